This is an optimization exercise on Yosys and OpenROAD, whose aim is small area, not a production implementation. RTL that was checked went through simulation tests only; none was proved equivalent to the original. Runs are listed by start time; runs that overlapped did not see each other's results, and the first one shown may already differ from the original design. The series may have gaps, and a smaller design here may also do less where the tests do not look. Only the layout flow was run in runs 3 and 4; the RTL was not checked for function there. Power figures rest on the tool's default switching activity, not on a simulated workload. No driver is modelled on the clock port, so clocking that relies on it looks cheaper here than on a real chip.

--- design/flow/config.mk ---
export PLATFORM = sky130hd
export DESIGN_NAME = hdmi
export DESIGN_NICKNAME = hdmi
export VERILOG_FILES = /design/flow/design.v
export SDC_FILE = /design/flow/constraint.sdc
export NUM_CORES = 4
export LEC_CHECK = 0
export CAP_MARGIN = 20
export CORE_MARGIN = 2
export CORE_UTILIZATION = 30
export SLEW_MARGIN = 20
--- design/flow/constraint.sdc ---
create_clock -name core_clock -period 10.0 [get_ports {I_CLK_PIXEL}]
set_input_delay 2.0000 -clock core_clock [delete_from_list [all_inputs] [get_ports {I_CLK_PIXEL}]]
set_output_delay 2.0000 -clock core_clock [all_outputs]
set_load 0.01 [all_outputs]
--- design/flow/design.v ---
module  hdmi_delay_line
  #(parameter G_WIDTH = 40, G_DEPTH = 11)
   (
    input                i_clk,
    input [G_WIDTH-1:0]  i_d,
    output [G_WIDTH-1:0] o_q
    );
   reg [0:G_DEPTH-1][G_WIDTH-1:0] q_pipe;
   always @(posedge i_clk) begin
      q_pipe   <= { i_d, q_pipe[0 : G_DEPTH-2] };
   end
   assign o_q = q_pipe[G_DEPTH-1];
endmodule
module encoder
(
 input CLK,
 input [7:0] DATA,
 input [1:0] C,
 input VDE,    
 input ADE,    
 input [3:0] AUX,
 output reg [9:0] ENCODED
 );
   wire [8:0]     xored;
   wire [8:0]     xnored;
   wire [3:0]     ones;
   reg [8:0]      data_word;
   reg [8:0]      data_word_inv;
   wire [3:0]     data_word_disparity;
   reg [3:0]      dc_bias;
   assign xored[0] = DATA[0];
   assign xored[1] = DATA[1] ^ xored[0];
   assign xored[2] = DATA[2] ^ xored[1];
   assign xored[3] = DATA[3] ^ xored[2];
   assign xored[4] = DATA[4] ^ xored[3];
   assign xored[5] = DATA[5] ^ xored[4];
   assign xored[6] = DATA[6] ^ xored[5];
   assign xored[7] = DATA[7] ^ xored[6];
   assign xored[8] = 1'b1;
   assign xnored[0] = DATA[0];
   assign xnored[1] = DATA[1] ~^ xnored[0];
   assign xnored[2] = DATA[2] ~^ xnored[1];
   assign xnored[3] = DATA[3] ~^ xnored[2];
   assign xnored[4] = DATA[4] ~^ xnored[3];
   assign xnored[5] = DATA[5] ~^ xnored[4];
   assign xnored[6] = DATA[6] ~^ xnored[5];
   assign xnored[7] = DATA[7] ~^ xnored[6];
   assign xnored[8] = 1'b0;
   assign ones = 4'b0 + DATA[0] + DATA[1] + DATA[2] + DATA[3] + DATA[4] + DATA[5] + DATA[6] + DATA[7];
   always @(ones, DATA[0], xnored, xored) begin
      if (ones > 4 || (ones == 4 && !DATA[0])) begin
         data_word     = xnored;
         data_word_inv = ~xnored;
      end else begin
         data_word     = xored;
         data_word_inv = ~xored;
      end
   end
   assign data_word_disparity = 4'b1100 + data_word[0] + data_word[1] + data_word[2] + data_word[3] + data_word[4] + data_word[5] + data_word[6] + data_word[7];
   always @(posedge CLK) begin
      if (VDE) begin
         if (dc_bias == 0 || data_word_disparity == 0) begin
            if (data_word[8]) begin
               ENCODED <= {2'b01, data_word[7:0]};
               dc_bias <= dc_bias + data_word_disparity;
            end else begin
               ENCODED <= {2'b10, data_word_inv[7:0]};
               dc_bias <= dc_bias - data_word_disparity;
            end
         end else if ((!dc_bias[3] && !data_word_disparity[3]) || (dc_bias[3] && data_word_disparity[3])) begin
            ENCODED <= {1'b1, data_word[8], data_word_inv[7:0]};
            dc_bias <= dc_bias + data_word[8] - data_word_disparity;
         end else begin
            ENCODED <= {1'b0, data_word};
            dc_bias <= dc_bias - data_word_inv[8] + data_word_disparity;
         end
      end else if (ADE) begin
         case (AUX)
           4'b0000 : ENCODED <= 10'b1010011100;
           4'b0001 : ENCODED <= 10'b1001100011;
           4'b0010 : ENCODED <= 10'b1011100100;
           4'b0011 : ENCODED <= 10'b1011100010;
           4'b0100 : ENCODED <= 10'b0101110001;
           4'b0101 : ENCODED <= 10'b0100011110;
           4'b0110 : ENCODED <= 10'b0110001110;
           4'b0111 : ENCODED <= 10'b0100111100;
           4'b1000 : ENCODED <= 10'b1011001100;
           4'b1001 : ENCODED <= 10'b0100111001;
           4'b1010 : ENCODED <= 10'b0110011100;
           4'b1011 : ENCODED <= 10'b1011000110;
           4'b1100 : ENCODED <= 10'b1010001110;
           4'b1101 : ENCODED <= 10'b1001110001;
           4'b1110 : ENCODED <= 10'b0101100011;
           default : ENCODED <= 10'b1011000011;
         endcase
      end else begin
         case (C)
           2'b00   : ENCODED <= 10'b1101010100;
           2'b01   : ENCODED <= 10'b0010101011;
           2'b10   : ENCODED <= 10'b0101010100;
           default : ENCODED <= 10'b1010101011;
         endcase
         dc_bias <= 0;
      end
   end
endmodule
module hdmidataencoder
#(parameter FREQ=27000000, FS=48000, CTS=27000, N=6144)
(
   input          i_pixclk,
   input          i_reset,
   input          i_hSync,
   input          i_vSync,
   input          i_blank,
   input          i_audio_enable,
   input          i_aspect_169,
   input [15:0]   i_audioL,
   input [15:0]   i_audioR,
   output [3:0]   o_d0,
   output [3:0]   o_d1,
   output [3:0]   o_d2,
   output         o_data
);
localparam [16:0] CTS_ = CTS;                      
localparam [16:0] AUDIO_TIMER_ADDITION = FS/1000;  
localparam [16:0] AUDIO_TIMER_LIMIT = FREQ/1000;   
localparam [191:0] channelStatus = (FS == 48000)?192'hc202004004:(FS == 44100)?192'hc200004004:192'hc203004004;
localparam [55:0] audioRegenPacket = {N[7:0], N[15:8], 8'h00, CTS[7:0], CTS[15:8], 16'h0000};
reg [23:0] audioPacketHeader;
reg [55:0] audioSubPacket0, audioSubPacket1, audioSubPacket2, audioSubPacket3;
reg [55:0] audioSample;
reg [7:0] channelStatusIdx;
reg [16:0] audioTimer;
reg [16:0] ctsTimer;
reg [1:0] samplesHead;
reg [3:0] dataChannel0;
reg [3:0] dataChannel1;
reg [3:0] dataChannel2;
reg [23:0] packetHeader;
reg [55:0] subpacket0, subpacket1, subpacket2, subpacket3;
reg [7:0] bchHdr;
reg [7:0] bchCode0, bchCode1, bchCode2, bchCode3;
reg [4:0] dataOffset;
reg tercData;
reg [15:0] audioRAvg;
reg [15:0] audioLAvg;
reg [15:0] counterX;
reg firstHSyncChange;
reg oddLine;
reg prevHSync;
reg prevBlank;
reg allowGeneration;
reg [3:0] dataChannel0_q;
reg [3:0] dataChannel1_q;
reg [3:0] dataChannel2_q;
reg tercData_q;
reg [23:0] pkH;
reg [55:0] pkD0, pkD1, pkD2, pkD3;
reg [8:0] ecc1;
reg [9:0] ecc2;
function [7:0] ECCcode;  
   input [7:0] code;
   input bita;
   input passthroughData;
   begin
      ECCcode = {code[6:0], 1'b0} ^ (((code[7] ^ bita) && passthroughData) ? 8'hC1 : 8'h00);
   end
endfunction
function [8:0] ECCu;
   input [7:0] code;
   input bita;
   input passthroughData;
   begin
      ECCu = {passthroughData?bita:code[7], ECCcode(code, bita, passthroughData)};
   end
endfunction
function [9:0] ECC2u;
   input [7:0] code;
   input bita;
   input bitb;
   input passthroughData;
   begin
      ECC2u = {passthroughData?bita:code[7],
               passthroughData?bitb:(code[6]^(((code[7]^bita) && passthroughData)?1'b1:1'b0)),
               ECCcode(ECCcode(code, bita, passthroughData), bitb, passthroughData)};
   end
endfunction
task SendPacket;
   input firstPacket;
begin
   dataChannel0[0]=i_hSync;
   dataChannel0[1]=i_vSync;
   dataChannel0[3]=(!firstPacket || dataOffset)?1'b1:1'b0;
   ecc1=ECCu(bchHdr, pkH[0], dataOffset<24?1'b1:1'b0);
   dataChannel0[2]=ecc1[8]; bchHdr=ecc1[7:0];
   ecc2=ECC2u(bchCode0, pkD0[0], pkD0[1], dataOffset<28?1'b1:1'b0);
   dataChannel1[0]=ecc2[9]; dataChannel2[0]=ecc2[8]; bchCode0=ecc2[7:0];
   ecc2=ECC2u(bchCode1, pkD1[0], pkD1[1], dataOffset<28?1'b1:1'b0);
   dataChannel1[1]=ecc2[9]; dataChannel2[1]=ecc2[8]; bchCode1=ecc2[7:0];
   ecc2=ECC2u(bchCode2, pkD2[0], pkD2[1], dataOffset<28?1'b1:1'b0);
   dataChannel1[2]=ecc2[9]; dataChannel2[2]=ecc2[8]; bchCode2=ecc2[7:0];
   ecc2=ECC2u(bchCode3, pkD3[0], pkD3[1], dataOffset<28?1'b1:1'b0);
   dataChannel1[3]=ecc2[9]; dataChannel2[3]=ecc2[8]; bchCode3=ecc2[7:0];
   pkH=pkH[23:1];
   pkD0=pkD0[55:2];
   pkD1=pkD1[55:2];
   pkD2=pkD2[55:2];
   pkD3=pkD3[55:2];
   dataOffset=dataOffset+5'b1;
end
endtask
task InfoGen;
begin
   if (ctsTimer >= CTS_) begin
      packetHeader=24'h000001;   
      subpacket0=audioRegenPacket;
      subpacket1=audioRegenPacket;
      subpacket2=audioRegenPacket;
      subpacket3=audioRegenPacket;
      ctsTimer = ctsTimer - CTS_ + 1'b1;
   end else begin
      if (!oddLine) begin
         packetHeader=24'h0D0282;   
         if (i_aspect_169) begin
            subpacket0=56'h000000002A1035;
         end else begin
            subpacket0=56'h00000000191046;
         end
         subpacket1=56'h00000000000000;
      end else begin
         packetHeader=24'h0A0184;   
         subpacket0=56'h00000000001160;
         subpacket1=56'h00000000000000;
      end
      subpacket2=56'h00000000000000;
      subpacket3=56'h00000000000000;
   end
end
endtask
task AproximateAudio;
begin
   audioLAvg = i_audioL;
   audioRAvg = i_audioR;
end
endtask
task AudioGen;
begin
   if (!( allowGeneration && counterX >= 32 && counterX < 64)) begin
      if (audioTimer>=AUDIO_TIMER_LIMIT) begin
         audioTimer=audioTimer-AUDIO_TIMER_LIMIT+AUDIO_TIMER_ADDITION;
         audioPacketHeader=audioPacketHeader|24'h000002|((channelStatusIdx==0?24'h100100:24'h000100)<<samplesHead);
         audioSample=((audioLAvg<<8)|(audioRAvg<<32)
                        |((^audioLAvg)?56'h08000000000000:56'h0)   
                        |((^audioRAvg)?56'h80000000000000:56'h0))  
                        ^(channelStatus[channelStatusIdx]?56'hCC000000000000:56'h0);
         case (samplesHead)
            2'd0: audioSubPacket0=audioSample;
            2'd1: audioSubPacket1=audioSample;
            2'd2: audioSubPacket2=audioSample;
            default: audioSubPacket3=audioSample;
         endcase  
         if (channelStatusIdx<191)
            channelStatusIdx=channelStatusIdx+8'd1;
         else
            channelStatusIdx=0;
         samplesHead=samplesHead+2'd1;
      end else begin
         audioTimer=audioTimer+AUDIO_TIMER_ADDITION;
         AproximateAudio();
      end
   end else begin
      audioTimer=audioTimer+AUDIO_TIMER_ADDITION;
      AproximateAudio();
      samplesHead=0;
   end
end
endtask
task SendPackets;
begin
   if (counterX<32) begin
      tercData=1;
      pkH=packetHeader; pkD0=subpacket0; pkD1=subpacket1; pkD2=subpacket2; pkD3=subpacket3;
      SendPacket(1);
      packetHeader=pkH; subpacket0=pkD0; subpacket1=pkD1; subpacket2=pkD2; subpacket3=pkD3;
   end else if (counterX<64)  begin
      pkH=audioPacketHeader; pkD0=audioSubPacket0; pkD1=audioSubPacket1; pkD2=audioSubPacket2; pkD3=audioSubPacket3;
      SendPacket(0);
      audioPacketHeader=pkH; audioSubPacket0=pkD0; audioSubPacket1=pkD1; audioSubPacket2=pkD2; audioSubPacket3=pkD3;
   end else begin
      tercData=0;
   end
end
endtask
always @(posedge i_pixclk)
if (i_reset) begin
   audioPacketHeader=0;
   audioSubPacket0=0;
   audioSubPacket1=0;
   audioSubPacket2=0;
   audioSubPacket3=0;
   channelStatusIdx=0;
   audioTimer=0;
   samplesHead=0;
   ctsTimer=0;
   dataChannel0_q<=0;
   dataChannel1_q<=0;
   dataChannel2_q<=0;
   tercData_q<=0;
   packetHeader=0;
   subpacket0=0;
   subpacket1=0;
   subpacket2=0;
   subpacket3=0;
   bchHdr=0;
   bchCode0=0;
   bchCode1=0;
   bchCode2=0;
   bchCode3=0;
   dataOffset=0;
   oddLine<=0;
   counterX<=0;
   prevHSync<=0;
   prevBlank<=0;
   firstHSyncChange<=0;
   allowGeneration<=0;
   audioRAvg=0;
   audioLAvg=0;
end else begin
   dataChannel0 = dataChannel0_q;
   dataChannel1 = dataChannel1_q;
   dataChannel2 = dataChannel2_q;
   tercData = tercData_q;
   AudioGen();
   if(allowGeneration) begin
      SendPackets();
   end else begin
      tercData=0;
   end
   ctsTimer = ctsTimer + 1'b1;
   if((prevBlank == 0) && (i_blank == 1))
      firstHSyncChange <= 1;
   if((prevBlank == 1) && (i_blank == 0))
      allowGeneration <= 0;
   if(prevHSync != i_hSync) begin
      if(firstHSyncChange) begin
         InfoGen();
         oddLine <= ! oddLine;
         counterX  <= 0;
         allowGeneration <= i_audio_enable;
      end else begin
         counterX  <= counterX + 1'b1;
      end
      firstHSyncChange <= !firstHSyncChange;
   end else
      counterX  <= counterX + 1'b1;
   prevBlank <= i_blank;
   prevHSync <= i_hSync;
   dataChannel0_q <= dataChannel0;
   dataChannel1_q <= dataChannel1;
   dataChannel2_q <= dataChannel2;
   tercData_q <= tercData;
end
assign o_d0 = dataChannel0_q;
assign o_d1 = dataChannel1_q;
assign o_d2 = dataChannel2_q;
assign o_data = tercData_q;
endmodule
module hdmi
#(parameter FREQ=25200000, FS=48000, CTS=25200, N=6144)
 (
   input        I_CLK_PIXEL,
   input        I_RESET,      
   input [7:0]  I_R,
   input [7:0]  I_G,
   input [7:0]  I_B,
   input        I_BLANK,
   input        I_HSYNC,
   input        I_VSYNC,
   input        I_ASPECT_169,
   input        I_AUDIO_ENABLE,
   input [15:0] I_AUDIO_PCM_L,
   input [15:0] I_AUDIO_PCM_R,
   output [9:0] O_RED,    
   output [9:0] O_GREEN,  
   output [9:0] O_BLUE    
);
   wire [9:0]   red;
   wire [9:0]   green;
   wire [9:0]   blue;
   wire [9:0]   enc0out;
   wire [9:0]   enc1out;
   wire [9:0]   enc2out;
   wire [29:0]  tx_in;
   wire [3:0]   tmds_d;
   wire         data;
   wire [3:0]   dataPacket0;
   wire [3:0]   dataPacket1;
   wire [3:0]   dataPacket2;
   wire [39:0]  delayLineIn;
   wire [39:0]  delayLineOut;
   wire [7:0]   ROut;
   wire [7:0]   GOut;
   wire [7:0]   BOut;
   wire         hSyncOut;
   wire         vSyncOut;
   wire         vdeOut;
   wire         dataOut;
   wire [1:0]   vhSyncOut;
   reg          prevBlank;
   reg          prevData;
   wire [3:0]   dataPacket0Out;
   wire [3:0]   dataPacket1Out;
   wire [3:0]   dataPacket2Out;
   reg          ctl0;
   reg          ctl1;
   reg          ctl2;
   reg          ctl3;
   wire [1:0]   ctl_10;
   wire [1:0]   ctl_32;
   reg [2:0]    state;
   reg [10:0]   clockCounter;
   assign delayLineIn[39:32] = I_R;
   assign delayLineIn[31:24] = I_G;
   assign delayLineIn[23:16] = I_B;
   assign delayLineIn[15] = I_HSYNC;
   assign delayLineIn[14] = I_VSYNC;
   assign delayLineIn[13] = !I_BLANK;
   assign delayLineIn[12] = data;
   assign delayLineIn[11:8] = dataPacket0;
   assign delayLineIn[7:4] = dataPacket1;
   assign delayLineIn[3:0] = dataPacket2;
   assign ROut = delayLineOut[39:32];
   assign GOut = delayLineOut[31:24];
   assign BOut = delayLineOut[23:16];
   assign hSyncOut = delayLineOut[15];
   assign vSyncOut = delayLineOut[14];
   assign vdeOut = delayLineOut[13];
   assign dataOut = delayLineOut[12];
   assign dataPacket0Out = delayLineOut[11:8];
   assign dataPacket1Out = delayLineOut[7:4];
   assign dataPacket2Out = delayLineOut[3:0];
   assign vhSyncOut = {vSyncOut , hSyncOut};
   assign ctl_10 = {ctl1, ctl0};
   assign ctl_32 = {ctl3, ctl2};
   always @(posedge I_CLK_PIXEL) begin
      if (I_RESET) begin
         state <= 3'b000;
         clockCounter <= 0;
         ctl0 <= 1'b0;
         ctl1 <= 1'b0;
         ctl2 <= 1'b0;
         ctl3 <= 1'b0;
      end else if (!prevBlank  && I_BLANK) begin
         state <= 3'b000;
         clockCounter <= 0;
      end else begin
         case (state)
            3'b000:
               if (!prevData && data) begin       
                  state <= 3'b100;
                  ctl0 <= 1'b1;
                  ctl1 <= 1'b0;
                  ctl2 <= 1'b1;
                  ctl3 <= 1'b0;
                  clockCounter <= 0;
               end else if (prevBlank && !I_BLANK) begin  
                  state <= 3'b010;
                  ctl0 <= 1'b1;
                  ctl1 <= 1'b0;
                  ctl2 <= 1'b0;
                  ctl3 <= 1'b0;
                  clockCounter <= 0;
               end
            3'b100:                     
               if (clockCounter == 8) begin
                  state <= 3'b101;
                  ctl0 <= 1'b0;
                  ctl1 <= 1'b0;
                  ctl2 <= 1'b0;
                  ctl3 <= 1'b0;
                  clockCounter <= 0;
               end else begin
                  clockCounter <= clockCounter + 1'b1;
               end
            3'b101:                     
               if (clockCounter == 1) begin
                  state <= 3'b111;
                  clockCounter <= 0;
               end else begin
                  clockCounter <= clockCounter + 1'b1;
               end
            3'b111:
               if (clockCounter == 11) begin                   
                  state <= 3'b110;
                  clockCounter <= 0;
               end else if (prevBlank && !I_BLANK) begin  
                  state <= 3'b010;
                  ctl0 <= 1'b1;
                  ctl1 <= 1'b0;
                  ctl2 <= 1'b0;
                  ctl3 <= 1'b0;
                  clockCounter <= 0;
               end else if (!data) begin                          
                  clockCounter <= clockCounter + 1'b1;
               end
            3'b110:                    
               if (clockCounter == 1) begin
                  state <= 3'b000;
                  clockCounter <= 0;
               end else begin
                  clockCounter <= clockCounter + 1'b1;
               end
            3'b010:                      
               if (clockCounter == 8)  begin
                  state <= 3'b011;
                  ctl0 <= 1'b0;
                  ctl1 <= 1'b0;
                  ctl2 <= 1'b0;
                  ctl3 <= 1'b0;
                  clockCounter <= 0;
               end else begin
                  clockCounter <= clockCounter + 1'b1;
               end
            3'b011:                     
               if (clockCounter == 1)  begin
                  state <= 3'b001;
                  clockCounter <= 0;
               end else begin
                  clockCounter <= clockCounter + 1'b1;
               end
            3'b001:
               if (clockCounter == 11)  begin                  
                  state <= 3'b000;
                  clockCounter <= 0;
               end else if (I_BLANK) begin                          
                  clockCounter <= clockCounter + 1'b1;
               end
         endcase
      end
      prevBlank <= I_RESET ? 1'b0 : I_BLANK;
      prevData <= I_RESET ? 1'b0 : data;
   end
   assign blue =  ((state == 3'b101 || state == 3'b110) && vhSyncOut == 2'b00) ? 10'b1010001110 :
                  ((state == 3'b101 || state == 3'b110) && vhSyncOut == 2'b01) ? 10'b1001110001 :
                  ((state == 3'b101 || state == 3'b110) && vhSyncOut == 2'b10) ? 10'b0101100011 :
                  ((state == 3'b101 || state == 3'b110) && vhSyncOut == 2'b11) ? 10'b1011000011 :
                  (state == 3'b011)                                                          ? 10'b1011001100 : enc0out;
   assign green = (state == 3'b011                                 ) ? 10'b0100110011 :
                  (state == 3'b101 || state == 3'b110) ? 10'b0100110011 : enc1out;
   assign red =   (state == 3'b011                                 ) ? 10'b1011001100 :
                  (state == 3'b101 || state == 3'b110) ? 10'b0100110011 : enc2out;
   hdmi_delay_line delay_line
     (
      .i_clk(I_CLK_PIXEL),
      .i_d(delayLineIn),
      .o_q(delayLineOut)
      );
   hdmidataencoder
     #(
       .FREQ(FREQ),
       .FS(FS),
       .CTS(CTS),
       .N(N)
       )
   dataencoder
     (
      .i_pixclk    (I_CLK_PIXEL),
      .i_reset     (I_RESET),
      .i_aspect_169 (I_ASPECT_169),
      .i_blank     (I_BLANK),
      .i_hSync     (I_HSYNC),
      .i_vSync     (I_VSYNC),
      .i_audio_enable  (I_AUDIO_ENABLE),
      .i_audioL    (I_AUDIO_PCM_L),
      .i_audioR    (I_AUDIO_PCM_R),
      .o_d0        (dataPacket0),
      .o_d1        (dataPacket1),
      .o_d2        (dataPacket2),
      .o_data      (data)
      );
   encoder enc0
     (
      .CLK      (I_CLK_PIXEL),
      .DATA     (BOut),
      .C        (vhSyncOut),
      .VDE      (vdeOut),
      .ADE      (dataOut),
      .AUX      (dataPacket0Out),
      .ENCODED  (enc0out)
     );
   encoder enc1
     (
     .CLK      (I_CLK_PIXEL),
     .DATA     (GOut),
     .C        (ctl_10),
     .VDE      (vdeOut),
     .ADE      (dataOut),
     .AUX      (dataPacket1Out),
     .ENCODED  (enc1out)
      );
   encoder enc2
     (
      .CLK     (I_CLK_PIXEL),
      .DATA    (ROut),
      .C       (ctl_32),
      .VDE     (vdeOut),
      .ADE     (dataOut),
      .AUX     (dataPacket2Out),
      .ENCODED (enc2out)
      );
assign O_RED   = red;
assign O_GREEN = green;
assign O_BLUE  = blue;
endmodule
--- design/flow/run.sh ---
#!/bin/bash
# synth_recipe.tcl (not shown) runs the flow's synth.tcl, then flattens the netlist and writes it again
# the make line also repeats each setting of config.mk as NAME=value (left out here)
make -C /OpenROAD-flow-scripts/flow DESIGN_CONFIG=/design/flow/config.mk WORK_HOME=/design/flow/orfs CLKGATE_MAP_FILE= SYNTH_SCRIPT=/design/flow/synth_recipe.tcl finish
==> summary.txt, run 1 <==
sw power slightly below 5 mW; sw frac 0.330; status complete, no violations; CTS Hold Bufs 0; Clk Latency, worst-skew pair 0.73 ns; Max-Cap Viols 0; worst vdd ir 0.535 mV; Post-synth EDFFs 12; Setup crit end enc2.dc_bias[3]; Final Cycle Share 0.847; Worst Setup SP delay_line.q_pipe[32]; first-pass GRT wire length approximately 140000 um; most frequent CP cell fa_1; Non-Filler Instances 6238; Clk pwr share 0.303; FF-to-FF path depth 28; CP required roughly 10 ns; worst hold start delay_line.q_pipe[57]; area share of the largest cell type after synthesis 0.547; Critical Path End Type flip-flop; area leader, netlist dfxtp_1; final RePlAce weighted congestion around 0.8; hold crit path type flip-flop to flip-flop; setup repair bufs after CTS 0; IO Count 93; Max H-tree Level 3; die width 379 um; Leakage 19.1 nW; Vias 28.9k; Reg clk slew, reported paths around 0.06 ns; total power per unit cell area roughly 300 nW/um^2; CTS root buf clkbuf_16; RSZ-0062 raised after global routing false; ratio of cells with drive above 1 in the final layout 0.0663; largest net degree at the start of global routing between 150 and 200; CP arrival between 8 and 9 ns; # DRC 0; final worst slack 1.53 ns; Combinational Power Share 0.358; Post-Synthesis Cell Area about 42000 um^2; dpl cells roughly 6k; Std-Cell Core Area roughly 140000 um^2; worst reg-to-reg setup slack between 1.5 and 2 ns; Worst R2R Start delay_line.q_pipe[32]; Post-DRT Antenna Nets 0; # resized after CTS 0; Slew HR 0.267; setup TNS 0 ns; Pins Over Slew Limit 0; clock buffer depth 3; Chip Height around 380 um; largest cells by area after synthesis dfxtp_1, nand2_1, mux2i_1; Final HPWL DP approximately 52000 um; CP Class flip-flop to flip-flop; area delta synth->final 15.5%; Mapped Cells between 4k and 5k; Final min period between 8 and 9 ns; Hold Path Depth 0; r2r endpoint enc2.dc_bias[3]; grt total ovfl 0; clk sinks about 1.2k; worst path bufs/invs 6; Slew @ Worst Pin 1.10 ns; library cells used by synthesis between 90 and 100; Crit path max-delay family adder cells; Stages on worst setup path 28; peak fanout along the critical path 10; Vias/cell 4.63; pre-CTS setup slack 1.34 ns; initial antenna violation count 1; All-Layer GR Usage 0.115; internal power ~9.9 mW; site row count ~140; setup violators final 0; Crit-path slowest cell xnor2_1; Inserted Clock Buffers 116; Avg Synthesized Cell Area just under 10 um^2; TritonRoute pass-1 iters 6; WL final 83800 um; fin nets 4472; die footprint ~140000 um^2; CTS tree yes; synth warn 4; Setup Skew roughly 0.044 ns; DR WL/cell between 10 and 15 um; Starting Density 0.302; final hold viol count 0; Seq pwr share 0.339; #FFs+latches synth between 1k and 1.5k; CP startpoint kind flip-flop; detailed router's first-iteration violation count roughly 1.8k; ys flop type dfxtp_1; Port-buffer cells 92; number of global-route vias before repair around 27k; Worst path max stage delay roughly 0.73 ns; register area share after synthesis 0.556; Max Freq roughly 120 MHz; FFs w/ async S/R, synth 0; Post-Syn Nets 4495
==> worst min-delay path by stage <==
stage,endpoint,slack [ns]
after floorplan,delay_line.q_pipe[100],0.31
after global placement,delay_line.q_pipe[75],0.31
after detailed placement,delay_line.q_pipe[178],0.31
after CTS,delay_line.q_pipe[17],0.29
after global routing,delay_line.q_pipe[17],0.29
final,delay_line.q_pipe[17],0.29
==> cell families after synthesis <==
| family | after synthesis | share of synthesized area |
|---|---|---|
| compound gates | 957 | 0.139 |
| buf+inv | 390 | 0.0372 |
| flops | 1166 | 0.556 |
| xor+xnor | 212 | 0.0442 |
| mux | 212 | 0.0505 |
| fa+ha+maj | 145 | 0.0493 |
| simple gates | 1207 | 0.124 |
==> power groups by stage <==
stage               Combinational, mW  Sequential [mW]  Clock (mW)
floorplan                        4.23             5.06           0
global placement                 5.10             5.12           0
detailed placement               5.28             5.12           0
CTS                              5.32             5.02        4.62
global route                     6.07             5.03        4.80
finish                           5.29             5.01        4.48
==> cell usage after synthesis, types with 23 or more instances <==
master,number
dfxtp_1,1154
ha_1,107
xor2_1,76
nor3_1,30
a31oi_1,23
clkbuf_1,184
xnor2_1,135
fa_1,36
nand3_1,28
nor2_1,291
nand2_1,664
buf_2,68
o22ai_1,139
and3_1,34
o21ai_1,24
mux2i_1,206
o21ai_0,115
a21oi_1,385
a22oi_1,79
inv_1,125
a211oi_1,44
==> worst reg2reg max path: cells and delay by family, from the launching register on <==
kind                       cells  cell delay [ns]
xor gates and xnor gates       5             1.42
and+or+nand+nor                1             0.27
adders and majority gates     11             4.53
DFF                            1             0.37
AOI/OAI and AO/OA              4             0.78
muxes                          1             0.36
buffers and inverters          6             0.46
==> per-layer routing <==
metal | vias up | track usage | part of all wire
met3 | 155 | 0.0219 | 0.040
met1 | 13600 | 0.154 | 0.48
li1 | 14600 | - | -
met5 | - | 0 | 0
met4 | 0 | 0.0368 | 0.026
met2 | 455 | 0.184 | 0.45
==> layout by cell type, fill, tap and decap left out, drive strengths merged, types with 23 or more instances in the layout <==
cell type	netlist	layout
nand3	29	29
o22ai	139	139
buf	78	29
inv	127	138
clkinv	1	34
o21ai	143	143
a22oi	79	79
xnor2	136	136
ha	107	107
clkbuf	184	154
nor2	292	292
a21oi	386	386
clkdlybuf4s50	0	91
and3	35	35
a31oi	24	24
nor3	34	34
nand2	667	667
fa	36	36
xor2	76	76
mux2i	206	206
a211oi	45	45
dfxtp	1154	1154
or3	23	23
==> area by class of cell <==
class / count / area [um^2]
antenna: 1 / 2.50
sequential: 1166 / 23500
clock inverter: 60 / 769
timing repair buffer: 121 / 1170
inverter: 128 / 480
tap: 1876 / 2350
multi-input combinational: 2733 / 17300
clock buffer: 153 / 3250
fill: 14000 / 90800
==> flip-flops by register name, indices dropped and copies added (netlist names), 11 cells and up, named ones only <==
signal,cells
dataencoder.ctsTimer,17
dataencoder.audioPacketHeader,24
dataencoder.audioTimer,13
dataencoder.audioRAvg,16
dataencoder.subpacket2,56
dataencoder.subpacket3,56
dataencoder.subpacket1,56
dataencoder.audioSubPacket1,56
dataencoder.audioSubPacket0,56
dataencoder.audioLAvg,16
dataencoder.audioSubPacket3,56
delay_line.q_pipe,428
clockCounter,11
dataencoder.audioSubPacket2,56
dataencoder.subpacket0,56
dataencoder.counterX,16
dataencoder.packetHeader,24
==> stage by stage <==
stage | area [um^2] | hold WS (ns) | util | total power, mW
after floorplan | 42200 | 0.310 | - | 9.29
after global placement | 44700 | 0.310 | 0.320 | 10.2
after detailed placement | 44700 | 0.312 | 0.320 | 10.4
after CTS | 48700 | 0.291 | 0.349 | 15.0
after global routing | 48700 | 0.289 | 0.349 | 15.9
final | 48700 | 0.287 | 0.349 | 14.8
==> run 2, diff against run 1 <==
==> design/flow/design.v (replaced) <==
module  hdmi_delay_line
  #(parameter G_WIDTH = 40, G_DEPTH = 11)
   (
    input                i_clk,
    input [G_WIDTH-1:0]  i_d,
    output [G_WIDTH-1:0] o_q
    );
   reg [G_WIDTH*G_DEPTH-1:0] q_pipe;
   always @(posedge i_clk) begin
      q_pipe <= {q_pipe, i_d};   
   end
   assign o_q = q_pipe[G_WIDTH*G_DEPTH-1 -: G_WIDTH];
endmodule
module encoder
(
 input CLK,
 input [7:0] DATA,
 input [1:0] C,
 input VDE,    
 input ADE,    
 input [3:0] AUX,
 output reg [9:0] ENCODED
 );
   wire [8:0]     xored;
   wire [8:0]     xnored;
   wire [3:0]     ones;
   reg [8:0]      data_word;
   reg [8:0]      data_word_inv;
   wire [3:0]     data_word_disparity;
   reg [3:0]      dc_bias;
   assign xored[0] = DATA[0];
   assign xored[1] = DATA[1] ^ xored[0];
   assign xored[2] = DATA[2] ^ xored[1];
   assign xored[3] = DATA[3] ^ xored[2];
   assign xored[4] = DATA[4] ^ xored[3];
   assign xored[5] = DATA[5] ^ xored[4];
   assign xored[6] = DATA[6] ^ xored[5];
   assign xored[7] = DATA[7] ^ xored[6];
   assign xored[8] = 1'b1;
   assign xnored[0] = DATA[0];
   assign xnored[1] = DATA[1] ~^ xnored[0];
   assign xnored[2] = DATA[2] ~^ xnored[1];
   assign xnored[3] = DATA[3] ~^ xnored[2];
   assign xnored[4] = DATA[4] ~^ xnored[3];
   assign xnored[5] = DATA[5] ~^ xnored[4];
   assign xnored[6] = DATA[6] ~^ xnored[5];
   assign xnored[7] = DATA[7] ~^ xnored[6];
   assign xnored[8] = 1'b0;
   assign ones = 4'b0 + DATA[0] + DATA[1] + DATA[2] + DATA[3] + DATA[4] + DATA[5] + DATA[6] + DATA[7];
   always @(ones, DATA[0], xnored, xored) begin
      if (ones > 4 || (ones == 4 && !DATA[0])) begin
         data_word     = xnored;
         data_word_inv = ~xnored;
      end else begin
         data_word     = xored;
         data_word_inv = ~xored;
      end
   end
   assign data_word_disparity = 4'b1100 + data_word[0] + data_word[1] + data_word[2] + data_word[3] + data_word[4] + data_word[5] + data_word[6] + data_word[7];
   always @(posedge CLK) begin
      if (VDE) begin
         if (dc_bias == 0 || data_word_disparity == 0) begin
            if (data_word[8]) begin
               ENCODED <= {2'b01, data_word[7:0]};
               dc_bias <= dc_bias + data_word_disparity;
            end else begin
               ENCODED <= {2'b10, data_word_inv[7:0]};
               dc_bias <= dc_bias - data_word_disparity;
            end
         end else if ((!dc_bias[3] && !data_word_disparity[3]) || (dc_bias[3] && data_word_disparity[3])) begin
            ENCODED <= {1'b1, data_word[8], data_word_inv[7:0]};
            dc_bias <= dc_bias + data_word[8] - data_word_disparity;
         end else begin
            ENCODED <= {1'b0, data_word};
            dc_bias <= dc_bias - data_word_inv[8] + data_word_disparity;
         end
      end else if (ADE) begin
         case (AUX)
           4'b0000 : ENCODED <= 10'b1010011100;
           4'b0001 : ENCODED <= 10'b1001100011;
           4'b0010 : ENCODED <= 10'b1011100100;
           4'b0011 : ENCODED <= 10'b1011100010;
           4'b0100 : ENCODED <= 10'b0101110001;
           4'b0101 : ENCODED <= 10'b0100011110;
           4'b0110 : ENCODED <= 10'b0110001110;
           4'b0111 : ENCODED <= 10'b0100111100;
           4'b1000 : ENCODED <= 10'b1011001100;
           4'b1001 : ENCODED <= 10'b0100111001;
           4'b1010 : ENCODED <= 10'b0110011100;
           4'b1011 : ENCODED <= 10'b1011000110;
           4'b1100 : ENCODED <= 10'b1010001110;
           4'b1101 : ENCODED <= 10'b1001110001;
           4'b1110 : ENCODED <= 10'b0101100011;
           default : ENCODED <= 10'b1011000011;
         endcase
      end else begin
         case (C)
           2'b00   : ENCODED <= 10'b1101010100;
           2'b01   : ENCODED <= 10'b0010101011;
           2'b10   : ENCODED <= 10'b0101010100;
           default : ENCODED <= 10'b1010101011;
         endcase
         dc_bias <= 0;
      end
   end
endmodule
module hdmidataencoder
#(parameter FREQ=27000000, FS=48000, CTS=27000, N=6144)
(
   input          i_pixclk,
   input          i_reset,
   input          i_hSync,
   input          i_vSync,
   input          i_blank,
   input          i_audio_enable,
   input          i_aspect_169,
   input [15:0]   i_audioL,
   input [15:0]   i_audioR,
   output [1:0]   o_d0,         
   output [3:0]   o_d1,
   output [3:0]   o_d2,
   output         o_data,
   output reg     o_prevBlank   
);
localparam [16:0] CTS_ = CTS;
localparam integer ATIMER_LIMIT = FREQ/FS;          
localparam [191:0] channelStatus = (FS == 48000)?192'hc202004004:(FS == 44100)?192'hc200004004:192'hc203004004;
localparam [55:0] audioRegenPacket = {N[7:0], N[15:8], 8'h00, CTS[7:0], CTS[15:8], 16'h0000};
reg [15:0] counterX;
reg        firstHSyncChange;
reg        oddLine;
reg        prevHSync;
reg        allowGeneration;
reg        wrapped;
reg [1:0]  pktType;             
reg [16:0] ctsTimer;
reg [9:0]  audioTimer;
reg [7:0]  channelStatusIdx;
reg [1:0]  samplesHead;
reg [23:0] audioPacketHeader;
reg [15:0] audioLAvg, audioRAvg;
reg [15:0] sL0, sL1, sL2, sL3;
reg [15:0] sR0, sR1, sR2, sR3;
reg [2:0]  sS0, sS1, sS2, sS3;   
reg [4:0]  sC0, sC1, sC2, sC3;   
reg [4:0]  dataOffset;
reg [7:0]  bchHdr, bchCode0, bchCode1, bchCode2, bchCode3;
function [7:0] ECCcode;
   input [7:0] code;
   input bita;
   input passthroughData;
   begin
      ECCcode = {code[6:0], 1'b0} ^ (((code[7] ^ bita) && passthroughData) ? 8'hC1 : 8'h00);
   end
endfunction
function [1:0] SubBits;
   input [15:0] l;
   input [15:0] r;
   input [2:0]  s;
   input [4:0]  cnt;
   reg [63:0] w;
   begin
      w = {8'h00, s[2], s[0], 2'b00, s[1], s[0], 2'b00, r, 8'h00, l, 8'h00};
      SubBits = w[{cnt, 1'b0} +: 2];
   end
endfunction
wire hEdge      = prevHSync != i_hSync;
wire load       = hEdge && firstHSyncChange;
wire lowX       = counterX[15:6] == 10'd0;
wire send1      = allowGeneration && lowX && !counterX[5];
wire send2      = allowGeneration && lowX &&  counterX[5];
wire send       = allowGeneration && lowX;
wire sample     = !send2 && (audioTimer >= ATIMER_LIMIT);
wire [16:0] cts1 = ctsTimer + 1'b1;
wire regen      = cts1 >= CTS_;
reg [23:0] fHdr;
reg [55:0] fSub0;
always @* begin
   case (pktType)
      2'd0: begin fHdr = 24'h000001; fSub0 = audioRegenPacket; end
      2'd1: begin fHdr = 24'h0D0282; fSub0 = 56'h00000000191046; end
      2'd2: begin fHdr = 24'h0D0282; fSub0 = 56'h000000002A1035; end
      default: begin fHdr = 24'h0A0184; fSub0 = 56'h00000000001160; end
   endcase
end
wire [55:0] fSubN = (pktType == 2'd0) ? audioRegenPacket : 56'h0;
wire [31:0] fHdrX  = {8'h00, fHdr};
wire [63:0] fSub0X = {8'h00, fSub0};
wire [63:0] fSubNX = {8'h00, fSubN};
wire        fHdrBit = !wrapped && fHdrX[counterX[4:0]];
wire [1:0]  fSub0Bits = wrapped ? 2'b00 : fSub0X[{counterX[4:0], 1'b0} +: 2];
wire [1:0]  fSubNBits = wrapped ? 2'b00 : fSubNX[{counterX[4:0], 1'b0} +: 2];
wire [1:0] a0 = SubBits(sL0, sR0, sS0, sC0);
wire [1:0] a1 = SubBits(sL1, sR1, sS1, sC1);
wire [1:0] a2 = SubBits(sL2, sR2, sS2, sC2);
wire [1:0] a3 = SubBits(sL3, sR3, sS3, sC3);
wire       hBit = send1 ? fHdrBit : audioPacketHeader[0];
wire [1:0] p0 = send1 ? fSub0Bits : a0;
wire [1:0] p1 = send1 ? fSubNBits : a1;
wire [1:0] p2 = send1 ? fSubNBits : a2;
wire [1:0] p3 = send1 ? fSubNBits : a3;
wire passH = dataOffset < 5'd24;
wire passD = dataOffset < 5'd28;
assign o_d0[0] = passH ? hBit : bchHdr[7];
assign o_d0[1] = !send1 || (dataOffset != 5'd0);
assign o_d1 = passD ? {p3[0], p2[0], p1[0], p0[0]} : {bchCode3[7], bchCode2[7], bchCode1[7], bchCode0[7]};
assign o_d2 = passD ? {p3[1], p2[1], p1[1], p0[1]} : {bchCode3[6], bchCode2[6], bchCode1[6], bchCode0[6]};
assign o_data = send;
wire       csBit = channelStatus[channelStatusIdx];
wire [2:0] sNew  = {(^audioRAvg) ^ csBit, (^audioLAvg) ^ csBit, csBit};
wire [23:0] hdrOr = 24'h000002 | ((channelStatusIdx == 8'd0 ? 24'h100100 : 24'h000100) << samplesHead);
always @(posedge i_pixclk) begin
   audioLAvg <= i_audioL;
   audioRAvg <= i_audioR;
   if (sample) begin
      case (samplesHead)
         2'd0: begin sL0 <= audioLAvg; sR0 <= audioRAvg; sS0 <= sNew; end
         2'd1: begin sL1 <= audioLAvg; sR1 <= audioRAvg; sS1 <= sNew; end
         2'd2: begin sL2 <= audioLAvg; sR2 <= audioRAvg; sS2 <= sNew; end
         default: begin sL3 <= audioLAvg; sR3 <= audioRAvg; sS3 <= sNew; end
      endcase
   end
   if (load)
      pktType <= regen ? 2'd0 : !oddLine ? (i_aspect_169 ? 2'd2 : 2'd1) : 2'd3;
end
always @(posedge i_pixclk)
if (i_reset) begin
   counterX <= 0;
   firstHSyncChange <= 0;
   oddLine <= 0;
   prevHSync <= 0;
   o_prevBlank <= 0;
   allowGeneration <= 0;
   wrapped <= 0;
   ctsTimer <= 0;
   audioTimer <= 0;
   channelStatusIdx <= 0;
   samplesHead <= 0;
   audioPacketHeader <= 0;
   sC0 <= 5'd28; sC1 <= 5'd28; sC2 <= 5'd28; sC3 <= 5'd28;
   dataOffset <= 0;
   bchHdr <= 0;
   bchCode0 <= 0; bchCode1 <= 0; bchCode2 <= 0; bchCode3 <= 0;
end else begin
   if (sample) begin
      audioTimer <= audioTimer - (ATIMER_LIMIT - 1);
      audioPacketHeader <= audioPacketHeader | hdrOr;
      channelStatusIdx <= (channelStatusIdx < 8'd191) ? channelStatusIdx + 8'd1 : 8'd0;
      samplesHead <= samplesHead + 2'd1;
      case (samplesHead)
         2'd0: sC0 <= 0;
         2'd1: sC1 <= 0;
         2'd2: sC2 <= 0;
         default: sC3 <= 0;
      endcase
   end else begin
      audioTimer <= audioTimer + 1'b1;
   end
   if (send2) begin
      samplesHead <= 0;
      audioPacketHeader <= audioPacketHeader >> 1;
      if (sC0 < 5'd28) sC0 <= sC0 + 1'b1;
      if (sC1 < 5'd28) sC1 <= sC1 + 1'b1;
      if (sC2 < 5'd28) sC2 <= sC2 + 1'b1;
      if (sC3 < 5'd28) sC3 <= sC3 + 1'b1;
   end
   if (send) begin
      bchHdr   <= ECCcode(bchHdr, hBit, passH);
      bchCode0 <= ECCcode(ECCcode(bchCode0, p0[0], passD), p0[1], passD);
      bchCode1 <= ECCcode(ECCcode(bchCode1, p1[0], passD), p1[1], passD);
      bchCode2 <= ECCcode(ECCcode(bchCode2, p2[0], passD), p2[1], passD);
      bchCode3 <= ECCcode(ECCcode(bchCode3, p3[0], passD), p3[1], passD);
      dataOffset <= dataOffset + 5'd1;
   end
   ctsTimer <= (load && regen) ? cts1 - CTS_ + 1'b1 : cts1;
   if (!o_prevBlank && i_blank)
      firstHSyncChange <= 1;
   if (o_prevBlank && !i_blank)
      allowGeneration <= 0;
   if (load) begin
      oddLine <= !oddLine;
      counterX <= 0;
      wrapped <= 0;
      allowGeneration <= i_audio_enable;
   end else begin
      counterX <= counterX + 1'b1;
      if (&counterX)
         wrapped <= 1;
   end
   if (hEdge)
      firstHSyncChange <= !firstHSyncChange;
   o_prevBlank <= i_blank;
   prevHSync <= i_hSync;
end
endmodule
module hdmi
#(parameter FREQ=25200000, FS=48000, CTS=25200, N=6144)
 (
   input        I_CLK_PIXEL,
   input        I_RESET,      
   input [7:0]  I_R,
   input [7:0]  I_G,
   input [7:0]  I_B,
   input        I_BLANK,
   input        I_HSYNC,
   input        I_VSYNC,
   input        I_ASPECT_169,
   input        I_AUDIO_ENABLE,
   input [15:0] I_AUDIO_PCM_L,
   input [15:0] I_AUDIO_PCM_R,
   output [9:0] O_RED,    
   output [9:0] O_GREEN,  
   output [9:0] O_BLUE    
);
   wire [9:0]   red;
   wire [9:0]   green;
   wire [9:0]   blue;
   wire [9:0]   enc0out;
   wire [9:0]   enc1out;
   wire [9:0]   enc2out;
   wire         dataNext;
   wire [1:0]   dataPacket0Next;
   wire [3:0]   dataPacket1Next;
   wire [3:0]   dataPacket2Next;
   wire [24:0]  videoOut;       
   wire [1:0]   syncOut11;      
   wire [1:0]   syncOut12;      
   wire [10:0]  dataLineOut;    
   wire [10:0]  dataLine1;      
   wire         data;
   wire [7:0]   ROut;
   wire [7:0]   GOut;
   wire [7:0]   BOut;
   wire         vdeOut;
   wire         dataOut;
   wire [1:0]   vhSyncOut;
   wire         prevBlank;
   reg          prevData;
   wire [3:0]   dataPacket0Out;
   wire [3:0]   dataPacket1Out;
   wire [3:0]   dataPacket2Out;
   reg          ctl0;
   reg          ctl2;
   reg [2:0]    state;
   reg [3:0]    clockCounter;
   hdmi_delay_line #(.G_WIDTH(25), .G_DEPTH(11)) video_line
     (.i_clk(I_CLK_PIXEL), .i_d({I_R, I_G, I_B, !I_BLANK}), .o_q(videoOut));
   hdmi_delay_line #(.G_WIDTH(2), .G_DEPTH(11)) sync_line
     (.i_clk(I_CLK_PIXEL), .i_d({I_VSYNC, I_HSYNC}), .o_q(syncOut11));
   hdmi_delay_line #(.G_WIDTH(2), .G_DEPTH(1)) sync_line2
     (.i_clk(I_CLK_PIXEL), .i_d(syncOut11), .o_q(syncOut12));
   hdmi_delay_line #(.G_WIDTH(11), .G_DEPTH(1)) data_line1
     (.i_clk(I_CLK_PIXEL), .i_d({dataNext, dataPacket0Next, dataPacket1Next, dataPacket2Next}), .o_q(dataLine1));
   hdmi_delay_line #(.G_WIDTH(11), .G_DEPTH(11)) data_line
     (.i_clk(I_CLK_PIXEL), .i_d(dataLine1), .o_q(dataLineOut));
   assign ROut = videoOut[24:17];
   assign GOut = videoOut[16:9];
   assign BOut = videoOut[8:1];
   assign vdeOut = videoOut[0];
   assign vhSyncOut = syncOut11;
   assign data = dataLine1[10];
   assign dataOut = dataLineOut[10];
   assign dataPacket0Out = {dataLineOut[9:8], syncOut12};
   assign dataPacket1Out = dataLineOut[7:4];
   assign dataPacket2Out = dataLineOut[3:0];
   always @(posedge I_CLK_PIXEL) begin
      if (I_RESET) begin
         state <= 3'b000;
         clockCounter <= 0;
         ctl0 <= 1'b0;
         ctl2 <= 1'b0;
      end else if (!prevBlank  && I_BLANK) begin
         state <= 3'b000;
         clockCounter <= 0;
      end else begin
         case (state)
            3'b000:
               if (!prevData && data) begin       
                  state <= 3'b100;
                  ctl0 <= 1'b1;
                  ctl2 <= 1'b1;
                  clockCounter <= 0;
               end else if (prevBlank && !I_BLANK) begin  
                  state <= 3'b010;
                  ctl0 <= 1'b1;
                  ctl2 <= 1'b0;
                  clockCounter <= 0;
               end
            3'b100:                     
               if (clockCounter == 8) begin
                  state <= 3'b101;
                  ctl0 <= 1'b0;
                  ctl2 <= 1'b0;
                  clockCounter <= 0;
               end else begin
                  clockCounter <= clockCounter + 1'b1;
               end
            3'b101:                     
               if (clockCounter == 1) begin
                  state <= 3'b111;
                  clockCounter <= 0;
               end else begin
                  clockCounter <= clockCounter + 1'b1;
               end
            3'b111:
               if (clockCounter == 11) begin                   
                  state <= 3'b110;
                  clockCounter <= 0;
               end else if (prevBlank && !I_BLANK) begin  
                  state <= 3'b010;
                  ctl0 <= 1'b1;
                  ctl2 <= 1'b0;
                  clockCounter <= 0;
               end else if (!data) begin                          
                  clockCounter <= clockCounter + 1'b1;
               end
            3'b110:                    
               if (clockCounter == 1) begin
                  state <= 3'b000;
                  clockCounter <= 0;
               end else begin
                  clockCounter <= clockCounter + 1'b1;
               end
            3'b010:                      
               if (clockCounter == 8)  begin
                  state <= 3'b011;
                  ctl0 <= 1'b0;
                  ctl2 <= 1'b0;
                  clockCounter <= 0;
               end else begin
                  clockCounter <= clockCounter + 1'b1;
               end
            3'b011:                     
               if (clockCounter == 1)  begin
                  state <= 3'b001;
                  clockCounter <= 0;
               end else begin
                  clockCounter <= clockCounter + 1'b1;
               end
            3'b001:
               if (clockCounter == 11)  begin                  
                  state <= 3'b000;
                  clockCounter <= 0;
               end else if (I_BLANK) begin                          
                  clockCounter <= clockCounter + 1'b1;
               end
         endcase
      end
      prevData <= I_RESET ? 1'b0 : data;
   end
   assign blue =  ((state == 3'b101 || state == 3'b110) && vhSyncOut == 2'b00) ? 10'b1010001110 :
                  ((state == 3'b101 || state == 3'b110) && vhSyncOut == 2'b01) ? 10'b1001110001 :
                  ((state == 3'b101 || state == 3'b110) && vhSyncOut == 2'b10) ? 10'b0101100011 :
                  ((state == 3'b101 || state == 3'b110) && vhSyncOut == 2'b11) ? 10'b1011000011 :
                  (state == 3'b011)                                                          ? 10'b1011001100 : enc0out;
   assign green = (state == 3'b011                                 ) ? 10'b0100110011 :
                  (state == 3'b101 || state == 3'b110) ? 10'b0100110011 : enc1out;
   assign red =   (state == 3'b011                                 ) ? 10'b1011001100 :
                  (state == 3'b101 || state == 3'b110) ? 10'b0100110011 : enc2out;
   hdmidataencoder
     #(
       .FREQ(FREQ),
       .FS(FS),
       .CTS(CTS),
       .N(N)
       )
   dataencoder
     (
      .i_pixclk    (I_CLK_PIXEL),
      .i_reset     (I_RESET),
      .i_aspect_169 (I_ASPECT_169),
      .i_blank     (I_BLANK),
      .i_hSync     (I_HSYNC),
      .i_vSync     (I_VSYNC),
      .i_audio_enable  (I_AUDIO_ENABLE),
      .i_audioL    (I_AUDIO_PCM_L),
      .i_audioR    (I_AUDIO_PCM_R),
      .o_d0        (dataPacket0Next),
      .o_d1        (dataPacket1Next),
      .o_d2        (dataPacket2Next),
      .o_data      (dataNext),
      .o_prevBlank (prevBlank)
      );
   encoder enc0
     (
      .CLK      (I_CLK_PIXEL),
      .DATA     (BOut),
      .C        (vhSyncOut),
      .VDE      (vdeOut),
      .ADE      (dataOut),
      .AUX      (dataPacket0Out),
      .ENCODED  (enc0out)
     );
   encoder enc1
     (
     .CLK      (I_CLK_PIXEL),
     .DATA     (GOut),
     .C        ({1'b0, ctl0}),
     .VDE      (vdeOut),
     .ADE      (dataOut),
     .AUX      (dataPacket1Out),
     .ENCODED  (enc1out)
      );
   encoder enc2
     (
      .CLK     (I_CLK_PIXEL),
      .DATA    (ROut),
      .C       ({1'b0, ctl2}),
      .VDE     (vdeOut),
      .ADE     (dataOut),
      .AUX     (dataPacket2Out),
      .ENCODED (enc2out)
      );
assign O_RED   = red;
assign O_GREEN = green;
assign O_BLUE  = blue;
endmodule
==> summary.txt, run 2 <==
Max Freq 119 MHz (+1.1%); DR WL/cell 13.7 um (+2.1%); RSZ-0062 raised after global routing false; setup TNS 0 ns (unchanged); WHS Endpoint data_line.q_pipe[40]; peak fanout along the critical path 13 (+3); Port-buffer cells 92 (unchanged); # DRC 0 (unchanged); total power per unit cell area 356 nW/um^2 (+17%); Inserted Clock Buffers 84 (-28%); fin nets 2968 (-34%); Vias 18.5k (-36%); Chip Height 322 um (-15%); Final min period 8.38 ns (-0.0934 ns); area share of the largest cell type after synthesis 0.441 (-0.106); die footprint 104000 um^2 (-28%); Leakage 13.5 nW (-29%); Setup Skew 0.0554 ns (+0.0118 ns); clk sinks 823 (-29%); CTS root buf clkbuf_16; Pins Over Slew Limit 0 (unchanged); antenna cell count 0 (-1); die width 322 um (-15%); Critical Path End Type flip-flop; count leader, synth dfxtp_1; most frequent cells in the layout dfxtp_1, nand2_1, nor2_1; FF-to-FF path depth 33 (+18%); setup repair bufs after CTS 0 (unchanged); Slew @ Worst Pin 0.890 ns (-0.210 ns); number of global-route vias before repair 17.7k (-35%); r2r endpoint enc2.dc_bias[3]; Crit path max-delay family adder cells; hold crit path type flip-flop to flip-flop; area delta synth->final 17.0%; site row count 116 (-15%); status complete, no violations; synth warn 8 (+4); hold slack 0.270 ns (-0.0174 ns); Post-DRT Antenna Nets 0 (unchanged); initial antenna violation count 1 (unchanged); Final Cycle Share 0.838 (-0.00934); Worst Setup SP video_line.q_pipe[267]; CP required 10.42 ns (about the same); largest net degree at the start of global routing 73 (-62%); Final HPWL DP 37600 um (-27%); area leader, netlist dfxtp_1; worst vdd ir 0.349 mV (-35%); register area share after synthesis 0.594 (+0.0379); Clk Latency, worst-skew pair 0.66 ns (-0.07 ns); Std-Cell Core Area 100000 um^2 (-28%); CTS tree yes; Starting Density 0.303 (+0.000513); Reg clk slew, reported paths 0.06 ns (about the same); worst reg-to-reg setup slack 1.62 ns (+0.09 ns); clock buffer depth 3 (unchanged); CP startpoint kind flip-flop; dpl cells 3971 (-34%); CP arrival 8.80 ns (-0.09 ns); worst path bufs/invs 8 (+2); Avg Synthesized Cell Area 11.3 um^2 (+15%); Pwr Total 12.6 mW (-14%); CTS Hold Bufs 0 (unchanged); first-pass GRT wire length 92000 um (-33%); Top Registers video_line.q_pipe x275, data_line.q_pipe x111, dataencoder.audioPacketHeader x24; IO Count 93 (unchanged); largest cells by area after synthesis dfxtp_1, edfxtp_1, ha_1; worst hold start data_line.q_pipe[29]; library cells used by synthesis 92 (-2.1%); All-Layer GR Usage 0.109 (-0.00553); Post-synth EDFFs 154 (+142); Max H-tree Level 3 (unchanged); Max-Cap Viols 0 (unchanged); Mapped Cells 2676 (-38%); max FFs per register 275 (-36%); ratio of cells with drive above 1 in the final layout 0.0777 (+0.0114); FFs w/ async S/R, synth 0 (unchanged); Post-Synthesis Cell Area 30300 um^2 (-28%); Post-Syn Nets 2884 (-36%); most common cell after layout, fill and taps aside dfxtp_1; Worst path max stage delay 0.54 ns (-0.19 ns); detailed router's first-iteration violation count 1163 (-34%); Commonest cells post-synth dfxtp_1, nand2_1, nor2_1; Crit-path slowest cell fa_1; # resized after CTS 0 (unchanged); Slew HR 0.407 (+0.140); number of fill cells 9858 (-30%); Vias/cell 4.48 (-3.1%); most frequent CP cell fa_1; TritonRoute pass-1 iters 5 (-1); #FFs+latches synth 823 (-29%); WL final 56700 um (-32%); final hold viol count 0 (unchanged); grt total ovfl 0 (unchanged); Worst R2R Start video_line.q_pipe[267]; Non-Filler Instances 4130 (-34%); final RePlAce weighted congestion 0.812 (+4.3%); ys flop type dfxtp_1; Hold Path Depth 0 (unchanged); Biggest register video_line.q_pipe; CP Class flip-flop to flip-flop; setup violators final 0 (unchanged)
## run 2: logic make-up after synthesis
logic type,after synthesis,synth area share
flip-flops,823,0.594
AND/OR/NAND/NOR,718,0.113
AO/OA/AOI/OAI,467,0.0977
buffers and inverters,224,0.0310
XOR/XNOR,215,0.0623
adder cells (fa/ha/maj),146,0.0690
multiplexers,83,0.0334
## run 2: how the worst max path moves through the flow
stage | end | slack (ns) | cells after the start
floorplan | enc0.dc_bias[3] | 1.98 | 32
global placement | enc2.dc_bias[3] | 1.72 | 33
detailed placement | enc2.dc_bias[3] | 1.65 | 33
CTS | enc2.dc_bias[3] | 1.60 | 33
global route | enc2.dc_bias[3] | 1.10 | 33
finish | enc2.dc_bias[3] | 1.62 | 33
## run 2: layout make-up
class	instances	area, um^2	share of cell area
clock inverters	44	574	0.0162
inverters	112	420	0.0118
repair buffers	110	1050	0.0296
flip-flops and latches	823	18000	0.508
clock buffers	114	2420	0.0681
well taps	1298	1620	0.0458
multi-input cells	1629	11400	0.321
## run 2: metal layers
metal / vias up / routed length, um / GRT usage
met5: - / 13 / 0
met4: 2 / 1240 / 0.0353
met3: 88 / 2690 / 0.0225
met2: 325 / 25600 / 0.174
met1: 8681 / 27100 / 0.147
li1: 9423 / - / -
## run 2: per-stage QoR
step | area (um^2) | utilization | setup slack (ns)
finish | 35500 | 0.354 | 1.62
floorplan | 30300 | - | 1.98
global placement | 32500 | 0.324 | 1.72
CTS | 35500 | 0.354 | 1.60
detailed placement | 32500 | 0.325 | 1.65
global route | 35500 | 0.354 | 1.10
## run 2: worst reg2reg max path, delay by kind of cell, from the launching register on
kind,cells,cell delay [ns]
compound gates,8,1.12
xor+xnor,1,0.17
fa+ha+maj,12,5.17
buf+inv,8,0.75
flops,1,0.38
simple gates,4,0.58
## run 2: power breakdown
| part | leakage [nW] | switching (mW) | internal, mW |
|---|---|---|---|
| logic | 5.11 | 3.07 | 2.60 |
| clock network | 1.46 | 1.34 | 1.89 |
| registers | 6.94 | 0.106 | 3.63 |
| total | 13.5 | 4.52 | 8.12 |
==> run 3, diff against run 2 <==
--- a/design/flow/design.v
+++ b/design/flow/design.v
@@ -21,59 +21,27 @@
  input [3:0] AUX,
  output reg [9:0] ENCODED
  );
-   wire [8:0]     xored;
-   wire [8:0]     xnored;
-   wire [3:0]     ones;
-   reg [8:0]      data_word;
-   reg [8:0]      data_word_inv;
-   wire [3:0]     data_word_disparity;
-   reg [3:0]      dc_bias;
-   assign xored[0] = DATA[0];
-   assign xored[1] = DATA[1] ^ xored[0];
-   assign xored[2] = DATA[2] ^ xored[1];
-   assign xored[3] = DATA[3] ^ xored[2];
-   assign xored[4] = DATA[4] ^ xored[3];
-   assign xored[5] = DATA[5] ^ xored[4];
-   assign xored[6] = DATA[6] ^ xored[5];
-   assign xored[7] = DATA[7] ^ xored[6];
-   assign xored[8] = 1'b1;
-   assign xnored[0] = DATA[0];
-   assign xnored[1] = DATA[1] ~^ xnored[0];
-   assign xnored[2] = DATA[2] ~^ xnored[1];
-   assign xnored[3] = DATA[3] ~^ xnored[2];
-   assign xnored[4] = DATA[4] ~^ xnored[3];
-   assign xnored[5] = DATA[5] ~^ xnored[4];
-   assign xnored[6] = DATA[6] ~^ xnored[5];
-   assign xnored[7] = DATA[7] ~^ xnored[6];
-   assign xnored[8] = 1'b0;
-   assign ones = 4'b0 + DATA[0] + DATA[1] + DATA[2] + DATA[3] + DATA[4] + DATA[5] + DATA[6] + DATA[7];
-   always @(ones, DATA[0], xnored, xored) begin
-      if (ones > 4 || (ones == 4 && !DATA[0])) begin
-         data_word     = xnored;
-         data_word_inv = ~xnored;
-      end else begin
-         data_word     = xored;
-         data_word_inv = ~xored;
-      end
-   end
-   assign data_word_disparity = 4'b1100 + data_word[0] + data_word[1] + data_word[2] + data_word[3] + data_word[4] + data_word[5] + data_word[6] + data_word[7];
+   wire [3:0] ones = DATA[0] + DATA[1] + DATA[2] + DATA[3] + DATA[4] + DATA[5] + DATA[6] + DATA[7];
+   wire       sel  = (ones > 4) || (ones == 4 && !DATA[0]);
+   wire [7:0] px;
+   assign px[0] = DATA[0];
+   genvar k;
+   generate for (k = 1; k < 8; k = k + 1) begin : g_px
+      assign px[k] = px[k-1] ^ DATA[k];
+   end endgenerate
+   wire [7:0] word = px ^ {sel, 1'b0, sel, 1'b0, sel, 1'b0, sel, 1'b0};
+   wire [3:0] n1   = word[0] + word[1] + word[2] + word[3] + word[4] + word[5] + word[6] + word[7];
+   wire [3:0] disp = n1 - 4'd4;
+   reg  [3:0] dc_bias;
+   wire cond0 = (dc_bias == 4'd0) || (n1 == 4'd4);
+   wire inv   = cond0 ? sel : (dc_bias[3] == disp[3]);
+   wire [3:0] dc_next = dc_bias + (inv ? -disp : disp)
+                        + ((!cond0 && inv && !sel) ? 4'd1 : 4'd0)
+                        - ((!cond0 && !inv && sel) ? 4'd1 : 4'd0);
    always @(posedge CLK) begin
       if (VDE) begin
-         if (dc_bias == 0 || data_word_disparity == 0) begin
-            if (data_word[8]) begin
-               ENCODED <= {2'b01, data_word[7:0]};
-               dc_bias <= dc_bias + data_word_disparity;
-            end else begin
-               ENCODED <= {2'b10, data_word_inv[7:0]};
-               dc_bias <= dc_bias - data_word_disparity;
-            end
-         end else if ((!dc_bias[3] && !data_word_disparity[3]) || (dc_bias[3] && data_word_disparity[3])) begin
-            ENCODED <= {1'b1, data_word[8], data_word_inv[7:0]};
-            dc_bias <= dc_bias + data_word[8] - data_word_disparity;
-         end else begin
-            ENCODED <= {1'b0, data_word};
-            dc_bias <= dc_bias - data_word_inv[8] + data_word_disparity;
-         end
+         ENCODED <= {inv, !sel, word ^ {8{inv}}};
+         dc_bias <= dc_next;
       end else if (ADE) begin
          case (AUX)
            4'b0000 : ENCODED <= 10'b1010011100;
@@ -138,7 +106,7 @@
 reg [7:0]  channelStatusIdx;
 reg [1:0]  samplesHead;
 reg [23:0] audioPacketHeader;
-reg [15:0] audioLAvg, audioRAvg;
+reg        sampleQ;             
 reg [15:0] sL0, sL1, sL2, sL3;
 reg [15:0] sR0, sR1, sR2, sR3;
 reg [2:0]  sS0, sS1, sS2, sS3;   
@@ -170,7 +138,11 @@
 wire send1      = allowGeneration && lowX && !counterX[5];
 wire send2      = allowGeneration && lowX &&  counterX[5];
 wire send       = allowGeneration && lowX;
-wire sample     = !send2 && (audioTimer >= ATIMER_LIMIT);
+wire sample     = sampleQ;
+wire send2Next  = !load && allowGeneration && !(o_prevBlank && !i_blank)
+                  && (counterX >= 16'd31) && (counterX <= 16'd62);
+wire sampleNext = !sampleQ && !send2Next && (audioTimer >= ATIMER_LIMIT - 1);
+wire [1:0] headNext = send2 ? 2'd0 : samplesHead;
 wire [16:0] cts1 = ctsTimer + 1'b1;
 wire regen      = cts1 >= CTS_;
 reg [23:0] fHdr;
@@ -207,17 +179,15 @@
 assign o_d2 = passD ? {p3[1], p2[1], p1[1], p0[1]} : {bchCode3[6], bchCode2[6], bchCode1[6], bchCode0[6]};
 assign o_data = send;
 wire       csBit = channelStatus[channelStatusIdx];
-wire [2:0] sNew  = {(^audioRAvg) ^ csBit, (^audioLAvg) ^ csBit, csBit};
+wire [2:0] sNew  = {(^i_audioR) ^ csBit, (^i_audioL) ^ csBit, csBit};
 wire [23:0] hdrOr = 24'h000002 | ((channelStatusIdx == 8'd0 ? 24'h100100 : 24'h000100) << samplesHead);
 always @(posedge i_pixclk) begin
-   audioLAvg <= i_audioL;
-   audioRAvg <= i_audioR;
-   if (sample) begin
-      case (samplesHead)
-         2'd0: begin sL0 <= audioLAvg; sR0 <= audioRAvg; sS0 <= sNew; end
-         2'd1: begin sL1 <= audioLAvg; sR1 <= audioRAvg; sS1 <= sNew; end
-         2'd2: begin sL2 <= audioLAvg; sR2 <= audioRAvg; sS2 <= sNew; end
-         default: begin sL3 <= audioLAvg; sR3 <= audioRAvg; sS3 <= sNew; end
+   if (sampleNext) begin
+      case (headNext)
+         2'd0: begin sL0 <= i_audioL; sR0 <= i_audioR; sS0 <= sNew; end
+         2'd1: begin sL1 <= i_audioL; sR1 <= i_audioR; sS1 <= sNew; end
+         2'd2: begin sL2 <= i_audioL; sR2 <= i_audioR; sS2 <= sNew; end
+         default: begin sL3 <= i_audioL; sR3 <= i_audioR; sS3 <= sNew; end
       endcase
    end
    if (load)
@@ -234,6 +204,7 @@
    wrapped <= 0;
    ctsTimer <= 0;
    audioTimer <= 0;
+   sampleQ <= 0;
    channelStatusIdx <= 0;
    samplesHead <= 0;
    audioPacketHeader <= 0;
@@ -242,6 +213,7 @@
    bchHdr <= 0;
    bchCode0 <= 0; bchCode1 <= 0; bchCode2 <= 0; bchCode3 <= 0;
 end else begin
+   sampleQ <= sampleNext;
    if (sample) begin
       audioTimer <= audioTimer - (ATIMER_LIMIT - 1);
       audioPacketHeader <= audioPacketHeader | hdrOr;
--- a/design/flow/config.mk
+++ b/design/flow/config.mk
@@ -7,5 +7,8 @@
 export LEC_CHECK = 0
 export CAP_MARGIN = 20
 export CORE_MARGIN = 2
-export CORE_UTILIZATION = 30
+export CORE_UTILIZATION = 50
+export CTS_BUF_LIST = sky130_fd_sc_hd__clkbuf_16
+export CTS_CLUSTER_DIAMETER = 100
+export CTS_CLUSTER_SIZE = 30
 export SLEW_MARGIN = 20
==> summary.txt, run 3 <==
Vias 17.4k (-5.8%); Final Cycle Share 0.900 (+0.0618); Clk Latency, worst-skew pair 0.60 ns (-0.06 ns); internal power 6.58 mW (-19%); Critical Path End Type flip-flop; fin nets 2738 (-7.7%); CP required 10.34 ns (-0.08 ns); TritonRoute pass-1 iters 5 (unchanged); site row count 87 (-25%); max FFs per register 275 (unchanged); Mapped Cells 2512 (-6.1%); register area share after synthesis 0.608 (+0.0144); Clk pwr share 0.168 (-0.088); clk sinks 792 (-3.8%); largest net degree at the start of global routing 75 (+2.7%); DR WL/cell 16.0 um (+16%); synth warn 8 (unchanged); count leader, synth dfxtp_1; Vias/cell 5.24 (+17%); library cells used by synthesis 83 (-9.8%); Biggest register video_line.q_pipe; sw power 3.46 mW (-24%); Avg Synthesized Cell Area 11.4 um^2 (+0.43%); Combinational Power Share 0.470 (+0.021); Leakage 11.8 nW (-13%); die footprint 59100 um^2 (-43%); detailed router's first-iteration violation count 1105 (-5.0%); # resized after CTS 0 (unchanged); Crit path max-delay family adder cells; IO Count 93 (unchanged); All-Layer GR Usage 0.180 (+0.0714); CTS Hold Bufs 0 (unchanged); area delta synth->final 9.41%; ratio of cells with drive above 1 in the final layout 0.0529 (-0.0248); Non-Filler Instances 3328 (-19%); CP arrival 9.34 ns (+0.54 ns); Post-synth EDFFs 154 (unchanged); Slew @ Worst Pin 1.00 ns (+0.112 ns); status complete, no violations; Pins Over Slew Limit 0 (unchanged); setup TNS 0 ns (unchanged); final hold viol count 0 (unchanged); antenna cell count 0 (unchanged); final RePlAce weighted congestion 0.839 (+3.4%); sw frac 0.344 (-0.0133); peak fanout along the critical path 10 (-3); Chip Height 243 um (-24%); Final Util 0.554 (+0.199); setup repair bufs after CTS 0 (unchanged); Commonest cells post-synth dfxtp_1, nand2_1, nor2_1; clock buffer depth 3 (unchanged); area share of the largest cell type after synthesis 0.447 (+0.00513); CP Class flip-flop to flip-flop; total power per unit cell area 321 nW/um^2 (-10%); hold crit path type flip-flop to flip-flop; CP startpoint kind flip-flop; die width 243 um (-24%); first-pass GRT wire length 87200 um (-5.1%); dpl cells 3273 (-18%); setup violators final 0 (unchanged); #FFs+latches synth 792 (-3.8%); WL final 53200 um (-6.2%); number of global-route vias before repair 17.0k (-4.2%); worst path bufs/invs 8 (unchanged); worst vdd ir 0.914 mV (+160%); # DRC 0 (unchanged); Max Freq 111 MHz (-6.9%); Crit-path slowest cell a21oi_1; most common cell after layout, fill and taps aside dfxtp_1; Seq pwr share 0.362 (+0.067); Post-Syn Nets 2697 (-6.5%); Reg clk slew, reported paths 0.11 ns (+0.05 ns); most frequent CP cell fa_1; Worst path max stage delay 0.72 ns (+0.18 ns); Inserted Clock Buffers 34 (-60%); area leader, netlist dfxtp_1; Final HPWL DP 36800 um (-2.2%); CTS tree yes; Top Registers video_line.q_pipe x275, data_line.q_pipe x111, dataencoder.audioPacketHeader x24; initial antenna violation count 0 (-1); grt total ovfl 0 (unchanged); RSZ-0062 raised after global routing false; Setup Skew 0.0335 ns (-0.0219 ns); CTS root buf clkbuf_16; Final min period 9.00 ns (+0.618 ns); most frequent cells in the layout dfxtp_1, nand2_1, nor2_1; Std-Cell Core Area 56500 um^2 (-44%); largest cells by area after synthesis dfxtp_1, edfxtp_1, ha_1; Max-Cap Viols 0 (unchanged); ys flop type dfxtp_1; Slew HR 0.330 (-0.0766); FFs w/ async S/R, synth 0 (unchanged); Post-Synthesis Cell Area 28600 um^2 (-5.7%); Port-buffer cells 92 (unchanged); Starting Density 0.506 (+0.203); Max H-tree Level 2 (-1); Post-DRT Antenna Nets 0 (unchanged)
[run 3: power by group through the flow]
stage	registers (mW)	logic (mW)	clock network, mW
2_1_floorplan	3.67	3.74	0
4_1_cts	3.64	4.77	1.76
3_3_place_gp	3.71	4.52	0
3_5_place_dp	3.71	4.74	0
5_1_grt	3.66	5.37	1.86
6_report	3.64	4.72	1.68
[run 3: stage by stage]
stage | setup slack (ns) | hold WS (ns) | power (mW) | instance area [um^2]
floorplan | 1.35 | 0.310 | 7.41 | 28600
global placement | 1.28 | 0.310 | 8.23 | 30200
detailed placement | 0.993 | 0.312 | 8.45 | 30200
CTS | 0.972 | 0.329 | 10.2 | 31300
global route | 0.354 | 0.332 | 10.9 | 31300
finish | 1.00 | 0.318 | 10.0 | 31300
[run 3: final cells by class]
type / count / area (um^2)
Tap cell: 756 / 946
Inverter: 119 / 447
Fill cell: 4758 / 25200
Timing Repair Buffer: 114 / 1080
Clock inverter: 21 / 219
Sequential cell: 792 / 17400
Clock buffer: 34 / 851
Multi-Input combinational cell: 1492 / 10300
[run 3: logic make-up (layout without fill, tap and decap cells)]
logic type                 Yosys count  in the layout  synth area share
buffers and inverters              228            288            0.0308
DFF                                792            792             0.608
xor gates and xnor gates           181            181            0.0557
muxes                               75             75            0.0336
and+or+nand+nor                    669            669             0.112
AOI/OAI and AO/OA                  445            445            0.0989
adders and majority gates          122            122            0.0612
[run 3: path summary, 6_finish.rpt]
check	end	startpoint	depth (start not counted)	slack [ns]
hold / removal	data_line.q_pipe[44]	data_line.q_pipe[33]	0	0.32
setup / recovery	enc2.dc_bias[3]	video_line.q_pipe[267]	36	1.00
hold reg to reg	data_line.q_pipe[44]	data_line.q_pipe[33]	0	0.32
setup reg to reg	enc2.dc_bias[3]	video_line.q_pipe[267]	36	1.00
[run 3: per-layer routing]
layer	wire, um	track usage	vias to the layer above
met5	0	0	-
met4	1580	0.0646	0
met3	1750	0.0217	93
met2	25900	0.314	315
met1	23900	0.232	8353
li1	-	-	8685
==> run 4, diff against run 3 <==
--- a/design/flow/config.mk
+++ b/design/flow/config.mk
@@ -8,7 +8,7 @@
 export CAP_MARGIN = 20
 export CORE_MARGIN = 2
 export CORE_UTILIZATION = 50
-export CTS_BUF_LIST = sky130_fd_sc_hd__clkbuf_16
-export CTS_CLUSTER_DIAMETER = 100
-export CTS_CLUSTER_SIZE = 30
+export CTS_BUF_LIST = sky130_fd_sc_hd__clkbuf_8
+export CTS_CLUSTER_DIAMETER = 60
+export CTS_CLUSTER_SIZE = 20
 export SLEW_MARGIN = 20
==> summary.txt, run 4 <==
TritonRoute pass-1 iters 7 (+2); number of global-route vias before repair 17.2k (+1.4%); most frequent CP cell fa_1; worst vdd ir 0.916 mV (+0.20%); synth warn 8 (unchanged); Final HPWL DP 36800 um (unchanged); Crit-path slowest cell a21oi_1; ratio of cells with drive above 1 in the final layout 0.0674 (+0.0146); clock buffer depth 3 (unchanged); largest cells by area after synthesis dfxtp_1, edfxtp_1, ha_1; die width 243 um (unchanged); Worst Setup SP video_line.q_pipe[267]; CTS tree yes; most common cell after layout, fill and taps aside dfxtp_1; setup repair bufs after CTS 0 (unchanged); ys flop type dfxtp_1; Mapped Cells 2512 (unchanged); grt total ovfl 0 (unchanged); final RePlAce weighted congestion 0.839 (unchanged); register area share after synthesis 0.608 (unchanged); Top Registers video_line.q_pipe x275, data_line.q_pipe x111, dataencoder.audioPacketHeader x24; # resized after CTS 0 (unchanged); Vias 17.6k (+0.82%); largest net degree at the start of global routing 75 (unchanged); Avg Synthesized Cell Area 11.4 um^2 (unchanged); Post-DRT Antenna Nets 0 (unchanged); CP arrival 9.42 ns (+0.08 ns); Port-buffer cells 92 (unchanged); Starting Density 0.506 (unchanged); Max Freq 111 MHz (about the same); WL final 53700 um (+1.0%); peak fanout along the critical path 10 (unchanged); Reg clk slew, reported paths 0.11 ns (about the same); first-pass GRT wire length 88000 um (+0.89%); CP startpoint kind flip-flop; Pins Over Slew Limit 0 (unchanged); Max-Cap Viols 0 (unchanged); Setup Skew 0.0302 ns (-0.00328 ns); CP Class flip-flop to flip-flop; FFs w/ async S/R, synth 0 (unchanged); area leader, netlist dfxtp_1; #FFs+latches synth 792 (unchanged); # DRC 0 (unchanged); total power per unit cell area 321 nW/um^2 (about the same); Critical Path End Type flip-flop; Worst R2R Start video_line.q_pipe[267]; CTS Hold Bufs 0 (unchanged); Post-Syn Nets 2697 (unchanged); area delta synth->final 9.84%; die footprint 59100 um^2 (unchanged); site row count 87 (unchanged); Pwr Total 10.1 mW (+0.33%); CP required 10.41 ns (+0.07 ns); Leakage 11.9 nW (+0.63%); worst hold start data_line.q_pipe[94]; fin nets 2759 (+0.77%); Worst path max stage delay 0.72 ns (about the same); worst path bufs/invs 8 (unchanged); status complete, no violations; Final min period 9.00 ns (+0.00412 ns); area share of the largest cell type after synthesis 0.447 (unchanged); library cells used by synthesis 83 (unchanged); DR WL/cell 16.0 um (-0.13%); Commonest cells post-synth dfxtp_1, nand2_1, nor2_1; Std-Cell Core Area 56500 um^2 (unchanged); Post-Synthesis Cell Area 28600 um^2 (unchanged); final hold viol count 0 (unchanged); max FFs per register 275 (unchanged); All-Layer GR Usage 0.182 (+0.00164); Slew HR 0.330 (-0.000711); detailed router's first-iteration violation count 1149 (+4.0%); antenna cell count 0 (unchanged); initial antenna violation count 1 (+1); Vias/cell 5.23 (-0.32%); CTS root buf clkbuf_8; IO Count 93 (unchanged); Chip Height 243 um (unchanged); most frequent cells in the layout dfxtp_1, nand2_1, nor2_1; RSZ-0062 raised after global routing false; setup violators final 0 (unchanged); Post-synth EDFFs 154 (unchanged); Slew @ Worst Pin 1.00 ns (+0.00212 ns); count leader, synth dfxtp_1; Final Cycle Share 0.900 (about the same); Inserted Clock Buffers 55 (+62%); hold crit path type flip-flop to flip-flop; Crit path max-delay family adder cells; Max H-tree Level 2 (unchanged); Biggest register video_line.q_pipe; setup TNS 0 ns (unchanged); Clk Latency, worst-skew pair 0.68 ns (+0.08 ns); clk sinks 792 (unchanged)
-- run 4: cell counts after synthesis --
No cell type changed its count.
-- run 4: layout make-up --
cell class / instances / area (um^2)
tap: 756 / 946
fill: 4787 / 25100
inverter: 119 / 447
timing repair buffer: 114 / 1080
clock buffer: 59 / 812
sequential: 792 / 17400
clock inverter: 34 / 379
multi-input combinational: 1492 / 10300
-- run 4: final timing paths --
kind                            to  slack [ns]  cells past startpoint
max                enc2.dc_bias[3]         1.0                     36
min          data_line.q_pipe[105]        0.32                      0
max reg2reg        enc2.dc_bias[3]         1.0                     36
min reg2reg  data_line.q_pipe[105]        0.32                      0
-- run 4: logic make-up (layout without fill, tap and decap cells) --
group                      after synthesis  count (layout)  synth area share
AOI/OAI and AO/OA                      445             445            0.0989
DFF                                    792             792             0.608
and+or+nand+nor                        669             669             0.112
xor gates and xnor gates               181             181            0.0557
adders and majority gates              122             122            0.0612
muxes                                   75              75            0.0336
buffers and inverters                  228             326            0.0308
-- run 4: worst register-to-register path, delay by kind of cell, from the launching register on --
kind	cells	cell delay, ns
XOR/XNOR	5	1.03
AO/OA/AOI/OAI	6	1.42
adder cells (fa/ha/maj)	13	4.89
buffers and inverters	8	0.65
flip-flops	1	0.36
AND/OR/NAND/NOR	4	0.41
-- run 4: power by group --
group	leakage [nW]	internal, mW	switching [mW]
Clock	0.626	0.678	1.04
Combinational	4.54	2.31	2.40
Sequential	6.70	3.56	0.0780
Total	11.9	6.55	3.52
-- run 4: per-layer routing --
| layer | wire length [um] | global-route usage | up-vias |
|---|---|---|---|
| li1 | - | - | 8740 |
| met3 | 1950 | 0.0265 | 104 |
| met1 | 24100 | 0.232 | 8432 |
| met5 | 12 | 0 | - |
| met4 | 1610 | 0.0664 | 2 |
| met2 | 26000 | 0.314 | 311 |
-- run 4: per-stage QoR --
step / cells / setup WS [ns] / hold WS [ns] / cell area [um^2] / utilization
after global routing: 3366 / 0.342 / 0.299 / 31400 / 0.556
after CTS: 3366 / 0.970 / 0.314 / 31400 / 0.556
final: 3366 / 0.999 / 0.318 / 31400 / 0.556
after detailed placement: 3273 / 0.993 / 0.312 / 30200 / 0.535
after global placement: 3273 / 1.28 / 0.310 / 30200 / 0.535
after floorplan: 2512 / 1.35 / 0.310 / 28600 / -
==> run 5, diff against run 4 <==
--- a/design/flow/design.v
+++ b/design/flow/design.v
@@ -21,8 +21,21 @@
  input [3:0] AUX,
  output reg [9:0] ENCODED
  );
-   wire [3:0] ones = DATA[0] + DATA[1] + DATA[2] + DATA[3] + DATA[4] + DATA[5] + DATA[6] + DATA[7];
-   wire       sel  = (ones > 4) || (ones == 4 && !DATA[0]);
+   function [3:0] popcount8;
+      input [7:0] v;
+      reg s1, c1, s2, c2, s3, c3, o0, c4, t, c5, o1, c6;
+      begin
+         s1 = v[0] ^ v[1] ^ v[2];  c1 = (v[0] & v[1]) | (v[0] & v[2]) | (v[1] & v[2]);
+         s2 = v[3] ^ v[4] ^ v[5];  c2 = (v[3] & v[4]) | (v[3] & v[5]) | (v[4] & v[5]);
+         s3 = v[6] ^ v[7];         c3 = v[6] & v[7];
+         o0 = s1 ^ s2 ^ s3;        c4 = (s1 & s2) | (s1 & s3) | (s2 & s3);
+         t  = c1 ^ c2 ^ c3;        c5 = (c1 & c2) | (c1 & c3) | (c2 & c3);
+         o1 = t ^ c4;              c6 = t & c4;
+         popcount8 = {c5 & c6, c5 ^ c6, o1, o0};
+      end
+   endfunction
+   wire [3:0] ones = popcount8(DATA);
+   wire       sel  = ones[3] | (ones[2] & (ones[1] | ones[0] | !DATA[0]));
    wire [7:0] px;
    assign px[0] = DATA[0];
    genvar k;
@@ -30,14 +43,19 @@
       assign px[k] = px[k-1] ^ DATA[k];
    end endgenerate
    wire [7:0] word = px ^ {sel, 1'b0, sel, 1'b0, sel, 1'b0, sel, 1'b0};
-   wire [3:0] n1   = word[0] + word[1] + word[2] + word[3] + word[4] + word[5] + word[6] + word[7];
-   wire [3:0] disp = n1 - 4'd4;
+   wire [3:0] n1   = popcount8(word);
+   wire [3:0] disp = {!n1[3] & !n1[2], !n1[2], n1[1:0]};
    reg  [3:0] dc_bias;
-   wire cond0 = (dc_bias == 4'd0) || (n1 == 4'd4);
+   wire cond0 = (dc_bias == 4'd0) || (disp == 4'd0);
    wire inv   = cond0 ? sel : (dc_bias[3] == disp[3]);
-   wire [3:0] dc_next = dc_bias + (inv ? -disp : disp)
-                        + ((!cond0 && inv && !sel) ? 4'd1 : 4'd0)
-                        - ((!cond0 && !inv && sel) ? 4'd1 : 4'd0);
+   wire       m = !inv & sel;
+   wire [3:0] xa = disp ^ {4{inv}};
+   wire [3:0] xb = {m, m, inv ^ sel, sel};
+   wire [3:0] cs_s = dc_bias ^ xa ^ xb;
+   wire [3:0] cs_c = (dc_bias & xa) | (dc_bias & xb) | (xa & xb);
+   wire       r1 = cs_s[1] & cs_c[0];
+   wire       r2 = (cs_s[2] & cs_c[1]) | (cs_s[2] & r1) | (cs_c[1] & r1);
+   wire [3:0] dc_next = {cs_s[3] ^ cs_c[2] ^ r2, cs_s[2] ^ cs_c[1] ^ r1, cs_s[1] ^ cs_c[0], cs_s[0]};
    always @(posedge CLK) begin
       if (VDE) begin
          ENCODED <= {inv, !sel, word ^ {8{inv}}};
@@ -92,6 +110,8 @@
 );
 localparam [16:0] CTS_ = CTS;
 localparam integer ATIMER_LIMIT = FREQ/FS;          
+localparam [9:0]  AT_STEP = 10'd0 - (ATIMER_LIMIT - 1);   
+localparam [16:0] CTS_STEP = 17'd2 - CTS_;                  
 localparam [191:0] channelStatus = (FS == 48000)?192'hc202004004:(FS == 44100)?192'hc200004004:192'hc203004004;
 localparam [55:0] audioRegenPacket = {N[7:0], N[15:8], 8'h00, CTS[7:0], CTS[15:8], 16'h0000};
 reg [15:0] counterX;
@@ -143,8 +163,7 @@
                   && (counterX >= 16'd31) && (counterX <= 16'd62);
 wire sampleNext = !sampleQ && !send2Next && (audioTimer >= ATIMER_LIMIT - 1);
 wire [1:0] headNext = send2 ? 2'd0 : samplesHead;
-wire [16:0] cts1 = ctsTimer + 1'b1;
-wire regen      = cts1 >= CTS_;
+wire regen      = (ctsTimer >= CTS_ - 1'b1) && !(&ctsTimer);
 reg [23:0] fHdr;
 reg [55:0] fSub0;
 always @* begin
@@ -193,6 +212,18 @@
    if (load)
       pktType <= regen ? 2'd0 : !oddLine ? (i_aspect_169 ? 2'd2 : 2'd1) : 2'd3;
 end
+wire bchStep = send || i_reset;
+wire passHs  = passH && !i_reset;
+wire passDs  = passD && !i_reset;
+always @(posedge i_pixclk) begin
+   if (bchStep) begin
+      bchHdr   <= ECCcode(bchHdr, hBit, passHs);
+      bchCode0 <= ECCcode(ECCcode(bchCode0, p0[0], passDs), p0[1], passDs);
+      bchCode1 <= ECCcode(ECCcode(bchCode1, p1[0], passDs), p1[1], passDs);
+      bchCode2 <= ECCcode(ECCcode(bchCode2, p2[0], passDs), p2[1], passDs);
+      bchCode3 <= ECCcode(ECCcode(bchCode3, p3[0], passDs), p3[1], passDs);
+   end
+end
 always @(posedge i_pixclk)
 if (i_reset) begin
    counterX <= 0;
@@ -210,12 +241,9 @@
    audioPacketHeader <= 0;
    sC0 <= 5'd28; sC1 <= 5'd28; sC2 <= 5'd28; sC3 <= 5'd28;
    dataOffset <= 0;
-   bchHdr <= 0;
-   bchCode0 <= 0; bchCode1 <= 0; bchCode2 <= 0; bchCode3 <= 0;
 end else begin
    sampleQ <= sampleNext;
    if (sample) begin
-      audioTimer <= audioTimer - (ATIMER_LIMIT - 1);
       audioPacketHeader <= audioPacketHeader | hdrOr;
       channelStatusIdx <= (channelStatusIdx < 8'd191) ? channelStatusIdx + 8'd1 : 8'd0;
       samplesHead <= samplesHead + 2'd1;
@@ -225,9 +253,8 @@
          2'd2: sC2 <= 0;
          default: sC3 <= 0;
       endcase
-   end else begin
-      audioTimer <= audioTimer + 1'b1;
    end
+   audioTimer <= audioTimer + (sample ? AT_STEP : 10'd1);
    if (send2) begin
       samplesHead <= 0;
       audioPacketHeader <= audioPacketHeader >> 1;
@@ -236,15 +263,9 @@
       if (sC2 < 5'd28) sC2 <= sC2 + 1'b1;
       if (sC3 < 5'd28) sC3 <= sC3 + 1'b1;
    end
-   if (send) begin
-      bchHdr   <= ECCcode(bchHdr, hBit, passH);
-      bchCode0 <= ECCcode(ECCcode(bchCode0, p0[0], passD), p0[1], passD);
-      bchCode1 <= ECCcode(ECCcode(bchCode1, p1[0], passD), p1[1], passD);
-      bchCode2 <= ECCcode(ECCcode(bchCode2, p2[0], passD), p2[1], passD);
-      bchCode3 <= ECCcode(ECCcode(bchCode3, p3[0], passD), p3[1], passD);
+   if (send)
       dataOffset <= dataOffset + 5'd1;
-   end
-   ctsTimer <= (load && regen) ? cts1 - CTS_ + 1'b1 : cts1;
+   ctsTimer <= ctsTimer + ((load && regen) ? CTS_STEP : 17'd1);
    if (!o_prevBlank && i_blank)
       firstHSyncChange <= 1;
    if (o_prevBlank && !i_blank)
--- a/design/flow/config.mk
+++ b/design/flow/config.mk
@@ -8,7 +8,7 @@
 export CAP_MARGIN = 20
 export CORE_MARGIN = 2
 export CORE_UTILIZATION = 50
-export CTS_BUF_LIST = sky130_fd_sc_hd__clkbuf_8
-export CTS_CLUSTER_DIAMETER = 60
-export CTS_CLUSTER_SIZE = 20
+export CTS_BUF_LIST = sky130_fd_sc_hd__clkbuf_16
+export CTS_CLUSTER_DIAMETER = 100
+export CTS_CLUSTER_SIZE = 30
 export SLEW_MARGIN = 20
==> summary.txt, run 5 <==
Synth Area in XOR/XNOR 0.0596 (+0.00388); Reg clk slew, reported paths 0.11 ns (about the same); Pins Over Slew Limit 0 (unchanged); final worst slack 2.47 ns (+1.47 ns); DR WL/cell 15.9 um (-0.17%); r2r endpoint enc2.dc_bias[3]; # resized after CTS 0 (unchanged); Slew @ Worst Pin 1.09 ns (+0.0881 ns); register area share after synthesis 0.644 (+0.0361); area leader, netlist dfxtp_1; Post-Synthesis Cell Area 27600 um^2 (-3.4%); antenna cell count 0 (unchanged); library cells used by synthesis 77 (-7.2%); clk sinks 792 (unchanged); Setup Skew 0.0176 ns (-0.0126 ns); worst hold start data_line.q_pipe[13]; FF/Latch Area 17800 um^2 (+2.3%); WL final 47800 um (-11%); die footprint 57100 um^2 (-3.4%); Biggest register video_line.q_pipe; worst vdd ir 0.179 mV (-80%); largest cells by area after synthesis dfxtp_1, edfxtp_1, ha_1; setup violators final 0 (unchanged); worst reg-to-reg setup slack 2.47 ns (+1.47 ns); Post-synth EDFFs 194 (+26%); grt peak-use layer met2; Port-buffer cells 92 (unchanged); Vias/cell 5.19 (-0.59%); Top Registers video_line.q_pipe x275, data_line.q_pipe x111, dataencoder.audioPacketHeader x24; initial antenna violation count 0 (-1); Final HPWL DP 32200 um (-13%); Max H-tree Level 1 (-1); # DRC 0 (unchanged); ys flop type dfxtp_1; TritonRoute pass-1 iters 5 (-2); Post-DRT Antenna Nets 0 (unchanged); Leakage 11.5 nW (-3.3%); die width 239 um (-1.7%); area share of the largest cell type after synthesis 0.433 (-0.0131); FF-to-FF path depth 25 (-31%); area delta synth->final 8.98%; Max-Cap Viols 0 (unchanged); clock buffer depth 3 (unchanged); Clk pwr share 0.206 (+0.035); Final min period 7.53 ns (-1.47 ns); #FFs+latches synth 792 (unchanged); hold crit path type flip-flop to flip-flop; Worst path max stage delay 0.58 ns (-0.14 ns); pre-CTS setup slack 2.44 ns (+1.45 ns); met1 Use GR 0.239 (+0.00680); sw power 2.21 mW (-37%); Mapped Cells 2224 (-11%); Inserted Clock Buffers 31 (-44%); Crit-path slowest cell fa_1; Critical Path End Type flip-flop; Commonest cells post-synth dfxtp_1, edfxtp_1, nor2_1; largest family of logic cells by synthesized area simple AND/OR/NAND/NOR gates; Worst R2R Start video_line.q_pipe[267]; CTS Hold Bufs 0 (unchanged); max FFs per register 275 (unchanged); Final Cycle Share 0.753 (-0.147); fin nets 2460 (-11%); multi-input logic area 9080 um^2 (-12%); most frequent CP cell ha_1; met3 Resource Use GR 0.0222 (-0.00437); site row count 86 (-1.1%); Simple-Gate Fraction of Synth Area 0.0888 (-0.0227); multiplexer area fraction after synthesis 0.0376 (+0.00400); complex-gate fraction of the synthesized area 0.0803 (-0.0186); Hold Path Depth 0 (unchanged); GR Layer Usage met2 0.276 (-0.0383); Seq pwr share 0.487 (+0.126); WHS Endpoint data_line.q_pipe[24]; RSZ-0062 raised after global routing false; most frequent cells in the layout dfxtp_1, edfxtp_1, nor2_1; CP Class flip-flop to flip-flop; Avg Synthesized Cell Area 12.4 um^2 (+9.1%); number of fill cells 4623 (-3.4%); CP required 10.41 ns (about the same); final RePlAce weighted congestion 0.823 (-2.0%); Vias 15.6k (-11%); status complete, no violations; largest net degree at the start of global routing 74 (-1.3%); Slew HR 0.271 (-0.0588); IO Count 93 (unchanged); Chip Height 239 um (-1.7%); Synth Area in Adders 0.0617 (+0.000454); ratio of cells with drive above 1 in the final layout 0.0513 (-0.0161); Post-Syn Nets 2404 (-11%); Starting Density 0.503 (-0.00295); sw frac 0.296 (-0.0529); setup repair bufs after CTS 0 (unchanged); Std-Cell Core Area 54900 um^2 (-2.9%); All-Layer GR Usage 0.169 (-0.0131); grt total ovfl 0 (unchanged); synth warn 8 (unchanged); Clk Latency, worst-skew pair 0.64 ns (-0.04 ns); setup TNS 0 ns (unchanged); number of global-route vias before repair 15.2k (-12%); CP arrival 7.94 ns (-1.48 ns); most common cell after layout, fill and taps aside dfxtp_1; first-pass GRT wire length 78300 um (-11%); Combinational Power Share 0.307 (-0.161); FFs w/ async S/R, synth 0 (unchanged); count leader, synth dfxtp_1; peak fanout along the critical path 10 (unchanged); CTS tree yes; CP startpoint kind flip-flop; internal power 5.24 mW (-20%); CTS root buf clkbuf_16; final hold viol count 0 (unchanged); Max Freq 133 MHz (+20%); detailed router's first-iteration violation count 1115 (-3.0%); total power per unit cell area 247 nW/um^2 (-23%)
## run 5: through the flow
step	std cells	area, um^2	hold WS [ns]	total power [mW]	utilization
floorplan	2224	27600	0.310	5.42	-
global placement	2950	29200	0.310	5.94	0.532
detailed placement	2951	29200	0.312	6.01	0.532
CTS	3003	30100	0.322	7.55	0.548
global route	3003	30100	0.325	7.97	0.549
finish	3003	30100	0.322	7.45	0.549
## run 5: final cells by class
class                           instances  area share
Clock buffer                           32      0.0266
Clock inverter                         20     0.00412
Inverter                              102      0.0127
Multi-Input combinational cell       1246       0.302
Sequential cell                       792       0.591
Tap cell                              704      0.0293
Timing Repair Buffer                  107      0.0342
## run 5: logic make-up after synthesis
kind of cell,Yosys count
adder cells (fa/ha/maj),120
buffers and inverters,186
XOR/XNOR,187
AO/OA/AOI/OAI,349
multiplexers,74
flip-flops,792
AND/OR/NAND/NOR,516
## run 5: how the worst max path moves through the flow
stage / from / to / slack, ns / depth (start not counted)
after floorplan: video_line.q_pipe[267] / enc2.dc_bias[3] / 3.01 / 26
after global placement: video_line.q_pipe[267] / enc2.dc_bias[3] / 2.72 / 25
after detailed placement: video_line.q_pipe[267] / enc2.dc_bias[3] / 2.44 / 25
after CTS: video_line.q_pipe[267] / enc2.dc_bias[3] / 2.44 / 25
after global routing: video_line.q_pipe[267] / enc2.dc_bias[3] / 2.04 / 25
final: video_line.q_pipe[267] / enc2.dc_bias[3] / 2.47 / 25
## run 5: critical path: cells and delay by family, from the launching register on
| kind | cells | cell delay [ns] |
|---|---|---|
| DFF | 1 | 0.49 |
| and+or+nand+nor | 3 | 0.68 |
| buffers and inverters | 4 | 0.29 |
| xor gates and xnor gates | 4 | 0.70 |
| AOI/OAI and AO/OA | 2 | 0.79 |
| adders and majority gates | 11 | 3.82 |
| muxes | 1 | 0.54 |
## run 5: metal layers
layer | vias to the layer above | share of wire | wire, um
li1 | 7775 | - | -
met1 | 7515 | 0.48 | 23100
met2 | 251 | 0.45 | 21800
met3 | 59 | 0.041 | 1980
met4 | 0 | 0.020 | 953
met5 | - | 0 | 0
## run 5: power by group through the flow
stage	registers, mW	logic [mW]	clock network (mW)
floorplan	3.66	1.76	0
global placement	3.70	2.24	0
detailed placement	3.70	2.31	0
CTS	3.63	2.32	1.60
global route	3.65	2.61	1.71
finish	3.63	2.29	1.54
==> run 6, diff against run 5 <==
--- a/design/flow/config.mk
+++ b/design/flow/config.mk
@@ -7,8 +7,9 @@
 export LEC_CHECK = 0
 export CAP_MARGIN = 20
 export CORE_MARGIN = 2
-export CORE_UTILIZATION = 50
+export CORE_UTILIZATION = 65
 export CTS_BUF_LIST = sky130_fd_sc_hd__clkbuf_16
 export CTS_CLUSTER_DIAMETER = 100
-export CTS_CLUSTER_SIZE = 30
+export CTS_CLUSTER_SIZE = 34
+export PLACE_DENSITY = 0.75
 export SLEW_MARGIN = 20
==> summary.txt, run 6 <==
antenna cell count 0 (unchanged); WL final 46900 um (-2.0%); Final HPWL DP 32100 um (-0.24%); Post-Synthesis Cell Area 27600 um^2 (unchanged); fin nets 2455 (-0.20%); die footprint 44200 um^2 (-23%); IO Count 93 (unchanged); Reg clk slew, reported paths 0.12 ns (about the same); most frequent cells in the layout dfxtp_1, edfxtp_1, nor2_1; sw power 2.14 mW (-3.1%); CTS Hold Bufs 0 (unchanged); die width 210 um (-12%); area leader, netlist dfxtp_1; CP required 10.38 ns (-0.03 ns); Vias 15.8k (+1.3%); detailed router's first-iteration violation count 1058 (-5.1%); CP Class flip-flop to flip-flop; Post-Syn Nets 2404 (unchanged); CP arrival 7.93 ns (about the same); Slew HR 0.306 (+0.0348); Clk Latency, worst-skew pair 0.61 ns (-0.03 ns); Starting Density 0.658 (+0.155); FFs w/ async S/R, synth 0 (unchanged); internal power 5.15 mW (-1.8%); Top Registers video_line.q_pipe x275, data_line.q_pipe x111, dataencoder.audioPacketHeader x24; CTS root buf clkbuf_16; Max H-tree Level 1 (unchanged); Crit-path slowest cell fa_1; Post-synth EDFFs 194 (unchanged); largest net degree at the start of global routing 74 (unchanged); final RePlAce weighted congestion 0.879 (+6.8%); Inserted Clock Buffers 27 (-13%); grt total ovfl 0 (unchanged); setup repair bufs after CTS 0 (unchanged); max FFs per register 275 (unchanged); area delta synth->final 7.62%; site row count 75 (-13%); Setup Skew 0.0349 ns (+0.0173 ns); Clk pwr share 0.190 (-0.016); Seq pwr share 0.498 (+0.011); Critical Path End Type flip-flop; library cells used by synthesis 77 (unchanged); Crit path max-delay family adder cells; dpl cells 2785 (-5.6%); Vias/cell 5.59 (+7.6%); Leakage 11.4 nW (-0.82%); RSZ-0062 raised after global routing false; clock buffer depth 3 (unchanged); register area share after synthesis 0.644 (unchanged); CP startpoint kind flip-flop; status complete, no violations; DR WL/cell 16.6 um (+4.1%); hold crit path type flip-flop to flip-flop; ratio of cells with drive above 1 in the final layout 0.0468 (-0.00456); All-Layer GR Usage 0.214 (+0.0447); Max-Cap Viols 0 (unchanged); worst vdd ir 0.216 mV (+20%); first-pass GRT wire length 76700 um (-2.0%); setup TNS 0 ns (unchanged); area share of the largest cell type after synthesis 0.433 (unchanged); # resized after CTS 0 (unchanged); Std-Cell Core Area 41900 um^2 (-24%); Final Cycle Share 0.755 (+0.00258); final hold viol count 0 (unchanged); Pins Over Slew Limit 0 (unchanged); Max Freq 132 MHz (-0.34%); peak fanout along the critical path 10 (unchanged); Post-DRT Antenna Nets 0 (unchanged); CTS tree yes; Avg Synthesized Cell Area 12.4 um^2 (unchanged); ys flop type dfxtp_1; Chip Height 210 um (-12%); Port-buffer cells 92 (unchanged); #FFs+latches synth 792 (unchanged); clk sinks 792 (unchanged); largest cells by area after synthesis dfxtp_1, edfxtp_1, ha_1; most common cell after layout, fill and taps aside dfxtp_1; Combinational Power Share 0.312 (+0.005); worst path bufs/invs 4 (unchanged); Non-Filler Instances 2827 (-5.9%); TritonRoute pass-1 iters 5 (unchanged); Slew @ Worst Pin 1.01 ns (-0.0797 ns); initial antenna violation count 0 (unchanged); Mapped Cells 2224 (unchanged); Commonest cells post-synth dfxtp_1, edfxtp_1, nor2_1; total power per unit cell area 245 nW/um^2 (-0.96%); # DRC 0 (unchanged); setup violators final 0 (unchanged); number of global-route vias before repair 15.2k (+0.0066%); count leader, synth dfxtp_1; Worst path max stage delay 0.58 ns (about the same); sw frac 0.294 (-0.00277); Biggest register video_line.q_pipe; Pwr Total 7.29 mW (-2.2%); synth warn 8 (unchanged); Final min period 7.55 ns (+0.0258 ns); most frequent CP cell ha_1
==> run 6: cell counts after synthesis <==
Identical to the previous run, type by type.
==> run 6: path summary, 6_finish.rpt <==
path | start | end | slack (ns) | cells past startpoint
worst max-delay path | video_line.q_pipe[267] | enc2.dc_bias[3] | 2.45 | 25
worst min-delay path | video_line.q_pipe[219] | video_line.q_pipe[244] | 0.33 | 0
worst max register to register | video_line.q_pipe[267] | enc2.dc_bias[3] | 2.45 | 25
worst min register to register | video_line.q_pipe[219] | video_line.q_pipe[244] | 0.33 | 0
==> run 6: stage by stage <==
| stage | setup slack, ns | instance area [um^2] | hold slack (ns) | utilization |
|---|---|---|---|---|
| floorplan | 3.01 | 27600 | 0.310 | - |
| global placement | 2.76 | 29000 | 0.309 | 0.690 |
| detailed placement | 2.45 | 29000 | 0.312 | 0.690 |
| CTS | 2.42 | 29700 | 0.328 | 0.709 |
| global route | 2.00 | 29700 | 0.336 | 0.709 |
| finish | 2.45 | 29700 | 0.325 | 0.709 |
==> run 6: kinds of logic after synthesis <==
family | count (synthesis) | synth area share
DFF | 792 | 0.644
and+or+nand+nor | 516 | 0.0888
AOI/OAI and AO/OA | 349 | 0.0803
xor gates and xnor gates | 187 | 0.0596
buffers and inverters | 186 | 0.0277
adders and majority gates | 120 | 0.0617
muxes | 74 | 0.0376
==> run 6: final cells by class <==
class | instances | area, um^2
clock buffers | 27 | 676
clock inverters | 15 | 87.6
fillers | 2950 | 12200
inverters | 102 | 383
multi-input cells | 1246 | 9080
flip-flops and latches | 792 | 17800
well taps | 539 | 674
repair buffers | 106 | 1020
==> run 6: metal layers <==
layer | wire length (um) | GRT usage | vias to the layer above
li1 | - | - | 7755
met1 | 21500 | 0.299 | 7618
met2 | 22300 | 0.361 | 352
met3 | 2020 | 0.0235 | 77
met4 | 1040 | 0.0518 | 0
met5 | 0 | 0 | -
==> run 6: power groups by stage <==
stage	clock [mW]	combinational [mW]	sequential, mW
6_report	1.38	2.28	3.63
4_1_cts	1.43	2.30	3.63
2_1_floorplan	0	1.76	3.66
5_1_grt	1.53	2.60	3.65
3_5_place_dp	0	2.29	3.70
3_3_place_gp	0	2.20	3.70
==> run 7, diff against run 6 <==
==> design/flow/flow/run.sh (new file) <==
#!/bin/bash
# The standard layout (standard.sh: the standard flow's synthesis, floorplan, power grid,
# placement, CTS and routing), with two settings passed to ORFS:
#  - port buffers use the smallest buffer cell;
#  - clock tree synthesis without dummy loads.
# make's full output goes to standard.log in the work folder.
set -euo pipefail
export BUFFER_PORTS_ARGS="-buffer_cell sky130_fd_sc_hd__buf_1"
export CTS_ARGS="-sink_clustering_enable -repair_clock_nets -sink_clustering_size 30 -sink_clustering_max_diameter 100 -buf_list sky130_fd_sc_hd__clkbuf_16 -dont_use_dummy_load"
bash standard.sh > standard.log 2>&1
==> design/flow/standard.sh (new file) <==
#!/bin/bash
# synth_recipe.tcl (not shown) runs the flow's synth.tcl, then flattens the netlist and writes it again
# the make line also repeats each setting of config.mk as NAME=value (left out here)
make -C /OpenROAD-flow-scripts/flow DESIGN_CONFIG=/design/flow/config.mk WORK_HOME=/design/flow/orfs CLKGATE_MAP_FILE= SYNTH_SCRIPT=/design/flow/synth_recipe.tcl "${@:-finish}"
--- a/design/flow/config.mk
+++ b/design/flow/config.mk
@@ -7,9 +7,8 @@
 export LEC_CHECK = 0
 export CAP_MARGIN = 20
 export CORE_MARGIN = 2
-export CORE_UTILIZATION = 65
+export CORE_UTILIZATION = 50
 export CTS_BUF_LIST = sky130_fd_sc_hd__clkbuf_16
 export CTS_CLUSTER_DIAMETER = 100
-export CTS_CLUSTER_SIZE = 34
-export PLACE_DENSITY = 0.75
+export CTS_CLUSTER_SIZE = 30
 export SLEW_MARGIN = 20
removed: design/flow/run.sh
==> summary.txt, run 7 <==
FF/Latch Area 17800 um^2 (about the same); fin nets 2458 (+0.12%); complex-gate fraction of the synthesized area 0.0803 (unchanged); setup repair bufs after CTS 0 (unchanged); peak fanout along the critical path 10 (unchanged); Post-Syn Nets 2404 (unchanged); largest family of logic cells by synthesized area simple AND/OR/NAND/NOR gates; CP Class flip-flop to flip-flop; worst path bufs/invs 4 (unchanged); Vias 15.6k (-1.5%); setup TNS 0 ns (unchanged); antenna cell count 0 (unchanged); Non-Filler Instances 2980 (+5.4%); Synth Area in Adders 0.0617 (unchanged); TritonRoute pass-1 iters 7 (+2); hold crit path type flip-flop to flip-flop; worst vdd ir 0.166 mV (-23%); Starting Density 0.503 (-0.155); IO Count 93 (unchanged); Mapped Cells 2224 (unchanged); Leakage 11.1 nW (-2.6%); Final HPWL DP 31800 um (-1.1%); Max Freq 133 MHz (+0.34%); die footprint 57100 um^2 (+29%); die width 239 um (+14%); DR WL/cell 15.8 um (-4.7%); Top Registers video_line.q_pipe x275, data_line.q_pipe x111, dataencoder.audioPacketHeader x24; most common cell after layout, fill and taps aside dfxtp_1; CP startpoint kind flip-flop; CP arrival 7.93 ns (about the same); Crit-path slowest cell fa_1; Inserted Clock Buffers 31 (+15%); library cells used by synthesis 77 (unchanged); Critical Path End Type flip-flop; # DRC 0 (unchanged); site row count 86 (+15%); dpl cells 2949 (+5.9%); clk sinks 792 (unchanged); Commonest cells post-synth dfxtp_1, edfxtp_1, nor2_1; # resized after CTS 0 (unchanged); final worst slack 2.47 ns (+0.0255 ns); Avg Synthesized Cell Area 12.4 um^2 (unchanged); count leader, synth dfxtp_1; register area share after synthesis 0.644 (unchanged); max FFs per register 275 (unchanged); largest net degree at the start of global routing 74 (unchanged); multi-input logic area 9090 um^2 (about the same); CTS tree yes; Max H-tree Level 1 (unchanged); FFs w/ async S/R, synth 0 (unchanged); total power per unit cell area 246 nW/um^2 (+0.44%); area share of the largest cell type after synthesis 0.433 (unchanged); Setup Skew 0.0484 ns (+0.0136 ns); RSZ-0062 raised after global routing false; #FFs+latches synth 792 (unchanged); initial antenna violation count 0 (unchanged); Crit path max-delay family adder cells; Simple-Gate Fraction of Synth Area 0.0888 (unchanged); ys flop type dfxtp_1; final hold viol count 0 (unchanged); grt total ovfl 0 (unchanged); multiplexer area fraction after synthesis 0.0376 (unchanged); Slew HR 0.278 (-0.0279); Synth Area in XOR/XNOR 0.0596 (unchanged); final RePlAce weighted congestion 0.835 (-5.0%); Post-synth EDFFs 194 (unchanged); largest cells by area after synthesis dfxtp_1, edfxtp_1, ha_1; most frequent cells in the layout dfxtp_1, edfxtp_1, nor2_1; number of global-route vias before repair 14.8k (-2.6%); status complete, no violations; most frequent CP cell ha_1; Final Cycle Share 0.753 (-0.00255); Post-Synthesis Cell Area 27600 um^2 (unchanged); number of fill cells 4673 (+58%); Clk Latency, worst-skew pair 0.63 ns (+0.02 ns); CTS root buf clkbuf_16; All-Layer GR Usage 0.166 (-0.0475); Slew @ Worst Pin 1.08 ns (+0.0694 ns); Biggest register video_line.q_pipe; CP required 10.40 ns (+0.02 ns); detailed router's first-iteration violation count 819 (-23%); clock buffer depth 3 (unchanged); Std-Cell Core Area 54900 um^2 (+31%); area delta synth->final 6.34%; Reg clk slew, reported paths 0.11 ns (about the same); Post-DRT Antenna Nets 0 (unchanged); Worst path max stage delay 0.57 ns (about the same); pre-CTS setup slack 2.42 ns (-0.0362 ns); CTS Hold Bufs 0 (unchanged); Final min period 7.53 ns (-0.0255 ns); synth warn 8 (unchanged); ratio of cells with drive above 1 in the final layout 0.0475 (+0.000686); WL final 47100 um (+0.43%); Port-buffer cells 92 (unchanged); Vias/cell 5.22 (-6.6%); Max-Cap Viols 0 (unchanged); hold slack 0.311 ns (-0.0140 ns); area leader, netlist dfxtp_1; first-pass GRT wire length 77000 um (+0.39%); Pins Over Slew Limit 0 (unchanged); Chip Height 239 um (+14%); setup violators final 0 (unchanged)
==> run 7: changes by cell type in the layout (fill, tap and decap cells not counted), sizes merged <==
| cell | before | now |
|---|---|---|
| clkdlybuf4s50 | 91 | 0 |
| clkinv | 2 | 0 |
| clkbuf | 27 | 32 |
| inv | 115 | 102 |
| buf | 15 | 104 |
==> run 7: stage by stage <==
step | area, um^2 | total power [mW] | utilization
after detailed placement | 28600 | 5.89 | 0.521
after floorplan | 27600 | 5.42 | -
final | 29400 | 7.23 | 0.535
after global placement | 28600 | 5.85 | 0.521
after CTS | 29400 | 7.33 | 0.535
after global routing | 29400 | 7.75 | 0.535
==> run 7: worst reg2reg max path: stages (launching register included) <==
cell	delay (ns)
dfxtp_1	0.49
fa_1	0.57
maj3_1	0.41
ha_1	0.27
nand3b_1	0.21
a21oi_4	0.40
xnor2_1	0.24
ha_1	0.30
xnor2_1	0.15
fa_1	0.43
inv_1	0.07
ha_1	0.13
inv_1	0.04
ha_1	0.30
a31oi_1	0.40
mux2i_4	0.55
inv_1	0.15
ha_1	0.32
fa_1	0.49
inv_1	0.04
ha_1	0.20
fa_1	0.37
xnor2_1	0.19
xnor2_1	0.09
or3_1	0.29
and3_1	0.17
==> run 7: worst paths after layout <==
check	from	end	slack, ns	cells past startpoint
hold / removal	data_line.q_pipe[35]	data_line.q_pipe[46]	0.31	0
setup reg to reg	video_line.q_pipe[267]	enc2.dc_bias[3]	2.47	25
setup / recovery	video_line.q_pipe[267]	enc2.dc_bias[3]	2.47	25
hold reg to reg	data_line.q_pipe[35]	data_line.q_pipe[46]	0.31	0
==> run 7: report_power, final <==
part	internal (mW)	total [mW]	switching [mW]
Combinational	1.00	2.17	1.17
Sequential	3.54	3.63	0.0850
Clock	0.555	1.43	0.879
Total	5.10	7.23	2.13
==> run 7: metal layers <==
metal,GRT usage,wire (um)
met1,0.239,23000
met2,0.270,21300
met3,0.0188,1890
met4,0.0407,911
met5,0,0
==> run 7: cell type report <==
class | instances | share of cell area
clock buffer | 31 | 0.0264
inverter | 102 | 0.0130
multi-input combinational | 1246 | 0.309
sequential | 792 | 0.606
tap | 704 | 0.0300
timing repair buffer | 105 | 0.0151
==> run 7: logic make-up after synthesis <==
family	count (synthesis)
AOI/OAI and AO/OA	349
muxes	74
buffers and inverters	186
xor gates and xnor gates	187
and+or+nand+nor	516
adders and majority gates	120
DFF	792
==> run 8, diff against run 7 <==
--- a/design/flow/design.v
+++ b/design/flow/design.v
@@ -34,8 +34,12 @@
          popcount8 = {c5 & c6, c5 ^ c6, o1, o0};
       end
    endfunction
-   wire [3:0] ones = popcount8(DATA);
-   wire       sel  = ones[3] | (ones[2] & (ones[1] | ones[0] | !DATA[0]));
+   wire s1 = DATA[1] ^ DATA[2] ^ DATA[3];
+   wire c1 = (DATA[1] & DATA[2]) | (DATA[1] & DATA[3]) | (DATA[2] & DATA[3]);
+   wire s2 = DATA[4] ^ DATA[5] ^ DATA[6];
+   wire c2 = (DATA[4] & DATA[5]) | (DATA[4] & DATA[6]) | (DATA[5] & DATA[6]);
+   wire c3 = (s1 & s2) | (s1 & DATA[7]) | (s2 & DATA[7]);
+   wire sel = (c1 & c2) | (c1 & c3) | (c2 & c3);
    wire [7:0] px;
    assign px[0] = DATA[0];
    genvar k;
==> design/flow/config.mk (replaced) <==
export PLATFORM = sky130hd
export DESIGN_NAME = hdmi
export DESIGN_NICKNAME = hdmi
export VERILOG_FILES = /design/flow/design.v
export SDC_FILE = /design/flow/constraint.sdc
export NUM_CORES = 4
export LEC_CHECK = 0
export CAP_MARGIN = 20
export CORE_MARGIN = 2
export CORE_UTILIZATION = 65
export PLACE_DENSITY = 0.75
export SLEW_MARGIN = 20
==> summary.txt, run 8 <==
Avg Synthesized Cell Area 12.5 um^2 (+0.28%); count leader, synth dfxtp_1; number of global-route vias before repair 15.1k (+1.7%); setup TNS 0 ns (unchanged); Seq pwr share 0.537 (+0.035); fin nets 2418 (-1.6%); Worst Setup SP video_line.q_pipe[252]; Critical Path End Type flip-flop; area delta synth->final 5.68%; ratio of cells with drive above 1 in the final layout 0.0524 (+0.00497); total power per unit cell area 233 nW/um^2 (-5.3%); FFs w/ async S/R, synth 0 (unchanged); Commonest cells post-synth dfxtp_1, edfxtp_1, nor2_1; Inserted Clock Buffers 30 (-3.2%); final hold viol count 0 (unchanged); CP startpoint kind flip-flop; area share of the largest cell type after synthesis 0.437 (+0.00392); WL final 46400 um (-1.4%); Max-Cap Viols 0 (unchanged); Max Freq 132 MHz (-0.72%); Clk Latency, worst-skew pair 0.63 ns (about the same); IO Count 93 (unchanged); initial antenna violation count 1 (+1); synth warn 8 (unchanged); setup violators final 0 (unchanged); Pins Over Slew Limit 0 (unchanged); site row count 75 (-13%); Max H-tree Level 1 (unchanged); Crit-path slowest cell a21oi_1; internal power 4.84 mW (-5.0%); area leader, netlist dfxtp_1; sw power 1.90 mW (-11%); detailed router's first-iteration violation count 1334 (+63%); Post-Synthesis Cell Area 27400 um^2 (-0.90%); clock buffer depth 3 (unchanged); Post-DRT Antenna Nets 0 (unchanged); ys flop type dfxtp_1; Mapped Cells 2198 (-1.2%); Starting Density 0.655 (+0.152); worst reg-to-reg setup slack 2.42 ns (-0.05 ns); FF-to-FF path depth 25 (unchanged); max FFs per register 275 (unchanged); Post-Syn Nets 2363 (-1.7%); Worst R2R Start video_line.q_pipe[252]; #FFs+latches synth 792 (unchanged); r2r endpoint enc0.dc_bias[3]; Top Registers video_line.q_pipe x275, data_line.q_pipe x111, dataencoder.audioPacketHeader x24; Combinational Power Share 0.255 (-0.045); first-pass GRT wire length 75600 um (-1.9%); RSZ-0062 raised after global routing false; number of fill cells 2941 (-37%); clk sinks 792 (unchanged); Vias 15.4k (-1.2%); Final HPWL DP 31800 um (+0.18%); Reg clk slew, reported paths 0.11 ns (about the same); All-Layer GR Usage 0.213 (+0.0470); worst vdd ir 0.201 mV (+21%); CP required 10.34 ns (-0.06 ns); hold crit path type flip-flop to flip-flop; Setup crit end enc0.dc_bias[3]; TritonRoute pass-1 iters 6 (-1); Std-Cell Core Area 41800 um^2 (-24%); CTS root buf clkbuf_16; Final min period 7.58 ns (+0.0547 ns); # resized after CTS 0 (unchanged); CP Class flip-flop to flip-flop; die footprint 43800 um^2 (-23%); Port-buffer cells 92 (unchanged); largest net degree at the start of global routing 80 (+8.1%); most common cell after layout, fill and taps aside dfxtp_1; DR WL/cell 16.6 um (+5.3%); Clk pwr share 0.209 (+0.011); pre-CTS setup slack 2.42 ns (+0.00624 ns); Leakage 11.0 nW (-0.70%); grt total ovfl 0 (unchanged); largest cells by area after synthesis dfxtp_1, edfxtp_1, xnor2_1; final RePlAce weighted congestion 0.839 (+0.43%); worst hold start data_line.q_pipe[46]; Setup Skew 0.0735 ns (+0.0250 ns); most frequent cells in the layout dfxtp_1, edfxtp_1, nor2_1; peak fanout along the critical path 10 (unchanged); Worst path max stage delay 0.85 ns (+0.28 ns); Vias/cell 5.51 (+5.5%); CP arrival 7.92 ns (about the same); Chip Height 209 um (-12%); # DRC 0 (unchanged); status complete, no violations; die width 209 um (-12%); Biggest register video_line.q_pipe; most frequent CP cell inv_1; register area share after synthesis 0.650 (+0.00583); antenna cell count 0 (unchanged); Slew @ Worst Pin 1.10 ns (+0.0138 ns); Slew HR 0.270 (-0.00824); CTS Hold Bufs 0 (unchanged); setup repair bufs after CTS 0 (unchanged); Final Cycle Share 0.758 (+0.00547); hold slack 0.302 ns (-0.00972 ns); sw frac 0.282 (-0.0131); Post-synth EDFFs 194 (unchanged); CTS tree yes; final worst slack 2.42 ns (-0.0547 ns); library cells used by synthesis 79 (+2.6%)
[run 8: worst min-delay path by stage]
stage                                        to  slack (ns)  depth (start not counted)
after floorplan             data_line.q_pipe[0]        0.31                          0
after detailed placement  data_line.q_pipe[104]        0.31                          0
final                      data_line.q_pipe[57]        0.30                          0
after CTS                  data_line.q_pipe[57]        0.30                          0
after global placement    video_line.q_pipe[91]        0.31                          0
after global routing       data_line.q_pipe[57]        0.30                          0
[run 8: area by class of cell]
cell class                      instances  area [um^2]  area share
Sequential cell                       792        17800       0.615
Multi-Input combinational cell       1222         8870       0.306
Clock buffer                           30          751      0.0260
Tap cell                              539          674      0.0233
Timing Repair Buffer                  108          467      0.0161
Inverter                               99          372      0.0128
[run 8: per-stage QoR]
step	instance area, um^2	utilization	power, mW	cells
6_report	28900	0.693	6.74	2790
5_1_grt	28900	0.693	7.15	2790
4_1_cts	28900	0.692	6.78	2789
3_5_place_dp	28200	0.674	5.41	2759
3_3_place_gp	28200	0.674	5.33	2759
2_1_floorplan	27400	-	5.02	2198
[run 8: critical path: cells and delay by family (launching register included)]
family / cells / cell delay [ns]
AO/OA/AOI/OAI: 2 / 1.15
XOR/XNOR: 3 / 0.60
adder cells (fa/ha/maj): 11 / 4.23
buffers and inverters: 6 / 0.41
flip-flops: 1 / 0.39
AND/OR/NAND/NOR: 3 / 0.56
[run 8: layer usage]
layer | global-route usage | up-vias | part of all wire
met5 | 0 | - | 0
met1 | 0.301 | 7370 | 0.47
li1 | - | 7600 | -
met3 | 0.0295 | 63 | 0.044
met2 | 0.353 | 342 | 0.47
met4 | 0.0505 | 0 | 0.020
[run 8: kinds of logic after synthesis]
| kind of cell | count (synthesis) | synth area share |
|---|---|---|
| xor gates and xnor gates | 186 | 0.0636 |
| and+or+nand+nor | 525 | 0.0915 |
| buffers and inverters | 184 | 0.0272 |
| muxes | 79 | 0.0373 |
| adders and majority gates | 108 | 0.0565 |
| DFF | 792 | 0.650 |
| AOI/OAI and AO/OA | 324 | 0.0737 |
[run 8: power groups by stage]
stage	combinational (mW)	sequential, mW	clock, mW
global placement	1.64	3.69	0
floorplan	1.36	3.65	0
global route	1.96	3.64	1.55
CTS	1.72	3.62	1.44
finish	1.72	3.62	1.41
detailed placement	1.71	3.69	0
==> run 9, diff against run 8 <==
--- a/design/flow/config.mk
+++ b/design/flow/config.mk
@@ -7,6 +7,6 @@
 export LEC_CHECK = 0
 export CAP_MARGIN = 20
 export CORE_MARGIN = 2
-export CORE_UTILIZATION = 65
-export PLACE_DENSITY = 0.75
+export CORE_UTILIZATION = 75
+export PLACE_DENSITY = 0.85
 export SLEW_MARGIN = 20
==> summary.txt, run 9 <==
CP Class flip-flop to flip-flop; TritonRoute pass-1 iters 7 (+1); library cells used by synthesis 79 (unchanged); largest net degree at the start of global routing 87 (+8.8%); Avg Synthesized Cell Area 12.5 um^2 (unchanged); most common cell after layout, fill and taps aside dfxtp_1; CP required 10.33 ns (about the same); Chip Height 195 um (-6.8%); Final Cycle Share 0.751 (-0.00724); Top Registers video_line.q_pipe x275, data_line.q_pipe x111, dataencoder.audioPacketHeader x24; setup repair bufs after CTS 0 (unchanged); RSZ-0062 raised after global routing false; Post-Syn Nets 2363 (unchanged); FFs w/ async S/R, synth 0 (unchanged); clk sinks 792 (unchanged); Pins Over Slew Limit 0 (unchanged); Post-Synthesis Cell Area 27400 um^2 (unchanged); Pwr Total 6.82 mW (+1.1%); ratio of cells with drive above 1 in the final layout 0.0512 (-0.00124); worst reg-to-reg setup slack 2.49 ns (+0.07 ns); Post-DRT Antenna Nets 0 (unchanged); Std-Cell Core Area 35700 um^2 (-14%); CP startpoint kind flip-flop; DR WL/cell 19.5 um (+17%); worst path bufs/invs 6 (unchanged); hold crit path type flip-flop to flip-flop; All-Layer GR Usage 0.275 (+0.0621); largest cells by area after synthesis dfxtp_1, edfxtp_1, xnor2_1; first-pass GRT wire length 82600 um (+9.3%); Biggest register video_line.q_pipe; area delta synth->final 5.23%; met3 Resource Use GR 0.0377 (+0.00820); IO Count 93 (unchanged); Final Util 0.806 (+0.113); final RePlAce weighted congestion 0.852 (+1.6%); Crit-path slowest cell a21oi_1; Clk Latency, worst-skew pair 0.66 ns (+0.03 ns); clock buffer depth 3 (unchanged); total power per unit cell area 237 nW/um^2 (+1.5%); worst vdd ir 0.263 mV (+31%); CTS Hold Bufs 0 (unchanged); max FFs per register 275 (unchanged); Commonest cells post-synth dfxtp_1, edfxtp_1, nor2_1; CTS root buf clkbuf_16; setup TNS 0 ns (unchanged); fin nets 2414 (-0.17%); Starting Density 0.766 (+0.110); die footprint 38000 um^2 (-13%); setup violators final 0 (unchanged); dpl cells 2678 (-2.9%); most frequent CP cell inv_1; detailed router's first-iteration violation count 1510 (+13%); # resized after CTS 0 (unchanged); Max H-tree Level 1 (unchanged); count leader, synth dfxtp_1; Port-buffer cells 92 (unchanged); site row count 69 (-8.0%); WL final 52700 um (+14%); CTS tree yes; area share of the largest cell type after synthesis 0.437 (unchanged); area leader, netlist dfxtp_1; Final HPWL DP 34100 um (+7.1%); Setup Skew 0.106 ns (+0.0329 ns); ys flop type dfxtp_1; Post-synth EDFFs 194 (unchanged); Non-Filler Instances 2708 (-2.9%); status complete, no violations; Slew @ Worst Pin 1.10 ns (+0.00797 ns); # DRC 0 (unchanged); CP arrival 7.84 ns (-0.08 ns); initial antenna violation count 1 (unchanged); Leakage 11.0 nW (-0.24%); number of fill cells 1992 (-32%); Crit path max-delay family adder cells; number of global-route vias before repair 15.9k (+5.2%); Vias/cell 5.95 (+7.9%); grt total ovfl 0 (unchanged); most frequent cells in the layout dfxtp_1, edfxtp_1, nor2_1; met1 Use GR 0.358 (+0.0569); Mapped Cells 2198 (unchanged); #FFs+latches synth 792 (unchanged); Max Freq 133 MHz (+0.96%); Final min period 7.51 ns (-0.0724 ns); Max-Cap Viols 0 (unchanged); Vias 16.1k (+4.8%); Slew HR 0.263 (-0.00632); die width 195 um (-6.8%); peak fanout along the critical path 10 (unchanged); Reg clk slew, reported paths 0.11 ns (about the same); grt peak-use layer met2; Inserted Clock Buffers 30 (unchanged); Critical Path End Type flip-flop; synth warn 8 (unchanged); final hold viol count 0 (unchanged); GR Layer Usage met2 0.480 (+0.127); register area share after synthesis 0.650 (unchanged); Worst path max stage delay 0.85 ns (about the same); antenna cell count 0 (unchanged)
-- run 9: cell types whose count changed in the layout (fill, tap and decap cells not counted), sizes merged --
cell    before  now
buf        107  104
clkbuf      31   30
-- run 9: worst paths after layout --
| check | startpoint | end | cells past startpoint |
|---|---|---|---|
| max reg2reg | video_line.q_pipe[252] | enc0.dc_bias[3] | 25 |
| min | data_line.q_pipe[14] | data_line.q_pipe[25] | 0 |
| min reg2reg | data_line.q_pipe[14] | data_line.q_pipe[25] | 0 |
| max | video_line.q_pipe[252] | enc0.dc_bias[3] | 25 |
-- run 9: final cells by class --
type                    count  area [um^2]  share of cell area
repair buffers            104          437              0.0152
clock buffers              30          751              0.0261
multi-input cells        1222         8870               0.308
flip-flops and latches    792        17800               0.618
well taps                 461          577              0.0200
inverters                  99          372              0.0129
-- run 9: logic make-up after synthesis --
| kind of cell | share of synthesized area |
|---|---|
| AOI/OAI and AO/OA | 0.0737 |
| xor gates and xnor gates | 0.0636 |
| adders and majority gates | 0.0565 |
| buffers and inverters | 0.0272 |
| DFF | 0.650 |
| muxes | 0.0373 |
| and+or+nand+nor | 0.0915 |
-- run 9: where the power goes --
| part | total, mW | internal, mW | switching (mW) |
|---|---|---|---|
| Sequential | 3.63 | 3.53 | 0.0976 |
| Combinational | 1.77 | 0.779 | 0.991 |
| Clock | 1.42 | 0.539 | 0.879 |
| Total | 6.82 | 4.85 | 1.97 |
-- run 9: routing by layer --
| layer | vias to the layer above | wire length [um] |
|---|---|---|
| met2 | 688 | 26000 |
| li1 | 7595 | - |
| met3 | 129 | 3620 |
| met1 | 7695 | 21300 |
| met4 | 2 | 1800 |
| met5 | - | 13 |
-- run 9: worst register-to-register path, cell delays in order (launching register included) --
cell and delay, ns:
dfxtp_1 0.38, inv_1 0.08, fa_1 0.53, inv_1 0.04
maj3_1 0.34, maj3_1 0.53, xor2_1 0.34, fa_1 0.50
fa_1 0.43, inv_1 0.06, ha_1 0.13, inv_1 0.04
ha_1 0.30, a31oi_1 0.28, nor2_1 0.07, a21oi_1 0.85
inv_1 0.19, ha_1 0.35, fa_1 0.48, inv_1 0.04
ha_1 0.20, fa_1 0.38, xnor2_1 0.20, xnor2_1 0.11
or3_1 0.30, and3_1 0.17
-- run 9: through the flow --
step,setup WS (ns),hold slack [ns],area [um^2]
finish,2.49,0.271,28800
global route,2.11,0.280,28800
detailed placement,2.47,0.312,28000
global placement,2.66,0.310,28000
CTS,2.45,0.272,28800
floorplan,3.47,0.310,27400
==> run 10, diff against run 9 <==
--- a/design/flow/design.v
+++ b/design/flow/design.v
@@ -133,7 +133,9 @@
 reg        sampleQ;             
 reg [15:0] sL0, sL1, sL2, sL3;
 reg [15:0] sR0, sR1, sR2, sR3;
-reg [2:0]  sS0, sS1, sS2, sS3;   
+reg        sS0, sS1, sS2, sS3;   
+reg        pL0, pL1, pL2, pL3;   
+reg        pR0, pR1, pR2, pR3;   
 reg [4:0]  sC0, sC1, sC2, sC3;   
 reg [4:0]  dataOffset;
 reg [7:0]  bchHdr, bchCode0, bchCode1, bchCode2, bchCode3;
@@ -148,14 +150,22 @@
 function [1:0] SubBits;
    input [15:0] l;
    input [15:0] r;
-   input [2:0]  s;
+   input        cs;
+   input        pl;
+   input        pr;
    input [4:0]  cnt;
    reg [63:0] w;
    begin
-      w = {8'h00, s[2], s[0], 2'b00, s[1], s[0], 2'b00, r, 8'h00, l, 8'h00};
+      w = {8'h00, pr ^ cs, cs, 2'b00, pl ^ cs, cs, 2'b00, r, 8'h00, l, 8'h00};
       SubBits = w[{cnt, 1'b0} +: 2];
    end
 endfunction
+function [1:0] SubField;
+   input [4:0] cnt;
+   begin
+      SubField = (cnt >= 5'd4 && cnt < 5'd12) ? 2'd1 : (cnt >= 5'd16 && cnt < 5'd24) ? 2'd2 : 2'd0;
+   end
+endfunction
 wire hEdge      = prevHSync != i_hSync;
 wire load       = hEdge && firstHSyncChange;
 wire lowX       = counterX[15:6] == 10'd0;
@@ -185,10 +195,14 @@
 wire        fHdrBit = !wrapped && fHdrX[counterX[4:0]];
 wire [1:0]  fSub0Bits = wrapped ? 2'b00 : fSub0X[{counterX[4:0], 1'b0} +: 2];
 wire [1:0]  fSubNBits = wrapped ? 2'b00 : fSubNX[{counterX[4:0], 1'b0} +: 2];
-wire [1:0] a0 = SubBits(sL0, sR0, sS0, sC0);
-wire [1:0] a1 = SubBits(sL1, sR1, sS1, sC1);
-wire [1:0] a2 = SubBits(sL2, sR2, sS2, sC2);
-wire [1:0] a3 = SubBits(sL3, sR3, sS3, sC3);
+wire [1:0] a0 = SubBits(sL0, sR0, sS0, pL0, pR0, sC0);
+wire [1:0] f0 = SubField(sC0);
+wire [1:0] a1 = SubBits(sL1, sR1, sS1, pL1, pR1, sC1);
+wire [1:0] f1 = SubField(sC1);
+wire [1:0] a2 = SubBits(sL2, sR2, sS2, pL2, pR2, sC2);
+wire [1:0] f2 = SubField(sC2);
+wire [1:0] a3 = SubBits(sL3, sR3, sS3, pL3, pR3, sC3);
+wire [1:0] f3 = SubField(sC3);
 wire       hBit = send1 ? fHdrBit : audioPacketHeader[0];
 wire [1:0] p0 = send1 ? fSub0Bits : a0;
 wire [1:0] p1 = send1 ? fSubNBits : a1;
@@ -202,17 +216,29 @@
 assign o_d2 = passD ? {p3[1], p2[1], p1[1], p0[1]} : {bchCode3[6], bchCode2[6], bchCode1[6], bchCode0[6]};
 assign o_data = send;
 wire       csBit = channelStatus[channelStatusIdx];
-wire [2:0] sNew  = {(^i_audioR) ^ csBit, (^i_audioL) ^ csBit, csBit};
 wire [23:0] hdrOr = 24'h000002 | ((channelStatusIdx == 8'd0 ? 24'h100100 : 24'h000100) << samplesHead);
 always @(posedge i_pixclk) begin
    if (sampleNext) begin
       case (headNext)
-         2'd0: begin sL0 <= i_audioL; sR0 <= i_audioR; sS0 <= sNew; end
-         2'd1: begin sL1 <= i_audioL; sR1 <= i_audioR; sS1 <= sNew; end
-         2'd2: begin sL2 <= i_audioL; sR2 <= i_audioR; sS2 <= sNew; end
-         default: begin sL3 <= i_audioL; sR3 <= i_audioR; sS3 <= sNew; end
+         2'd0: begin sL0 <= i_audioL; sR0 <= i_audioR; sS0 <= csBit; end
+         2'd1: begin sL1 <= i_audioL; sR1 <= i_audioR; sS1 <= csBit; end
+         2'd2: begin sL2 <= i_audioL; sR2 <= i_audioR; sS2 <= csBit; end
+         default: begin sL3 <= i_audioL; sR3 <= i_audioR; sS3 <= csBit; end
       endcase
    end
+   if (sample && samplesHead == 2'd0) begin pL0 <= 0; pR0 <= 0; end
+   else if (send2) begin pL0 <= pL0 ^ (f0[0] & ^a0); pR0 <= pR0 ^ (f0[1] & ^a0); end
+   if (sample && samplesHead == 2'd1) begin pL1 <= 0; pR1 <= 0; end
+   else if (send2) begin pL1 <= pL1 ^ (f1[0] & ^a1); pR1 <= pR1 ^ (f1[1] & ^a1); end
+   if (sample && samplesHead == 2'd2) begin pL2 <= 0; pR2 <= 0; end
+   else if (send2) begin pL2 <= pL2 ^ (f2[0] & ^a2); pR2 <= pR2 ^ (f2[1] & ^a2); end
+   if (sample && samplesHead == 2'd3) begin pL3 <= 0; pR3 <= 0; end
+   else if (send2) begin pL3 <= pL3 ^ (f3[0] & ^a3); pR3 <= pR3 ^ (f3[1] & ^a3); end
+   sampleQ <= sampleNext;
+   if (load)
+      wrapped <= 0;
+   else if (&counterX)
+      wrapped <= 1;
    if (load)
       pktType <= regen ? 2'd0 : !oddLine ? (i_aspect_169 ? 2'd2 : 2'd1) : 2'd3;
 end
@@ -236,17 +262,14 @@
    prevHSync <= 0;
    o_prevBlank <= 0;
    allowGeneration <= 0;
-   wrapped <= 0;
    ctsTimer <= 0;
    audioTimer <= 0;
-   sampleQ <= 0;
    channelStatusIdx <= 0;
    samplesHead <= 0;
    audioPacketHeader <= 0;
    sC0 <= 5'd28; sC1 <= 5'd28; sC2 <= 5'd28; sC3 <= 5'd28;
    dataOffset <= 0;
 end else begin
-   sampleQ <= sampleNext;
    if (sample) begin
       audioPacketHeader <= audioPacketHeader | hdrOr;
       channelStatusIdx <= (channelStatusIdx < 8'd191) ? channelStatusIdx + 8'd1 : 8'd0;
@@ -277,12 +300,9 @@
    if (load) begin
       oddLine <= !oddLine;
       counterX <= 0;
-      wrapped <= 0;
       allowGeneration <= i_audio_enable;
    end else begin
       counterX <= counterX + 1'b1;
-      if (&counterX)
-         wrapped <= 1;
    end
    if (hEdge)
       firstHSyncChange <= !firstHSyncChange;
--- a/design/flow/config.mk
+++ b/design/flow/config.mk
@@ -7,6 +7,6 @@
 export LEC_CHECK = 0
 export CAP_MARGIN = 20
 export CORE_MARGIN = 2
-export CORE_UTILIZATION = 75
-export PLACE_DENSITY = 0.85
+export CORE_UTILIZATION = 65
+export PLACE_DENSITY = 0.75
 export SLEW_MARGIN = 20
==> summary.txt, run 10 <==
grt total ovfl 0 (unchanged); Leakage 10.9 nW (-1.2%); Slew @ Worst Pin 0.988 ns (-0.116 ns); Post-Synthesis Cell Area 27200 um^2 (-0.50%); CP Class flip-flop to flip-flop; FFs w/ async S/R, synth 0 (unchanged); Critical Path End Type flip-flop; count leader, synth dfxtp_1; Port-buffer cells 92 (unchanged); Chip Height 209 um (+7.0%); Reg clk slew, reported paths 0.11 ns (about the same); setup TNS 0 ns (unchanged); first-pass GRT wire length 73200 um (-11%); ratio of cells with drive above 1 in the final layout 0.0468 (-0.00435); worst vdd ir 0.143 mV (-46%); Setup crit end enc1.dc_bias[3]; synth warn 8 (unchanged); Slew HR 0.340 (+0.0773); Worst R2R Start video_line.q_pipe[264]; met3 wire len 1680 um (-54%); Crit-path slowest cell mux2i_2; Top Registers video_line.q_pipe x275, data_line.q_pipe x111, dataencoder.audioPacketHeader x24; clock buffer depth 3 (unchanged); WL final 44800 um (-15%); All-Layer GR Usage 0.206 (-0.0691); number of fill cells 2916 (+46%); Commonest cells post-synth dfxtp_1, edfxtp_1, nor2_1; Max H-tree Level 1 (unchanged); Final Cycle Share 0.679 (-0.0719); max FFs per register 275 (unchanged); # DRC 0 (unchanged); Starting Density 0.663 (-0.103); sw power 1.79 mW (-8.8%); Max Freq 147 MHz (+11%); hold crit path type flip-flop to flip-flop; Post-DRT Antenna Nets 0 (unchanged); Std-Cell Core Area 41100 um^2 (+15%); CTS Hold Bufs 0 (unchanged); clk sinks 792 (unchanged); CP arrival 7.14 ns (-0.70 ns); most common cell after layout, fill and taps aside dfxtp_1; DR top layer met4; Worst Setup SP video_line.q_pipe[264]; r2r endpoint enc1.dc_bias[3]; Final HPWL DP 31000 um (-9.1%); die width 209 um (+7.0%); CP required 10.35 ns (+0.02 ns); Final Util 0.699 (-0.107); crit path cell chain fa_1, nor2_1, o21ai_0, maj3_1, xor2_1, fa_1, fa_1, inv_1, ha_1, inv_1, ha_1, a31oi_1, mux2i_2, ha_1, fa_1, inv_1, ha_1, fa_1, xnor2_1, or3_1, and3_1; final RePlAce weighted congestion 0.851 (-0.21%); CP startpoint kind flip-flop; Clk pwr share 0.209 (about the same); area leader, netlist dfxtp_1; Mapped Cells 2202 (+0.18%); CTS root buf clkbuf_16; Max-Cap Viols 0 (unchanged); Avg Synthesized Cell Area 12.4 um^2 (-0.68%); most frequent cells in the layout dfxtp_1, edfxtp_1, nor2_1; Inserted Clock Buffers 30 (unchanged); site row count 74 (+7.2%); fin nets 2411 (-0.12%); sw frac 0.272 (-0.0166); worst reg-to-reg setup slack 3.21 ns (+0.72 ns); status complete, no violations; RSZ-0062 raised after global routing false; area share of the largest cell type after synthesis 0.445 (+0.00807); detailed router's first-iteration violation count 1095 (-27%); largest net degree at the start of global routing 81 (-6.9%); FF/Latch Area 17700 um^2 (-0.45%); initial antenna violation count 0 (-1); antenna cell count 0 (unchanged); #FFs+latches synth 792 (unchanged); Setup Skew 0.0469 ns (-0.0594 ns); Hold Path Depth 0 (unchanged); library cells used by synthesis 79 (unchanged); Vias 15.4k (-4.6%); total power per unit cell area 230 nW/um^2 (-3.0%); Post-Syn Nets 2369 (+0.25%); final hold viol count 0 (unchanged); Seq pwr share 0.549 (+0.017); TritonRoute pass-1 iters 5 (-2); register area share after synthesis 0.650 (about the same); Combinational Power Share 0.241 (-0.019); die footprint 43600 um^2 (+14%); WL met2 22300 um (-14%); peak fanout along the critical path 10 (unchanged); Vias/cell 5.54 (-6.9%); FF-to-FF path depth 21 (-16%); Final min period 6.79 ns (-0.719 ns); most frequent CP cell fa_1; final worst slack 3.21 ns (+0.719 ns); Worst path max stage delay 0.74 ns (-0.11 ns); Biggest register video_line.q_pipe; CTS tree yes; area delta synth->final 5.55%; multi-input logic area 8820 um^2 (-0.52%); setup repair bufs after CTS 0 (unchanged); largest cells by area after synthesis dfxtp_1, edfxtp_1, ha_1; worst hold start data_line.q_pipe[96]; wl on met1 19300 um (-9.2%); # resized after CTS 0 (unchanged); pre-CTS setup slack 2.99 ns (+0.513 ns); Clk Latency, worst-skew pair 0.60 ns (-0.06 ns); number of global-route vias before repair 14.8k (-6.7%); ys flop type dfxtp_1; Post-synth EDFFs 186 (-4.1%); setup violators final 0 (unchanged); IO Count 93 (unchanged); Pins Over Slew Limit 0 (unchanged); internal power 4.80 mW (-0.94%); DR WL/cell 16.2 um (-17%)
## run 10: changes by cell type after synthesis, moves of 12 or more
cell / previous run / this run
a22oi_1: 1 / 13
a31oi_1: 31 / 18
clkbuf_1: 60 / 78
mux2_2: 17 / 3
mux2i_1: 44 / 32
mux4_2: 13 / 28
nand2_1: 144 / 156
o21ai_0: 50 / 62
o21ai_1: 0 / 12
xnor2_1: 111 / 85
xor2_1: 63 / 80
## run 10: cell type report
| type | count | share of cell area |
|---|---|---|
| Multi-Input combinational cell | 1224 | 0.307 |
| Inverter | 90 | 0.0118 |
| Timing Repair Buffer | 106 | 0.0157 |
| Sequential cell | 792 | 0.616 |
| Clock buffer | 30 | 0.0261 |
| Tap cell | 532 | 0.0232 |
## run 10: stage by stage
stage / cells / total power, mW / area (um^2) / hold WS [ns]
global route: 2774 / 6.98 / 28700 / 0.333
global placement: 2743 / 5.18 / 28000 / 0.310
CTS: 2773 / 6.64 / 28700 / 0.325
detailed placement: 2743 / 5.28 / 28000 / 0.312
finish: 2774 / 6.60 / 28700 / 0.322
floorplan: 2202 / 4.93 / 27200 / 0.310
## run 10: worst min-delay path by stage
stage	endpoint	slack, ns
final	data_line.q_pipe[107]	0.32
after global routing	data_line.q_pipe[73]	0.33
after global placement	video_line.q_pipe[91]	0.31
after detailed placement	data_line.q_pipe[108]	0.31
after CTS	data_line.q_pipe[73]	0.32
after floorplan	data_line.q_pipe[0]	0.31
## run 10: worst max-delay path: cells and delay by family, from the launching register on
| kind | cells | cell delay (ns) |
|---|---|---|
| buffers and inverters | 3 | 0.14 |
| muxes | 1 | 0.74 |
| xor gates and xnor gates | 2 | 0.40 |
| and+or+nand+nor | 3 | 0.60 |
| DFF | 1 | 0.44 |
| adders and majority gates | 10 | 3.88 |
| AOI/OAI and AO/OA | 2 | 0.38 |
## run 10: logic make-up after synthesis
logic type	Yosys count	synth area share
AOI/OAI and AO/OA	335	0.0760
adders and majority gates	107	0.0566
buffers and inverters	186	0.0265
xor gates and xnor gates	172	0.0577
muxes	63	0.0362
DFF	792	0.650
and+or+nand+nor	547	0.0966
## run 10: power groups by stage
stage / sequential (mW) / combinational, mW / clock (mW)
after CTS: 3.63 / 1.58 / 1.43
after global routing: 3.65 / 1.79 / 1.54
after detailed placement: 3.70 / 1.58 / 0
final: 3.62 / 1.59 / 1.38
after floorplan: 3.66 / 1.27 / 0
after global placement: 3.69 / 1.49 / 0
## run 10: routing by layer
layer / track usage / vias to the layer above
li1: - / 7614
met1: 0.261 / 7365
met2: 0.367 / 309
met3: 0.0230 / 83
met4: 0.0764 / 0
met5: 0 / -
==> run 11, diff against run 10 <==
--- a/design/flow/design.v
+++ b/design/flow/design.v
@@ -114,8 +114,9 @@
 );
 localparam [16:0] CTS_ = CTS;
 localparam integer ATIMER_LIMIT = FREQ/FS;          
-localparam [9:0]  AT_STEP = 10'd0 - (ATIMER_LIMIT - 1);   
-localparam [16:0] CTS_STEP = 17'd2 - CTS_;                  
+localparam integer CTS_MOD = CTS - 1;                        
+localparam integer CTS_HTOP = 131071 / CTS_MOD;               
+localparam integer CTS_LTOP = 131071 - CTS_HTOP * CTS_MOD;    
 localparam [191:0] channelStatus = (FS == 48000)?192'hc202004004:(FS == 44100)?192'hc200004004:192'hc203004004;
 localparam [55:0] audioRegenPacket = {N[7:0], N[15:8], 8'h00, CTS[7:0], CTS[15:8], 16'h0000};
 reg [15:0] counterX;
@@ -125,8 +126,10 @@
 reg        allowGeneration;
 reg        wrapped;
 reg [1:0]  pktType;             
-reg [16:0] ctsTimer;
-reg [9:0]  audioTimer;
+reg [14:0] ctsLo;
+reg [2:0]  ctsHi;
+reg [9:0]  audioLo;
+reg        audioHi;
 reg [7:0]  channelStatusIdx;
 reg [1:0]  samplesHead;
 reg [23:0] audioPacketHeader;
@@ -175,9 +178,12 @@
 wire sample     = sampleQ;
 wire send2Next  = !load && allowGeneration && !(o_prevBlank && !i_blank)
                   && (counterX >= 16'd31) && (counterX <= 16'd62);
-wire sampleNext = !sampleQ && !send2Next && (audioTimer >= ATIMER_LIMIT - 1);
+wire audioLoWrap = audioLo == ATIMER_LIMIT - 1;
+wire sampleNext = !sampleQ && !send2Next && (audioHi || audioLoWrap);
 wire [1:0] headNext = send2 ? 2'd0 : samplesHead;
-wire regen      = (ctsTimer >= CTS_ - 1'b1) && !(&ctsTimer);
+wire ctsLoWrap  = ctsLo == CTS_MOD - 1;
+wire ctsTop     = (ctsHi == CTS_HTOP) && (ctsLo == CTS_LTOP);    
+wire regen      = (ctsHi != 3'd0) && !ctsTop;                   
 reg [23:0] fHdr;
 reg [55:0] fSub0;
 always @* begin
@@ -262,8 +268,10 @@
    prevHSync <= 0;
    o_prevBlank <= 0;
    allowGeneration <= 0;
-   ctsTimer <= 0;
-   audioTimer <= 0;
+   ctsLo <= 0;
+   ctsHi <= 0;
+   audioLo <= 0;
+   audioHi <= 0;
    channelStatusIdx <= 0;
    samplesHead <= 0;
    audioPacketHeader <= 0;
@@ -281,7 +289,8 @@
          default: sC3 <= 0;
       endcase
    end
-   audioTimer <= audioTimer + (sample ? AT_STEP : 10'd1);
+   audioLo <= audioLoWrap ? 10'd0 : audioLo + 1'b1;
+   audioHi <= audioLoWrap ? 1'b1 : sample ? 1'b0 : audioHi;
    if (send2) begin
       samplesHead <= 0;
       audioPacketHeader <= audioPacketHeader >> 1;
@@ -292,7 +301,13 @@
    end
    if (send)
       dataOffset <= dataOffset + 5'd1;
-   ctsTimer <= ctsTimer + ((load && regen) ? CTS_STEP : 17'd1);
+   if (ctsTop) begin
+      ctsLo <= 0;
+      ctsHi <= 0;
+   end else begin
+      ctsLo <= ctsLoWrap ? 15'd0 : ctsLo + 1'b1;
+      ctsHi <= ctsHi + ctsLoWrap - (load && regen);
+   end
    if (!o_prevBlank && i_blank)
       firstHSyncChange <= 1;
    if (o_prevBlank && !i_blank)
==> summary.txt, run 11 <==
status complete, no violations; register area share after synthesis 0.652 (+0.00183); synth warn 8 (unchanged); fin nets 2415 (+0.17%); max FFs per register 275 (unchanged); TritonRoute pass-1 iters 5 (unchanged); Pins Over Slew Limit 0 (unchanged); hold crit path type flip-flop to flip-flop; number of fill cells 2895 (-0.72%); Setup Skew 0.0370 ns (-0.00991 ns); Slew HR 0.341 (+0.000525); CTS tree yes; Critical Path End Type flip-flop; area delta synth->final 5.63% (about the same); Worst Setup SP video_line.q_pipe[268]; largest cells by area after synthesis dfxtp_1, edfxtp_1, ha_1; IO Count 93 (unchanged); die width 209 um (about the same); Slew @ Worst Pin 0.986 ns (-0.00147 ns); detailed router's first-iteration violation count 952 (-13%); CP Class flip-flop to flip-flop; Post-synth EDFFs 186 (unchanged); Avg Synthesized Cell Area 12.3 um^2 (-0.42%); Chip Height 209 um (about the same); CTS root buf clkbuf_16; first-pass GRT wire length 75900 um (+3.7%); ratio of cells with drive above 1 in the final layout 0.0497 (+0.00283); site row count 74 (unchanged); Final Cycle Share 0.711 (+0.0317); Post-Synthesis Cell Area 27200 um^2 (about the same); setup TNS 0 ns (unchanged); FFs w/ async S/R, synth 0 (unchanged); Clk Latency, worst-skew pair 0.60 ns (about the same); Final min period 7.11 ns (+0.317 ns); Max-Cap Viols 0 (unchanged); worst hold start data_line.q_pipe[67]; Worst R2R Start video_line.q_pipe[268]; hold slack 0.326 ns (+0.00334 ns); worst vdd ir 0.204 mV (+43%); most common cell after layout, fill and taps aside dfxtp_1; area share of the largest cell type after synthesis 0.447 (+0.00172); RSZ-0062 raised after global routing false; All-Layer GR Usage 0.214 (+0.00767); total power per unit cell area 231 nW/um^2 (+0.76%); number of global-route vias before repair 15.1k (+2.0%); Post-DRT Antenna Nets 0 (unchanged); antenna cell count 0 (unchanged); Starting Density 0.662 (about the same); Final HPWL DP 31700 um (+2.2%); area leader, netlist dfxtp_1; ys flop type dfxtp_1; CP startpoint kind flip-flop; Std-Cell Core Area 41100 um^2 (unchanged); count leader, synth dfxtp_1; most frequent cells in the layout dfxtp_1, edfxtp_1, nor2_1; Mapped Cells 2210 (+0.36%); # DRC 0 (unchanged); Reg clk slew, reported paths 0.11 ns (about the same); Vias/cell 5.50 (-0.73%); Max H-tree Level 1 (unchanged); setup repair bufs after CTS 0 (unchanged); largest net degree at the start of global routing 74 (-8.6%); #FFs+latches synth 794 (+0.25%); Port-buffer cells 92 (unchanged); final hold viol count 0 (unchanged); clock buffer depth 3 (unchanged); initial antenna violation count 1 (+1); Post-Syn Nets 2368 (-0.042%); WL final 46200 um (+3.1%); CP required 10.37 ns (+0.02 ns); clk sinks 794 (+0.25%); die footprint 43500 um^2 (about the same); Top Registers video_line.q_pipe x275, data_line.q_pipe x111, dataencoder.audioPacketHeader x24; DR WL/cell 16.6 um (+2.6%); peak fanout along the critical path 10 (unchanged); Biggest register video_line.q_pipe; CTS Hold Bufs 0 (unchanged); grt total ovfl 0 (unchanged); Vias 15.3k (-0.27%); # resized after CTS 0 (unchanged); Max Freq 141 MHz (-4.5%); CP arrival 7.48 ns (+0.34 ns); library cells used by synthesis 79 (unchanged); Inserted Clock Buffers 30 (unchanged); Leakage 10.8 nW (-0.56%); Commonest cells post-synth dfxtp_1, edfxtp_1, nor2_1; setup violators final 0 (unchanged); final RePlAce weighted congestion 0.867 (+2.0%)
-- run 11: critical path, stage by stage (launching register included) --
cell	delay, ns
dfxtp_1	0.36
inv_1	0.07
fa_1	0.53
inv_1	0.04
maj3_1	0.35
maj3_1	0.51
xnor2_1	0.37
fa_1	0.50
fa_1	0.42
inv_1	0.06
ha_1	0.13
inv_1	0.04
ha_1	0.30
a31oi_1	0.34
nor2_1	0.12
a21oi_2	0.51
inv_1	0.13
ha_1	0.33
fa_1	0.51
inv_1	0.04
ha_1	0.20
fa_1	0.37
xnor2_1	0.15
or3_1	0.31
and3_1	0.19
-- run 11: power breakdown --
| part | switching, mW | internal, mW | total [mW] |
|---|---|---|---|
| Sequential | 0.0820 | 3.53 | 3.61 |
| Clock | 0.862 | 0.539 | 1.40 |
| Combinational | 0.900 | 0.736 | 1.64 |
| Total | 1.84 | 4.81 | 6.65 |
-- run 11: final timing paths --
check                              end  slack [ns]  cells past startpoint
hold reg to reg   data_line.q_pipe[78]        0.33                      0
setup reg to reg       enc2.dc_bias[3]        2.89                     24
hold / removal    data_line.q_pipe[78]        0.33                      0
setup / recovery       enc2.dc_bias[3]        2.89                     24
-- run 11: metrics by stage --
step	utilization	std cells	power, mW	area (um^2)	setup WS, ns
finish	0.699	2787	6.65	28800	2.89
global route	0.699	2787	7.03	28800	2.48
CTS	0.699	2787	6.68	28700	2.63
detailed placement	0.681	2757	5.31	28000	2.64
global placement	0.681	2757	5.19	28000	2.74
floorplan	-	2210	4.92	27200	3.38
-- run 11: cells by family (layout without fill, tap and decap cells) --
family / count (synthesis) / count (layout) / synth area share
multiplexers: 66 / 66 / 0.0371
flip-flops: 794 / 794 / 0.652
adder cells (fa/ha/maj): 100 / 100 / 0.0532
AND/OR/NAND/NOR: 568 / 568 / 0.0997
buffers and inverters: 192 / 237 / 0.0273
XOR/XNOR: 170 / 170 / 0.0576
AO/OA/AOI/OAI: 320 / 320 / 0.0727
-- run 11: layout make-up --
type / instances / area, um^2 / share of cell area
Clock buffer: 30 / 751 / 0.0261
Sequential cell: 794 / 17800 / 0.618
Timing Repair Buffer: 106 / 452 / 0.0157
Multi-Input combinational cell: 1224 / 8750 / 0.304
Inverter: 101 / 379 / 0.0132
Tap cell: 532 / 666 / 0.0232
-- run 11: metal layers --
layer  GRT usage  wire length [um]  up-vias
met5           0                 0        -
met4      0.0559              1010        0
met3      0.0237              2180       67
met2       0.366             22100      348
met1       0.294             20900     7306
li1            -                 -     7609
==> run 12, diff against run 11 <==
==> design/flow/design.v: back to that of run 10 <==
==> design/flow/flow/run.sh (replaced) <==
#!/bin/bash
# The standard layout (standard.sh), with three changes:
#  - after the standard synthesis, its combinational logic is mapped again for
#    area (flow/reopt.tcl; registers, their cells and names are unchanged);
#  - port buffers use the smallest buffer cell;
#  - clock tree synthesis without dummy loads.
# Each tool's full output goes to a log in the work folder: synth.log (standard
# synthesis), reopt.log (re-mapping), standard.log (the rest of the layout).
set -euo pipefail
export BUFFER_PORTS_ARGS="-buffer_cell sky130_fd_sc_hd__buf_1"
export CTS_ARGS="-sink_clustering_enable -repair_clock_nets -sink_clustering_size 30 -sink_clustering_max_diameter 100 -buf_list sky130_fd_sc_hd__clkbuf_16 -dont_use_dummy_load"
bash standard.sh synth > synth.log 2>&1
results="orfs/results/${FLOW_PLATFORM}/hdmi/base"
yosys_exe="$(command -v yosys || echo "${FLOW_HOME}/../tools/install/yosys/bin/yosys")"
cp "${results}/1_2_yosys.v" standard_synth.v
REOPT_LIB="${FLOW_HOME}/platforms/${FLOW_PLATFORM}/lib/sky130_fd_sc_hd__tt_025C_1v80.lib" \
REOPT_NETLIST="$PWD/${results}/1_2_yosys.v" REOPT_TOP="${FLOW_TOP}" \
   "${yosys_exe}" -c flow/reopt.tcl > reopt.log 2>&1
# the netlist is now newer than 1_synth.odb, so make redoes that step first
bash standard.sh finish > standard.log 2>&1
==> design/flow/flow/reopt.tcl (new file) <==
# Re-map the combinational logic of the standard synthesis netlist for area
# (ABC area mapping). The registers are kept as they are: the same cells with
# the same instance names. Run by run.sh as: yosys -c reopt.tcl
# Environment: REOPT_LIB (liberty file), REOPT_NETLIST (netlist, rewritten in
# place), REOPT_TOP (top module).
set lib $::env(REOPT_LIB)
set netlist $::env(REOPT_NETLIST)
set top $::env(REOPT_TOP)

# the platform's don't-use cells (probe and lpflow cells)
set f [open $lib r]
set text [read $f]
close $f
set dont_use {}
foreach {m name} [regexp -all -inline {cell \("?(sky130_fd_sc_hd__(?:lpflow|probe)\w*)"?\)} $text] {
   lappend dont_use -dont_use $name
}

puts "reopt: [expr {[llength $dont_use] / 2}] dont-use cells"
yosys read_liberty -ignore_miss_func $lib
yosys read_verilog $netlist
yosys hierarchy -top $top
# registers stay cell instances; every other cell becomes its logic function
yosys setattr -mod -set keep_hierarchy 1 {sky130_fd_sc_hd__*df*} {sky130_fd_sc_hd__*dl*}
yosys flatten
yosys opt_clean
yosys techmap
yosys opt -fast
yosys abc -liberty $lib {*}$dont_use -script "+strash;dc2;dch;map -a;topo"
yosys opt_clean -purge
yosys setundef -zero
yosys splitnets
yosys opt_clean -purge
yosys hilomap -singleton -hicell sky130_fd_sc_hd__conb_1 HI -locell sky130_fd_sc_hd__conb_1 LO
yosys insbuf -buf sky130_fd_sc_hd__buf_4 A X
yosys select $top
yosys tee -o reopt_stat.txt stat -liberty $lib
yosys write_verilog -noattr -nohex -nodec -selected $netlist
==> summary.txt, run 12 <==
crit path cell chain clkinv_1, nor2_1, clkinv_1, nand2_1, clkinv_1, nor2_1, clkinv_1, or2_2, buf_1; final hold viol count 0 (unchanged); Post-Synthesis Cell Area 25600 um^2 (-5.9%); WHS Endpoint data_line.q_pipe[74]; # resized after CTS 0 (unchanged); largest net degree at the start of global routing 54 (-27%); Worst R2R Start video_line.q_pipe[256]; Final Cycle Share 0.587 (-0.124); Final Util 0.709 (+0.00918); Crit-path slowest cell nor2_1; peak fanout along the critical path 13 (+3); DR WL/cell 15.2 um (-8.6%); number of global-route vias before repair 15.7k (+4.2%); CP startpoint kind flip-flop; setup repair bufs after CTS 0 (unchanged); All-Layer GR Usage 0.227 (+0.0131); Chip Height 202 um (-3.0%); TritonRoute pass-1 iters 5 (unchanged); worst hold start data_line.q_pipe[63]; Reg clk slew, reported paths 0.11 ns (about the same); setup violators final 0 (unchanged); max FFs per register 275 (unchanged); Port-buffer cells 92 (unchanged); RSZ-0062 raised after global routing false; initial antenna violation count 0 (-1); total power per unit cell area 230 nW/um^2 (-0.60%); synth warn 8 (unchanged); Vias 16.5k (+7.6%); grt total ovfl 0 (unchanged); die footprint 41000 um^2 (-5.8%); Combinational Power Share 0.210 (-0.036); CTS tree yes; post-route design area 27400 um^2 (-4.5%); sw power 1.78 mW (-3.5%); Clk Latency, worst-skew pair 0.61 ns (about the same); Hold Path Depth 0 (unchanged); setup TNS 0 ns (unchanged); Seq pwr share 0.570 (+0.027); number of fill cells 2829 (-2.3%); Worst path max stage delay 0.55 ns (+0.02 ns); clk sinks 792 (-0.25%); most common cell after layout, fill and taps aside dfxtp_1; area delta synth->final 7.19%; Setup Skew 0.0488 ns (+0.0118 ns); worst vdd ir 0.155 mV (-24%); Vias/cell 5.37 (-2.3%); FF/Latch Area 17700 um^2 (-0.23%); antenna cell count 0 (unchanged); most frequent cells in the layout dfxtp_1, nor2_1, clkinv_1; Starting Density 0.661 (-0.00108); Max-Cap Viols 0 (unchanged); Final min period 5.87 ns (-1.24 ns); Max H-tree Level 1 (unchanged); Critical Path End Type output pin; CP required 8.00 ns (-2.37 ns); detailed router's first-iteration violation count 1149 (+21%); Mapped Cells 2420 (+9.5%); CTS Hold Bufs 0 (unchanged); placed inst area 26700 um^2 (-4.6%); status complete, no violations; Biggest register video_line.q_pipe; worst reg-to-reg setup slack 4.36 ns (+1.47 ns); die width 202 um (-3.0%); Std-Cell Core Area 38700 um^2 (-5.8%); Inserted Clock Buffers 30 (unchanged); Pins Over Slew Limit 0 (unchanged); Post-DRT Antenna Nets 0 (unchanged); FF-to-FF path depth 32 (+33%); Post-Syn Nets 2483 (+4.9%); CP arrival 3.87 ns (-3.61 ns); CTS root buf clkbuf_16; Pwr Total 6.31 mW (-5.1%); CP Class flip-flop to output pin; Slew HR 0.234 (-0.107); most frequent CP cell clkinv_1; fin nets 2618 (+8.4%); internal power 4.53 mW (-5.7%); site row count 72 (-2.7%); hold crit path type flip-flop to flip-flop; Slew @ Worst Pin 1.14 ns (+0.151 ns); Top Registers video_line.q_pipe x275, data_line.q_pipe x111, dataencoder.audioPacketHeader x24; Max Freq 170 MHz (+21%); final RePlAce weighted congestion 0.889 (+2.5%); r2r endpoint enc0.dc_bias[3]; WL final 46600 um (+0.75%); # DRC 0 (unchanged); multi-input logic area 6810 um^2 (-22%); Avg Synthesized Cell Area 10.6 um^2 (-14%); IO Count 93 (unchanged); ratio of cells with drive above 1 in the final layout 0.0309 (-0.0187); clock buffer depth 3 (unchanged); sw frac 0.282 (+0.00466); Clk pwr share 0.221 (+0.010); first-pass GRT wire length 75500 um (-0.58%); Leakage 10.2 nW (-5.1%); Final HPWL DP 32700 um (+3.3%)
==> run 12: cell type report <==
cell class	count	share of cell area
repair buffers	103	0.0156
flip-flops and latches	792	0.645
inverters	292	0.0399
well taps	518	0.0236
multi-input cells	1336	0.248
clock buffers	30	0.0273
==> run 12: power groups by stage <==
stage | combinational [mW] | sequential [mW] | clock, mW
6_report | 1.32 | 3.59 | 1.39
5_1_grt | 1.50 | 3.62 | 1.53
4_1_cts | 1.32 | 3.60 | 1.44
3_5_place_dp | 1.31 | 3.67 | 0
3_3_place_gp | 1.26 | 3.66 | 0
2_1_floorplan | 1.04 | 3.64 | 0
==> run 12: stage by stage <==
| stage | cells | worst slack (ns) | hold slack (ns) |
|---|---|---|---|
| 2_1_floorplan | 2420 | 4.63 | 0.310 |
| 3_3_place_gp | 3041 | 3.86 | 0.310 |
| 3_5_place_dp | 3041 | 3.72 | 0.312 |
| 4_1_cts | 3071 | 4.14 | 0.333 |
| 5_1_grt | 3071 | 3.56 | 0.333 |
| 6_report | 3071 | 4.13 | 0.323 |
==> run 12: routing by layer <==
| metal | vias to the layer above | part of all wire | track usage |
|---|---|---|---|
| met1 | 7665 | 0.43 | 0.291 |
| met3 | 97 | 0.053 | 0.0289 |
| met5 | - | 0 | 0 |
| met2 | 409 | 0.49 | 0.399 |
| li1 | 8327 | - | - |
| met4 | 0 | 0.030 | 0.0779 |
==> run 12: worst max-delay path: cells and delay by family (launching register included) <==
family	cells	cell delay (ns)
and+or+nand+nor	4	1.57
buffers and inverters	5	1.30
DFF	1	0.39
==> run 12: how the worst max path moves through the flow <==
stage             start                  endpoint  slack [ns]
3_5_place_dp    I_HSYNC  dataencoder.ctsTimer[16]        3.72
4_1_cts        state[0]                O_GREEN[5]        4.14
2_1_floorplan   I_HSYNC  dataencoder.ctsTimer[16]        4.63
5_1_grt         I_HSYNC  dataencoder.ctsTimer[16]        3.56
6_report       state[0]                O_GREEN[5]        4.13
3_3_place_gp    I_HSYNC  dataencoder.ctsTimer[16]        3.86
==> run 13, diff against run 12 <==
==> design/flow/design.v: back to that of run 11 <==
==> summary.txt, run 13 <==
Slew @ Worst Pin 1.07 ns (-0.0684 ns); DR WL/cell 15.9 um (+4.6%); met3 Resource Use GR 0.0265 (-0.00241); most frequent CP cell nor2_1; CP startpoint kind flip-flop; Crit path max-delay family compound AO/OA/AOI/OAI gates; Slew HR 0.280 (+0.0461); TritonRoute pass-1 iters 6 (+1); Clk Latency, worst-skew pair 0.59 ns (-0.02 ns); Mapped Cells 2428 (+0.33%); grt peak-use layer met2; Biggest register video_line.q_pipe; Final HPWL DP 34300 um (+4.9%); met1 Use GR 0.301 (+0.00908); final hold viol count 0 (unchanged); Post-Syn Nets 2491 (+0.32%); Critical Path End Type flip-flop; Worst path max stage delay 0.84 ns (+0.29 ns); antenna cell count 0 (unchanged); setup repair bufs after CTS 0 (unchanged); setup TNS 0 ns (unchanged); GR Layer Usage met2 0.419 (+0.0205); clock buffer depth 3 (unchanged); RSZ-0062 raised after global routing false; Max H-tree Level 1 (unchanged); Non-Filler Instances 3078 (+0.23%); placed inst area 26700 um^2 (about the same); Vias 16.8k (+2.1%); Starting Density 0.660 (-0.000954); IO Count 93 (unchanged); Top Registers video_line.q_pipe x275, data_line.q_pipe x111, dataencoder.audioPacketHeader x24; most frequent cells in the layout dfxtp_1, nor2_1, clkinv_1; Vias/cell 5.47 (+1.9%); Setup Skew 0.0378 ns (-0.0110 ns); # DRC 0 (unchanged); detailed router's first-iteration violation count 1222 (+6.4%); max FFs per register 275 (unchanged); worst vdd ir 0.154 mV (-1.2%); initial antenna violation count 0 (unchanged); # resized after CTS 0 (unchanged); largest net degree at the start of global routing 41 (-24%); CP required 10.36 ns (+2.36 ns); synth warn 8 (unchanged); Reg clk slew, reported paths 0.11 ns (about the same); number of global-route vias before repair 16.4k (+3.9%); Chip Height 203 um (about the same); Final min period 5.94 ns (+0.0711 ns); Port-buffer cells 92 (unchanged); Post-Synthesis Cell Area 25600 um^2 (about the same); Post-DRT Antenna Nets 0 (unchanged); All-Layer GR Usage 0.237 (+0.0100); CP Class flip-flop to flip-flop; Crit-path slowest cell o21ai_0; total power per unit cell area 231 nW/um^2 (+0.32%); clk sinks 794 (+0.25%); CTS Hold Bufs 0 (unchanged); WL final 48800 um (+4.8%); post-route design area 27500 um^2 (about the same); ratio of cells with drive above 1 in the final layout 0.0262 (-0.00477); final RePlAce weighted congestion 0.912 (+2.5%); Leakage 10.1 nW (-1.1%); hold crit path type flip-flop to flip-flop; CTS root buf clkbuf_16; Pins Over Slew Limit 0 (unchanged); Std-Cell Core Area 38800 um^2 (+0.23%); peak fanout along the critical path 8 (-5); Max Freq 168 MHz (-1.2%); Max-Cap Viols 0 (unchanged); hold slack 0.290 ns (-0.0321 ns); dpl cells 3047 (+0.20%); area delta synth->final 7.18% (about the same); Inserted Clock Buffers 30 (unchanged); grt total ovfl 0 (unchanged); most common cell after layout, fill and taps aside dfxtp_1; status complete, no violations; worst path bufs/invs 4 (-1); CTS tree yes; die width 203 um (about the same); first-pass GRT wire length 78900 um (+4.6%); die footprint 41000 um^2 (about the same); Avg Synthesized Cell Area 10.6 um^2 (-0.24%); fin nets 2625 (+0.27%); CP arrival 6.30 ns (+2.43 ns); setup violators final 0 (unchanged); Final Cycle Share 0.594 (+0.00711); site row count 72 (unchanged)
-- run 13: cell type report --
class	count	area (um^2)
sequential	794	17800
fill	2792	11400
multi-input combinational	1339	6780
inverter	295	1110
clock buffer	30	751
tap	518	648
timing repair buffer	102	424
-- run 13: final timing paths --
path	startpoint	to	slack [ns]	cells after the start
worst max-delay path	video_line.q_pipe[263]	enc1.dc_bias[3]	4.06	28
worst min-delay path	video_line.q_pipe[11]	video_line.q_pipe[36]	0.29	0
worst max register to register	video_line.q_pipe[263]	enc1.dc_bias[3]	4.06	28
worst min register to register	video_line.q_pipe[11]	video_line.q_pipe[36]	0.29	0
-- run 13: report_power, final --
| part | switching [mW] | internal, mW |
|---|---|---|
| logic | 0.878 | 0.473 |
| clock network | 0.861 | 0.539 |
| registers | 0.0752 | 3.51 |
| total | 1.82 | 4.52 |
-- run 13: layer usage --
metal	vias up	wire length, um
li1	8399	-
met1	7821	20700
met2	494	23800
met3	129	2620
met4	0	1800
met5	-	0
-- run 13: metrics by stage --
stage / worst slack (ns) / utilization / total power, mW
6_report: 4.06 / 0.708 / 6.34
5_1_grt: 3.47 / 0.708 / 6.68
4_1_cts: 4.12 / 0.707 / 6.36
3_5_place_dp: 4.14 / 0.688 / 4.99
3_3_place_gp: 4.45 / 0.688 / 4.94
2_1_floorplan: 4.23 / - / 4.68
==> run 14, diff against run 13 <==
==> design/flow/design.v: back to that of run 10 <==
--- a/design/flow/flow/reopt.tcl
+++ b/design/flow/flow/reopt.tcl
@@ -26,7 +26,7 @@
 yosys opt_clean
 yosys techmap
 yosys opt -fast
-yosys abc -liberty $lib {*}$dont_use -script "+strash;dc2;dch;map -a;topo"
+yosys abc -liberty $lib {*}$dont_use -script "+strash;&get -n;&deepsyn -T 60;&put;dch;map -a;topo"
 yosys opt_clean -purge
 yosys setundef -zero
 yosys splitnets
==> summary.txt, run 14 <==
CP startpoint kind flip-flop; number of global-route vias before repair 15.5k (-5.1%); Slew @ Worst Pin 1.10 ns (+0.0289 ns); placed inst area 26400 um^2 (-1.3%); Biggest register video_line.q_pipe; # resized after CTS 0 (unchanged); Seq pwr share 0.605 (+0.039); Final Cycle Share 0.593 (-0.00123); Combinational Power Share 0.161 (-0.052); Post-DRT Antenna Nets 0 (unchanged); status complete, no violations; CP required 10.47 ns (+0.11 ns); All-Layer GR Usage 0.234 (-0.00337); detailed router's first-iteration violation count 1160 (-5.1%); Vias/cell 5.40 (-1.4%); setup repair bufs after CTS 0 (unchanged); Mapped Cells 2374 (-2.2%); worst vdd ir 0.198 mV (+29%); CTS Hold Bufs 0 (unchanged); Port-buffer cells 92 (unchanged); setup violators final 0 (unchanged); initial antenna violation count 0 (unchanged); setup TNS 0 ns (unchanged); RSZ-0062 raised after global routing false; most common cell after layout, fill and taps aside dfxtp_1; Inserted Clock Buffers 30 (unchanged); Clk Latency, worst-skew pair 0.62 ns (+0.03 ns); Vias 16.3k (-3.1%); die width 201 um (-0.67%); CP arrival 6.40 ns (+0.10 ns); IO Count 93 (unchanged); Post-Synthesis Cell Area 25300 um^2 (-1.4%); peak fanout along the critical path 7 (-1); total power per unit cell area 221 nW/um^2 (-4.3%); Leakage 10.1 nW (-0.51%); Reg clk slew, reported paths 0.11 ns (about the same); Pins Over Slew Limit 0 (unchanged); final RePlAce weighted congestion 0.926 (+1.6%); Setup Skew 0.0558 ns (+0.0180 ns); synth warn 8 (unchanged); pre-CTS setup slack 4.20 ns (+0.0526 ns); Max H-tree Level 1 (unchanged); most frequent cells in the layout dfxtp_1, nand2_1, clkinv_1, nor2_1, edfxtp_1; largest net degree at the start of global routing 41 (unchanged); Starting Density 0.656 (-0.00443); clock buffer depth 3 (unchanged); Clk pwr share 0.234 (+0.013); WL final 47600 um (-2.6%); internal power 4.40 mW (-2.6%); Max-Cap Viols 0 (unchanged); # DRC 0 (unchanged); Max Freq 169 MHz (+0.21%); final worst slack 4.07 ns (+0.0123 ns); Post-Syn Nets 2437 (-2.2%); post-route design area 27100 um^2 (-1.2%); clk sinks 792 (-0.25%); sw power 1.59 mW (-13%); area delta synth->final 7.39%; Final min period 5.93 ns (-0.0123 ns); most frequent CP cell nand2_1; final hold viol count 0 (unchanged); sw frac 0.265 (-0.0214); ratio of cells with drive above 1 in the final layout 0.0303 (+0.00416); DR WL/cell 15.7 um (-0.86%); Crit path max-delay family simple AND/OR/NAND/NOR gates; Crit-path slowest cell nor2_1; Worst path max stage delay 0.42 ns (-0.42 ns); worst path bufs/invs 7 (+3); Avg Synthesized Cell Area 10.6 um^2 (+0.88%); CTS tree yes; Std-Cell Core Area 38600 um^2 (-0.70%); Top Registers video_line.q_pipe x275, data_line.q_pipe x111, dataencoder.audioPacketHeader x24; Critical Path End Type flip-flop; fin nets 2571 (-2.1%); hold crit path type flip-flop to flip-flop; Slew HR 0.265 (-0.0144); hold slack 0.320 ns (+0.0300 ns); antenna cell count 0 (unchanged); CP Class flip-flop to flip-flop; Chip Height 201 um (-0.67%); CTS root buf clkbuf_16; TritonRoute pass-1 iters 5 (-1); Final HPWL DP 33200 um (-3.3%); grt total ovfl 0 (unchanged); max FFs per register 275 (unchanged); site row count 72 (unchanged); die footprint 40500 um^2 (-1.3%); first-pass GRT wire length 76900 um (-2.5%)
[run 14: layer usage]
metal | part of all wire | track usage | wire length, um
met5 | 0 | 0 | 0
met4 | 0.027 | 0.0659 | 1280
met3 | 0.051 | 0.0293 | 2450
met2 | 0.47 | 0.397 | 22300
met1 | 0.45 | 0.318 | 21500
[run 14: area by class of cell]
cell class,count,area (um^2)
well taps,518,648
repair buffers,102,440
multi-input cells,1294,6510
flip-flops and latches,792,17700
fillers,2872,11400
clock buffers,30,751
inverters,288,1080
[run 14: worst paths after layout]
| path | slack [ns] | depth (start not counted) | from | to |
|---|---|---|---|---|
| setup / recovery | 4.07 | 35 | video_line.q_pipe[272] | enc2.dc_bias[3] |
| hold / removal | 0.32 | 0 | video_line.q_pipe[199] | video_line.q_pipe[224] |
| setup reg to reg | 4.07 | 35 | video_line.q_pipe[272] | enc2.dc_bias[3] |
| hold reg to reg | 0.32 | 0 | video_line.q_pipe[199] | video_line.q_pipe[224] |
[run 14: power by group through the flow]
stage	Sequential, mW	Clock, mW	Combinational (mW)
after CTS	3.62	1.44	0.953
after global routing	3.65	1.54	1.10
after detailed placement	3.69	0	0.947
after floorplan	3.66	0	0.730
final	3.62	1.40	0.965
after global placement	3.69	0	0.917
[run 14: per-stage QoR]
step	utilization	total power, mW	std cells
2_1_floorplan	-	4.39	2374
4_1_cts	0.703	6.02	3023
6_report	0.704	5.99	3024
3_3_place_gp	0.684	4.60	2993
3_5_place_dp	0.684	4.64	2993
5_1_grt	0.704	6.29	3024
[run 14: worst register-to-register path, delay by kind of cell, from the launching register on]
kind | cells | cell delay, ns
xor+xnor | 4 | 0.75
compound gates | 7 | 1.52
flops | 1 | 0.37
buf+inv | 7 | 0.91
simple gates | 17 | 2.25
==> run 15, diff against run 14 <==
--- a/design/flow/flow/reopt.tcl
+++ b/design/flow/flow/reopt.tcl
@@ -26,7 +26,7 @@
 yosys opt_clean
 yosys techmap
 yosys opt -fast
-yosys abc -liberty $lib {*}$dont_use -script "+strash;&get -n;&deepsyn -T 60;&put;dch;map -a;topo"
+yosys abc -liberty $lib {*}$dont_use -script "+strash;&get -n;&deepsyn -T 60;&dch;&nf -R 1000 -p;&put;topo"
 yosys opt_clean -purge
 yosys setundef -zero
 yosys splitnets
==> summary.txt, run 15 <==
clock buffer depth 3 (unchanged); number of global-route vias before repair 14.1k (-8.9%); CTS root buf clkbuf_16; Reg clk slew, reported paths 0.10 ns (about the same); CTS tree yes; antenna cell count 0 (unchanged); die width 200 um (-0.65%); Vias 15.0k (-7.8%); Post-DRT Antenna Nets 0 (unchanged); Chip Height 200 um (-0.65%); Biggest register video_line.q_pipe; status complete, no violations; WL met2 20700 um (-7.1%); hold slack 0.326 ns (+0.00572 ns); # DRC 0 (unchanged); All-Layer GR Usage 0.219 (-0.0148); peak fanout along the critical path 5 (-2); final RePlAce weighted congestion 0.874 (-5.6%); CTS Hold Bufs 0 (unchanged); ratio of cells with drive above 1 in the final layout 0.0234 (-0.00694); max FFs per register 275 (unchanged); CP required 10.36 ns (-0.11 ns); Slew @ Worst Pin 1.11 ns (+0.00847 ns); RSZ-0062 raised after global routing false; synth warn 8 (unchanged); total power per unit cell area 228 nW/um^2 (+3.2%); Leakage 9.86 nW (-2.1%); WL final 43700 um (-8.1%); Final min period 5.93 ns (+0.00118 ns); most frequent CP cell xnor2_1; IO Count 93 (unchanged); area delta synth->final 7.48% (about the same); worst vdd ir 0.166 mV (-16%); first-pass GRT wire length 69800 um (-9.2%); Slew HR 0.261 (-0.00446); Avg Synthesized Cell Area 12.5 um^2 (+17%); setup violators final 0 (unchanged); site row count 71 (-1.4%); Final HPWL DP 29900 um (-10%); detailed router's first-iteration violation count 1183 (+2.0%); Crit path max-delay family compound AO/OA/AOI/OAI gates; largest net degree at the start of global routing 73 (+78%); Worst path max stage delay 0.56 ns (+0.14 ns); Post-Syn Nets 2066 (-15%); fin nets 2203 (-14%); Clk Latency, worst-skew pair 0.61 ns (about the same); setup TNS 0 ns (unchanged); TritonRoute pass-1 iters 6 (+1); DR WL/cell 16.5 um (+4.9%); CP arrival 6.29 ns (-0.11 ns); most common cell after layout, fill and taps aside dfxtp_1; Final Util 0.710 (+0.00611); grt total ovfl 0 (unchanged); clk sinks 792 (unchanged); worst path bufs/invs 0 (-7); final hold viol count 0 (unchanged); CP Class flip-flop to flip-flop; Pins Over Slew Limit 0 (unchanged); Top Registers video_line.q_pipe x275, data_line.q_pipe x111, dataencoder.audioPacketHeader x24; hold crit path type flip-flop to flip-flop; met3 wire len 2410 um (-1.7%); Starting Density 0.661 (+0.00511); Critical Path End Type flip-flop; Crit-path slowest cell o31ai_1; crit path cell chain xor2_1, nand2_1, o21a_1, a2111oi_0, o31a_1, xnor2_1, mux2i_1, xnor2_1, xor2_1, nand2b_1, o31ai_1, o31ai_1, a21oi_1, nor2_1, nor2_1, xnor2_1, o21ai_0, a221o_1, nand3_1, nand2_1, o21ai_0, a21oi_1; Inserted Clock Buffers 30 (unchanged); # resized after CTS 0 (unchanged); Vias/cell 5.68 (+5.3%); Post-Synthesis Cell Area 24900 um^2 (-1.3%); Max Freq 169 MHz (about the same); DR top layer met4; initial antenna violation count 0 (unchanged); Mapped Cells 2003 (-16%); CP startpoint kind flip-flop; die footprint 40000 um^2 (-1.3%); setup repair bufs after CTS 0 (unchanged); Final Cycle Share 0.593 (about the same); Setup Skew 0.0612 ns (+0.00545 ns); most frequent cells in the layout dfxtp_1, edfxtp_1, nor2_1; Port-buffer cells 92 (unchanged); wl on met1 19200 um (-11%); Max-Cap Viols 0 (unchanged); Max H-tree Level 1 (unchanged); Std-Cell Core Area 37800 um^2 (-2.1%)
## run 15: layout make-up
| class | instances | area [um^2] |
|---|---|---|
| inverter | 34 | 128 |
| multi-input combinational | 1177 | 7140 |
| fill | 2682 | 10900 |
| timing repair buffer | 105 | 444 |
| clock buffer | 30 | 751 |
| tap | 511 | 639 |
| sequential | 792 | 17700 |
## run 15: power by group
part	total, mW	switching (mW)	internal (mW)
logic	1.10	0.632	0.466
registers	3.62	0.102	3.52
clock network	1.39	0.851	0.539
## run 15: final timing paths
check,startpoint,end,slack (ns),cells past startpoint
worst max-delay path,video_line.q_pipe[272],enc2.dc_bias[3],4.07,22
worst min-delay path,video_line.q_pipe[44],video_line.q_pipe[69],0.33,0
worst max register to register,video_line.q_pipe[272],enc2.dc_bias[3],4.07,22
worst min register to register,video_line.q_pipe[44],video_line.q_pipe[69],0.33,0
## run 15: through the flow
| step | cell area [um^2] | total power, mW | std cells | worst slack (ns) |
|---|---|---|---|---|
| 2_1_floorplan | 24900 | 4.51 | 2003 | 4.10 |
| 3_3_place_gp | 26100 | 4.74 | 2619 | 4.42 |
| 3_5_place_dp | 26100 | 4.77 | 2619 | 4.14 |
| 4_1_cts | 26800 | 6.14 | 2649 | 4.14 |
| 5_1_grt | 26800 | 6.41 | 2649 | 3.44 |
| 6_report | 26800 | 6.11 | 2649 | 4.07 |
## run 15: routing by layer
metal  GRT usage  vias up
li1            -     7416
met1       0.293     7104
met2       0.372      434
met3      0.0294       91
met4      0.0716        0
met5           0        -
==> run 16, diff against run 15 <==
--- a/design/flow/flow/reopt.tcl
+++ b/design/flow/flow/reopt.tcl
@@ -26,7 +26,7 @@
 yosys opt_clean
 yosys techmap
 yosys opt -fast
-yosys abc -liberty $lib {*}$dont_use -script "+strash;&get -n;&deepsyn -T 60;&dch;&nf -R 1000 -p;&put;topo"
+yosys abc -liberty $lib {*}$dont_use -script "+strash;&get -n;&deepsyn -T 60;&dch -f;&nf -R 1000 -p -F 8 -C 32;&put;topo"
 yosys opt_clean -purge
 yosys setundef -zero
 yosys splitnets
==> summary.txt, run 16 <==
CP startpoint kind flip-flop; Biggest register video_line.q_pipe; final hold viol count 0 (unchanged); Seq pwr share 0.595 (+0.002); hold slack 0.310 ns (-0.0161 ns); Setup Skew 0.0654 ns (+0.00424 ns); DR WL/cell 16.7 um (+1.1%); worst vdd ir 0.209 mV (+26%); Port-buffer cells 92 (unchanged); total power per unit cell area 226 nW/um^2 (-0.57%); Slew @ Worst Pin 1.22 ns (+0.111 ns); wl on met1 19200 um (+0.28%); worst path bufs/invs 1 (+1); Max-Cap Viols 0 (unchanged); fin nets 2178 (-1.1%); Max Freq 169 MHz (+0.52%); clk sinks 792 (unchanged); CP required 10.37 ns (about the same); CP Class flip-flop to flip-flop; final RePlAce weighted congestion 0.887 (+1.5%); Vias 15.0k (-0.29%); CTS Hold Bufs 0 (unchanged); Clk pwr share 0.229 (about the same); Slew HR 0.185 (-0.0757); peak fanout along the critical path 8 (+3); die footprint 39800 um^2 (-0.34%); placed inst area 26000 um^2 (-0.30%); setup violators final 0 (unchanged); Worst path max stage delay 0.60 ns (+0.04 ns); Reg clk slew, reported paths 0.10 ns (about the same); Avg Synthesized Cell Area 12.6 um^2 (+0.96%); CTS root buf clkbuf_16; RSZ-0062 raised after global routing false; Final min period 5.90 ns (-0.0307 ns); setup TNS 0 ns (unchanged); Final HPWL DP 29700 um (-0.62%); area delta synth->final 7.52% (about the same); detailed router's first-iteration violation count 1248 (+5.5%); Chip Height 200 um (-0.17%); CP arrival 6.27 ns (-0.02 ns); Crit path max-delay family compound AO/OA/AOI/OAI gates; Final Cycle Share 0.590 (-0.00307); antenna cell count 0 (unchanged); IO Count 93 (unchanged); Std-Cell Core Area 37700 um^2 (-0.24%); TritonRoute pass-1 iters 5 (-1); initial antenna violation count 1 (+1); Leakage 9.88 nW (+0.25%); first-pass GRT wire length 69600 um (-0.38%); WL final 43800 um (+0.16%); Vias/cell 5.72 (+0.66%); Combinational Power Share 0.176 (-0.004); # DRC 0 (unchanged); most common cell after layout, fill and taps aside dfxtp_1; Top Registers video_line.q_pipe x275, data_line.q_pipe x111, dataencoder.audioPacketHeader x24; Post-Syn Nets 2040 (-1.3%); Post-DRT Antenna Nets 0 (unchanged); internal power 4.49 mW (-0.68%); CTS tree yes; clock buffer depth 3 (unchanged); sw power 1.56 mW (-1.5%); most frequent cells in the layout dfxtp_1, edfxtp_1, nor2_1; All-Layer GR Usage 0.219 (+0.000345); post-route design area 26700 um^2 (-0.32%); synth warn 8 (unchanged); Inserted Clock Buffers 30 (unchanged); # resized after CTS 0 (unchanged); site row count 71 (unchanged); Max H-tree Level 1 (unchanged); max FFs per register 275 (unchanged); setup repair bufs after CTS 0 (unchanged); Starting Density 0.660 (-0.000767); Crit-path slowest cell a22oi_1; DR top layer met4; crit path cell chain xor2_1, nand2_1, o21ai_0, nand2b_1, nand2_1, a22oi_1, clkinv_1, o21ai_0, xnor2_1, xor2_1, nor2b_1, a221o_1, nand2_1, o21bai_1, mux2i_1, xnor2_1, nor2_1, a21oi_1, nor2_1, o21ai_0, or2_0, nand2_1, o21ai_0, a21oi_1; Post-Synthesis Cell Area 24900 um^2 (-0.35%); Pins Over Slew Limit 0 (unchanged); number of global-route vias before repair 14.1k (-0.48%); Mapped Cells 1977 (-1.3%); status complete, no violations; sw frac 0.258 (-0.00156); WL met2 20900 um (+0.69%); ratio of cells with drive above 1 in the final layout 0.0246 (+0.00122); Critical Path End Type flip-flop; die width 200 um (-0.17%); hold crit path type flip-flop to flip-flop; largest net degree at the start of global routing 57 (-22%); Clk Latency, worst-skew pair 0.61 ns (about the same); met3 wire len 2480 um (+2.9%); grt total ovfl 0 (unchanged)
==> run 16: changes by cell type in the layout (fill, tap and decap cells not counted), moves of 9 or more <==
cell,before,now
nor4b_1,1,12
o21ai_0,92,106
xor2_1,50,65
a22oi_1,34,20
nand2b_1,31,22
nand2_1,134,121
==> run 16: layout make-up <==
class	count	area (um^2)
Clock buffer	30	751
Tap cell	511	639
Sequential cell	792	17700
Inverter	39	146
Timing Repair Buffer	106	452
Fill cell	2714	10900
Multi-Input combinational cell	1146	7030
==> run 16: final timing paths <==
check | cells past startpoint | startpoint | slack [ns] | endpoint
max | 24 | video_line.q_pipe[272] | 4.10 | enc2.dc_bias[3]
min | 0 | data_line.q_pipe[53] | 0.31 | data_line.q_pipe[64]
max reg2reg | 24 | video_line.q_pipe[272] | 4.10 | enc2.dc_bias[3]
min reg2reg | 0 | data_line.q_pipe[53] | 0.31 | data_line.q_pipe[64]
==> run 16: routing by layer <==
layer,up-vias,track usage
met4,0,0.0705
met5,-,0
met3,84,0.0248
met2,460,0.375
li1,7360,-
met1,7097,0.294
==> run 16: power by group through the flow <==
stage | logic, mW | clock network (mW) | registers (mW)
detailed placement | 1.05 | 0 | 3.68
global placement | 1.02 | 0 | 3.67
finish | 1.06 | 1.38 | 3.60
floorplan | 0.830 | 0 | 3.65
global route | 1.19 | 1.54 | 3.63
CTS | 1.06 | 1.43 | 3.61
==> run 16: metrics by stage <==
step | setup slack, ns | total power, mW | util | cells
floorplan | 4.12 | 4.48 | - | 1977
global placement | 4.40 | 4.69 | 0.690 | 2594
detailed placement | 4.18 | 4.73 | 0.690 | 2594
CTS | 4.16 | 6.09 | 0.710 | 2624
global route | 3.45 | 6.36 | 0.710 | 2624
finish | 4.10 | 6.05 | 0.710 | 2624

==> afterwards: timing with drivers on the ports <==
In the flow no input, the clock included, has a driving cell. The finished layouts below were timed again as built, in two steps. Step 1: set_driving_cell puts a clkbuf_16 on I_CLK_PIXEL and a buf_2 on each other input, an assumption about the parent block. Step 2 also shifts input and output timing later by t, the mid clock arrival at the registers, as if the neighbouring blocks saw the same clock. Three values: ideal, step 1, step 2; two values: the first two.
run	t, ns	setup WS [ns]	worst setup path at the end
run 1	0.780	1.528 / 1.528 / 1.528	register to register
run 2	0.696	1.622 / 1.622 / 1.622	register to register
run 3	0.637	1.003 / 1.003 / 1.003	register to register
run 4	0.714	0.999 / 0.999 / 0.999	register to register
run 5	0.693	2.474 / 2.474 / 2.474	register to register
run 6	0.650	2.448 / 2.448 / 2.448	register to register
run 7	0.666	2.474 / 2.474 / 2.474	register to register
run 8	0.647	2.419 / 2.419 / 2.419	register to register
run 9	0.658	2.491 / 2.491 / 2.491	register to register
run 10	0.635	3.210 / 3.210 / 3.210	register to register
run 11	0.639	2.893 / 2.893 / 2.893	register to register
run 12	0.642	4.129 / 4.073 / 3.679	input to register
run 13	0.639	4.058 / 4.058 / 4.058	register to register
run 14	0.644	4.070 / 4.070 / 4.070	register to register
run 15	0.629	4.069 / 4.069 / 4.069	register to register
run 16	0.634	4.100 / 4.100 / 4.100	register to register
After both steps every run listed still meets setup and hold. The setup slack of run 12, which loses most, moves by -0.056 ns with the drivers and by -0.450 ns with both steps.
